This is an optimization exercise on Yosys and OpenROAD, whose aim is a short achievable clock period and few clock cycles, not a production implementation. Where RTL was checked, it was by simulation tests only, not by an equivalence proof against the original. The runs stand in the order in which they began. Some may have run side by side, so a run need not build on the results above it, and the first need not be the original design. Not every run is shown, and edits may drop behaviour that the tests do not exercise. The RTL of runs 2 and 3 was laid out without a check of its function.

===== flow/design.v =====
module Register(
    clk,
	rst_n,
    read_reg_1,
    read_reg_2,
    write_reg,
    write_data,
    RegWrite,
    read_data_1,
    read_data_2
);
input  clk;
input  rst_n;
input  RegWrite;
input  [4:0] read_reg_1;
input  [4:0] read_reg_2;
input  [4:0] write_reg;
input  [31:0] write_data;
output [31:0] read_data_1;
output [31:0] read_data_2;
reg  [31:0]      reg_file [0:31];
reg  [31:0] next_reg_file [0:31];
assign read_data_1 = reg_file[read_reg_1];
assign read_data_2 = reg_file[read_reg_2];
integer k;
always@(*) begin
    for (k=0; k < 32; k=k+1)
        next_reg_file[k] = reg_file[k];
    if (RegWrite && (write_reg != 5'd0))
        next_reg_file[write_reg] = write_data;
end
always@(posedge clk) begin
    if (~rst_n) begin
        for (k=0; k < 32; k=k+1)
            reg_file[k] <= 32'b0;
    end
    else begin
        for (k=0; k < 32; k=k+1)
            reg_file[k] <= next_reg_file[k];
    end
end
endmodule
module Control(
    opcode,
    funct,
    RegDst,
    Jump,
    Branch,
    NEqual,
    MemRead,
    MemtoReg,
    ALUOp,
    MemWrite,
    ALUSrc,
    RegWrite,
    Jal,
    Jr
);
input  [5:0] opcode;
input  [5:0] funct;
output RegDst;
output Jump;
output Branch;
output NEqual;
output MemRead;
output MemtoReg;
output MemWrite;
output ALUSrc;
output RegWrite;
output Jal;
output Jr;
output [1:0] ALUOp;
wire   isRtype  = ~(opcode[3] | opcode[2] | opcode[1] | opcode[0]);
assign RegDst   = ~(opcode[5] | opcode[3]);
assign Jump     = ~opcode[5] &  opcode[1];
assign Branch   =  opcode[2];
assign NEqual   =  opcode[0];
assign MemRead  =  opcode[5] & ~opcode[3];
assign MemtoReg =  opcode[5] & ~opcode[3];
assign MemWrite =  opcode[5] &  opcode[3];
assign ALUSrc   =  opcode[3] |  opcode[1];
assign RegWrite = (opcode[5] ^  opcode[3]) | ( isRtype & (funct[5] | ~funct[3]) ) | Jal;
assign Jal      = ~opcode[5] &  opcode[1] & opcode[0];
assign Jr       =  isRtype & ~funct [5] & funct [3];
assign ALUOp    = (opcode[5] | opcode[3] )? 2'b00 :
                   opcode[2]? 2'b01 : 2'b10;
endmodule
module ALU_control(
    funct,
    ALUOp,
    ALUCtrl
);
input  [5:0] funct;
input  [1:0] ALUOp;
output [3:0] ALUCtrl;
assign ALUCtrl[3] = 1'b0;
assign ALUCtrl[2] = ( ~ALUOp[1] & ALUOp[0] ) | ( ALUOp[1] & ~ALUOp[0] & ( ~funct[5] | funct[1] ) );
assign ALUCtrl[1] = ~ALUOp[1] | ( funct[5] & ~funct[2] );
assign ALUCtrl[0] = ALUOp[1] & ( ( funct[3] & funct[1] ) | ( funct[2] & funct[0] ) | ( ~funct[5] & funct[1] ) );
endmodule
module ALU(
    in0,
    in1,
    ALUCtrl,
    shamt,
    Zero,
    ALUResult
);
input  [31:0] in0;
input  [31:0] in1;
input  [3:0]  ALUCtrl;
input  [4:0]  shamt;
output Zero;
output [31:0] ALUResult;
wire [31:0] add_or_sub = ALUCtrl[2] ? in0 - in1 : in0 + in1;
assign ALUResult = ALUCtrl[2:1] == 2'b00 ? ( ALUCtrl[0]? in0 | in1 : in0 & in1 ) :
                   ALUCtrl[2:1] == 2'b10 ? ( ALUCtrl[0]? in1 >> shamt : in1 << shamt ) :
                   ALUCtrl[1:0] == 2'b10 ? add_or_sub :
                   ALUCtrl[1:0] == 2'b11 ? { 31'b0, (in0[31] ^ in1[31])? in0[31] : add_or_sub[31] } :
                   32'b0;
assign Zero = ( ALUResult == 32'b0 );
endmodule
module SingleCycleMIPS( 
    clk,
    rst_n,
    IR_addr,
    IR,
    ReadDataMem,
    CEN,
    WEN,
    A,
    Data2Mem,
    OEN
);
input         clk, rst_n;
input  [31:0] IR;
output [31:0] IR_addr;
input  [31:0] ReadDataMem;  
output        CEN;  
output        WEN;  
output [6:0]  A;  
output [31:0] Data2Mem;  
output        OEN;  
reg  [31:0] pc;
wire [31:0] next_pc;
wire [5:0] opcode = IR[31:26];
wire [4:0] rs     = IR[25:21];
wire [4:0] rt     = IR[20:16];
wire [4:0] rd     = IR[15:11];
wire [4:0] shamt  = IR[10: 6];
wire [5:0] funct  = IR[ 5: 0];
wire [31:0] extimm = { {16{IR[15]}}, IR[15: 0] };
wire [25:0] addr   = IR[25: 0];
wire RegDst, Branch, NEqual, MemRead, MemtoReg, MemWrite, ALUSrc, RegWrite, Jump, Jal, Jr;
wire [1:0] ALUOp;
wire [3:0] ALUCtrl;
wire        Zero;
wire [31:0] reg_data_1;
wire [31:0] reg_data_2;
wire [31:0] ALU_result;
wire [31:0] added_addr  = pc + 32'd4;
wire [31:0] branch_addr = added_addr + (extimm << 2);
wire [31:0] jump_addr   = { added_addr[31:28], IR[25:0], 2'b00 };
wire [ 4:0] write_reg = Jal? 5'd31: (RegDst? rd : rt);
wire [31:0] ALUInput  = ALUSrc? extimm : reg_data_2;
wire [31:0] DatatoReg = Jal? added_addr : (MemtoReg? ReadDataMem : ALU_result);
wire [31:0] branched  = (Branch & (NEqual ^ Zero))? branch_addr : added_addr;
wire [31:0] jumped    = Jump? jump_addr : branched;
assign CEN = WEN & OEN;
assign WEN = ~MemWrite;
assign OEN = ~MemRead;
assign A   = ALU_result[8:2];
assign Data2Mem = reg_data_2;
assign next_pc  = Jr? reg_data_1 : jumped;
assign IR_addr  = pc;
always@(posedge clk) begin
	if (~rst_n) pc <= 32'b0;
	else 		pc <= next_pc;
end
Register mips_reg(
   .clk(clk),
   .rst_n(rst_n),
   .read_reg_1(rs),
   .read_reg_2(rt),
   .write_reg(write_reg),
   .write_data(DatatoReg),
   .RegWrite(RegWrite),
   .read_data_1(reg_data_1),
   .read_data_2(reg_data_2)
);
Control ctrl(
    .opcode(opcode),
    .funct(funct),
    .RegDst(RegDst),
    .Jump(Jump),
    .Branch(Branch),
    .NEqual(NEqual),
    .MemRead(MemRead),
    .MemtoReg(MemtoReg),
    .ALUOp(ALUOp),
    .MemWrite(MemWrite),
    .ALUSrc(ALUSrc),
    .RegWrite(RegWrite),
    .Jal(Jal),
    .Jr(Jr)
);
ALU_control alu_ctrl(
    .funct(funct),
    .ALUOp(ALUOp),
    .ALUCtrl(ALUCtrl)
);
ALU alu(
    .in0(reg_data_1),
    .in1(ALUInput),
    .ALUCtrl(ALUCtrl),
    .shamt(shamt),
    .Zero(Zero),
    .ALUResult(ALU_result)
);
endmodule

===== flow/run.sh =====
#!/bin/bash
# synth_recipe.tcl (not shown) runs the flow's synth.tcl, then flattens the netlist and writes it again
# the make line also repeats each setting of config.mk as NAME=value (left out here)
make -C /OpenROAD-flow-scripts/flow DESIGN_CONFIG=/design/flow/config.mk WORK_HOME=/design/flow/orfs CLKGATE_MAP_FILE= SYNTH_SCRIPT=/design/flow/synth_recipe.tcl finish

===== flow/config.mk =====
export PLATFORM = sky130hd
export DESIGN_NAME = SingleCycleMIPS
export DESIGN_NICKNAME = SingleCycleMIPS
export VERILOG_FILES = /design/flow/design.v
export SDC_FILE = /design/flow/constraint.sdc
export NUM_CORES = 8
export LEC_CHECK = 0
export CAP_MARGIN = 40
export CORE_MARGIN = 2
export CORE_UTILIZATION = 35
export SETUP_SLACK_MARGIN = 5
export SLEW_MARGIN = 40

===== flow/constraint.sdc =====
create_clock -name core_clock -period 9.0 [get_ports {clk}]
set_input_delay 1.8000 -clock core_clock [delete_from_list [all_inputs] [get_ports {clk}]]
set_output_delay 1.8000 -clock core_clock [all_outputs]
set_load 0.01 [all_outputs]

==> results of run 1 <==
-- cells in the mapped netlist (21+ instances only) --
cell type / instances / share of area, %
nor2_1: 1233 / 7.6
dfxtp_1: 1056 / 35
a211oi_1: 768 / 9.4
clkbuf_1: 662 / 4.1
nand2_1: 636 / 3.9
a22oi_1: 557 / 6.8
and3_1: 426 / 4.4
a21oi_1: 359 / 2.9
mux2i_1: 218 / 3.6
nand3_1: 159 / 1.3
o21ai_0: 142 / 1.2
a2111oi_0: 127 / 1.8
nor3_1: 91 / 0.75
nand4_1: 83 / 0.85
xnor2_1: 75 / 1.1
ha_1: 69 / 1.4
inv_1: 67 / 0.41
a221oi_1: 66 / 0.95
buf_1: 66 / 0.41
and4_1: 58 / 0.83
and2_1: 50 / 0.51
nor4_1: 48 / 0.49
o211ai_1: 45 / 0.55
buf_2: 40 / 0.33
a31oi_1: 38 / 0.39
a22o_1: 35 / 0.50
nand2b_1: 34 / 0.35
xor2_1: 28 / 0.40
o31ai_1: 25 / 0.31
maj3_1: 23 / 0.38
or3_1: 23 / 0.24
nand3b_1: 21 / 0.26
-- cells by family after synthesis --
group,count (synthesis)
buffers and inverters,851
XOR/XNOR,104
flip-flops,1056
AND/OR/NAND/NOR,2961
adder cells (fa/ha/maj),94
AO/OA/AOI/OAI,2457
multiplexers,247
-- state kept, by name, indices dropped and copies added, names as in the netlist --
signal	count
pc	32
mips_reg.reg_file	1024
-- worst min-delay path: stages (launching register included) --
cell and delay (ns):
dfxtp_1 0.32, nand2_1 0.05, a21oi_1 0.05
-- per-stage QoR --
step | utilization (%) | TNS (ns) | worst slack, ns
final | 50.2 | 0 | 0.356
after CTS | 46.9 | 0 | 0.518
after global placement | 42.6 | -299.15 | -1.26
after global routing | 50.1 | 0 | 0.261
after detailed placement | 42.8 | -248.33 | -1.06
after floorplan | - | 0 | 0.451
-- metal layers --
| metal | global-route usage (%) | vias up | wire length (um) |
|---|---|---|---|
| met4 | 41.9 | 20 | 51900 |
| met3 | 18.7 | 2484 | 72800 |
| li1 | - | 31100 | - |
| met2 | 67.1 | 7364 | 181000 |
| met1 | 57.3 | 37500 | 160000 |
| met5 | 0.242 | - | 269 |
-- how the worst max path moves through the flow --
stage	startpoint	to	cells past startpoint
2_1_floorplan	IR[19]	pc[15]	33
3_3_place_gp	IR[19]	pc[2]	35
3_5_place_dp	IR[18]	pc[4]	32
4_1_cts	IR[20]	A[5]	27
5_1_grt	IR[20]	mips_reg.reg_file[28][31]	43
6_report	IR[23]	pc[14]	36
-- final cells by class --
class	instances	area, um^2
Inverter	73	294
Tap cell	2325	2910
Multi-Input combinational cell	5865	42000
Clock inverter	65	825
Sequential cell	1056	21100
Timing Repair Buffer	1589	16600
Antenna cell	44	110
Clock buffer	154	3320
Fill cell	16500	86500
-- what timing repair did --
item | CTS | global route
resized for setup | 423 | 848
setup buffers | 110 | 125
endpoints found under the setup margin | 1065 | 1064
pin swaps | 124 | 176
cloned | 9 | 48
==> reports/qor.yml, run 1 <==
outcome:
  status: "no timing/DRC/antenna violations"
placed_design:
  dp_cells: 10600
  place_area_um2: 74400
  dp_hpwl_um: 317000
  port_buffers: 138
  gp_congestion: 1.09
critical_path:
  worst_setup_path_end_kind: "flip-flop"
  critical_path.top_delay_family: "compound AO/OA/AOI/OAI gates"
  critPathKind: "in -> reg"
  r2r_slack_ns: 1.72
  timing.rr.end: "pc[14]"
  slowest_delay_ns: 0.84
  cp_max_fo: 7
  crit_slowest_cell: "a21oi_1"
  crit_path_start_kind: "input pin"
  timing.critical_path.arrival_ns: 9.35
  cpMostUsedCell: "buf_4"
  rr_startpoint: "mips_reg.reg_file[17][0]"
  worstRegToRegCells: 40
  worst_ep_required_time_ns: 9.71
  crit_buf_inv: 12
die:
  fp.dieW_um: 422
  ios: 140
  start_util_pct: 35.2
  die_h_um: 422
  coreArea_um2: 174000
  rows: 153
  die-area_um2: 178000
logic_synthesis:
  synth_seq_cells: 1056
  ys_warn_count: 4
  synth_top_family_by_area: "compound AO/OA/AOI/OAI gates"
  syn_inst: 7770
  synth-simple-area-share_pct: 22.8
  synth-compound-area-share_pct: 29.4
  syn_area_um2: 61100
  ys_seq_area_share_pct: 34.6
  synthArstFlopShare_pct: 0
  synthXorXnorAreaFrac_pct: 1.50
  synth_mux_area_share_pct: 4.40
  synthAdderAreaFrac_pct: 1.86
  synth_edf_count: 0
  synthFlopType: "dfxtp_1"
  syn_avg_cell_area_um2: 7.86
  synth.distinct_cells: 109
timing:
  slew_violations: 0
  worstMarginPinSlew_ns: 1.10
  max_freq_mhz: 116
  post-route-period-util_pct: 96.0
  final_hold_viol_count: 0
  finalClockSkew_ns: 0.0904
  rsz0062_at_grt: "true"
  setup_violations: 0
  holdWs_ns: 0.474
  period_minus_slack_ns: 8.64
  slew_headroom_pct: 26.6
clocking:
  ctsHtreeMaxLevel: 3
  clk_pin_slew_worst_paths_ns: 0.06
  clkLatencyLatePin_ns: 0.87
  cts_root_buf: "clkbuf_16"
  numCtsBuffers: 117
  cts_tree: "done"
  clock-sinks: 1056
  cts_buffer_depth: 3
  hold_buffers: 0
layout:
  fin_area_um2: 87200
  drive_above_1_share_pct: 29.4
  syn2layout_area_growth_pct: 42.7
  layout_common_cells: "1144 x nor2_1, 1056 x dfxtp_1, 1011 x buf_4"
  fin_nets: 8839
  final_common_cell: "nor2_1"
  stdcell_count: 11200
global_route:
  grt_max_degree: 187
  antenna_found_initial: 47
  grt_overflow: 0
  grt_pass1_vias: 70200
  grt_pass1_wl_um: 600000
  grtUsageTotal_pct: 48.2
routing:
  wl_um: 466000
  drt_iter0_drc: 14000
  dr.pass1.iters: 13
  drt-vias-per-instance: 7.03
  ant_nets: 0
  wl_per_cell_um: 41.7
  drc_errors: 0
  via_count: 78500
worst_hold_path:
  hp-class: "reg -> reg"
  holdPathEnd: "mips_reg.reg_file[8][18]"
  hold_path_depth: 2
  hp-start: "mips_reg.reg_file[8][18]"
flow_run:
  maxCapViolations: 0
Testbench counts, summed over its fixed seeds: cycles 41,605.
Power of run 1 is not shown: the default activity estimate is doubtful for this run.
==> run 2: changes to the inputs <==
==> flow/design.v (replaced) <==
module Register(
    clk,
    rst_n,
    read_reg_1,
    read_reg_2,
    write_reg,
    write_data,
    read_data_1,
    read_data_2
);
input         clk;
input         rst_n;
input  [4:0]  read_reg_1;
input  [4:0]  read_reg_2;
input  [4:0]  write_reg;      
input  [31:0] write_data;
output [31:0] read_data_1;
output [31:0] read_data_2;
reg  [31:0] rf [1:31];
wire [31:0] rv [0:31];
assign rv[0] = 32'd0;
genvar g;
generate
    for (g = 1; g < 32; g = g + 1) begin : regs
        assign rv[g] = rf[g];
        always @(posedge clk) begin
            if (~rst_n)
                rf[g] <= 32'd0;
            else if (write_reg == g)
                rf[g] <= write_data;
        end
    end
endgenerate
assign read_data_1 = rv[read_reg_1];
assign read_data_2 = rv[read_reg_2];
endmodule
module Control(
    instr,
    op_add,
    op_sub,
    op_and,
    op_or,
    op_slt,
    op_sll,
    op_srl,
    op_imm,
    op_link,
    is_lw,
    is_sw,
    is_beq,
    is_bne,
    is_j,
    is_jal,
    is_jr,
    use_rs,
    use_rt,
    dst
);
input  [31:0] instr;
output op_add, op_sub, op_and, op_or, op_slt, op_sll, op_srl, op_imm, op_link;
output is_lw, is_sw, is_beq, is_bne, is_j, is_jal, is_jr;
output use_rs;       
output use_rt;       
output [4:0] dst;    
wire [5:0] opcode = instr[31:26];
wire [5:0] funct  = instr[5:0];
wire       rtype  = (opcode == 6'h00);
wire r_add = rtype & (funct == 6'h20);
wire r_sub = rtype & (funct == 6'h22);
wire r_and = rtype & (funct == 6'h24);
wire r_or  = rtype & (funct == 6'h25);
wire r_slt = rtype & (funct == 6'h2a);
wire r_sll = rtype & (funct == 6'h00);
wire r_srl = rtype & (funct == 6'h02);
wire r_jr  = rtype & (funct == 6'h08);
wire i_addi = (opcode == 6'h08);
assign is_lw   = (opcode == 6'h23);
assign is_sw   = (opcode == 6'h2b);
assign is_beq  = (opcode == 6'h04);
assign is_bne  = (opcode == 6'h05);
assign is_j    = (opcode == 6'h02);
assign is_jal  = (opcode == 6'h03);
assign is_jr   = r_jr;
assign op_add  = r_add | i_addi;
assign op_sub  = r_sub;
assign op_and  = r_and;
assign op_or   = r_or;
assign op_slt  = r_slt;
assign op_sll  = r_sll;
assign op_srl  = r_srl;
assign op_imm  = i_addi;
assign op_link = is_jal;
wire r_wr = r_add | r_sub | r_and | r_or | r_slt | r_sll | r_srl;
assign dst = is_jal ? 5'd31 :
             r_wr   ? instr[15:11] :
             (i_addi | is_lw) ? instr[20:16] : 5'd0;
assign use_rs = ~(is_j | is_jal);
assign use_rt = rtype | is_beq | is_bne;
endmodule
module ALU(
    in0,
    in1,
    imm,
    shamt,
    op_add,
    op_sub,
    op_and,
    op_or,
    op_slt,
    op_sll,
    op_srl,
    op_imm,
    op_link,
    link,
    result
);
input  [31:0] in0;
input  [31:0] in1;
input  [31:0] imm;
input  [4:0]  shamt;
input         op_add, op_sub, op_and, op_or, op_slt, op_sll, op_srl, op_imm, op_link;
input  [31:0] link;
output [31:0] result;
wire [31:0] addb = op_imm ? imm : in1;
wire [31:0] sum  = in0 + addb;
wire [31:0] diff = in0 - in1;
wire        lt   = (in0[31] ^ in1[31]) ? in0[31] : diff[31];
assign result = ({32{op_add}}  & sum)
              | ({32{op_sub}}  & diff)
              | ({32{op_and}}  & (in0 & in1))
              | ({32{op_or}}   & (in0 | in1))
              | ({32{op_slt}}  & {31'd0, lt})
              | ({32{op_sll}}  & (in1 << shamt))
              | ({32{op_srl}}  & (in1 >> shamt))
              | ({32{op_link}} & link);
endmodule
module SingleCycleMIPS( 
    clk,
    rst_n,
    IR_addr,
    IR,
    ReadDataMem,
    CEN,
    WEN,
    A,
    Data2Mem,
    OEN
);
input         clk, rst_n;
input  [31:0] IR;
output [31:0] IR_addr;
input  [31:0] ReadDataMem;  
output        CEN;  
output        WEN;  
output [6:0]  A;  
output [31:0] Data2Mem;  
output        OEN;  
reg  [31:0] pc;           
reg  [31:0] ras;          
reg         e_valid;
reg  [31:0] e_a, e_b;     
reg  [31:0] e_imm;
reg  [4:0]  e_shamt;
reg  [31:0] e_pc4;
reg  [31:0] e_alt;        
reg         e_pt;         
reg  [4:0]  e_dst;        
reg         e_fa, e_fb;   
reg         e_fsd;        
reg         e_add, e_sub, e_and, e_or, e_slt, e_sll, e_srl, e_imm_op, e_link;
reg         e_lw, e_sw, e_beq, e_bne, e_jr;
reg  [31:0] m_res;
reg  [4:0]  m_dst;        
reg         m_lw;
reg         CEN_r, WEN_r, OEN_r;
reg  [6:0]  A_r;
reg  [31:0] D_r;
assign IR_addr  = pc;
assign CEN      = CEN_r;
assign WEN      = WEN_r;
assign OEN      = OEN_r;
assign A        = A_r;
assign Data2Mem = D_r;
wire [4:0] f_rs = IR[25:21];
wire [4:0] f_rt = IR[20:16];
wire [31:0] f_imm = { {16{IR[15]}}, IR[15:0] };
wire f_add, f_sub, f_and, f_or, f_slt, f_sll, f_srl, f_imm_op, f_link;
wire f_lw, f_sw, f_beq, f_bne, f_j, f_jal, f_jr, f_use_rs, f_use_rt;
wire [4:0] f_dst;
Control ctrl(
    .instr(IR),
    .op_add(f_add), .op_sub(f_sub), .op_and(f_and), .op_or(f_or),
    .op_slt(f_slt), .op_sll(f_sll), .op_srl(f_srl), .op_imm(f_imm_op),
    .op_link(f_link),
    .is_lw(f_lw), .is_sw(f_sw), .is_beq(f_beq), .is_bne(f_bne),
    .is_j(f_j), .is_jal(f_jal), .is_jr(f_jr),
    .use_rs(f_use_rs), .use_rt(f_use_rt),
    .dst(f_dst)
);
wire [31:0] f_pc4     = pc + 32'd4;
wire [31:0] f_btarget = f_pc4 + { f_imm[29:0], 2'b00 };
wire [31:0] f_jtarget = { f_pc4[31:28], IR[25:0], 2'b00 };
wire        f_br      = f_beq | f_bne;
wire        f_pt      = f_br & IR[15];          
wire stall = e_lw & (e_dst != 5'd0) &
             ((f_use_rs & (f_rs == e_dst)) | (f_use_rt & (f_rt == e_dst)));
wire [31:0] m_wdata = m_lw ? ReadDataMem : m_res;
wire [31:0] rf_a, rf_b;
wire [31:0] f_a = ((f_rs == m_dst) & (m_dst != 5'd0)) ? m_wdata : rf_a;
wire [31:0] f_b = ((f_rt == m_dst) & (m_dst != 5'd0)) ? m_wdata : rf_b;
Register mips_reg(
    .clk(clk),
    .rst_n(rst_n),
    .read_reg_1(f_rs),
    .read_reg_2(f_rt),
    .write_reg(m_dst),
    .write_data(m_wdata),
    .read_data_1(rf_a),
    .read_data_2(rf_b)
);
wire [31:0] opa = e_fa ? m_res : e_a;
wire [31:0] opb = e_fb ? m_res : e_b;
wire [31:0] e_res;
ALU alu(
    .in0(opa),
    .in1(opb),
    .imm(e_imm),
    .shamt(e_shamt),
    .op_add(e_add), .op_sub(e_sub), .op_and(e_and), .op_or(e_or),
    .op_slt(e_slt), .op_sll(e_sll), .op_srl(e_srl), .op_imm(e_imm_op),
    .op_link(e_link),
    .link(e_pc4),
    .result(e_res)
);
wire        e_eq     = (opa == opb);
wire        e_taken  = (e_beq & e_eq) | (e_bne & ~e_eq);
wire        redirect = e_valid & ( ((e_beq | e_bne) & (e_taken ^ e_pt)) |
                                   (e_jr & (opa != e_alt)) );
wire [31:0] redir_pc = e_jr ? opa : e_alt;
wire [8:0]  e_addr   = opa[8:0] + e_imm[8:0];
wire [31:0] e_sdata  = e_fsd ? ReadDataMem : opb;
wire [31:0] f_next = (f_j | f_jal) ? f_jtarget :
                     f_pt          ? f_btarget :
                     f_jr          ? ras       : f_pc4;
wire        f_go   = ~redirect & ~stall;    
always @(posedge clk) begin
    if (~rst_n) begin
        pc      <= 32'd0;
        e_valid <= 1'b0;
        e_dst   <= 5'd0;
        e_lw    <= 1'b0;
        m_dst   <= 5'd0;
        m_lw    <= 1'b0;
        CEN_r   <= 1'b1;
        WEN_r   <= 1'b1;
        OEN_r   <= 1'b1;
    end else begin
        if (redirect)     pc <= redir_pc;
        else if (~stall)  pc <= f_next;
        e_valid <= f_go;
        e_dst   <= f_go ? f_dst : 5'd0;
        e_lw    <= f_go & f_lw;
        m_dst   <= e_valid ? e_dst : 5'd0;
        m_lw    <= e_valid & e_lw;
        CEN_r   <= ~(e_valid & (e_lw | e_sw));
        WEN_r   <= ~(e_valid & e_sw);
        OEN_r   <= ~(e_valid & e_lw);
    end
end
always @(posedge clk) begin
    if (f_go & f_jal) ras <= f_pc4;
    e_a      <= f_a;
    e_b      <= f_b;
    e_imm    <= f_imm;
    e_shamt  <= IR[10:6];
    e_pc4    <= f_pc4;
    e_alt    <= f_jr ? ras : (f_pt ? f_pc4 : f_btarget);
    e_pt     <= f_pt;
    e_fa     <= (f_rs == e_dst) & (e_dst != 5'd0);
    e_fb     <= (f_rt == e_dst) & (e_dst != 5'd0);
    e_fsd    <= (f_rt == e_dst) & (e_dst != 5'd0) & e_lw;
    e_add    <= f_add;
    e_sub    <= f_sub;
    e_and    <= f_and;
    e_or     <= f_or;
    e_slt    <= f_slt;
    e_sll    <= f_sll;
    e_srl    <= f_srl;
    e_imm_op <= f_imm_op;
    e_link   <= f_link;
    e_sw     <= f_sw;
    e_beq    <= f_beq;
    e_bne    <= f_bne;
    e_jr     <= f_jr;
    m_res    <= e_res;
    if (e_valid & (e_lw | e_sw)) A_r <= e_addr[8:2];
    if (e_valid & e_sw)          D_r <= e_sdata;
end
endmodule
--- a/flow/config.mk
+++ b/flow/config.mk
@@ -7,2 +7,3 @@
 export LEC_CHECK = 0
+export ABC_CLOCK_PERIOD_IN_PS = 2500
 export CAP_MARGIN = 40
==> reports/qor.yml, run 2 <==
outcome:
  status: "no timing/DRC/antenna violations"
timing:
  slew_violations: 0
  finalClockSkew_ns: 0.0579
  max_freq_mhz: 239
  setup_violations: 0
  worstMarginPinSlew_ns: 1.09
  slew_headroom_pct: 27.2
  period_minus_slack_ns: 4.18
  rsz0062_at_grt: "true"
  post-route-period-util_pct: 46.4
  final_hold_viol_count: 0
  setup-tns-final_ns: 0
layout:
  largest-register: "mips_reg.rf"
  syn2layout_area_growth_pct: 21.0
  nFillCells: 18600
  fin_nets: 7864
  final_common_cell: "dfxtp_1"
  layout_common_cells: "1208 x dfxtp_1, 1131 x nor2_1, 948 x a211oi_1"
  largest_register_ffs: 992
  drive_above_1_share_pct: 15.9
routing:
  wl_per_cell_um: 36.3
  dr.pass1.iters: 15
  via_count: 71800
  ant_nets: 0
  drc_errors: 0
  wl_um: 373000
  drt-vias-per-instance: 6.98
  drt_iter0_drc: 13600
logic_synthesis:
  synth_edf_count: 71
  synthFlopType: "dfxtp_1"
  synth_seq_cells: 1304
  synth_commonest_cells: "1233 x dfxtp_1, 1233 x nor2_1, 960 x a211oi_1, 693 x clkbuf_1, 403 x a22oi_1"
  ys_warn_count: 3
  synthArstFlopShare_pct: 0
  syn_inst: 7697
  yosys-top-cells-area: "dfxtp_1 37%, a211oi_1 11%, nor2_1 6.9%"
  synth.largest_area_cell: "dfxtp_1"
  yosysTopAreaCellShare_pct: 36.6
  syn_avg_cell_area_um2: 8.76
  syn_area_um2: 67400
  synth.distinct_cells: 88
  ys_seq_area_share_pct: 39.8
global_route:
  grt_pass1_wl_um: 513000
  grt_overflow: 0
  grtUsageTotal_pct: 36.2
  busiest_layer: "met2"
  grt_pass1_vias: 65500
  use_met2_pct: 52.4
  met3_usage_pct: 13.2
  antenna_found_initial: 13
  gr-usage-met1_pct: 44.0
  grt_max_degree: 188
worst_hold_path:
  hp-class: "reg -> reg"
critical_path:
  crit_path_start_kind: "flip-flop"
  critPathKind: "reg -> reg"
  worst_ep_required_time_ns: 9.66
  worst_setup_path_end_kind: "flip-flop"
  timing.critical_path.arrival_ns: 4.84
  cp_max_fo: 6
clocking:
  clock-sinks: 1304
  numCtsBuffers: 145
  cts_tree: "done"
  clkLatencyLatePin_ns: 0.85
  clk_pin_slew_worst_paths_ns: 0.07
  cts_buffer_depth: 3
  hold_buffers: 0
  cts_root_buf: "clkbuf_16"
  ctsHtreeMaxLevel: 4
die:
  fp.dieW_um: 443
  coreArea_um2: 192000
  rows: 161
  ios: 140
  die_h_um: 443
  die-area_um2: 196000
  start_util_pct: 35.1
placed_design:
  gp_congestion: 1.05
  dp_hpwl_um: 232000
  port_buffers: 139
flow_run:
  maxCapViolations: 0
run 2: cell types whose count changed in the layout (fill, tap and decap cells not counted), sizes merged, moves of 74 or more:
cell     before   now
a211oi      769   963
ha           69   163
o211a         6    80
nand2       637   333
a2111oi     132     8
inv          74   148
and3        427    23
dfxtp      1056  1233
buf        1455   410
a221oi       68   277
a22oi       557   403
a21oi       361   177
a22o         35   258
run 2: per-layer routing:
metal | up-vias | wire [um]
li1 | 29200 | -
met3 | 2192 | 52700
met4 | 26 | 35500
met2 | 6343 | 151000
met5 | - | 383
met1 | 34000 | 133000
run 2: final timing paths:
kind / start / endpoint / slack (ns) / depth (start not counted)
hold / removal: ras[1] / e_alt[1] / 0.46 / 2
setup / recovery: m_res[7] / m_res[31] / 4.82 / 17
hold reg to reg: ras[1] / e_alt[1] / 0.46 / 2
setup reg to reg: m_res[7] / m_res[31] / 4.82 / 17
run 2: per-stage QoR:
step                      worst slack, ns  hold WS [ns]  util [%]  cell area (um^2)  instances
after floorplan                      4.92         0.373         -             67700       7697
after global placement               3.20         0.453      37.4             71700       9779
after detailed placement             3.33         0.460      38.1             73100       9855
after CTS                            4.90         0.456      41.6             79800      10200
after global routing                 4.69         0.485      42.5             81500      10300
final                                4.82         0.459      42.5             81600      10300
run 2: cell families after synthesis:
group / Yosys count / share of synthesized area (%)
AND/OR/NAND/NOR: 2119 / 13.5
adder cells (fa/ha/maj): 167 / 3.15
multiplexers: 302 / 5.48
flip-flops: 1304 / 39.8
buffers and inverters: 909 / 5.21
XOR/XNOR: 162 / 2.11
AO/OA/AOI/OAI: 2734 / 30.7
run 2: critical path, stage by stage (launching register included):
cell and delay, ns:
dfxtp_1 0.52, mux2_2 0.41, inv_1 0.10, ha_1 0.35, nor2_2 0.22, nand3_2 0.20, nor3_4 0.27, o21ai_1 0.08
nand2b_1 0.14, a211o_1 0.24, a31oi_4 0.14, nand2b_4 0.18, a31oi_4 0.21, fa_1 0.44, nand2_1 0.06, o21ai_0 0.08
a211oi_1 0.18, o221ai_1 0.15
run 2: cell type report:
class	count	area (um^2)	area share, %
diodes	15	37.5	0.0460
clock buffers	194	4060	4.97
clock inverters	66	815	0.999
inverters	138	538	0.660
multi-input cells	5486	40100	49.2
flip-flops and latches	1304	26900	32.9
well taps	2526	3160	3.88
repair buffers	556	5970	7.32
run 2: what timing repair did:
item                                   4_1_cts  5_1_grt
pin swaps                                   46       38
cloned                                       4        6
setup endpoints to repair                  175      123
gates resized for setup                    245      204
setup buffers                               80       56
endpoints found under the hold margin        0        0
Power of run 2 is not shown: the default activity estimate is doubtful for this run.
==> run 3: changes to the inputs <==
--- a/flow/design.v
+++ b/flow/design.v
@@ -8,3 +8,5 @@
     read_data_1,
-    read_data_2
+    read_data_2,
+    offset,
+    addr_1
 );
@@ -18,5 +20,9 @@
 output [31:0] read_data_2;
+input  [8:0]  offset;
+output [6:0]  addr_1;     
 reg  [31:0] rf [1:31];
 wire [31:0] rv [0:31];
+wire [8:0]  rs [0:31];
 assign rv[0] = 32'd0;
+assign rs[0] = offset;
 genvar g;
@@ -25,2 +31,3 @@
         assign rv[g] = rf[g];
+        KSAdd #(.W(9)) oadd(.a(rf[g][8:0]), .b(offset), .cin(1'b0), .s(rs[g]));
         always @(posedge clk) begin
@@ -35,2 +42,4 @@
 assign read_data_2 = rv[read_reg_2];
+wire   [8:0] sel_sum = rs[read_reg_1];
+assign addr_1      = sel_sum[8:2];
 endmodule
@@ -102,3 +111,2 @@
     in1,
-    imm,
     shamt,
@@ -111,3 +119,2 @@
     op_srl,
-    op_imm,
     op_link,
@@ -117,14 +124,12 @@
 input  [31:0] in0;
-input  [31:0] in1;
-input  [31:0] imm;
+input  [31:0] in1;        
 input  [4:0]  shamt;
-input         op_add, op_sub, op_and, op_or, op_slt, op_sll, op_srl, op_imm, op_link;
+input         op_add, op_sub, op_and, op_or, op_slt, op_sll, op_srl, op_link;
 input  [31:0] link;
 output [31:0] result;
-wire [31:0] addb = op_imm ? imm : in1;
-wire [31:0] sum  = in0 + addb;
-wire [31:0] diff = in0 - in1;
-wire        lt   = (in0[31] ^ in1[31]) ? in0[31] : diff[31];
-assign result = ({32{op_add}}  & sum)
-              | ({32{op_sub}}  & diff)
+wire        inv = op_sub | op_slt;
+wire [31:0] sum;
+KSAdd #(.W(32)) adder(.a(in0), .b(in1 ^ {32{inv}}), .cin(inv), .s(sum));
+wire lt = (in0[31] ^ in1[31]) ? in0[31] : sum[31];
+assign result = ({32{op_add | op_sub}} & sum)
               | ({32{op_and}}  & (in0 & in1))
@@ -136,2 +141,49 @@
 endmodule
+module KSAdd #(parameter W = 32) (
+    input  [W-1:0] a,
+    input  [W-1:0] b,
+    input          cin,
+    output [W-1:0] s
+);
+wire [W-1:0] p0 = a ^ b;
+wire [W-1:0] g  = { a[W-1:1] & b[W-1:1], (a[0] & b[0]) | (p0[0] & cin) };
+wire [W-1:0] p  = { p0[W-1:1], 1'b0 };
+wire [W-1:0] gl [0:5];
+wire [W-1:0] pl [0:5];
+assign gl[0] = g;
+assign pl[0] = p;
+genvar l, i;
+generate
+    for (l = 0; l < 5; l = l + 1) begin : lv
+        for (i = 0; i < W; i = i + 1) begin : bt
+            if (i >= (1 << l)) begin : comb
+                assign gl[l+1][i] = gl[l][i] | (pl[l][i] & gl[l][i - (1 << l)]);
+                assign pl[l+1][i] = pl[l][i] & pl[l][i - (1 << l)];
+            end else begin : pass
+                assign gl[l+1][i] = gl[l][i];
+                assign pl[l+1][i] = pl[l][i];
+            end
+        end
+    end
+endgenerate
+assign s = p0 ^ { gl[5][W-2:0], cin };
+endmodule
+module IncDec #(parameter W = 20) (
+    input  [W-1:0] a,
+    output [W-1:0] inc,
+    output [W-1:0] dec
+);
+genvar i;
+generate
+    for (i = 0; i < W; i = i + 1) begin : bt
+        if (i == 0) begin : b0
+            assign inc[i] = ~a[i];
+            assign dec[i] = ~a[i];
+        end else begin : bn
+            assign inc[i] = a[i] ^ (&a[i-1:0]);
+            assign dec[i] = a[i] ^ ~(|a[i-1:0]);
+        end
+    end
+endgenerate
+endmodule
 module SingleCycleMIPS( 
@@ -161,3 +213,2 @@
 reg  [31:0] e_a, e_b;     
-reg  [31:0] e_imm;
 reg  [4:0]  e_shamt;
@@ -166,10 +217,9 @@
 reg         e_pt;         
+reg         e_bsign;      
+reg  [5:0]  e_bidx;       
 reg  [4:0]  e_dst;        
-reg         e_fa, e_fb;   
-reg         e_fsd;        
-reg         e_add, e_sub, e_and, e_or, e_slt, e_sll, e_srl, e_imm_op, e_link;
-reg         e_lw, e_sw, e_beq, e_bne, e_jr;
-reg  [31:0] m_res;
-reg  [4:0]  m_dst;        
-reg         m_lw;
+reg         e_add, e_sub, e_and, e_or, e_slt, e_sll, e_srl, e_link;
+reg         e_lw, e_beq, e_bne, e_jr;
+reg  [31:0] w_res;        
+reg  [4:0]  w_dst;        
 reg         CEN_r, WEN_r, OEN_r;
@@ -183,4 +233,4 @@
 assign Data2Mem = D_r;
-wire [4:0] f_rs = IR[25:21];
-wire [4:0] f_rt = IR[20:16];
+wire [4:0]  f_rs  = IR[25:21];
+wire [4:0]  f_rt  = IR[20:16];
 wire [31:0] f_imm = { {16{IR[15]}}, IR[15:0] };
@@ -200,12 +250,24 @@
 wire [31:0] f_pc4     = pc + 32'd4;
-wire [31:0] f_btarget = f_pc4 + { f_imm[29:0], 2'b00 };
 wire [31:0] f_jtarget = { f_pc4[31:28], IR[25:0], 2'b00 };
-wire        f_br      = f_beq | f_bne;
-wire        f_pt      = f_br & IR[15];          
-wire stall = e_lw & (e_dst != 5'd0) &
-             ((f_use_rs & (f_rs == e_dst)) | (f_use_rt & (f_rt == e_dst)));
-wire [31:0] m_wdata = m_lw ? ReadDataMem : m_res;
+wire [10:0] bt_lo;
+wire        bt_c = bt_lo[10];
+wire        bt_s = IR[15];
+wire [19:0] pc_hi_p1, pc_hi_m1;
+KSAdd #(.W(11)) btadd(.a({1'b0, pc[11:2]}), .b({1'b0, IR[9:0]}), .cin(1'b1), .s(bt_lo));
+IncDec #(.W(20)) pchi(.a(pc[31:12]), .inc(pc_hi_p1), .dec(pc_hi_m1));
+wire [19:0] bt_hi_c1  = bt_s ? pc[31:12] : pc_hi_p1;
+wire [19:0] bt_hi_c0  = bt_s ? pc_hi_m1  : pc[31:12];
+wire [31:0] f_btarget = { (bt_c ? bt_hi_c1 : bt_hi_c0), bt_lo[9:0], pc[1:0] };
+reg  [1:0]  bht [0:63];
+wire        f_flip = bht[pc[7:2]][1];
+wire        f_br   = f_beq | f_bne;
+wire        f_pt   = f_br & (IR[15] ^ f_flip);
+wire [31:0] e_res;
+wire [31:0] e_val = e_lw ? ReadDataMem : e_res;
+wire        fe_a  = (f_rs == e_dst) & (e_dst != 5'd0);
+wire        fe_b  = (f_rt == e_dst) & (e_dst != 5'd0);
+wire        fw_a  = (f_rs == w_dst) & (w_dst != 5'd0);
+wire        fw_b  = (f_rt == w_dst) & (w_dst != 5'd0);
 wire [31:0] rf_a, rf_b;
-wire [31:0] f_a = ((f_rs == m_dst) & (m_dst != 5'd0)) ? m_wdata : rf_a;
-wire [31:0] f_b = ((f_rt == m_dst) & (m_dst != 5'd0)) ? m_wdata : rf_b;
+wire [6:0]  rf_addr;
 Register mips_reg(
@@ -215,17 +277,21 @@
     .read_reg_2(f_rt),
-    .write_reg(m_dst),
-    .write_data(m_wdata),
+    .write_reg(w_dst),
+    .write_data(w_res),
     .read_data_1(rf_a),
-    .read_data_2(rf_b)
+    .read_data_2(rf_b),
+    .offset(IR[8:0]),
+    .addr_1(rf_addr)
 );
-wire [31:0] opa = e_fa ? m_res : e_a;
-wire [31:0] opb = e_fb ? m_res : e_b;
-wire [31:0] e_res;
+wire [31:0] f_a = fe_a ? e_val : (fw_a ? w_res : rf_a);
+wire [31:0] f_b = fe_b ? e_val : (fw_b ? w_res : rf_b);
+wire [8:0]  ld_sum, w_sum;
+KSAdd #(.W(9)) ldadd(.a(ReadDataMem[8:0]), .b(IR[8:0]), .cin(1'b0), .s(ld_sum));
+KSAdd #(.W(9)) wadd(.a(w_res[8:0]), .b(IR[8:0]), .cin(1'b0), .s(w_sum));
+wire [6:0]  f_addr = fe_a ? ld_sum[8:2] : (fw_a ? w_sum[8:2] : rf_addr);
 ALU alu(
-    .in0(opa),
-    .in1(opb),
-    .imm(e_imm),
+    .in0(e_a),
+    .in1(e_b),
     .shamt(e_shamt),
     .op_add(e_add), .op_sub(e_sub), .op_and(e_and), .op_or(e_or),
-    .op_slt(e_slt), .op_sll(e_sll), .op_srl(e_srl), .op_imm(e_imm_op),
+    .op_slt(e_slt), .op_sll(e_sll), .op_srl(e_srl),
     .op_link(e_link),
@@ -234,13 +300,35 @@
 );
-wire        e_eq     = (opa == opb);
+wire        e_eq     = (e_a == e_b);
 wire        e_taken  = (e_beq & e_eq) | (e_bne & ~e_eq);
 wire        redirect = e_valid & ( ((e_beq | e_bne) & (e_taken ^ e_pt)) |
-                                   (e_jr & (opa != e_alt)) );
-wire [31:0] redir_pc = e_jr ? opa : e_alt;
-wire [8:0]  e_addr   = opa[8:0] + e_imm[8:0];
-wire [31:0] e_sdata  = e_fsd ? ReadDataMem : opb;
-wire [31:0] f_next = (f_j | f_jal) ? f_jtarget :
-                     f_pt          ? f_btarget :
-                     f_jr          ? ras       : f_pc4;
+                                   (e_jr & (e_a != e_alt)) );
+wire [31:0] redir_pc = e_jr ? e_a : e_alt;
+reg         u_upd, u_flip;
+reg  [5:0]  u_bidx;
+always @(posedge clk) begin
+    u_flip <= e_taken ^ e_bsign;
+    u_bidx <= e_bidx;
+    u_upd  <= rst_n & e_valid & (e_beq | e_bne);
+end
+genvar bi;
+generate
+    for (bi = 0; bi < 64; bi = bi + 1) begin : bhtu
+        always @(posedge clk) begin
+            if (~rst_n)
+                bht[bi] <= 2'b01;
+            else if (u_upd & (u_bidx == bi)) begin
+                if (~u_flip & (bht[bi] != 2'b00)) bht[bi] <= bht[bi] - 2'b01;
+                if ( u_flip & (bht[bi] != 2'b11)) bht[bi] <= bht[bi] + 2'b01;
+            end
+        end
+    end
+endgenerate
+wire        stall  = (f_lw | f_sw) & fe_a & ~e_lw;
 wire        f_go   = ~redirect & ~stall;    
+wire [31:0] f_other = stall         ? pc        :
+                      (f_j | f_jal) ? f_jtarget :
+                      f_jr          ? ras       : f_pc4;
+wire        f_tbr   = f_pt & ~stall;
+wire [31:0] f_next  = redirect ? redir_pc  :
+                      f_tbr    ? f_btarget : f_other;
 always @(posedge clk) begin
@@ -251,4 +339,3 @@
         e_lw    <= 1'b0;
-        m_dst   <= 5'd0;
-        m_lw    <= 1'b0;
+        w_dst   <= 5'd0;
         CEN_r   <= 1'b1;
@@ -257,4 +344,3 @@
     end else begin
-        if (redirect)     pc <= redir_pc;
-        else if (~stall)  pc <= f_next;
+        pc      <= f_next;
         e_valid <= f_go;
@@ -262,7 +348,6 @@
         e_lw    <= f_go & f_lw;
-        m_dst   <= e_valid ? e_dst : 5'd0;
-        m_lw    <= e_valid & e_lw;
-        CEN_r   <= ~(e_valid & (e_lw | e_sw));
-        WEN_r   <= ~(e_valid & e_sw);
-        OEN_r   <= ~(e_valid & e_lw);
+        CEN_r   <= ~(f_go & (f_lw | f_sw));
+        WEN_r   <= ~(f_go & f_sw);
+        OEN_r   <= ~(f_go & f_lw);
+        w_dst   <= e_dst;
     end
@@ -272,4 +357,3 @@
     e_a      <= f_a;
-    e_b      <= f_b;
-    e_imm    <= f_imm;
+    e_b      <= f_imm_op ? f_imm : f_b;
     e_shamt  <= IR[10:6];
@@ -278,5 +362,4 @@
     e_pt     <= f_pt;
-    e_fa     <= (f_rs == e_dst) & (e_dst != 5'd0);
-    e_fb     <= (f_rt == e_dst) & (e_dst != 5'd0);
-    e_fsd    <= (f_rt == e_dst) & (e_dst != 5'd0) & e_lw;
+    e_bsign  <= IR[15];
+    e_bidx   <= pc[7:2];
     e_add    <= f_add;
@@ -288,5 +371,3 @@
     e_srl    <= f_srl;
-    e_imm_op <= f_imm_op;
     e_link   <= f_link;
-    e_sw     <= f_sw;
     e_beq    <= f_beq;
@@ -294,5 +375,5 @@
     e_jr     <= f_jr;
-    m_res    <= e_res;
-    if (e_valid & (e_lw | e_sw)) A_r <= e_addr[8:2];
-    if (e_valid & e_sw)          D_r <= e_sdata;
+    if (f_lw | f_sw) A_r <= f_addr;
+    if (f_sw)        D_r <= f_b;
+    w_res    <= e_val;
 end
==> flow/flow/run.sh (new file) <==
#!/bin/bash
# Layout flow: the standard synthesis unchanged, then the standard ORFS
# steps with a larger setup repair margin so that repair_timing keeps
# improving paths past 5 ns of slack. Each tool's output goes to its own log.
set -euo pipefail
bash standard.sh synth > synth.log 2>&1
bash standard.sh SETUP_SLACK_MARGIN=7 TNS_END_PERCENT=100 finish > layout.log 2>&1
==> flow/standard.sh (new file) <==
#!/bin/bash
# synth_recipe.tcl (not shown) runs the flow's synth.tcl, then flattens the netlist and writes it again
# the make line also repeats each setting of config.mk as NAME=value (left out here)
make -C /OpenROAD-flow-scripts/flow DESIGN_CONFIG=/design/flow/config.mk WORK_HOME=/design/flow/orfs CLKGATE_MAP_FILE= SYNTH_SCRIPT=/design/flow/synth_recipe.tcl "${@:-finish}"
--- a/flow/config.mk
+++ b/flow/config.mk
@@ -7,6 +7,6 @@
 export LEC_CHECK = 0
-export ABC_CLOCK_PERIOD_IN_PS = 2500
 export CAP_MARGIN = 40
 export CORE_MARGIN = 2
-export CORE_UTILIZATION = 35
+export CORE_UTILIZATION = 60
+export PLACE_DENSITY = 0.7
 export SETUP_SLACK_MARGIN = 5
removed: flow/run.sh
==> reports/qor.yml, run 3 <==
logic_synthesis:
  ys_seq_area_share_pct: 33.3
  syn_avg_cell_area_um2: 7.87
  yosysTopAreaCellShare_pct: 30.9
  syn_inst: 11200
  synth_edf_count: 71
  synth.largest_area_cell: "dfxtp_1"
  ys_warn_count: 7
  yosys-top-cells-area: "dfxtp_1 31%, nand2_1 12%, a21boi_0 9.0%"
  synth_seq_cells: 1430
  yosysMostFrequentCell: "nand2_1"
  syn_area_um2: 88200
  synthFlopType: "dfxtp_1"
  synth_commonest_cells: "2717 x nand2_1, 1359 x dfxtp_1, 1054 x a21boi_0, 959 x a22oi_1, 805 x clkbuf_1"
  synth.distinct_cells: 99
  synthArstFlopShare_pct: 0
clocking:
  ctsHtreeMaxLevel: 4
  clock-sinks: 1430
  numCtsBuffers: 154
  cts_root_buf: "clkbuf_16"
  cts_buffer_depth: 3
die:
  start_util_pct: 60.5
  ios: 140
  die_h_um: 387
  fp.dieW_um: 387
  rows: 140
outcome:
  lastStage: "5_1_grt"
  status: "aborted with a tool error"
  error: "[ERROR GRT-0116] Global routing finished with congestion. Check the congestion regions in the DRC Viewer."
placed_design:
  gp_congestion: 1.18
  port_buffers: 139
  dp_hpwl_um: 324000
global_route:
  grt_max_degree: 135
  grt_pass1_vias: 129000
  grt_pass1_wl_um: 1050000
  grtUsageTotal_pct: 94.1
  grt_overflow: 6470
## run 3: changes by cell type after synthesis, moves of 112 or more
| cell | delta |
|---|---|
| a21o_1 | +129 |
| a22o_1 | -217 |
| a21oi_1 | +190 |
| a22oi_1 | +556 |
| a221oi_1 | -213 |
| a21boi_0 | +1052 |
| nor2_1 | -723 |
| ha_1 | +193 |
| nand2_1 | +2385 |
| dfxtp_1 | +126 |
| clkbuf_1 | +112 |
| a211oi_1 | -901 |
## run 3: metal layers
layer  overflow  track usage, %
met5         97            67.9
met4       1616            94.1
met3        617            84.1
met2       3501             106
met1        639            92.3
## run 3: timing repair
action,CTS
gates cloned,189
hold buffers,0
setup endpoints to repair,1475
pin swaps,486
resized for setup,2759
setup buffers,761
endpoints found under the hold margin,0
## run 3: kinds of logic after synthesis
logic type	Yosys count	share of synthesized area, %
simple gates	4246	20.8
buf+inv	1134	5.02
fa+ha+maj	358	5.10
mux	243	3.79
flops	1430	33.3
xor+xnor	348	3.46
compound gates	3446	28.5
## run 3: through the flow
step	instances	setup slack [ns]	util [%]	hold WS, ns	instance area, um^2
detailed placement	12600	2.79	63.9	0.312	93100
floorplan	11200	4.48	-	0.310	92900
CTS	13800	4.85	81.0	0.324	118000
global placement	12600	2.56	63.4	0.310	92500
## run 3: worst min path at each step
| stage | start | to | slack (ns) | cells after the start |
|---|---|---|---|---|
| 4_1_cts | e_bidx[0] | u_bidx[0] | 0.32 | 0 |
| 3_3_place_gp | e_bidx[3] | u_bidx[3] | 0.31 | 0 |
| 2_1_floorplan | e_bidx[0] | u_bidx[0] | 0.31 | 0 |
| 3_5_place_dp | e_bidx[4] | u_bidx[4] | 0.31 | 0 |
==> run 4: changes to the inputs <==
--- a/flow/design.v
+++ b/flow/design.v
@@ -8,5 +8,3 @@
     read_data_1,
-    read_data_2,
-    offset,
-    addr_1
+    read_data_2
 );
@@ -20,9 +18,5 @@
 output [31:0] read_data_2;
-input  [8:0]  offset;
-output [6:0]  addr_1;     
 reg  [31:0] rf [1:31];
 wire [31:0] rv [0:31];
-wire [8:0]  rs [0:31];
 assign rv[0] = 32'd0;
-assign rs[0] = offset;
 genvar g;
@@ -31,3 +25,2 @@
         assign rv[g] = rf[g];
-        KSAdd #(.W(9)) oadd(.a(rf[g][8:0]), .b(offset), .cin(1'b0), .s(rs[g]));
         always @(posedge clk) begin
@@ -42,4 +35,2 @@
 assign read_data_2 = rv[read_reg_2];
-wire   [8:0] sel_sum = rs[read_reg_1];
-assign addr_1      = sel_sum[8:2];
 endmodule
@@ -213,2 +204,3 @@
 reg  [31:0] e_a, e_b;     
+reg  [31:0] e_imm;
 reg  [4:0]  e_shamt;
@@ -217,9 +209,10 @@
 reg         e_pt;         
-reg         e_bsign;      
 reg  [5:0]  e_bidx;       
 reg  [4:0]  e_dst;        
+reg         e_fsd;        
 reg         e_add, e_sub, e_and, e_or, e_slt, e_sll, e_srl, e_link;
-reg         e_lw, e_beq, e_bne, e_jr;
-reg  [31:0] w_res;        
-reg  [4:0]  w_dst;        
+reg         e_lw, e_sw, e_beq, e_bne, e_jr;
+reg  [31:0] m_res;
+reg  [4:0]  m_dst;        
+reg         m_lw;
 reg         CEN_r, WEN_r, OEN_r;
@@ -233,4 +226,4 @@
 assign Data2Mem = D_r;
-wire [4:0]  f_rs  = IR[25:21];
-wire [4:0]  f_rt  = IR[20:16];
+wire [4:0] f_rs = IR[25:21];
+wire [4:0] f_rt = IR[20:16];
 wire [31:0] f_imm = { {16{IR[15]}}, IR[15:0] };
@@ -250,24 +243,24 @@
 wire [31:0] f_pc4     = pc + 32'd4;
-wire [31:0] f_jtarget = { f_pc4[31:28], IR[25:0], 2'b00 };
+wire [31:0] f_btarget;
 wire [10:0] bt_lo;
-wire        bt_c = bt_lo[10];
-wire        bt_s = IR[15];
+wire        bt_c  = bt_lo[10];
+wire        bt_s  = IR[15];
 wire [19:0] pc_hi_p1, pc_hi_m1;
-KSAdd #(.W(11)) btadd(.a({1'b0, pc[11:2]}), .b({1'b0, IR[9:0]}), .cin(1'b1), .s(bt_lo));
 IncDec #(.W(20)) pchi(.a(pc[31:12]), .inc(pc_hi_p1), .dec(pc_hi_m1));
-wire [19:0] bt_hi_c1  = bt_s ? pc[31:12] : pc_hi_p1;
-wire [19:0] bt_hi_c0  = bt_s ? pc_hi_m1  : pc[31:12];
-wire [31:0] f_btarget = { (bt_c ? bt_hi_c1 : bt_hi_c0), bt_lo[9:0], pc[1:0] };
+KSAdd #(.W(11)) btadd(.a({1'b0, pc[11:2]}), .b({1'b0, IR[9:0]}), .cin(1'b1), .s(bt_lo));
+wire [19:0] bt_hi_c1 = bt_s ? pc[31:12] : pc_hi_p1;
+wire [19:0] bt_hi_c0 = bt_s ? pc_hi_m1  : pc[31:12];
+assign f_btarget[11:0]  = { bt_lo[9:0], pc[1:0] };
+assign f_btarget[31:12] = bt_c ? bt_hi_c1 : bt_hi_c0;
+wire [31:0] f_jtarget = { f_pc4[31:28], IR[25:0], 2'b00 };
+wire        f_br      = f_beq | f_bne;
 reg  [1:0]  bht [0:63];
-wire        f_flip = bht[pc[7:2]][1];
-wire        f_br   = f_beq | f_bne;
-wire        f_pt   = f_br & (IR[15] ^ f_flip);
-wire [31:0] e_res;
-wire [31:0] e_val = e_lw ? ReadDataMem : e_res;
-wire        fe_a  = (f_rs == e_dst) & (e_dst != 5'd0);
-wire        fe_b  = (f_rt == e_dst) & (e_dst != 5'd0);
-wire        fw_a  = (f_rs == w_dst) & (w_dst != 5'd0);
-wire        fw_b  = (f_rt == w_dst) & (w_dst != 5'd0);
+wire        f_agree   = ~bht[pc[7:2]][1];
+wire        f_pt      = f_br & (IR[15] ^ ~f_agree);
+wire stall = e_lw & (e_dst != 5'd0) &
+             ((f_use_rs & (f_rs == e_dst)) | (f_use_rt & (f_rt == e_dst)));
+wire [31:0] m_wdata = m_lw ? ReadDataMem : m_res;
 wire [31:0] rf_a, rf_b;
-wire [6:0]  rf_addr;
+wire [31:0] f_a = ((f_rs == m_dst) & (m_dst != 5'd0)) ? m_wdata : rf_a;
+wire [31:0] f_b = ((f_rt == m_dst) & (m_dst != 5'd0)) ? m_wdata : rf_b;
 Register mips_reg(
@@ -277,18 +270,13 @@
     .read_reg_2(f_rt),
-    .write_reg(w_dst),
-    .write_data(w_res),
+    .write_reg(m_dst),
+    .write_data(m_wdata),
     .read_data_1(rf_a),
-    .read_data_2(rf_b),
-    .offset(IR[8:0]),
-    .addr_1(rf_addr)
+    .read_data_2(rf_b)
 );
-wire [31:0] f_a = fe_a ? e_val : (fw_a ? w_res : rf_a);
-wire [31:0] f_b = fe_b ? e_val : (fw_b ? w_res : rf_b);
-wire [8:0]  ld_sum, w_sum;
-KSAdd #(.W(9)) ldadd(.a(ReadDataMem[8:0]), .b(IR[8:0]), .cin(1'b0), .s(ld_sum));
-KSAdd #(.W(9)) wadd(.a(w_res[8:0]), .b(IR[8:0]), .cin(1'b0), .s(w_sum));
-wire [6:0]  f_addr = fe_a ? ld_sum[8:2] : (fw_a ? w_sum[8:2] : rf_addr);
+wire [31:0] opa = e_a;
+wire [31:0] opb = e_b;
+wire [31:0] e_res;
 ALU alu(
-    .in0(e_a),
-    .in1(e_b),
+    .in0(opa),
+    .in1(opb),
     .shamt(e_shamt),
@@ -300,13 +288,15 @@
 );
-wire        e_eq     = (e_a == e_b);
+wire        e_eq     = (opa == opb);
 wire        e_taken  = (e_beq & e_eq) | (e_bne & ~e_eq);
 wire        redirect = e_valid & ( ((e_beq | e_bne) & (e_taken ^ e_pt)) |
-                                   (e_jr & (e_a != e_alt)) );
-wire [31:0] redir_pc = e_jr ? e_a : e_alt;
-reg         u_upd, u_flip;
+                                   (e_jr & (opa != e_alt)) );
+wire [31:0] redir_pc = e_jr ? opa : e_alt;
+wire [8:0]  e_addr   = opa[8:0] + e_imm[8:0];
+wire [31:0] e_sdata  = e_fsd ? ReadDataMem : opb;
+reg         u_upd, u_agrees;
 reg  [5:0]  u_bidx;
 always @(posedge clk) begin
-    u_flip <= e_taken ^ e_bsign;
-    u_bidx <= e_bidx;
-    u_upd  <= rst_n & e_valid & (e_beq | e_bne);
+    u_agrees <= e_taken ^ ~e_imm[31];
+    u_bidx   <= e_bidx;
+    u_upd    <= rst_n & e_valid & (e_beq | e_bne);
 end
@@ -319,4 +309,4 @@
             else if (u_upd & (u_bidx == bi)) begin
-                if (~u_flip & (bht[bi] != 2'b00)) bht[bi] <= bht[bi] - 2'b01;
-                if ( u_flip & (bht[bi] != 2'b11)) bht[bi] <= bht[bi] + 2'b01;
+                if (u_agrees & (bht[bi] != 2'b00))  bht[bi] <= bht[bi] - 2'b01;
+                if (~u_agrees & (bht[bi] != 2'b11)) bht[bi] <= bht[bi] + 2'b01;
             end
@@ -325,4 +315,2 @@
 endgenerate
-wire        stall  = (f_lw | f_sw) & fe_a & ~e_lw;
-wire        f_go   = ~redirect & ~stall;    
 wire [31:0] f_other = stall         ? pc        :
@@ -331,4 +319,8 @@
 wire        f_tbr   = f_pt & ~stall;
-wire [31:0] f_next  = redirect ? redir_pc  :
-                      f_tbr    ? f_btarget : f_other;
+wire [31:0] f_next  = redirect ? redir_pc :
+                      f_tbr    ? { (bt_c ? bt_hi_c1 : bt_hi_c0), bt_lo[9:0], pc[1:0] } :
+                      f_other;
+wire        f_go   = ~redirect & ~stall;    
+wire        fwd_a  = (f_rs == e_dst) & (e_dst != 5'd0);
+wire        fwd_b  = (f_rt == e_dst) & (e_dst != 5'd0);
 always @(posedge clk) begin
@@ -339,3 +331,4 @@
         e_lw    <= 1'b0;
-        w_dst   <= 5'd0;
+        m_dst   <= 5'd0;
+        m_lw    <= 1'b0;
         CEN_r   <= 1'b1;
@@ -344,3 +337,3 @@
     end else begin
-        pc      <= f_next;
+        pc <= f_next;
         e_valid <= f_go;
@@ -348,6 +341,7 @@
         e_lw    <= f_go & f_lw;
-        CEN_r   <= ~(f_go & (f_lw | f_sw));
-        WEN_r   <= ~(f_go & f_sw);
-        OEN_r   <= ~(f_go & f_lw);
-        w_dst   <= e_dst;
+        m_dst   <= e_valid ? e_dst : 5'd0;
+        m_lw    <= e_valid & e_lw;
+        CEN_r   <= ~(e_valid & (e_lw | e_sw));
+        WEN_r   <= ~(e_valid & e_sw);
+        OEN_r   <= ~(e_valid & e_lw);
     end
@@ -356,4 +350,5 @@
     if (f_go & f_jal) ras <= f_pc4;
-    e_a      <= f_a;
-    e_b      <= f_imm_op ? f_imm : f_b;
+    e_a      <= fwd_a ? e_res : f_a;
+    e_b      <= f_imm_op ? f_imm : (fwd_b ? e_res : f_b);
+    e_imm    <= f_imm;
     e_shamt  <= IR[10:6];
@@ -362,4 +357,4 @@
     e_pt     <= f_pt;
-    e_bsign  <= IR[15];
     e_bidx   <= pc[7:2];
+    e_fsd    <= fwd_b & e_lw;
     e_add    <= f_add;
@@ -372,2 +367,3 @@
     e_link   <= f_link;
+    e_sw     <= f_sw;
     e_beq    <= f_beq;
@@ -375,5 +371,5 @@
     e_jr     <= f_jr;
-    if (f_lw | f_sw) A_r <= f_addr;
-    if (f_sw)        D_r <= f_b;
-    w_res    <= e_val;
+    m_res    <= e_res;
+    if (e_valid & (e_lw | e_sw)) A_r <= e_addr[8:2];
+    if (e_valid & e_sw)          D_r <= e_sdata;
 end
==> flow/run.sh (new file) <==
#!/bin/bash
# synth_recipe.tcl (not shown) runs the flow's synth.tcl, then flattens the netlist and writes it again
# the make line also repeats each setting of config.mk as NAME=value (left out here)
make -C /OpenROAD-flow-scripts/flow DESIGN_CONFIG=/design/flow/config.mk WORK_HOME=/design/flow/orfs CLKGATE_MAP_FILE= SYNTH_SCRIPT=/design/flow/synth_recipe.tcl finish
--- a/flow/config.mk
+++ b/flow/config.mk
@@ -7,6 +7,6 @@
 export LEC_CHECK = 0
+export ABC_CLOCK_PERIOD_IN_PS = 2500
 export CAP_MARGIN = 40
 export CORE_MARGIN = 2
-export CORE_UTILIZATION = 60
-export PLACE_DENSITY = 0.7
+export CORE_UTILIZATION = 35
 export SETUP_SLACK_MARGIN = 5
removed: flow/flow/run.sh
removed: flow/standard.sh
==> reports/qor.yml, run 4 <==
layout:
  nFillCells: 20700
  syn2layout_area_growth_pct: 18.0
  largest_register_ffs: 992
  final_common_cell: "nor2_1"
  fin_nets: 8843
  drive_above_1_share_pct: 12.3
  largest-register: "mips_reg.rf"
  largest_registers: "mips_reg.rf: 992 flops, bht: 128 flops"
  layout_common_cells: "1341 x nor2_1, 1336 x dfxtp_1, 1013 x a211oi_1"
worst_hold_path:
  hp-class: "reg -> reg"
  hp-start: "e_bidx[1]"
logic_synthesis:
  syn_area_um2: 73400
  yosys-top-cells-area: "dfxtp_1 37%, a211oi_1 10%, nor2_1 7.2%"
  synth_seq_cells: 1439
  synth_commonest_cells: "1407 x nor2_1, 1368 x dfxtp_1, 1020 x a211oi_1, 768 x clkbuf_1, 689 x a22oi_1"
  syn_inst: 8798
  synth.distinct_cells: 93
  syn_avg_cell_area_um2: 8.35
  synth.largest_area_cell: "dfxtp_1"
  synthArstFlopShare_pct: 0
  synth_edf_count: 71
  synthFlopType: "dfxtp_1"
  yosysMostFrequentCell: "nor2_1"
  ys_seq_area_share_pct: 40.2
  ys_warn_count: 6
  yosysTopAreaCellShare_pct: 37.3
die:
  start_util_pct: 35.1
  coreArea_um2: 209000
  die_h_um: 462
  ios: 140
  rows: 168
  die-area_um2: 213000
  fp.dieW_um: 462
timing:
  slew_headroom_pct: 32.8
  slew_violations: 0
  final_hold_viol_count: 0
  finalClockSkew_ns: 0.0590
  period_minus_slack_ns: 4.16
  setup_violations: 0
  worstMarginPinSlew_ns: 1.01
  post-route-period-util_pct: 46.2
  rsz0062_at_grt: "true"
  setup-tns-final_ns: 0
  max_freq_mhz: 241
global_route:
  antenna_found_initial: 25
  grt_pass1_vias: 72000
  grt_overflow: 0
  grt_max_degree: 178
  grtUsageTotal_pct: 35.9
  grt_pass1_wl_um: 553000
critical_path:
  worst_ep_required_time_ns: 9.78
  crit_path_cell_trace: "clkdlybuf4s15_2 > nand3b_1 > nor2_4 > buf_6 > a22oi_1 > nand3_1 > nor4_1 > o221ai_1 > o211ai_1 > nand2_1"
  critPathKind: "in -> reg"
  crit_slowest_cell: "buf_6"
  rr_startpoint: "e_shamt[1]"
  worst_setup_path_end_kind: "flip-flop"
  slowest_delay_ns: 0.60
  crit_path_start_kind: "input pin"
  startpoint: "IR[20]"
  timing.critical_path.arrival_ns: 4.94
  cp_max_fo: 25
routing:
  wl_per_cell_um: 34.7
  ant_nets: 0
  wl_um: 402000
  via_count: 78900
  drt-vias-per-instance: 6.81
  drt_iter0_drc: 14200
  drc_errors: 0
  dr.pass1.iters: 15
clocking:
  numCtsBuffers: 159
  cts_tree: "done"
  ctsHtreeMaxLevel: 4
  cts_buffer_depth: 3
  cts_root_buf: "clkbuf_16"
  clk_pin_slew_worst_paths_ns: 0.07
  clock-sinks: 1439
  hold_buffers: 0
  clkLatencyLatePin_ns: 0.86
placed_design:
  port_buffers: 139
  gp_congestion: 1.02
  dp_hpwl_um: 253000
flow_run:
  maxCapViolations: 0
outcome:
  status: "no timing/DRC/antenna violations"
==> run 4: cell types whose count changed after synthesis, moves of 203 or more <==
cell      before   now
nand2_1     2717   627
a21boi_0    1054     3
a211oi_1      59  1020
nor2_1       510  1407
a22oi_1      959   689
ha_1         356   132
o21ai_0      177   380
==> run 4: worst paths after layout <==
check                    to  slack (ns)  cells after the start
hold / removal    u_bidx[1]        0.33                      0
setup / recovery     e_b[9]        4.84                     10
setup reg to reg    e_b[16]        5.04                     11
hold reg to reg   u_bidx[1]        0.33                      0
==> run 4: timing repair <==
item	CTS	global route
setup buffers	48	71
pin swaps	33	40
resized for setup	174	127
endpoints found under the setup margin	184	107
cloned	2	7
==> run 4: per-stage QoR <==
stage | cell area, um^2 | worst slack (ns) | instances | util [%] | hold WS [ns]
after CTS | 85200 | 4.82 | 11500 | 40.8 | 0.325
after detailed placement | 79000 | 3.10 | 11200 | 37.8 | 0.312
after global placement | 78000 | 3.07 | 11100 | 37.3 | 0.310
after floorplan | 73500 | 4.99 | 8798 | - | 0.310
after global routing | 86600 | 4.97 | 11600 | 41.4 | 0.329
final | 86600 | 4.84 | 11600 | 41.4 | 0.326
==> run 4: routing by layer <==
layer	GRT usage, %	part of all wire [%]
met3	14.5	15
met5	0.701	0.063
met2	50.5	40
met4	23.1	8.5
met1	45.1	37
==> run 4: logic make-up after synthesis <==
family / after synthesis / share of synthesized area, %
buf+inv: 1042 / 5.47
mux: 188 / 3.60
flops: 1439 / 40.2
fa+ha+maj: 134 / 2.30
simple gates: 2822 / 16.7
xor+xnor: 156 / 1.88
compound gates: 3017 / 29.8
==> run 4: layout make-up <==
cell class / count / area (um^2) / share of cell area, %
multi-input cells: 6320 / 41800 / 48.2
flip-flops and latches: 1439 / 29600 / 34.1
repair buffers: 575 / 5860 / 6.77
clock buffers: 223 / 4550 / 5.25
well taps: 2805 / 3510 / 4.05
clock inverters: 60 / 689 / 0.796
inverters: 148 / 586 / 0.676
diodes: 22 / 55.1 / 0.0636
==> run 4: critical path, delay by kind of cell <==
family,cells,cell delay (ns)
buffers and inverters,2,0.99
AO/OA/AOI/OAI,3,0.89
AND/OR/NAND/NOR,5,1.21
Testbench counts for the RTL of run 4, summed over its fixed seeds: cycles 45,876.
Power of run 4 is not shown: the default activity estimate is doubtful for this run.
==> run 5: changes to the inputs <==
==> flow/design.v (replaced) <==
module Register(
    clk,
    rst_n,
    read_reg_1,
    read_reg_2,
    write_reg,
    write_data,
    read_data_1,
    read_data_2,
    offset,
    addr_1
);
input         clk;
input         rst_n;
input  [4:0]  read_reg_1;
input  [4:0]  read_reg_2;
input  [4:0]  write_reg;      
input  [31:0] write_data;
output [31:0] read_data_1;
output [31:0] read_data_2;
input  [8:0]  offset;
output [6:0]  addr_1;     
reg  [31:0] rf [1:31];
wire [31:0] rv [0:31];
wire [8:0]  rs [0:31];
assign rv[0] = 32'd0;
assign rs[0] = offset;
genvar g;
generate
    for (g = 1; g < 32; g = g + 1) begin : regs
        assign rv[g] = rf[g];
        KSAdd #(.W(9)) oadd(.a(rf[g][8:0]), .b(offset), .cin(1'b0), .s(rs[g]));
        always @(posedge clk) begin
            if (~rst_n)
                rf[g] <= 32'd0;
            else if (write_reg == g)
                rf[g] <= write_data;
        end
    end
endgenerate
assign read_data_1 = rv[read_reg_1];
assign read_data_2 = rv[read_reg_2];
wire   [8:0] sel_sum = rs[read_reg_1];
assign addr_1      = sel_sum[8:2];
endmodule
module Control(
    instr,
    op_add,
    op_sub,
    op_and,
    op_or,
    op_slt,
    op_sll,
    op_srl,
    op_imm,
    op_link,
    is_lw,
    is_sw,
    is_beq,
    is_bne,
    is_j,
    is_jal,
    is_jr,
    use_rs,
    use_rt,
    dst
);
input  [31:0] instr;
output op_add, op_sub, op_and, op_or, op_slt, op_sll, op_srl, op_imm, op_link;
output is_lw, is_sw, is_beq, is_bne, is_j, is_jal, is_jr;
output use_rs;       
output use_rt;       
output [4:0] dst;    
wire [5:0] opcode = instr[31:26];
wire [5:0] funct  = instr[5:0];
wire       rtype  = (opcode == 6'h00);
wire r_add = rtype & (funct == 6'h20);
wire r_sub = rtype & (funct == 6'h22);
wire r_and = rtype & (funct == 6'h24);
wire r_or  = rtype & (funct == 6'h25);
wire r_slt = rtype & (funct == 6'h2a);
wire r_sll = rtype & (funct == 6'h00);
wire r_srl = rtype & (funct == 6'h02);
wire r_jr  = rtype & (funct == 6'h08);
wire i_addi = (opcode == 6'h08);
assign is_lw   = (opcode == 6'h23);
assign is_sw   = (opcode == 6'h2b);
assign is_beq  = (opcode == 6'h04);
assign is_bne  = (opcode == 6'h05);
assign is_j    = (opcode == 6'h02);
assign is_jal  = (opcode == 6'h03);
assign is_jr   = r_jr;
assign op_add  = r_add | i_addi;
assign op_sub  = r_sub;
assign op_and  = r_and;
assign op_or   = r_or;
assign op_slt  = r_slt;
assign op_sll  = r_sll;
assign op_srl  = r_srl;
assign op_imm  = i_addi;
assign op_link = is_jal;
wire r_wr = r_add | r_sub | r_and | r_or | r_slt | r_sll | r_srl;
assign dst = is_jal ? 5'd31 :
             r_wr   ? instr[15:11] :
             (i_addi | is_lw) ? instr[20:16] : 5'd0;
assign use_rs = ~(is_j | is_jal);
assign use_rt = rtype | is_beq | is_bne;
endmodule
module ALU(
    in0,
    in1,
    shamt,
    op_add,
    op_sub,
    op_and,
    op_or,
    op_slt,
    op_sll,
    op_srl,
    op_link,
    link,
    sum,
    lt,
    other
);
input  [31:0] in0;
input  [31:0] in1;        
input  [4:0]  shamt;
input         op_add, op_sub, op_and, op_or, op_slt, op_sll, op_srl, op_link;
input  [31:0] link;
output [31:0] sum;
output        lt;
output [31:0] other;
wire        inv = op_sub | op_slt;
wire [31:0] s;
KSAdd #(.W(32)) adder(.a(in0), .b(in1 ^ {32{inv}}), .cin(inv), .s(s));
assign sum   = {32{op_add | op_sub}} & s;
assign lt    = op_slt & ((in0[31] ^ in1[31]) ? in0[31] : s[31]);
assign other = ({32{op_and}}  & (in0 & in1))
             | ({32{op_or}}   & (in0 | in1))
             | ({32{op_sll}}  & (in1 << shamt))
             | ({32{op_srl}}  & (in1 >> shamt))
             | ({32{op_link}} & link);
endmodule
module KSAdd #(parameter W = 32) (
    input  [W-1:0] a,
    input  [W-1:0] b,
    input          cin,
    output [W-1:0] s
);
wire [W-1:0] p0 = a ^ b;
wire [W-1:0] g  = { a[W-1:1] & b[W-1:1], (a[0] & b[0]) | (p0[0] & cin) };
wire [W-1:0] p  = { p0[W-1:1], 1'b0 };
wire [W-1:0] gl [0:5];
wire [W-1:0] pl [0:5];
assign gl[0] = g;
assign pl[0] = p;
genvar l, i;
generate
    for (l = 0; l < 5; l = l + 1) begin : lv
        for (i = 0; i < W; i = i + 1) begin : bt
            if (i >= (1 << l)) begin : comb
                assign gl[l+1][i] = gl[l][i] | (pl[l][i] & gl[l][i - (1 << l)]);
                assign pl[l+1][i] = pl[l][i] & pl[l][i - (1 << l)];
            end else begin : pass
                assign gl[l+1][i] = gl[l][i];
                assign pl[l+1][i] = pl[l][i];
            end
        end
    end
endgenerate
assign s = p0 ^ { gl[5][W-2:0], cin };
endmodule
module IncDec #(parameter W = 20) (
    input  [W-1:0] a,
    output [W-1:0] inc,
    output [W-1:0] dec
);
genvar i;
generate
    for (i = 0; i < W; i = i + 1) begin : bt
        if (i == 0) begin : b0
            assign inc[i] = ~a[i];
            assign dec[i] = ~a[i];
        end else begin : bn
            assign inc[i] = a[i] ^ (&a[i-1:0]);
            assign dec[i] = a[i] ^ ~(|a[i-1:0]);
        end
    end
endgenerate
endmodule
module SingleCycleMIPS( 
    clk,
    rst_n,
    IR_addr,
    IR,
    ReadDataMem,
    CEN,
    WEN,
    A,
    Data2Mem,
    OEN
);
input         clk, rst_n;
input  [31:0] IR;
output [31:0] IR_addr;
input  [31:0] ReadDataMem;  
output        CEN;  
output        WEN;  
output [6:0]  A;  
output [31:0] Data2Mem;  
output        OEN;  
localparam BTB_B = 6;             
localparam BTB_N = 1 << BTB_B;
reg  [31:0] pc;           
reg         d_valid;      
reg  [31:0] d_ir;
reg  [31:0] d_pc;
reg         d_pt;
reg  [11:2] d_ptgt;
reg         e_valid;      
reg  [31:0] e_a, e_b;     
reg  [4:0]  e_shamt;
reg  [31:0] e_pc4;
reg  [11:2] e_tgt;        
reg  [19:0] e_jhi;        
reg         e_bcy, e_bs;  
reg         e_pt;         
reg  [11:2] e_ptgt;       
reg  [19:0] e_pchi;       
reg  [4:0]  e_dst;        
reg         e_add, e_sub, e_and, e_or, e_slt, e_sll, e_srl, e_link;
reg         e_lw, e_beq, e_bne, e_j, e_jr;
reg  [31:0] w_res;        
reg  [4:0]  w_dst;        
reg         CEN_r, WEN_r, OEN_r;
reg  [6:0]  A_r;
reg  [31:0] D_r;
assign IR_addr  = pc;
assign CEN      = CEN_r;
assign WEN      = WEN_r;
assign OEN      = OEN_r;
assign A        = A_r;
assign Data2Mem = D_r;
reg              bt_v   [0:BTB_N-1];
reg              bt_j   [0:BTB_N-1];
reg  [1:0]       bt_c   [0:BTB_N-1];
reg  [11:2]      bt_t   [0:BTB_N-1];
wire [BTB_B-1:0] f_bidx = pc[BTB_B+1:2];
wire             f_pt   = bt_v[f_bidx] & (bt_j[f_bidx] | bt_c[f_bidx][1]);
wire [11:2]      f_ptgt = bt_t[f_bidx];
wire [31:0]      f_pc4;
wire [29:0]      f_pc4_dec;
IncDec #(.W(30)) pcinc(.a(pc[31:2]), .inc(f_pc4[31:2]), .dec(f_pc4_dec));
assign f_pc4[1:0] = pc[1:0];
wire [31:0]      f_pred = f_pt ? { pc[31:12], f_ptgt, 2'b00 } : f_pc4;
wire [4:0]  d_rs  = d_ir[25:21];
wire [4:0]  d_rt  = d_ir[20:16];
wire [31:0] d_imm = { {16{d_ir[15]}}, d_ir[15:0] };
wire d_add, d_sub, d_and, d_or, d_slt, d_sll, d_srl, d_imm_op, d_link;
wire d_lw, d_sw, d_beq, d_bne, d_j, d_jal, d_jr, d_use_rs, d_use_rt;
wire [4:0] d_dst;
Control ctrl(
    .instr(d_ir),
    .op_add(d_add), .op_sub(d_sub), .op_and(d_and), .op_or(d_or),
    .op_slt(d_slt), .op_sll(d_sll), .op_srl(d_srl), .op_imm(d_imm_op),
    .op_link(d_link),
    .is_lw(d_lw), .is_sw(d_sw), .is_beq(d_beq), .is_bne(d_bne),
    .is_j(d_j), .is_jal(d_jal), .is_jr(d_jr),
    .use_rs(d_use_rs), .use_rt(d_use_rt),
    .dst(d_dst)
);
wire [31:0] d_pc4     = d_pc + 32'd4;
wire [31:0] d_jtarget = { d_pc4[31:28], d_ir[25:0], 2'b00 };
wire [10:0] bt_lo;
KSAdd #(.W(11)) btadd(.a({1'b0, d_pc[11:2]}), .b({1'b0, d_ir[9:0]}), .cin(1'b1), .s(bt_lo));
wire [31:0] e_sum, e_other;
wire        e_lt;
wire [31:0] e_res = e_sum | e_other | { 31'd0, e_lt };
wire [31:0] e_val = e_lw ? ReadDataMem : e_res;
wire        fe_a  = (d_rs == e_dst) & (e_dst != 5'd0);
wire        fe_b  = (d_rt == e_dst) & (e_dst != 5'd0);
wire        fw_a  = (d_rs == w_dst) & (w_dst != 5'd0);
wire        fw_b  = (d_rt == w_dst) & (w_dst != 5'd0);
wire [31:0] rf_a, rf_b;
wire [6:0]  rf_addr;
Register mips_reg(
    .clk(clk),
    .rst_n(rst_n),
    .read_reg_1(d_rs),
    .read_reg_2(d_rt),
    .write_reg(w_dst),
    .write_data(w_res),
    .read_data_1(rf_a),
    .read_data_2(rf_b),
    .offset(d_ir[8:0]),
    .addr_1(rf_addr)
);
wire        fa_rf = ~fe_a & ~fw_a;
wire        fa_w  = ~fe_a &  fw_a;
wire        fa_ld =  fe_a &  e_lw;
wire        fb_rf = ~fe_b & ~fw_b;
wire        fb_w  = ~fe_b &  fw_b;
wire        fb_ld =  fe_b &  e_lw;
wire [31:0] d_a = ({32{fe_a}}  & (e_sum | e_other | { 31'd0, e_lt }))
                | ({32{fa_ld}} & ReadDataMem)
                | ({32{fa_w}}  & w_res)
                | ({32{fa_rf}} & rf_a);
wire [31:0] d_b = ({32{fe_b}}  & (e_sum | e_other | { 31'd0, e_lt }))
                | ({32{fb_ld}} & ReadDataMem)
                | ({32{fb_w}}  & w_res)
                | ({32{fb_rf}} & rf_b);
wire [31:0] d_bi = ({32{fe_b & ~d_imm_op}}  & (e_sum | e_other | { 31'd0, e_lt }))
                 | ({32{fb_ld & ~d_imm_op}} & ReadDataMem)
                 | ({32{fb_w  & ~d_imm_op}} & w_res)
                 | ({32{fb_rf & ~d_imm_op}} & rf_b)
                 | ({32{d_imm_op}}          & d_imm);
wire [8:0]  ld_sum, w_sum;
KSAdd #(.W(9)) ldadd(.a(ReadDataMem[8:0]), .b(d_ir[8:0]), .cin(1'b0), .s(ld_sum));
KSAdd #(.W(9)) wadd(.a(w_res[8:0]), .b(d_ir[8:0]), .cin(1'b0), .s(w_sum));
wire [6:0]  d_addr = fe_a ? ld_sum[8:2] : (fw_a ? w_sum[8:2] : rf_addr);
ALU alu(
    .in0(e_a),
    .in1(e_b),
    .shamt(e_shamt),
    .op_add(e_add), .op_sub(e_sub), .op_and(e_and), .op_or(e_or),
    .op_slt(e_slt), .op_sll(e_sll), .op_srl(e_srl),
    .op_link(e_link),
    .link(e_pc4),
    .sum(e_sum),
    .lt(e_lt),
    .other(e_other)
);
wire [19:0] e_pchi_p1, e_pchi_m1;
IncDec #(.W(20)) pchi(.a(e_pchi), .inc(e_pchi_p1), .dec(e_pchi_m1));
wire        e_bsame  = (e_bcy == e_bs);
wire [19:0] e_bhi    = e_bsame ? e_pchi : (e_bcy ? e_pchi_p1 : e_pchi_m1);
wire [31:0] e_atgt   = e_jr ? e_a : { (e_j ? e_jhi : e_bhi), e_tgt, 2'b00 };
wire        e_hi_ok  = e_jr ? (e_a[31:12] == e_pchi) :
                       e_j  ? (e_jhi == e_pchi) : e_bsame;
wire        e_lo_ok  = ((e_jr ? e_a[11:0] : { e_tgt, 2'b00 }) == { e_ptgt, 2'b00 });
wire        e_tgt_ok = e_hi_ok & e_lo_ok;
wire        e_eq     = (e_a == e_b);
wire        e_br     = e_beq | e_bne;
wire        e_taken  = e_j | e_jr | (e_beq & e_eq) | (e_bne & ~e_eq);
wire        redirect = e_valid & ((e_taken != e_pt) | (e_taken & ~e_tgt_ok));
wire [31:0] redir_pc = e_taken ? e_atgt : e_pc4;
reg              u_upd, u_ctl, u_taken, u_br, u_pt;
reg  [BTB_B-1:0] u_bidx;
reg  [11:2]      u_tgt;
always @(posedge clk) begin
    u_upd   <= rst_n & e_valid;
    u_ctl   <= e_br | e_j | e_jr;
    u_br    <= e_br;
    u_taken <= e_taken;
    u_pt    <= e_pt;
    u_bidx  <= e_pc4[BTB_B+1:2] - 1'b1;
    u_tgt   <= e_atgt[11:2];
end
genvar bi;
generate
    for (bi = 0; bi < BTB_N; bi = bi + 1) begin : btbu
        always @(posedge clk) begin
            if (~rst_n) begin
                bt_v[bi] <= 1'b0;
            end else if (u_upd & (u_bidx == bi)) begin
                if (u_ctl & u_taken) begin
                    bt_v[bi] <= 1'b1;
                    bt_j[bi] <= ~u_br;
                    bt_t[bi] <= u_tgt;
                    if (~bt_v[bi] | bt_j[bi])  bt_c[bi] <= 2'b10;
                    else if (bt_c[bi] != 2'b11) bt_c[bi] <= bt_c[bi] + 2'b01;
                end else if (u_ctl) begin
                    if (bt_c[bi] != 2'b00) bt_c[bi] <= bt_c[bi] - 2'b01;
                end else if (u_pt) begin
                    bt_v[bi] <= 1'b0;
                end
            end
        end
    end
endgenerate
wire        stall  = d_valid & (d_lw | d_sw) & fe_a & ~e_lw;
wire        d_go   = d_valid & ~redirect & ~stall;    
wire [31:0] f_next = redirect ? redir_pc :
                     stall    ? pc       : f_pred;
always @(posedge clk) begin
    if (~rst_n) begin
        pc      <= 32'd0;
        d_valid <= 1'b0;
        e_valid <= 1'b0;
        e_dst   <= 5'd0;
        e_lw    <= 1'b0;
        w_dst   <= 5'd0;
        CEN_r   <= 1'b1;
        WEN_r   <= 1'b1;
        OEN_r   <= 1'b1;
    end else begin
        pc      <= f_next;
        if (redirect)    d_valid <= 1'b0;
        else if (~stall) d_valid <= 1'b1;
        e_valid <= d_go;
        e_dst   <= d_go ? d_dst : 5'd0;
        e_lw    <= d_go & d_lw;
        CEN_r   <= ~(d_go & (d_lw | d_sw));
        WEN_r   <= ~(d_go & d_sw);
        OEN_r   <= ~(d_go & d_lw);
        w_dst   <= e_dst;
    end
end
always @(posedge clk) begin
    if (~stall) begin
        d_ir   <= IR;
        d_pc   <= pc;
        d_pt   <= f_pt;
        d_ptgt <= f_ptgt;
    end
    e_a      <= d_a;
    e_b      <= d_bi;
    e_shamt  <= d_ir[10:6];
    e_pc4    <= d_pc4;
    e_tgt    <= (d_j | d_jal) ? d_ir[9:0] : bt_lo[9:0];
    e_jhi    <= d_jtarget[31:12];
    e_bcy    <= bt_lo[10];
    e_bs     <= d_ir[15];
    e_pt     <= d_pt;
    e_ptgt   <= d_ptgt;
    e_pchi   <= d_pc[31:12];
    e_add    <= d_add;
    e_sub    <= d_sub;
    e_and    <= d_and;
    e_or     <= d_or;
    e_slt    <= d_slt;
    e_sll    <= d_sll;
    e_srl    <= d_srl;
    e_link   <= d_link;
    e_beq    <= d_beq;
    e_bne    <= d_bne;
    e_j      <= d_j | d_jal;
    e_jr     <= d_jr;
    A_r      <= d_addr;
    D_r      <= d_b;
    w_res    <= e_val;
end
endmodule
==> flow/flow/run.sh (new file) <==
#!/bin/bash
# Layout flow: the standard synthesis unchanged, then the standard ORFS
# steps with a larger setup repair margin so that repair_timing keeps
# improving paths past 5 ns of slack. Each tool's output goes to its own log.
set -euo pipefail
bash standard.sh synth > synth.log 2>&1
bash standard.sh SETUP_SLACK_MARGIN=6 TNS_END_PERCENT=100 finish > layout.log 2>&1
==> flow/standard.sh (new file) <==
#!/bin/bash
# synth_recipe.tcl (not shown) runs the flow's synth.tcl, then flattens the netlist and writes it again
# the make line also repeats each setting of config.mk as NAME=value (left out here)
make -C /OpenROAD-flow-scripts/flow DESIGN_CONFIG=/design/flow/config.mk WORK_HOME=/design/flow/orfs CLKGATE_MAP_FILE= SYNTH_SCRIPT=/design/flow/synth_recipe.tcl "${@:-finish}"
--- a/flow/config.mk
+++ b/flow/config.mk
@@ -7,6 +7,6 @@
 export LEC_CHECK = 0
-export ABC_CLOCK_PERIOD_IN_PS = 2500
 export CAP_MARGIN = 40
 export CORE_MARGIN = 2
-export CORE_UTILIZATION = 35
+export CORE_UTILIZATION = 45
+export PLACE_DENSITY = 0.6
 export SETUP_SLACK_MARGIN = 5
removed: flow/run.sh
==> reports/qor.yml, run 5 <==
timing:
  post-route-period-util_pct: 42.8
  slew_violations: 0
  max_freq_mhz: 260
  final_hold_viol_count: 0
  finalClockSkew_ns: 0.150
  slew_headroom_pct: 26.0
  setup_violations: 0
  worstMarginPinSlew_ns: 1.11
  setup-tns-final_ns: 0
  rsz0062_at_grt: "true"
  period_minus_slack_ns: 3.85
logic_synthesis:
  ys_warn_count: 10
  syn_area_um2: 117000
  synth_top_family_by_area: "compound AO/OA/AOI/OAI gates"
  synthFlopType: "dfxtp_1"
  synth-compound-area-share_pct: 21.6
  synthAdderAreaFrac_pct: 5.10
  synth_edf_count: 907
  synth-simple-area-share_pct: 17.0
  yosys-top-cells-area: "dfxtp_1 23%, edfxtp_1 23%, nand2_1 8.4%"
  synth.largest_area_cell: "dfxtp_1"
  synth.distinct_cells: 102
  synth_seq_cells: 2273
  yosysMostFrequentCell: "nand2_1"
  yosysTopAreaCellShare_pct: 23.3
  syn_inst: 13100
  synth_mux_area_share_pct: 2.32
  syn_avg_cell_area_um2: 8.97
  synthXorXnorAreaFrac_pct: 2.89
  ys_seq_area_share_pct: 46.6
  synth_commonest_cells: "2637 x nand2_1, 1399 x a21oi_1, 1366 x dfxtp_1, 1254 x a22oi_1, 907 x edfxtp_1"
  synthArstFlopShare_pct: 0
critical_path:
  crit_path_start_kind: "flip-flop"
  cpMostUsedCell: "buf_4"
  crit_slowest_cell: "a222oi_1"
  worst_ep_required_time_ns: 9.76
  timing.critical_path.arrival_ns: 4.61
  cp_max_fo: 8
  crit_path_cell_trace: "buf_12 > or3b_4 > nor2_4 > buf_4 > buf_6 > a222oi_1 > o21ai_0 > nor2_1 > nand3_2 > a31oi_4 > o21ai_2 > buf_4"
  worst_setup_path_end_kind: "flip-flop"
  critPathKind: "reg -> reg"
  slowest_delay_ns: 0.89
global_route:
  grt_overflow: 0
  grt_max_degree: 165
  grt_pass1_vias: 115000
  grt_pass1_wl_um: 987000
  antenna_found_initial: 78
  grtUsageTotal_pct: 54.3
routing:
  dr.pass1.iters: 17
  ant_nets: 0
  wl_um: 751000
  wl_per_cell_um: 43.4
  drt_iter0_drc: 27900
  via_count: 129000
  drt-vias-per-instance: 7.43
  drc_errors: 0
placed_design:
  port_buffers: 139
  dp_hpwl_um: 463000
  gp_congestion: 1.03
layout:
  syn2layout_area_growth_pct: 28.1
  largest_register_ffs: 992
  drive_above_1_share_pct: 22.4
  fin_nets: 14200
  final_common_cell: "nand2_1"
  layout_common_cells: "2555 x nand2_1, 1282 x a21oi_1, 1205 x dfxtp_1"
  largest_registers: "mips_reg.rf: 992 flops, bt_t: 640 flops, bt_c: 128 flops"
  fin_util_pct: 57.9
  nFillCells: 22000
  largest-register: "mips_reg.rf"
clocking:
  ctsHtreeMaxLevel: 4
  cts_tree: "done"
  clock-sinks: 2273
  cts_root_buf: "clkbuf_16"
  clkLatencyLatePin_ns: 1.00
  clk_pin_slew_worst_paths_ns: 0.06
  hold_buffers: 0
  numCtsBuffers: 245
  cts_buffer_depth: 4
die:
  ios: 140
  rows: 187
  coreArea_um2: 259000
  fp.dieW_um: 514
  start_util_pct: 45.2
  die-area_um2: 264000
  die_h_um: 514
outcome:
  status: "no timing/DRC/antenna violations"
worst_hold_path:
  hp-class: "reg -> reg"
flow_run:
  maxCapViolations: 0
run 5: path summary, 6_finish.rpt:
kind | startpoint | slack (ns) | cells after the start | endpoint
worst max-delay path | d_ir[17] | 5.15 | 12 | e_b[30]
worst min-delay path | d_ptgt[5] | 0.34 | 0 | e_ptgt[5]
worst max register to register | d_ir[17] | 5.15 | 12 | e_b[30]
worst min register to register | d_ptgt[5] | 0.34 | 0 | e_ptgt[5]
run 5: logic make-up (layout without fill, tap and decap cells):
group | Yosys count | after routing
other | 0 | 76
buffers and inverters | 1373 | 2120
flip-flops | 2273 | 2273
XOR/XNOR | 386 | 386
adder cells (fa/ha/maj) | 476 | 476
AND/OR/NAND/NOR | 4522 | 4529
multiplexers | 189 | 189
AO/OA/AOI/OAI | 3848 | 3849
run 5: layout make-up:
| class | count | area [um^2] | area share, % |
|---|---|---|---|
| repair inverters | 2 | 16.3 | 0.0108 |
| flip-flops and latches | 2273 | 55000 | 36.7 |
| clock inverters | 102 | 1190 | 0.793 |
| repair buffers | 1328 | 15000 | 9.98 |
| diodes | 76 | 190 | 0.127 |
| inverters | 345 | 1350 | 0.902 |
| multi-input cells | 9429 | 66100 | 44.1 |
| well taps | 3402 | 4260 | 2.84 |
| clock buffers | 343 | 6950 | 4.63 |
run 5: what timing repair did:
action / in CTS / in global routing
gates cloned: 49 / 4
endpoints found under the hold margin: 0 / 0
setup endpoints to repair: 1606 / 640
gates resized for setup: 1620 / 524
setup buffers: 568 / 192
pin swaps: 378 / 318
run 5: worst max-delay path: cells and delay by family (launching register included):
kind                   cells  cell delay, ns
and+or+nand+nor            4            0.91
buffers and inverters      4            0.68
DFF                        1            0.48
AOI/OAI and AO/OA          4            1.57
run 5: stage by stage:
stage               setup slack [ns]  cell area, um^2  instances  hold slack [ns]
floorplan                       5.54           119000      13100            0.323
global placement                2.64           124000      15900            0.325
global route                    5.19           150000      17200            0.349
finish                          5.15           150000      17300            0.342
CTS                             5.34           145000      17000            0.339
detailed placement              3.64           125000      16000            0.327
run 5: routing by layer:
layer	vias to the layer above	routed length, um	share of wire [%]	track usage, %
li1	49000	-	-	-
met1	61800	261000	35	67.0
met2	13600	278000	37	70.8
met3	4183	137000	18	30.2
met4	88	74000	9.8	37.1
met5	-	1480	0.20	2.21
Testbench counts for the RTL of run 5, summed over its fixed seeds: cycles 45,385.
Power of run 5 is not shown: the default activity estimate is doubtful for this run.
==> run 6: changes to the inputs <==
--- a/flow/design.v
+++ b/flow/design.v
@@ -3,4 +3,4 @@
     rst_n,
-    read_reg_1,
-    read_reg_2,
+    sel_1,
+    sel_2,
     write_reg,
@@ -9,4 +9,3 @@
     read_data_2,
-    offset,
-    addr_1
+    lo
 );
@@ -14,4 +13,4 @@
 input         rst_n;
-input  [4:0]  read_reg_1;
-input  [4:0]  read_reg_2;
+input  [31:0] sel_1;          
+input  [31:0] sel_2;
 input  [4:0]  write_reg;      
@@ -20,9 +19,8 @@
 output [31:0] read_data_2;
-input  [8:0]  offset;
-output [6:0]  addr_1;     
+output [31*9-1:0] lo;          
 reg  [31:0] rf [1:31];
-wire [31:0] rv [0:31];
-wire [8:0]  rs [0:31];
-assign rv[0] = 32'd0;
-assign rs[0] = offset;
+wire [31:0] t1 [0:31];
+wire [31:0] t2 [0:31];
+assign t1[0] = 32'd0;
+assign t2[0] = 32'd0;
 genvar g;
@@ -30,4 +28,5 @@
     for (g = 1; g < 32; g = g + 1) begin : regs
-        assign rv[g] = rf[g];
-        KSAdd #(.W(9)) oadd(.a(rf[g][8:0]), .b(offset), .cin(1'b0), .s(rs[g]));
+        assign lo[(g-1)*9 +: 9] = rf[g][8:0];
+        assign t1[g] = t1[g-1] | ({32{sel_1[g]}} & rf[g]);
+        assign t2[g] = t2[g-1] | ({32{sel_2[g]}} & rf[g]);
         always @(posedge clk) begin
@@ -40,6 +39,4 @@
 endgenerate
-assign read_data_1 = rv[read_reg_1];
-assign read_data_2 = rv[read_reg_2];
-wire   [8:0] sel_sum = rs[read_reg_1];
-assign addr_1      = sel_sum[8:2];
+assign read_data_1 = t1[31];
+assign read_data_2 = t2[31];
 endmodule
@@ -111,2 +108,4 @@
     in1,
+    in1x,
+    cin,
     shamt,
@@ -127,2 +126,4 @@
 input  [31:0] in1;        
+input  [31:0] in1x;       
+input         cin;        
 input  [4:0]  shamt;
@@ -133,5 +134,5 @@
 output [31:0] other;
-wire        inv = op_sub | op_slt;
-wire [31:0] s;
-KSAdd #(.W(32)) adder(.a(in0), .b(in1 ^ {32{inv}}), .cin(inv), .s(s));
+wire [32:0] sx;
+wire [31:0] s = sx[32:1];
+KSAdd #(.W(33)) adder(.a({in0, 1'b1}), .b({in1x, cin}), .s(sx));
 assign sum   = {32{op_add | op_sub}} & s;
@@ -147,3 +148,2 @@
     input  [W-1:0] b,
-    input          cin,
     output [W-1:0] s
@@ -151,8 +151,6 @@
 wire [W-1:0] p0 = a ^ b;
-wire [W-1:0] g  = { a[W-1:1] & b[W-1:1], (a[0] & b[0]) | (p0[0] & cin) };
-wire [W-1:0] p  = { p0[W-1:1], 1'b0 };
 wire [W-1:0] gl [0:5];
 wire [W-1:0] pl [0:5];
-assign gl[0] = g;
-assign pl[0] = p;
+assign gl[0] = a & b;
+assign pl[0] = p0;
 genvar l, i;
@@ -171,3 +169,3 @@
 endgenerate
-assign s = p0 ^ { gl[5][W-2:0], cin };
+assign s = p0 ^ { gl[5][W-2:0], 1'b0 };
 endmodule
@@ -191,2 +189,65 @@
 endmodule
+module Fwd (
+    input  [31:0] sum,       
+    input  [31:0] other,
+    input         lt,
+    input  [31:0] rdm,       
+    input  [31:0] w,         
+    input  [31:0] rf,        
+    input  [31:0] imm,
+    input         s_e, s_ld, s_w, s_rf, s_imm,
+    input         inv,
+    output [31:0] y
+);
+assign y = {32{inv}} ^ ( ({32{s_e}}   & (sum | other | { 31'd0, lt }))
+                       | ({32{s_ld}}  & rdm)
+                       | ({32{s_w}}   & w)
+                       | ({32{s_rf}}  & rf)
+                       | ({32{s_imm}} & imm) );
+endmodule
+module Mux4 #(parameter W = 1) (
+    input  [W-1:0] d0, d1, d2, d3,
+    input  [1:0]   s,
+    output [W-1:0] y
+);
+assign y = s[1] ? (s[0] ? d3 : d2) : (s[0] ? d1 : d0);
+endmodule
+module Mux64 #(parameter W = 1) (
+    input  [64*W-1:0] d,
+    input  [5:0]      s,
+    output [W-1:0]    y
+);
+wire [16*W-1:0] l1;
+wire [4*W-1:0]  l2;
+genvar i;
+generate
+    for (i = 0; i < 16; i = i + 1) begin : m1
+        Mux4 #(.W(W)) m(.d0(d[(4*i)*W +: W]), .d1(d[(4*i+1)*W +: W]),
+                        .d2(d[(4*i+2)*W +: W]), .d3(d[(4*i+3)*W +: W]),
+                        .s(s[1:0]), .y(l1[i*W +: W]));
+    end
+    for (i = 0; i < 4; i = i + 1) begin : m2
+        Mux4 #(.W(W)) m(.d0(l1[(4*i)*W +: W]), .d1(l1[(4*i+1)*W +: W]),
+                        .d2(l1[(4*i+2)*W +: W]), .d3(l1[(4*i+3)*W +: W]),
+                        .s(s[3:2]), .y(l2[i*W +: W]));
+    end
+endgenerate
+Mux4 #(.W(W)) m3(.d0(l2[0 +: W]), .d1(l2[W +: W]), .d2(l2[2*W +: W]), .d3(l2[3*W +: W]),
+                 .s(s[5:4]), .y(y));
+endmodule
+module AOMux #(parameter N = 32, W = 7) (
+    input  [N*W-1:0] d,
+    input  [N-1:0]   sel,
+    output [W-1:0]   y
+);
+wire [W-1:0] t [0:N];
+assign t[0] = {W{1'b0}};
+genvar k;
+generate
+    for (k = 0; k < N; k = k + 1) begin : o
+        assign t[k+1] = t[k] | ({W{sel[k]}} & d[k*W +: W]);
+    end
+endgenerate
+assign y = t[N];
+endmodule
 module SingleCycleMIPS( 
@@ -220,4 +281,19 @@
 reg  [11:2] d_ptgt;
+reg  [31:0] d_rs_oh, d_rt_oh;     
+reg  [31:0] d_rs_sel, d_rt_sel;   
+reg         d_fe_a, d_fe_b;       
+reg         d_fw_a, d_fw_b;       
+reg  [4:0]  d_dst_r;              
+reg         d_mem;                
+reg         d_stall;              
+reg         d_immr;               
+reg  [31*7-1:0] d_sums;           
+reg  [31:0] d_rs_asel;            
+reg         d_fww;                
+reg  [6:0]  d_fww_sum;            
+reg         d_invr;               
 reg         e_valid;      
 reg  [31:0] e_a, e_b;     
+reg  [31:0] e_bx;         
+reg         e_cin;        
 reg  [4:0]  e_shamt;
@@ -248,5 +324,14 @@
 reg  [11:2]      bt_t   [0:BTB_N-1];
+reg              bt_p   [0:BTB_N-1];    
 wire [BTB_B-1:0] f_bidx = pc[BTB_B+1:2];
-wire             f_pt   = bt_v[f_bidx] & (bt_j[f_bidx] | bt_c[f_bidx][1]);
-wire [11:2]      f_ptgt = bt_t[f_bidx];
+wire             f_pt;
+wire [11:2]      f_ptgt;
+wire [64*11-1:0] bt_all;
+genvar bj;
+generate
+    for (bj = 0; bj < BTB_N; bj = bj + 1) begin : btbr
+        assign bt_all[bj*11 +: 11] = { bt_p[bj], bt_t[bj] };
+    end
+endgenerate
+Mux64 #(.W(11)) btbmux(.d(bt_all), .s(f_bidx), .y({ f_pt, f_ptgt }));
 wire [31:0]      f_pc4;
@@ -256,2 +341,37 @@
 wire [31:0]      f_pred = f_pt ? { pc[31:12], f_ptgt, 2'b00 } : f_pc4;
+wire [4:0]  f_rs    = IR[25:21];
+wire [4:0]  f_rt    = IR[20:16];
+wire [31:0] f_rs_oh = 32'd1 << f_rs;
+wire [31:0] f_rt_oh = 32'd1 << f_rt;
+wire [4:0]  d_dst;
+wire        f_fe_a  = d_valid & (d_dst_r != 5'd0) & (f_rs == d_dst_r);
+wire        f_fe_b  = d_valid & (d_dst_r != 5'd0) & (f_rt == d_dst_r);
+wire        f_mem   = (IR[31:26] == 6'h23) | (IR[31:26] == 6'h2b);
+wire [4:0]  f_dst;
+wire        f_sub, f_slt, f_imm_op;
+Control fctrl(
+    .instr(IR),
+    .op_add(), .op_sub(f_sub), .op_and(), .op_or(),
+    .op_slt(f_slt), .op_sll(), .op_srl(), .op_imm(f_imm_op),
+    .op_link(),
+    .is_lw(), .is_sw(), .is_beq(), .is_bne(),
+    .is_j(), .is_jal(), .is_jr(),
+    .use_rs(), .use_rt(),
+    .dst(f_dst)
+);
+wire        f_fw_a  = ~f_fe_a & (e_dst != 5'd0) & (f_rs == e_dst);
+wire        f_fw_b  = ~f_fe_b & (e_dst != 5'd0) & (f_rt == e_dst);
+wire [31*9-1:0] rf_lo;
+wire        f_fww_a = ~f_fe_a & ~f_fw_a & (w_dst != 5'd0) & (f_rs == w_dst);
+wire [31*7-1:0] f_sums;
+wire [8:0]  f_wws;
+genvar ak;
+generate
+    for (ak = 0; ak < 31; ak = ak + 1) begin : asum
+        wire [8:0] sk;
+        KSAdd #(.W(9)) oadd(.a(rf_lo[ak*9 +: 9]), .b(IR[8:0]), .s(sk));
+        assign f_sums[ak*7 +: 7] = sk[8:2];
+    end
+endgenerate
+KSAdd #(.W(9)) wwadd(.a(w_res[8:0]), .b(IR[8:0]), .s(f_wws));
 wire [4:0]  d_rs  = d_ir[25:21];
@@ -261,3 +381,2 @@
 wire d_lw, d_sw, d_beq, d_bne, d_j, d_jal, d_jr, d_use_rs, d_use_rt;
-wire [4:0] d_dst;
 Control ctrl(
@@ -274,4 +393,5 @@
 wire [31:0] d_jtarget = { d_pc4[31:28], d_ir[25:0], 2'b00 };
-wire [10:0] bt_lo;
-KSAdd #(.W(11)) btadd(.a({1'b0, d_pc[11:2]}), .b({1'b0, d_ir[9:0]}), .cin(1'b1), .s(bt_lo));
+wire [11:0] bt_sx;
+wire [10:0] bt_lo = bt_sx[11:1];
+KSAdd #(.W(12)) btadd(.a({1'b0, d_pc[11:2], 1'b1}), .b({1'b0, d_ir[9:0], 1'b1}), .s(bt_sx));
 wire [31:0] e_sum, e_other;
@@ -280,6 +400,6 @@
 wire [31:0] e_val = e_lw ? ReadDataMem : e_res;
-wire        fe_a  = (d_rs == e_dst) & (e_dst != 5'd0);
-wire        fe_b  = (d_rt == e_dst) & (e_dst != 5'd0);
-wire        fw_a  = (d_rs == w_dst) & (w_dst != 5'd0);
-wire        fw_b  = (d_rt == w_dst) & (w_dst != 5'd0);
+wire        fe_a  = d_fe_a;
+wire        fe_b  = d_fe_b;
+wire        fw_a  = d_fw_a;
+wire        fw_b  = d_fw_b;
 wire [31:0] rf_a, rf_b;
@@ -289,4 +409,4 @@
     .rst_n(rst_n),
-    .read_reg_1(d_rs),
-    .read_reg_2(d_rt),
+    .sel_1(d_rs_sel),
+    .sel_2(d_rt_sel),
     .write_reg(w_dst),
@@ -295,28 +415,27 @@
     .read_data_2(rf_b),
-    .offset(d_ir[8:0]),
-    .addr_1(rf_addr)
+    .lo(rf_lo)
 );
-wire        fa_rf = ~fe_a & ~fw_a;
-wire        fa_w  = ~fe_a &  fw_a;
-wire        fa_ld =  fe_a &  e_lw;
-wire        fb_rf = ~fe_b & ~fw_b;
-wire        fb_w  = ~fe_b &  fw_b;
-wire        fb_ld =  fe_b &  e_lw;
-wire [31:0] d_a = ({32{fe_a}}  & (e_sum | e_other | { 31'd0, e_lt }))
-                | ({32{fa_ld}} & ReadDataMem)
-                | ({32{fa_w}}  & w_res)
-                | ({32{fa_rf}} & rf_a);
-wire [31:0] d_b = ({32{fe_b}}  & (e_sum | e_other | { 31'd0, e_lt }))
-                | ({32{fb_ld}} & ReadDataMem)
-                | ({32{fb_w}}  & w_res)
-                | ({32{fb_rf}} & rf_b);
-wire [31:0] d_bi = ({32{fe_b & ~d_imm_op}}  & (e_sum | e_other | { 31'd0, e_lt }))
-                 | ({32{fb_ld & ~d_imm_op}} & ReadDataMem)
-                 | ({32{fb_w  & ~d_imm_op}} & w_res)
-                 | ({32{fb_rf & ~d_imm_op}} & rf_b)
-                 | ({32{d_imm_op}}          & d_imm);
+wire        fa_w  = fw_a;
+wire        fa_ld = fe_a & e_lw;
+wire        fb_w  = fw_b;
+wire        fb_ld = fe_b & e_lw;
+wire [31:0] d_a, d_b, d_bi, d_bx;
+Fwd fwa (.sum(e_sum), .other(e_other), .lt(e_lt), .rdm(ReadDataMem), .w(w_res),
+         .rf(rf_a), .imm(d_imm), .s_e(fe_a), .s_ld(fa_ld), .s_w(fa_w),
+         .s_rf(1'b1), .s_imm(1'b0), .inv(1'b0), .y(d_a));
+Fwd fwb (.sum(e_sum), .other(e_other), .lt(e_lt), .rdm(ReadDataMem), .w(w_res),
+         .rf(rf_b), .imm(d_imm), .s_e(fe_b), .s_ld(fb_ld), .s_w(fb_w),
+         .s_rf(1'b1), .s_imm(1'b0), .inv(1'b0), .y(d_b));
+Fwd fwbi(.sum(e_sum), .other(e_other), .lt(e_lt), .rdm(ReadDataMem), .w(w_res),
+         .rf(rf_b), .imm(d_imm), .s_e(fe_b & ~d_immr), .s_ld(fb_ld & ~d_immr),
+         .s_w(fb_w & ~d_immr), .s_rf(~d_immr), .s_imm(d_immr), .inv(1'b0), .y(d_bi));
+Fwd fwbx(.sum(e_sum), .other(e_other), .lt(e_lt), .rdm(ReadDataMem), .w(w_res),
+         .rf(rf_b), .imm(d_imm), .s_e(fe_b & ~d_immr), .s_ld(fb_ld & ~d_immr),
+         .s_w(fb_w & ~d_immr), .s_rf(~d_immr), .s_imm(d_immr), .inv(d_invr), .y(d_bx));
 wire [8:0]  ld_sum, w_sum;
-KSAdd #(.W(9)) ldadd(.a(ReadDataMem[8:0]), .b(d_ir[8:0]), .cin(1'b0), .s(ld_sum));
-KSAdd #(.W(9)) wadd(.a(w_res[8:0]), .b(d_ir[8:0]), .cin(1'b0), .s(w_sum));
-wire [6:0]  d_addr = fe_a ? ld_sum[8:2] : (fw_a ? w_sum[8:2] : rf_addr);
+KSAdd #(.W(9)) ldadd(.a(ReadDataMem[8:0]), .b(d_ir[8:0]), .s(ld_sum));
+KSAdd #(.W(9)) wadd(.a(w_res[8:0]), .b(d_ir[8:0]), .s(w_sum));
+AOMux #(.N(32), .W(7)) amux(.d({ d_sums, d_ir[8:2] }), .sel(d_rs_asel), .y(rf_addr));
+wire [6:0]  d_addr = ({7{fa_ld}} & ld_sum[8:2]) | ({7{fa_w}} & w_sum[8:2])
+                   | ({7{d_fww}} & d_fww_sum) | rf_addr;
 ALU alu(
@@ -324,2 +443,4 @@
     .in1(e_b),
+    .in1x(e_bx),
+    .cin(e_cin),
     .shamt(e_shamt),
@@ -365,2 +486,3 @@
                 bt_v[bi] <= 1'b0;
+                bt_p[bi] <= 1'b0;
             end else if (u_upd & (u_bidx == bi)) begin
@@ -368,2 +490,3 @@
                     bt_v[bi] <= 1'b1;
+                    bt_p[bi] <= ~u_br | ~bt_v[bi] | bt_j[bi] | (bt_c[bi] != 2'b00);
                     bt_j[bi] <= ~u_br;
@@ -374,4 +497,6 @@
                     if (bt_c[bi] != 2'b00) bt_c[bi] <= bt_c[bi] - 2'b01;
+                    bt_p[bi] <= bt_v[bi] & (bt_j[bi] | (bt_c[bi] == 2'b11));
                 end else if (u_pt) begin
                     bt_v[bi] <= 1'b0;
+                    bt_p[bi] <= 1'b0;
                 end
@@ -381,3 +506,3 @@
 endgenerate
-wire        stall  = d_valid & (d_lw | d_sw) & fe_a & ~e_lw;
+wire        stall  = d_valid & d_stall;
 wire        d_go   = d_valid & ~redirect & ~stall;    
@@ -411,6 +536,32 @@
     if (~stall) begin
-        d_ir   <= IR;
-        d_pc   <= pc;
-        d_pt   <= f_pt;
-        d_ptgt <= f_ptgt;
+        d_ir     <= IR;
+        d_pc     <= pc;
+        d_pt     <= f_pt;
+        d_ptgt   <= f_ptgt;
+        d_rs_oh  <= f_rs_oh;
+        d_rt_oh  <= f_rt_oh;
+        d_rs_sel <= (f_fe_a | f_fw_a) ? 32'd0 : f_rs_oh;
+        d_rt_sel <= (f_fe_b | f_fw_b) ? 32'd0 : f_rt_oh;
+        d_fe_a   <= f_fe_a;
+        d_fe_b   <= f_fe_b;
+        d_fw_a   <= f_fw_a;
+        d_fw_b   <= f_fw_b;
+        d_dst_r  <= f_dst;
+        d_mem    <= f_mem;
+        d_immr   <= f_imm_op;
+        d_sums   <= f_sums;
+        d_rs_asel <= (f_fe_a | f_fw_a | f_fww_a) ? 32'd0 : f_rs_oh;
+        d_fww    <= f_fww_a;
+        d_fww_sum <= f_wws[8:2];
+        d_invr   <= f_sub | f_slt;
+        d_stall  <= f_mem & f_fe_a & ~d_lw;
+    end else begin
+        d_rs_sel <= d_fe_a ? 32'd0 : d_rs_oh;
+        d_rt_sel <= d_fe_b ? 32'd0 : d_rt_oh;
+        d_fe_a   <= 1'b0;
+        d_fe_b   <= 1'b0;
+        d_fw_a   <= d_fe_a;
+        d_fw_b   <= d_fe_b;
+        d_stall  <= 1'b0;
+        d_fww    <= 1'b0;
     end
@@ -418,2 +569,4 @@
     e_b      <= d_bi;
+    e_bx     <= d_bx;
+    e_cin    <= d_invr;
     e_shamt  <= d_ir[10:6];
==> flow/flow/run.sh (replaced) <==
#!/bin/bash
set -euo pipefail
bash standard.sh synth > synth.log 2>&1
bash standard.sh SETUP_SLACK_MARGIN=6 TNS_END_PERCENT=100 finish > layout.log 2>&1
--- a/flow/config.mk
+++ b/flow/config.mk
@@ -13 +13,3 @@
 export SLEW_MARGIN = 40
+export SYNTH_HIERARCHICAL = 1
+export SYNTH_MINIMUM_KEEP_SIZE = 0
==> reports/qor.yml, run 6 <==
routing:
  drc_errors: 0
  wl_per_cell_um: 31.7
  dr.pass1.iters: 10
  ant_nets: 0
  drt-vias-per-instance: 6.46
  wl_um: 598000
  drt_iter0_drc: 18100
  via_count: 122000
die:
  die-area_um2: 327000
  ios: 140
  start_util_pct: 45.2
  coreArea_um2: 321000
  rows: 208
  fp.dieW_um: 572
  die_h_um: 572
critical_path:
  r2r_slack_ns: 5.48
  rr_startpoint: "pc[2]"
  startpoint: "pc[2]"
  crit_path_cell_trace: "buf_16 > buf_12 > mux4_2 > mux4_2 > mux4_2 > buf_12 > nor2_4 > buf_12 > mux2_4 > a31oi_1 > a221oi_1"
  cp_max_fo: 9
  critPathKind: "reg -> reg"
  crit_end: "pc[30]"
  worstRegToRegCells: 11
  timing.rr.end: "pc[30]"
  slowest_delay_ns: 0.58
  crit_slowest_cell: "mux4_2"
  timing.critical_path.arrival_ns: 4.34
  worst_setup_path_end_kind: "flip-flop"
  crit_path_start_kind: "flip-flop"
  worst_ep_required_time_ns: 9.82
logic_synthesis:
  syn_avg_cell_area_um2: 10.0
  ys_warn_count: 18
  syn_area_um2: 145000
  syn_inst: 14500
placed_design:
  port_buffers: 139
  dp_hpwl_um: 386000
  gp_congestion: 1.00
  place_area_um2: 149000
layout:
  fin_area_um2: 167000
  fin_nets: 14800
  drive_above_1_share_pct: 16.6
  final_common_cell: "nand2_1"
  largest-register: "mips_reg.rf"
  largest_registers: "mips_reg.rf: 992 flops, bt_t: 640 flops, d_sums: 217 flops"
  largest_register_ffs: 992
  layout_common_cells: "2504 x nand2_1, 1357 x dfxtp_1, 1232 x edfxtp_1"
  syn2layout_area_growth_pct: 15.0
global_route:
  grtUsageTotal_pct: 35.0
  grt_overflow: 0
  antenna_found_initial: 49
  grt_pass1_wl_um: 829000
  grt_max_degree: 146
  grt_pass1_vias: 110000
outcome:
  status: "no timing/DRC/antenna violations"
clocking:
  ctsHtreeMaxLevel: 5
  hold_buffers: 0
  cts_buffer_depth: 4
  clkLatencyLatePin_ns: 0.99
  numCtsBuffers: 310
  clock-sinks: 2763
  cts_root_buf: "clkbuf_16"
  clk_pin_slew_worst_paths_ns: 0.06
  cts_tree: "done"
timing:
  post-route-period-util_pct: 39.1
  period_minus_slack_ns: 3.52
  worstMarginPinSlew_ns: 0.916
  slew_headroom_pct: 39.0
  setup-tns-final_ns: 0
  max_freq_mhz: 284
  slew_violations: 0
  finalClockSkew_ns: 0.108
  rsz0062_at_grt: "true"
  final_hold_viol_count: 0
  setup_violations: 0
flow_run:
  maxCapViolations: 0
worst_hold_path:
  hp-class: "reg -> reg"
[run 6: metrics by stage]
stage                     hold slack [ns]  cells  setup slack, ns  util, %
final                               0.340  18800             5.48     52.0
after global placement              0.325  17900             3.62     46.2
after detailed placement            0.327  17900             3.59     46.3
after floorplan                     0.323  14500             5.65        -
after CTS                           0.340  18700             5.48     50.9
after global routing                0.346  18800             5.45     52.0
[run 6: worst min-delay path by stage]
| stage | depth (start not counted) | slack, ns | to | start |
|---|---|---|---|---|
| 3_5_place_dp | 0 | 0.33 | e_jhi[11] | d_ir[21] |
| 2_1_floorplan | 0 | 0.32 | e_jhi[11] | d_ir[21] |
| 6_report | 0 | 0.34 | e_jhi[11] | d_ir[21] |
| 3_3_place_gp | 0 | 0.33 | e_jhi[12] | d_ir[22] |
| 4_1_cts | 0 | 0.34 | e_jhi[11] | d_ir[21] |
| 5_1_grt | 0 | 0.35 | e_jhi[11] | d_ir[21] |
[run 6: routing by layer]
metal	GRT usage (%)	share of wire (%)
met5	0	0.040
met4	19.1	6.6
met3	10.0	13
met2	50.3	41
met1	47.2	39
[run 6: timing repair]
item	in CTS	in global routing
buffers inserted	136	136
pin swaps	93	162
cloned	29	18
resized for setup	984	430
endpoints found under the hold margin	0	0
setup endpoints to repair	2449	1243
[run 6: worst max-delay path: cells and delay by family, from the launching register on]
kind	cells	cell delay, ns
flops	1	0.42
mux	4	1.91
buf+inv	4	0.61
simple gates	1	0.12
compound gates	2	0.28
[run 6: area by class of cell]
| class | count | area [um^2] |
|---|---|---|
| inverter | 355 | 1390 |
| sequential | 2763 | 68000 |
| multi-input combinational | 10100 | 73300 |
| timing repair buffer | 737 | 8240 |
| timing repair inverter | 1 | 8.76 |
| clock buffer | 428 | 8890 |
| clock inverter | 139 | 1630 |
| antenna | 24 | 60.1 |
| fill | 28500 | 154000 |
| tap | 4305 | 5390 |
Testbench counts for the RTL of run 6, summed over its fixed seeds: cycles 45,385.
Power of run 6 is not shown: the default activity estimate is doubtful for this run.
==> run 7: changes to the inputs <==
--- a/flow/design.v
+++ b/flow/design.v
@@ -252,2 +252,24 @@
 endmodule
+module Mux32 #(parameter W = 1) (
+    input  [32*W-1:0] d,
+    input  [4:0]      s,
+    output [W-1:0]    y
+);
+wire [8*W-1:0] l1;
+wire [2*W-1:0] l2;
+genvar i;
+generate
+    for (i = 0; i < 8; i = i + 1) begin : m1
+        Mux4 #(.W(W)) m(.d0(d[(4*i)*W +: W]), .d1(d[(4*i+1)*W +: W]),
+                        .d2(d[(4*i+2)*W +: W]), .d3(d[(4*i+3)*W +: W]),
+                        .s(s[1:0]), .y(l1[i*W +: W]));
+    end
+    for (i = 0; i < 2; i = i + 1) begin : m2
+        Mux4 #(.W(W)) m(.d0(l1[(4*i)*W +: W]), .d1(l1[(4*i+1)*W +: W]),
+                        .d2(l1[(4*i+2)*W +: W]), .d3(l1[(4*i+3)*W +: W]),
+                        .s(s[3:2]), .y(l2[i*W +: W]));
+    end
+endgenerate
+assign y = s[4] ? l2[W +: W] : l2[0 +: W];
+endmodule
 module SingleCycleMIPS( 
@@ -273,3 +295,3 @@
 output        OEN;  
-localparam BTB_B = 6;             
+localparam BTB_B = 5;             
 localparam BTB_N = 1 << BTB_B;
@@ -328,3 +350,3 @@
 wire [11:2]      f_ptgt;
-wire [64*11-1:0] bt_all;
+wire [BTB_N*11-1:0] bt_all;
 genvar bj;
@@ -335,3 +357,3 @@
 endgenerate
-Mux64 #(.W(11)) btbmux(.d(bt_all), .s(f_bidx), .y({ f_pt, f_ptgt }));
+Mux32 #(.W(11)) btbmux(.d(bt_all), .s(f_bidx), .y({ f_pt, f_ptgt }));
 wire [31:0]      f_pc4;
==> reports/qor.yml, run 7 <==
placed_design:
  place_area_um2: 127000
  gp_congestion: 1.01
  dp_hpwl_um: 365000
  port_buffers: 139
flow_run:
  maxCapViolations: 0
layout:
  largest_registers: "mips_reg.rf: 992 flops, bt_t: 320 flops, d_sums: 217 flops"
  largest-register: "mips_reg.rf"
  fin_nets: 13300
  largest_register_ffs: 992
  final_common_cell: "nand2_1"
  syn2layout_area_growth_pct: 14.0
  fin_area_um2: 142000
  layout_common_cells: "2394 x nand2_1, 1312 x dfxtp_1, 1136 x a22oi_1"
  drive_above_1_share_pct: 15.9
timing:
  slew_headroom_pct: 30.6
  period_minus_slack_ns: 3.34
  setup_violations: 0
  max_freq_mhz: 300
  finalClockSkew_ns: 0.0611
  holdWs_ns: 0.337
  final_hold_viol_count: 0
  setup-tns-final_ns: 0
  post-route-period-util_pct: 37.1
  rsz0062_at_grt: "true"
  worstMarginPinSlew_ns: 1.03
  slew_violations: 0
critical_path:
  worst_ep_required_time_ns: 7.20
  crit_slowest_cell: "dfxtp_4"
  critPathKind: "reg -> out"
  crit_buf_inv: 2
  rr_startpoint: "e_cin"
  cp.depth: 2
  slowest_delay_ns: 0.37
  crit_path_start_kind: "flip-flop"
  crit_path_cell_trace: "buf_12 > buf_6"
  cp_max_fo: 2
  worst_setup_path_end_kind: "primary output"
  worstRegToRegCells: 13
  startpoint: "pc[4]"
  timing.critical_path.arrival_ns: 1.54
  critical_path.top_delay_family: "flip-flops"
die:
  fp.dieW_um: 530
  coreArea_um2: 276000
  ios: 140
  die_h_um: 530
  rows: 193
  die-area_um2: 281000
  start_util_pct: 45.1
outcome:
  status: "no timing/DRC/antenna violations"
clocking:
  cts_buffer_depth: 4
  hold_buffers: 0
  cts_tree: "done"
  numCtsBuffers: 269
  clk_pin_slew_worst_paths_ns: 0.06
  ctsHtreeMaxLevel: 5
  cts_root_buf: "clkbuf_16"
  clkLatencyLatePin_ns: 0.92
  clock-sinks: 2282
global_route:
  grt_max_degree: 260
  grt_overflow: 0
  antenna_found_initial: 50
  grt_pass1_vias: 103000
  grtUsageTotal_pct: 37.9
  grt_pass1_wl_um: 770000
logic_synthesis:
  syn_inst: 13100
  ys_warn_count: 18
  syn_avg_cell_area_um2: 9.50
  syn_area_um2: 124000
routing:
  dr.pass1.iters: 11
  via_count: 111000
  wl_um: 556000
  drt_iter0_drc: 15700
  wl_per_cell_um: 33.2
  drc_errors: 0
  drt-vias-per-instance: 6.61
  ant_nets: 0
worst_hold_path:
  hold_path_depth: 0
  hp-class: "reg -> reg"
  hp-start: "d_pc[1]"
run 7: per-layer routing:
| layer | vias up | track usage [%] | wire, um |
|---|---|---|---|
| met1 | 54200 | 49.6 | 214000 |
| li1 | 47100 | - | - |
| met2 | 7477 | 54.5 | 231000 |
| met4 | 16 | 25.4 | 43600 |
| met3 | 1749 | 10.2 | 66800 |
| met5 | - | 0.0171 | 92 |
run 7: worst register-to-register path, delay by kind of cell (launching register included):
kind / cells / cell delay [ns]
AOI/OAI and AO/OA: 5 / 1.18
xor gates and xnor gates: 1 / 0.15
adders and majority gates: 2 / 0.52
and+or+nand+nor: 3 / 0.81
DFF: 1 / 0.32
muxes: 1 / 0.09
buffers and inverters: 1 / 0.15
run 7: area by class of cell:
type                    instances  area (um^2)
diodes                         18         45.0
clock buffers                 377         7680
clock inverters               103         1020
fillers                     24700       134000
inverters                     241          933
multi-input cells            9388        66900
flip-flops and latches       2282        54200
well taps                    3705         4640
repair buffers                602         6370
repair inverters                1         8.76
run 7: worst paths after layout:
check	end	slack, ns
hold / removal	e_pc4[1]	0.34
setup reg to reg	D_r[23]	5.75
hold reg to reg	e_pc4[1]	0.34
setup / recovery	IR_addr[4]	5.66
run 7: what timing repair did:
action,in CTS,in global routing
gates cloned,15,13
buffers inserted,147,51
endpoints found under the setup margin,1204,805
gates resized for setup,986,409
pin swaps,96,138
run 7: stage by stage:
step	worst slack, ns	std cells	util [%]
finish	5.66	16700	51.4
global route	5.63	16700	51.4
CTS	5.61	16600	50.6
detailed placement	4.21	16000	46.1
global placement	4.25	16000	45.9
floorplan	5.55	13100	-
Testbench counts for the RTL of run 7, summed over its fixed seeds: cycles 45,675.
Power of run 7 is not shown: the default activity estimate is doubtful for this run.
==> run 8: changes to the inputs <==
--- a/flow/design.v
+++ b/flow/design.v
@@ -326,2 +326,3 @@
 reg         e_pt;         
+reg         e_skip1;      
 reg  [11:2] e_ptgt;       
@@ -368,4 +369,5 @@
 wire [4:0]  d_dst;
-wire        f_fe_a  = d_valid & (d_dst_r != 5'd0) & (f_rs == d_dst_r);
-wire        f_fe_b  = d_valid & (d_dst_r != 5'd0) & (f_rt == d_dst_r);
+wire        skipsq;
+wire        f_fe_a  = d_valid & ~skipsq & (d_dst_r != 5'd0) & (f_rs == d_dst_r);
+wire        f_fe_b  = d_valid & ~skipsq & (d_dst_r != 5'd0) & (f_rt == d_dst_r);
 wire        f_mem   = (IR[31:26] == 6'h23) | (IR[31:26] == 6'h2b);
@@ -488,5 +490,6 @@
 wire        e_taken  = e_j | e_jr | (e_beq & e_eq) | (e_bne & ~e_eq);
-wire        redirect = e_valid & ((e_taken != e_pt) | (e_taken & ~e_tgt_ok));
+assign      skipsq   = e_valid & e_skip1 & e_taken & ~e_pt & d_valid & ~d_pt & ~d_stall;
+wire        redirect = e_valid & ((e_taken != e_pt) | (e_taken & ~e_tgt_ok)) & ~skipsq;
 wire [31:0] redir_pc = e_taken ? e_atgt : e_pc4;
-reg              u_upd, u_ctl, u_taken, u_br, u_pt;
+reg              u_upd, u_ctl, u_taken, u_br, u_pt, u_skip1;
 reg  [BTB_B-1:0] u_bidx;
@@ -499,2 +502,3 @@
     u_pt    <= e_pt;
+    u_skip1 <= e_skip1;
     u_bidx  <= e_pc4[BTB_B+1:2] - 1'b1;
@@ -512,3 +516,4 @@
                     bt_v[bi] <= 1'b1;
-                    bt_p[bi] <= ~u_br | ~bt_v[bi] | bt_j[bi] | (bt_c[bi] != 2'b00);
+                    bt_p[bi] <= ~u_br | (u_skip1 ? (bt_v[bi] & ~bt_j[bi] & (bt_c[bi] >= 2'b10))
+                                                 : (~bt_v[bi] | bt_j[bi] | (bt_c[bi] != 2'b00)));
                     bt_j[bi] <= ~u_br;
@@ -519,3 +524,3 @@
                     if (bt_c[bi] != 2'b00) bt_c[bi] <= bt_c[bi] - 2'b01;
-                    bt_p[bi] <= bt_v[bi] & (bt_j[bi] | (bt_c[bi] == 2'b11));
+                    bt_p[bi] <= bt_v[bi] & (bt_j[bi] | (~u_skip1 & (bt_c[bi] == 2'b11)));
                 end else if (u_pt) begin
@@ -529,3 +534,3 @@
 wire        stall  = d_valid & d_stall;
-wire        d_go   = d_valid & ~redirect & ~stall;    
+wire        d_go   = d_valid & ~redirect & ~stall & ~skipsq;    
 wire [31:0] f_next = redirect ? redir_pc :
@@ -600,2 +605,3 @@
     e_pt     <= d_pt;
+    e_skip1  <= (d_beq | d_bne) & (d_ir[15:0] == 16'd1);
     e_ptgt   <= d_ptgt;
==> reports/qor.yml, run 8 <==
outcome:
  status: "no timing/DRC/antenna violations"
flow_run:
  maxCapViolations: 0
routing:
  wl_um: 557000
  drt-vias-per-instance: 6.58
  dr.pass1.iters: 12
  wl_per_cell_um: 32.5
  drt_iter0_drc: 15600
  ant_nets: 0
  via_count: 113000
  drc_errors: 0
layout:
  stdcell_count: 17100
  syn2layout_area_growth_pct: 17.6
  multi_input_area_um2: 71500
  layout_common_cells: "2459 x nand2_1, 1343 x dfxtp_1, 1135 x a22oi_1"
  final_common_cell: "nand2_1"
  fin_nets: 13700
  drive_above_1_share_pct: 19.2
  largest_register_ffs: 992
  largest-register: "mips_reg.rf"
  seq_area_um2: 54200
  largest_registers: "mips_reg.rf: 992 flops, bt_t: 320 flops, d_sums: 217 flops"
  nFillCells: 24400
clocking:
  ctsHtreeMaxLevel: 5
  cts_buffer_depth: 4
  clkLatencyLatePin_ns: 0.95
  cts_root_buf: "clkbuf_16"
  cts_tree: "done"
  clk_pin_slew_worst_paths_ns: 0.06
  clock-sinks: 2284
  numCtsBuffers: 268
worst_hold_path:
  hold_path_depth: 0
  hp-class: "reg -> reg"
placed_design:
  gp_congestion: 1.02
  dp_hpwl_um: 368000
  port_buffers: 139
  post-place-ws_ns: 4.28
  dp_cells: 16300
global_route:
  grt_pass1_wl_um: 770000
  grt_pass1_vias: 105000
  grt_max_degree: 194
  antenna_found_initial: 53
  grt_overflow: 0
  grtUsageTotal_pct: 37.1
timing:
  finalClockSkew_ns: 0.0704
  post-route-period-util_pct: 38.8
  final_hold_viol_count: 0
  period_minus_slack_ns: 3.50
  slew_violations: 0
  worstMarginPinSlew_ns: 1.29
  setup_violations: 0
  max_freq_mhz: 286
  slew_headroom_pct: 14.0
  rsz0062_at_grt: "true"
  setup-tns-final_ns: 0
  fin_ws_ns: 5.50
critical_path:
  cp_max_fo: 2
  crit_buf_inv: 3
  worstRegToRegCells: 13
  critPathKind: "reg -> out"
  crit_slowest_cell: "dfxtp_4"
  cp.depth: 3
  worst_setup_path_end_kind: "primary output"
  critical_path.top_delay_family: "buffers and inverters"
  worst_ep_required_time_ns: 7.20
  slowest_delay_ns: 0.38
  timing.critical_path.arrival_ns: 1.70
  cpMostUsedCell: "buf_16"
  crit_path_cell_trace: "buf_16 > buf_16 > buf_6"
  crit_path_start_kind: "flip-flop"
die:
  coreArea_um2: 279000
  die_h_um: 533
  rows: 194
  ios: 140
  die-area_um2: 284000
  fp.dieW_um: 533
  start_util_pct: 45.1
logic_synthesis:
  syn_area_um2: 126000
  syn_avg_cell_area_um2: 9.40
  ys_warn_count: 18
  syn_inst: 13400
==> run 8: path summary, 6_finish.rpt <==
path | start | endpoint | slack (ns)
worst max-delay path | pc[2] | IR_addr[2] | 5.50
worst min-delay path | d_ir[22] | e_jhi[12] | 0.34
worst max register to register | e_cin | e_b[27] | 5.61
worst min register to register | d_ir[22] | e_jhi[12] | 0.34
==> run 8: layout make-up <==
class,instances,area share [%]
inverter,257,0.671
sequential,2284,36.6
multi-input combinational,9628,48.3
clock inverter,113,0.826
clock buffer,363,5.04
tap,3724,3.15
timing repair buffer,728,5.33
antenna,23,0.0389
==> run 8: metrics by stage <==
step / hold WS (ns) / instance area [um^2] / utilization (%)
floorplan: 0.323 / 128000 / -
global placement: 0.325 / 130000 / 46.6
detailed placement: 0.327 / 131000 / 46.8
CTS: 0.336 / 145000 / 51.8
global route: 0.343 / 148000 / 53.0
finish: 0.339 / 148000 / 53.1
==> run 8: what timing repair did <==
action / in CTS / in global routing
buffers inserted: 176 / 89
pin swaps: 161 / 308
endpoints found under the hold margin: 0 / 0
hold buffers: 0 / 0
setup endpoints to repair: 1158 / 912
gates resized for setup: 1131 / 618
gates cloned: 23 / 16
==> run 8: layer usage <==
metal	global-route usage (%)	vias up	wire, um
met4	23.5	32	42400
met1	47.9	55300	212000
li1	-	48300	-
met5	0	-	321
met2	55.1	7341	238000
met3	9.55	1677	64400
Testbench counts for the RTL of run 8, summed over its fixed seeds: cycles 45,293.
Power of run 8 is not shown: the default activity estimate is doubtful for this run.
==> run 9: changes to the inputs <==
--- a/flow/design.v
+++ b/flow/design.v
@@ -274,2 +274,24 @@
 endmodule
+module Add3 #(parameter W = 9) (
+    input  [W-1:0] a,
+    input  [W-1:0] b,
+    input  [W-1:0] c,
+    input          cin,
+    output [W-1:0] s
+);
+wire [W-1:0] x = a ^ b ^ c;
+wire [W-1:0] y = { (a[W-2:0] & b[W-2:0]) | (a[W-2:0] & c[W-2:0]) | (b[W-2:0] & c[W-2:0]), cin };
+KSAdd #(.W(W)) add(.a(x), .b(y), .s(s));
+endmodule
+module OutReg #(parameter W = 32) (
+    input              clk,
+    input              rst_n,
+    input      [W-1:0] d,
+    output reg [W-1:0] q
+);
+always @(posedge clk) begin
+    if (~rst_n) q <= {W{1'b0}};
+    else        q <= d;
+end
+endmodule
 module SingleCycleMIPS( 
@@ -337,3 +359,2 @@
 reg  [31:0] D_r;
-assign IR_addr  = pc;
 assign CEN      = CEN_r;
@@ -462,3 +483,7 @@
 AOMux #(.N(32), .W(7)) amux(.d({ d_sums, d_ir[8:2] }), .sel(d_rs_asel), .y(rf_addr));
+wire [8:0]  e_osum;
+Add3 #(.W(9)) eadd(.a(e_a[8:0]), .b(e_bx[8:0]), .c(d_ir[8:0]), .cin(e_cin), .s(e_osum));
+wire        fa_alu = fe_a & ~e_lw;
 wire [6:0]  d_addr = ({7{fa_ld}} & ld_sum[8:2]) | ({7{fa_w}} & w_sum[8:2])
+                   | ({7{fa_alu}} & e_osum[8:2])
                    | ({7{d_fww}} & d_fww_sum) | rf_addr;
@@ -537,2 +562,3 @@
                      stall    ? pc       : f_pred;
+OutReg #(.W(32)) pc_out(.clk(clk), .rst_n(rst_n), .d(f_next), .q(IR_addr));
 always @(posedge clk) begin
@@ -583,3 +609,3 @@
         d_invr   <= f_sub | f_slt;
-        d_stall  <= f_mem & f_fe_a & ~d_lw;
+        d_stall  <= f_mem & f_fe_a & ~d_lw & ~d_add & ~d_sub;
     end else begin
==> reports/qor.yml, run 9 <==
outcome:
  status: "no timing/DRC/antenna violations"
clocking:
  clk_pin_slew_worst_paths_ns: 0.06
  cts_tree: "done"
  cts_buffer_depth: 4
  ctsHtreeMaxLevel: 5
  clkLatencyLatePin_ns: 0.94
  clock-sinks: 2316
  numCtsBuffers: 271
  hold_buffers: 0
  cts_root_buf: "clkbuf_16"
routing:
  dr.pass1.iters: 8
  ant_nets: 0
  drt-vias-per-instance: 6.59
  via_count: 112000
  wl_um: 552000
  drt_iter0_drc: 16500
  wl_per_cell_um: 32.3
  drc_errors: 0
timing:
  finalClockSkew_ns: 0.0814
  period_minus_slack_ns: 3.31
  slew_violations: 0
  rsz0062_at_grt: "true"
  setup_violations: 0
  setup-tns-final_ns: 0
  max_freq_mhz: 302
  slew_headroom_pct: 34.7
  final_hold_viol_count: 0
  post-route-period-util_pct: 36.8
  worstMarginPinSlew_ns: 0.979
global_route:
  antenna_found_initial: 45
  grtUsageTotal_pct: 36.7
  grt_max_degree: 146
  grt_pass1_vias: 105000
  grt_overflow: 0
  grt_pass1_wl_um: 768000
logic_synthesis:
  ys_warn_count: 19
  syn_area_um2: 127000
  syn_inst: 13400
  syn_avg_cell_area_um2: 9.47
die:
  die-area_um2: 286000
  ios: 140
  rows: 194
  coreArea_um2: 280000
  die_h_um: 535
  fp.dieW_um: 535
  start_util_pct: 45.3
critical_path:
  critPathKind: "reg -> reg"
  critical_path.top_delay_family: "multiplexers"
  startpoint: "pc[2]"
  crit_slowest_cell: "mux4_2"
  crit_path_cell_trace: "buf_12 > mux4_2 > mux4_2 > mux2_4 > nor2_4 > buf_12 > buf_6 > buf_16 > mux2i_2 > mux2i_1 > and2_2"
  slowest_delay_ns: 0.58
  timing.critical_path.arrival_ns: 4.14
  rr_startpoint: "pc[2]"
  cp_max_fo: 5
  crit_buf_inv: 4
  worst_setup_path_end_kind: "flip-flop"
  crit_path_start_kind: "flip-flop"
  worst_ep_required_time_ns: 9.84
placed_design:
  port_buffers: 139
  dp_hpwl_um: 361000
  gp_congestion: 1.02
  place_area_um2: 130000
  dp_cells: 16300
layout:
  final_common_cell: "nand2_1"
  largest-register: "mips_reg.rf"
  fin_util_pct: 52.0
  drive_above_1_share_pct: 16.3
  syn2layout_area_growth_pct: 14.9
  fin_nets: 13700
  largest_register_ffs: 992
  stdcell_count: 17100
  fin_area_um2: 146000
  layout_common_cells: "2356 x nand2_1, 1354 x dfxtp_1, 1155 x a22oi_1"
  largest_registers: "mips_reg.rf: 992 flops, bt_t: 320 flops, d_sums: 217 flops"
worst_hold_path:
  hp-class: "reg -> reg"
  hp-start: "d_ptgt[11]"
flow_run:
  maxCapViolations: 0
run 9: timing repair:
action	in CTS	in global routing
gates resized for setup	1012	494
gates cloned	32	10
endpoints found under the setup margin	1432	987
pin swaps	90	152
hold endpoints to repair	0	0
setup buffers	108	79
run 9: area by class of cell:
cell class	instances	area (um^2)
clock buffer	363	7640
inverter	271	1050
tap	3724	4660
fill	24900	134000
timing repair buffer	651	7120
multi-input combinational	9600	68700
clock inverter	121	1550
antenna	23	57.6
sequential	2316	54800
run 9: worst paths after layout:
kind | to | slack (ns) | cells past startpoint
setup / recovery | pc_out.q[30] | 5.69 | 11
hold / removal | e_ptgt[11] | 0.32 | 0
setup reg to reg | pc_out.q[30] | 5.69 | 11
hold reg to reg | e_ptgt[11] | 0.32 | 0
run 9: through the flow:
step | setup WS [ns] | hold WS [ns]
after floorplan | 5.68 | 0.323
after global placement | 4.03 | 0.324
after detailed placement | 4.03 | 0.327
after CTS | 5.70 | 0.332
after global routing | 5.68 | 0.348
final | 5.69 | 0.320
run 9: routing by layer:
metal | vias up | track usage, % | wire length (um)
met1 | 55000 | 48.3 | 212000
met4 | 32 | 22.1 | 39200
li1 | 48200 | - | -
met2 | 7549 | 53.7 | 232000
met3 | 1664 | 10.1 | 68300
met5 | - | 0 | 331
Testbench counts for the RTL of run 9, summed over its fixed seeds: cycles 45,109.
Power of run 9 is not shown: the default activity estimate is doubtful for this run.
==> run 10: changes to the inputs <==
--- a/flow/design.v
+++ b/flow/design.v
@@ -196,2 +196,17 @@
     input  [31:0] rf,        
+    input         s_e, s_ld, s_w,
+    output [31:0] y
+);
+assign y = ({32{s_e}}  & (sum | other | { 31'd0, lt }))
+         | ({32{s_ld}} & rdm)
+         | ({32{s_w}}  & w)
+         | rf;
+endmodule
+module FwdB #(parameter INV = 0) (
+    input  [31:0] sum,
+    input  [31:0] other,
+    input         lt,
+    input  [31:0] rdm,
+    input  [31:0] w,
+    input  [31:0] rf,
     input  [31:0] imm,
@@ -201,7 +216,14 @@
 );
-assign y = {32{inv}} ^ ( ({32{s_e}}   & (sum | other | { 31'd0, lt }))
-                       | ({32{s_ld}}  & rdm)
-                       | ({32{s_w}}   & w)
-                       | ({32{s_rf}}  & rf)
-                       | ({32{s_imm}} & imm) );
+wire [31:0] t = ({32{s_e}}   & (sum | other | { 31'd0, lt }))
+              | ({32{s_ld}}  & rdm)
+              | ({32{s_w}}   & w)
+              | ({32{s_rf}}  & rf)
+              | ({32{s_imm}} & imm);
+generate
+    if (INV) begin : x
+        assign y = t ^ {32{inv}};
+    end else begin : p
+        assign y = t;
+    end
+endgenerate
 endmodule
@@ -349,2 +371,3 @@
 reg         e_skip1;      
+reg         e_tok;        
 reg  [11:2] e_ptgt;       
@@ -379,3 +402,4 @@
 endgenerate
-Mux32 #(.W(11)) btbmux(.d(bt_all), .s(f_bidx), .y({ f_pt, f_ptgt }));
+reg  [BTB_N-1:0] pc_oh;
+AOMux #(.N(BTB_N), .W(11)) btbmux(.d(bt_all), .sel(pc_oh), .y({ f_pt, f_ptgt }));
 wire [31:0]      f_pc4;
@@ -468,11 +492,9 @@
 Fwd fwa (.sum(e_sum), .other(e_other), .lt(e_lt), .rdm(ReadDataMem), .w(w_res),
-         .rf(rf_a), .imm(d_imm), .s_e(fe_a), .s_ld(fa_ld), .s_w(fa_w),
-         .s_rf(1'b1), .s_imm(1'b0), .inv(1'b0), .y(d_a));
+         .rf(rf_a), .s_e(fe_a), .s_ld(fa_ld), .s_w(fa_w), .y(d_a));
 Fwd fwb (.sum(e_sum), .other(e_other), .lt(e_lt), .rdm(ReadDataMem), .w(w_res),
-         .rf(rf_b), .imm(d_imm), .s_e(fe_b), .s_ld(fb_ld), .s_w(fb_w),
-         .s_rf(1'b1), .s_imm(1'b0), .inv(1'b0), .y(d_b));
-Fwd fwbi(.sum(e_sum), .other(e_other), .lt(e_lt), .rdm(ReadDataMem), .w(w_res),
+         .rf(rf_b), .s_e(fe_b), .s_ld(fb_ld), .s_w(fb_w), .y(d_b));
+FwdB #(.INV(0)) fwbi(.sum(e_sum), .other(e_other), .lt(e_lt), .rdm(ReadDataMem), .w(w_res),
          .rf(rf_b), .imm(d_imm), .s_e(fe_b & ~d_immr), .s_ld(fb_ld & ~d_immr),
          .s_w(fb_w & ~d_immr), .s_rf(~d_immr), .s_imm(d_immr), .inv(1'b0), .y(d_bi));
-Fwd fwbx(.sum(e_sum), .other(e_other), .lt(e_lt), .rdm(ReadDataMem), .w(w_res),
+FwdB #(.INV(1)) fwbx(.sum(e_sum), .other(e_other), .lt(e_lt), .rdm(ReadDataMem), .w(w_res),
          .rf(rf_b), .imm(d_imm), .s_e(fe_b & ~d_immr), .s_ld(fb_ld & ~d_immr),
@@ -507,7 +529,4 @@
 wire [19:0] e_bhi    = e_bsame ? e_pchi : (e_bcy ? e_pchi_p1 : e_pchi_m1);
-wire [31:0] e_atgt   = e_jr ? e_a : { (e_j ? e_jhi : e_bhi), e_tgt, 2'b00 };
-wire        e_hi_ok  = e_jr ? (e_a[31:12] == e_pchi) :
-                       e_j  ? (e_jhi == e_pchi) : e_bsame;
-wire        e_lo_ok  = ((e_jr ? e_a[11:0] : { e_tgt, 2'b00 }) == { e_ptgt, 2'b00 });
-wire        e_tgt_ok = e_hi_ok & e_lo_ok;
+wire [31:0] e_atgt   = e_jr ? e_a : { (e_j ? e_jhi : e_bhi), e_tgt, (e_j ? 2'b00 : e_pc4[1:0]) };
+wire        e_tgt_ok = e_jr ? (e_a == { e_pchi, e_ptgt, 2'b00 }) : e_tok;
 wire        e_eq     = (e_a == e_b);
@@ -560,2 +579,7 @@
 wire        d_go   = d_valid & ~redirect & ~stall & ~skipsq;    
+wire [BTB_N-1:0] oh_redir = e_taken ? (32'd1 << e_atgt[6:2]) : (32'd1 << e_pc4[6:2]);
+wire [BTB_N-1:0] oh_next  = redirect ? oh_redir :
+                            stall    ? pc_oh    :
+                            f_pt     ? (32'd1 << f_ptgt[6:2]) :
+                                       { pc_oh[BTB_N-2:0], pc_oh[BTB_N-1] };
 wire [31:0] f_next = redirect ? redir_pc :
@@ -566,2 +590,3 @@
         pc      <= 32'd0;
+        pc_oh   <= 32'd1;
         d_valid <= 1'b0;
@@ -576,2 +601,3 @@
         pc      <= f_next;
+        pc_oh   <= oh_next;
         if (redirect)    d_valid <= 1'b0;
@@ -632,2 +658,4 @@
     e_skip1  <= (d_beq | d_bne) & (d_ir[15:0] == 16'd1);
+    e_tok    <= (d_j | d_jal) ? (d_jtarget[31:2] == { d_pc[31:12], d_ptgt })
+                              : ((bt_lo[9:0] == d_ptgt) & (bt_lo[10] == d_ir[15]) & (d_pc[1:0] == 2'b00));
     e_ptgt   <= d_ptgt;
==> reports/qor.yml, run 10 <==
outcome:
  status: "no timing/DRC/antenna violations"
global_route:
  grt_max_degree: 138
  grt_pass1_wl_um: 781000
  antenna_found_initial: 60
  grt_pass1_vias: 105000
  grt_overflow: 0
  grtUsageTotal_pct: 37.7
critical_path:
  slowest_delay_ns: 0.42
  crit_buf_inv: 1
  crit_slowest_cell: "dfxtp_4"
  critPathKind: "reg -> out"
  worst_ep_required_time_ns: 7.20
  timing.critical_path.arrival_ns: 1.48
  crit_path_start_kind: "flip-flop"
  critical_path.top_delay_family: "flip-flops"
  worst_setup_path_end_kind: "primary output"
  cp_max_fo: 1
  r2r_slack_ns: 5.85
  crit_path_cell_trace: "buf_6"
clocking:
  numCtsBuffers: 272
  cts_buffer_depth: 4
  ctsHtreeMaxLevel: 5
  cts_tree: "done"
  clock-sinks: 2349
  cts_root_buf: "clkbuf_16"
  hold_buffers: 0
  clkLatencyLatePin_ns: 0.94
  clk_pin_slew_worst_paths_ns: 0.06
routing:
  wl_per_cell_um: 33.4
  wl_um: 571000
  via_count: 115000
  ant_nets: 0
  drt-vias-per-instance: 6.73
  drc_errors: 0
  dr.pass1.iters: 12
  drt_iter0_drc: 18700
die:
  die-area_um2: 285000
  fp.dieW_um: 534
  coreArea_um2: 279000
  ios: 140
  rows: 194
  start_util_pct: 45.2
  die_h_um: 534
worst_hold_path:
  hp-class: "reg -> reg"
timing:
  max_freq_mhz: 305
  setup_violations: 0
  final_hold_viol_count: 0
  period_minus_slack_ns: 3.28
  worstMarginPinSlew_ns: 1.02
  finalClockSkew_ns: 0.0729
  slew_violations: 0
  rsz0062_at_grt: "true"
  setup-tns-final_ns: 0
  post-route-period-util_pct: 36.4
  slew_headroom_pct: 32.1
layout:
  nFillCells: 25100
  syn2layout_area_growth_pct: 14.2
  drive_above_1_share_pct: 15.3
  largest-register: "mips_reg.rf"
  final_common_cell: "nand2_1"
  largest_registers: "mips_reg.rf: 992 flops, bt_t: 320 flops, d_sums: 217 flops"
  fin_nets: 13700
  largest_register_ffs: 992
  layout_common_cells: "2412 x nand2_1, 1356 x dfxtp_1, 1170 x a22oi_1"
placed_design:
  gp_congestion: 1.04
  dp_hpwl_um: 373000
  port_buffers: 139
logic_synthesis:
  ys_warn_count: 20
  syn_area_um2: 126000
  syn_inst: 13500
  syn_avg_cell_area_um2: 9.36
flow_run:
  maxCapViolations: 0
## run 10: layer usage
layer | track usage (%) | vias up | routed length [um]
met2 | 52.4 | 8283 | 228000
li1 | - | 48600 | -
met3 | 13.8 | 1832 | 83700
met4 | 21.2 | 46 | 39000
met1 | 50.3 | 56300 | 220000
met5 | 0 | - | 285
## run 10: layout make-up
class / count / area, um^2 / area share (%)
antenna: 25 / 62.6 / 0.0433
sequential: 2349 / 55600 / 38.5
clock inverter: 118 / 1280 / 0.890
inverter: 259 / 1020 / 0.705
timing repair inverter: 2 / 25.0 / 0.0173
tap: 3724 / 4660 / 3.23
multi-input combinational: 9657 / 67600 / 46.9
clock buffer: 375 / 7820 / 5.42
timing repair buffer: 597 / 6240 / 4.32
## run 10: worst paths after layout
kind | start | endpoint | cells after the start
worst max register to register | e_a[14] | pc_oh[6] | 12
worst max-delay path | pc_out.q[5] | IR_addr[5] | 1
worst min-delay path | e_skip1 | u_skip1 | 0
worst min register to register | e_skip1 | u_skip1 | 0
## run 10: metrics by stage
stage | instance area (um^2) | setup WS (ns) | hold WS, ns | instances | util, %
floorplan | 127000 | 5.60 | 0.331 | 13500 | -
global placement | 129000 | 4.07 | 0.351 | 16400 | 46.1
detailed placement | 129000 | 4.07 | 0.337 | 16400 | 46.2
CTS | 140000 | 5.64 | 0.350 | 16900 | 50.1
global route | 144000 | 5.69 | 0.352 | 17100 | 51.6
finish | 144000 | 5.72 | 0.347 | 17100 | 51.7
## run 10: what timing repair did
item / 4_1_cts / 5_1_grt
buffers inserted: 44 / 120
resized for setup: 713 / 619
gates cloned: 5 / 26
endpoints found under the setup margin: 1261 / 903
hold endpoints to repair: 0 / 0
pin swaps: 31 / 149
Testbench counts for the RTL of run 10, summed over its fixed seeds: cycles 45,109.
Power of run 10 is not shown: the default activity estimate is doubtful for this run.
==> run 11: changes to the inputs <==
==> flow/flow/run.sh (replaced) <==
#!/bin/bash
set -euo pipefail
bash standard.sh synth > synth.log 2>&1
bash standard.sh SETUP_SLACK_MARGIN=6.5 TNS_END_PERCENT=100 finish > layout.log 2>&1
==> reports/qor.yml, run 11 <==
timing:
  setup-tns-final_ns: 0
  period_minus_slack_ns: 3.25
  max_freq_mhz: 307
  fin_ws_ns: 5.75
  finalClockSkew_ns: 0.0610
  slew_violations: 0
  setup_violations: 0
  slew_headroom_pct: 27.2
  worstMarginPinSlew_ns: 1.08
  post-route-period-util_pct: 36.2
  rsz0062_at_grt: "true"
  final_hold_viol_count: 0
critical_path:
  r2r_slack_ns: 5.75
  timing.rr.end: "e_bx[7]"
  rr_startpoint: "d_rt_sel[1]"
  crit_slowest_cell: "dfxtp_4"
  worst_setup_path_end_kind: "primary output"
  crit_buf_inv: 1
  critPathKind: "reg -> out"
  cp_max_fo: 1
  slowest_delay_ns: 0.41
  crit_path_start_kind: "flip-flop"
  worstRegToRegCells: 11
  critical_path.top_delay_family: "flip-flops"
  worst_ep_required_time_ns: 7.20
  timing.critical_path.arrival_ns: 1.45
  crit_path_cell_trace: "buf_6"
routing:
  drc_errors: 0
  wl_met2_um: 246000
  met3_wirelength_um: 90700
  drt-vias-per-instance: 6.76
  wl_met1_um: 229000
  drt_iter0_drc: 18900
  wl_per_cell_um: 34.4
  wl_um: 610000
  via_count: 120000
  ant_nets: 0
  dr.pass1.iters: 10
  top_layer_used: "met5"
placed_design:
  dp_hpwl_um: 372000
  gp_congestion: 1.02
  place_area_um2: 129000
  dp_cells: 16400
  post-place-ws_ns: 4.21
  port_buffers: 139
clocking:
  cts_root_buf: "clkbuf_16"
  hold_buffers: 0
  clk_pin_slew_worst_paths_ns: 0.06
  numCtsBuffers: 275
  clock-sinks: 2349
  cts_tree: "done"
  cts_buffer_depth: 4
  ctsHtreeMaxLevel: 5
  clkLatencyLatePin_ns: 0.94
global_route:
  grt_pass1_vias: 111000
  grt_overflow: 0
  antenna_found_initial: 73
  grt_max_degree: 141
  grtUsageTotal_pct: 40.0
  grt_pass1_wl_um: 826000
layout:
  largest_register_ffs: 992
  layout_common_cells: "2354 x nand2_1, 1358 x dfxtp_1, 1061 x a22oi_1"
  syn2layout_area_growth_pct: 27.3
  stdcell_count: 17700
  fin_area_um2: 161000
  fin_nets: 14300
  largest-register: "mips_reg.rf"
  largest_registers: "mips_reg.rf: 992 flops, bt_t: 320 flops, d_sums: 217 flops"
  final_common_cell: "nand2_1"
  drive_above_1_share_pct: 26.2
die:
  coreArea_um2: 279000
  ios: 140
  die-area_um2: 285000
  start_util_pct: 45.2
  fp.dieW_um: 534
  die_h_um: 534
  rows: 194
logic_synthesis:
  syn_area_um2: 126000
  syn_avg_cell_area_um2: 9.36
  ys_warn_count: 20
  syn_inst: 13500
worst_hold_path:
  hp-start: "e_skip1"
  hold_path_depth: 0
  holdPathEnd: "u_skip1"
  hp-class: "reg -> reg"
flow_run:
  maxCapViolations: 0
outcome:
  status: "no timing/DRC/antenna violations"
## run 11: cell count changes in the layout (fill, tap and decap cells not counted), sizes merged, moves of 8 or more
cell           before   now
clkbuf            401   415
bufbuf              1     9
clkdlybuf4s50      40    32
buf               524  1137
clkinv             92    77
diode              25    34
## run 11: metal layers
metal	vias up	global-route usage, %
met2	9010	56.4
met4	28	23.3
met3	2131	14.7
met1	58700	52.2
met5	-	0.550
li1	50000	-
## run 11: cell type report
| cell class | count | area [um^2] |
|---|---|---|
| fillers | 23300 | 119000 |
| multi-input cells | 9657 | 75800 |
| flip-flops and latches | 2349 | 55600 |
| repair buffers | 1215 | 14600 |
| clock buffers | 389 | 7830 |
| well taps | 3724 | 4660 |
| clock inverters | 112 | 1190 |
| inverters | 259 | 1030 |
| diodes | 34 | 85.1 |
| repair inverters | 1 | 11.3 |
## run 11: through the flow
| step | hold WS [ns] | util [%] |
|---|---|---|
| after global routing | 0.382 | 57.5 |
| after CTS | 0.376 | 54.9 |
| after detailed placement | 0.351 | 46.3 |
| after global placement | 0.356 | 46.1 |
| final | 0.379 | 57.6 |
| after floorplan | 0.331 | - |
## run 11: how the worst max path moves through the flow
stage / from / to / slack [ns] / cells past startpoint
detailed placement: IR[21] / d_rs_asel[26] / 4.21 / 9
finish: pc_out.q[2] / IR_addr[2] / 5.75 / 1
global route: pc_out.q[2] / IR_addr[2] / 5.72 / 1
floorplan: ReadDataMem[0] / A_r[6] / 5.62 / 9
global placement: IR[22] / d_rs_asel[19] / 4.05 / 8
CTS: pc_out.q[2] / IR_addr[2] / 5.69 / 1
## run 11: what timing repair did
item | CTS | global route
gates resized for setup | 2469 | 915
hold endpoints to repair | 0 | 0
pin swaps | 539 | 577
cloned | 65 | 28
setup endpoints to repair | 2167 | 1330
setup buffers | 440 | 253
Power of run 11 is not shown: the default activity estimate is doubtful for this run.

re-timing with driven ports:
The results above use ideal ports. As a check the final layouts listed here were re-extracted and re-timed, cells and wires unchanged. Step 1 (the two cells are an assumption about what drives the block):
set clk [get_ports {clk}]
set_driving_cell -lib_cell sky130_fd_sc_hd__clkbuf_16 $clk
set_driving_cell -lib_cell sky130_fd_sc_hd__buf_2 [delete_from_list [all_inputs] $clk]
Step 2, shift: input delay + t, output delay - t, t = (earliest + latest rising clock arrival at the registers) / 2. This alone moves slack from input paths to output paths. a / b / c = no drivers / after step 1 / after step 2; a / b = the first two.
run | t (ns) | slack for setup (ns) | slew at the worst register clock pin (ns) | worst data-port slew with drivers (ns)
run 1 | 0.905 | 0.356 / 0.319 / -0.508 | 0.07 / 0.07 | 0.15
run 2 | 0.906 | 4.820 / 4.820 / 4.089 | 0.08 / 0.08 | 0.09
run 4 | 0.935 | 4.844 / 4.735 / 3.800 | 0.07 / 0.07 | 0.21
run 5 | 1.036 | 5.149 / 5.149 / 4.687 | 0.09 / 0.09 | 0.08
run 6 | 1.058 | 5.482 / 5.369 / 4.814 | 0.07 / 0.07 | 0.27
run 7 | 0.999 | 5.664 / 5.565 / 4.887 | 0.08 / 0.08 | 0.27
run 8 | 1.010 | 5.504 / 5.407 / 5.017 | 0.07 / 0.07 | 0.22
run 9 | 0.998 | 5.691 / 5.652 / 4.868 | 0.07 / 0.07 | 0.33
run 10 | 0.997 | 5.720 / 5.627 / 4.817 | 0.07 / 0.07 | 0.30
run 11 | 1.002 | 5.746 / 5.650 / 4.972 | 0.07 / 0.07 | 0.41
Met with ideal ports but missed after step 2: setup timing in run 1. For run 4, which loses most, drivers alone change the setup slack by -0.109 ns; drivers and shift together by -1.044 ns.
